Context: an optimization exercise on an open-source flow, tuned for small area. The choices shown serve that exercise and are no tape-out recipe. Function was checked by simulation only, so behaviour that the tests miss may differ from the original. Runs are listed by start time; runs that overlapped did not see each other's results, and the first one shown may already differ from the original design. The series may have gaps, and a smaller design here may also do less where the tests do not look.

==> design.v <==
module LZdetect2(
	IN,
	VALID,
	POSITION
);
	input [1:0] IN;
	output VALID, POSITION;
	assign VALID = IN[1] | IN[0];
	assign POSITION = ~IN[1];
endmodule
module LZdetect4(
	IN,
	VALID,
	POSITION
);
	input [3:0] IN;
	output VALID;
	output [1:0] POSITION;
	wire V_Upper, V_Lower, P_Upper, P_Lower;
	LZdetect2 u32 (IN[3:2], V_Upper, P_Upper);
	LZdetect2 u10 (IN[1:0], V_Lower, P_Lower);
	assign VALID = V_Upper | V_Lower;
	assign POSITION[1] = ~V_Upper;
	assign POSITION[0] = V_Upper? P_Upper : P_Lower;
endmodule
module LZdetect8(
	IN,
	VALID,
	POSITION
);
	input [7:0] IN;
	output VALID;
	output [2:0] POSITION;
	wire V_Upper, V_Lower;
	wire [1:0] P_Upper, P_Lower;
	LZdetect4 u32 (IN[7:4], V_Upper, P_Upper);
	LZdetect4 u10 (IN[3:0], V_Lower, P_Lower);
	assign VALID = V_Upper | V_Lower;
	assign POSITION[2] = ~V_Upper;
	assign POSITION[1:0] = V_Upper? P_Upper : P_Lower;
endmodule
module FP_MUL(
	input [15:0] opA_i, opB_i,
	output [15:0] MUL_o
);
	reg SIGN_A, SIGN_B;  
	reg [4:0] EXPO_A, EXPO_B;  
	reg [9:0] MANT_A, MANT_B;  
	reg Sign;  
	reg [4:0] Exponent;  
	reg [9:0] Mantisa;  
	reg [10:0] Mant_val_A, Mant_val_B;  
	reg signed [6:0] Expo_result;  
	reg signed [6:0] Expo_shifted;  
	reg [21:0] Mant_result;  
	reg [32:0] Mant_rounded;  
	reg signed [6:0] Expo_shifted_plus_10;  
	reg [5:0] denorm_round_ind;  
	reg [5:0] round_bit_ind;  
	wire [2:0] zero_count1[0:2];  
	wire valid1[0:2];  
	reg [4:0] zero_detected1;  
	reg [4:0] zero_index;  
	wire [2:0] zero_count2[0:2];  
	wire valid2[0:2];  
	reg [4:0] zero_detected2;  
	reg denorm;  
	reg round_bit;  
	reg [32:0] round_val;  
	integer count;  
	reg [15:0] mul_out;  
	reg [72:0] Mant_rounded_den;
	reg unsigned [5:0] denorm_ind;  
	reg Ex_A_den, Ex_B_den;
	always @(*) begin
		SIGN_A = opA_i[15];  
		SIGN_B = opB_i[15];
		EXPO_A = opA_i[14:10];  
		EXPO_B = opB_i[14:10];	
		MANT_A = opA_i[9:0];  
		MANT_B = opB_i[9:0];
	end
	always @* begin
		if (EXPO_A == 5'b00000) Ex_A_den = 1;
		else Ex_A_den = 0;
		if (EXPO_B == 5'b00000) Ex_B_den = 1;
		else Ex_B_den = 0;
	end
	always @* begin
		Sign = SIGN_A ^ SIGN_B;  
	end
	always @* begin
		Expo_result = {1'b0, EXPO_A} + {1'b0, EXPO_B} - 15;  
	end
	always @(*)begin
		if (EXPO_A == 0) Mant_val_A = {1'b0, MANT_A};  
		else Mant_val_A = {1'b1, MANT_A};  
		if (EXPO_B == 0) Mant_val_B = {1'b0, MANT_B};  
		else Mant_val_B = {1'b1, MANT_B};  
	end
	always @* begin
		Mant_result = Mant_val_A * Mant_val_B;
	end
	LZdetect8 u1(.IN(Mant_result[21:14]), .VALID(valid1[0]), .POSITION(zero_count1[0]));  
	LZdetect8 u2(.IN(Mant_result[13:6]), .VALID(valid1[1]), .POSITION(zero_count1[1]));  
	LZdetect8 u3(.IN({Mant_result[5:0], 2'b00}), .VALID(valid1[2]), .POSITION(zero_count1[2]));  
	LZdetect8 u11(.IN(Mant_rounded[32:25]), .VALID(valid2[0]), .POSITION(zero_count2[0]));  
	LZdetect8 u12(.IN(Mant_rounded[24:17]), .VALID(valid2[1]), .POSITION(zero_count2[1]));  
	LZdetect8 u13(.IN({Mant_rounded[16:9]}), .VALID(valid2[2]), .POSITION(zero_count2[2]));  
	always @(*)begin
		if (valid1[0] == 1) zero_detected1 = zero_count1[0];
		else if (valid1[1] == 1) zero_detected1 = zero_count1[1] + 8;
		else if (valid1[2] == 1) zero_detected1 = zero_count1[2] + 16;
		else zero_detected1 = 5'b11111;  
		if (valid2[0] == 1) zero_detected2 = zero_count2[0];
		else if (valid2[1] == 1) zero_detected2 = zero_count2[1] + 8;
		else if (valid2[2] == 1) zero_detected2 = zero_count2[2] + 16;
		else zero_detected2 = 5'b11111;
	end
	always @*begin
		zero_index = 21-zero_detected1;
	end
	always @*begin
		Expo_shifted = Expo_result + 1 - zero_detected1 + Ex_A_den + Ex_B_den;
		Expo_shifted_plus_10 = Expo_shifted + 10;
	end
	always @(*) begin
		if (EXPO_A == 5'b11111 || EXPO_B == 5'b11111) begin  
			Exponent = 5'b11111;
			denorm = 0;
		end else if(zero_detected1 == 0) begin  
			if (Expo_result + 1 >= 31) begin  
				Exponent = 5'b11111;  
			end else begin  
				Exponent = Expo_result + 1;  
			end
			denorm = 0;
		end else if (Expo_shifted > 0) begin  
			Exponent = Expo_shifted;
			denorm = 0;
		end else begin
			Exponent = 5'b00000;
			denorm = 1;
		end
	end
	always @*begin
		denorm_round_ind = 21-zero_detected1-Expo_shifted+1;
		round_bit_ind = 21-zero_detected1 - 10 - Expo_shifted;
	end
	always @(*) begin
		round_bit = 1'b0;
		count = 0;
		round_val = 33'b0;
		if (denorm == 1) begin  
			if (zero_index < Expo_shifted_plus_10) begin  
				Mant_rounded = {1'b0, Mant_result, 10'b0};
			end else begin 
				round_bit = Mant_result[round_bit_ind];
				for (count = 0; count < 33; count++)begin
					if (count == denorm_round_ind) round_val[count] = 1;
					else round_val[count] = 0;
				end
				Mant_rounded = {1'b0, Mant_result, 10'b0} + ((round_bit == 0)? {32'b0}:round_val);
			end
		end else if (21-zero_detected1 < 11) begin  
			Mant_rounded = {1'b0, Mant_result, 10'b0};  
		end else begin  
			round_bit = Mant_result[21-zero_detected1-11];  
			for (count = 0; count < 33; count++)begin
				if (count == 21-zero_detected1) round_val[count] = 1;
				else round_val[count] = 0;
			end
			Mant_rounded = {1'b0, Mant_result, 10'b0} + ((round_bit == 0)? {32'b0}:round_val);
		end
	end
	always @*begin
		Mant_rounded_den = {31'b0, Mant_rounded, 9'b0};
	end
	always @*begin
		denorm_ind = 32 - zero_detected2 - Expo_shifted;
	end
	always @(*) begin
		if (zero_detected1 == 5'b11111) begin  
			Mantisa = 10'b0000_0000_00;
		end else if (denorm == 1) begin  
			Mantisa = Mant_rounded_den[denorm_ind + 9 -: 10];
		end else begin  
			Mantisa = Mant_rounded_den[32 - zero_detected2 - 1 + 9 -: 10];
		end
	end
	always @(*) begin
		if (EXPO_A != 5'b11111 && EXPO_B != 5'b11111) mul_out = {Sign, Exponent, Mantisa};  
		else mul_out = 16'b0_11111_0000000000;  
	end
	assign MUL_o = mul_out;
endmodule
module FP_ADD(
	input [15:0] opA_i, opB_i,
	output [15:0] ADD_o
);
	reg SIGN_A, SIGN_B;  
	reg [4:0] EXPO_A, EXPO_B;  
	reg [9:0] MANT_A, MANT_B;  
	reg Sign;  
	reg [4:0] Exponent;  
	reg [9:0] Mantisa;  
	reg [21:0] Mant_val_A, Mant_val_B;  
	reg [21:0] Mant_A_shifted, Mant_B_shifted;  
	reg [21:0] Mant_result;  
	reg [41:0] Mant_rounded;  
	reg [4:0] Expo_result;  
	reg signed [6:0] Expo_shifted;  
	reg signed [6:0] Expo_shifted_plus_10;  
	reg [5:0] denorm_round_ind;  
	reg [5:0] round_bit_ind;  
	reg [1:0] AB_abs;  
	reg [1:0] AB_sign;  
	parameter AB_same = 2'b00, A_bigger_B = 2'b01, B_bigger_A = 2'b10;  
	parameter nA_nB = 2'b00, nA_pB = 2'b01, pA_nB = 2'b10, pA_pB = 2'b11;  
	wire [2:0] zero_count[0:2];  
	wire valid[0:2];  
	reg [4:0] zero_detected;  
	reg [4:0] zero_index;  
	reg denorm;  
	reg unsigned [5:0] denorm_ind;  
	reg round_bit;  
	reg [41:0] round_val;  
	integer count;  
	wire [72:0] Mant_rounded_pad;
	reg [15:0] add_out;  
	always @(*) begin
		SIGN_A = opA_i[15];  
		SIGN_B = opB_i[15];
		EXPO_A = opA_i[14:10];  
		EXPO_B = opB_i[14:10];	
		MANT_A = opA_i[9:0];  
		MANT_B = opB_i[9:0];
	end
	always @*begin
		if (EXPO_A == 0) Mant_val_A = {2'b00, MANT_A, 10'b0};  
		else Mant_val_A = {1'b0, 1'b1, MANT_A, 10'b0};  
		if (EXPO_B == 0) Mant_val_B = {2'b00, MANT_B, 10'b0};  
		else Mant_val_B = {1'b0, 1'b1, MANT_B, 10'b0};  
	end
	always @*begin
		if (EXPO_A == EXPO_B)begin  
			Mant_A_shifted = Mant_val_A;
			Mant_B_shifted = Mant_val_B;
		end else if (EXPO_A > EXPO_B)begin
			Mant_A_shifted = Mant_val_A;
			Mant_B_shifted = Mant_val_B >> (EXPO_A - EXPO_B);
		end else begin
			Mant_A_shifted = Mant_val_A >> (EXPO_B - EXPO_A);
			Mant_B_shifted = Mant_val_B;
		end
	end
	always @*begin
		if (EXPO_A == EXPO_B)begin  
			Expo_result = EXPO_A;
			if (Mant_A_shifted == Mant_B_shifted) AB_abs = AB_same;
			else if (Mant_A_shifted > Mant_B_shifted) AB_abs = A_bigger_B;
			else AB_abs = B_bigger_A;
		end else if (EXPO_A > EXPO_B)begin
			Expo_result = EXPO_A;
			AB_abs = A_bigger_B;
		end else begin
			Expo_result = EXPO_B;
			AB_abs = B_bigger_A;
		end
	end
	always @*begin
		if (SIGN_A == 1'b1 && SIGN_B == 1'b1) AB_sign = nA_nB;
		else if (SIGN_A == 1'b1 && SIGN_B == 1'b0) AB_sign = nA_pB;
		else if (SIGN_A == 1'b0 && SIGN_B == 1'b1) AB_sign = pA_nB;
		else AB_sign = pA_pB;
	end
	always @*begin
		Sign = 1'b0;
		Mant_result = 22'b0;
		case(AB_sign)
			nA_nB : begin
				Sign = 1'b1;
				Mant_result = Mant_A_shifted + Mant_B_shifted;
			end
			nA_pB : begin
				case(AB_abs)
					AB_same : begin
						Sign = 1'b0;
						Mant_result = 22'b0;
					end
					A_bigger_B : begin
						Sign = 1'b1;
						Mant_result = Mant_A_shifted - Mant_B_shifted;
					end
					B_bigger_A : begin
						Sign = 1'b0;
						Mant_result = Mant_B_shifted - Mant_A_shifted;
					end
				endcase
			end
			pA_nB : begin
				case(AB_abs)
					AB_same : begin
						Sign = 1'b0;
						Mant_result = 22'b0;
					end
					A_bigger_B : begin
						Sign = 1'b0;
						Mant_result = Mant_A_shifted - Mant_B_shifted;
					end
					B_bigger_A : begin
						Sign = 1'b1;
						Mant_result = Mant_B_shifted - Mant_A_shifted;
					end
				endcase
			end
			pA_pB : begin
				Sign = 1'b0;
				Mant_result = Mant_A_shifted + Mant_B_shifted;
			end
		endcase
	end
	LZdetect8 u1(.IN(Mant_result[21:14]), .VALID(valid[0]), .POSITION(zero_count[0]));  
	LZdetect8 u2(.IN(Mant_result[13:6]), .VALID(valid[1]), .POSITION(zero_count[1]));  
	LZdetect8 u3(.IN({Mant_result[5:0], 2'b00}), .VALID(valid[2]), .POSITION(zero_count[2]));  
	always @(*)begin
		if (valid[0] == 1) zero_detected = zero_count[0];
		else if (valid[1] == 1) zero_detected = zero_count[1] + 8;
		else if (valid[2] == 1) zero_detected = zero_count[2] + 16;
		else zero_detected = 5'b11111;  
	end
	always @*begin
		zero_index = 21-zero_detected;
	end
	always @*begin
		Expo_shifted = Expo_result + 1 - zero_detected;
		Expo_shifted_plus_10 = Expo_shifted + 10;
	end
	always @(*) begin
		if (EXPO_A == 5'b11111 || EXPO_B == 5'b11111) begin  
			Exponent = 5'b11111;
			denorm = 0;
		end else if (zero_detected == 0) begin  
			if (Expo_result + 1 >= 31) begin  
				Exponent = 5'b11111;  
			end else begin  
				Exponent = Expo_result + 1;  
			end
			denorm = 0;
		end else if (Expo_shifted > 0) begin  
			Exponent = Expo_shifted;
			denorm = 0;
		end else begin
			Exponent = 5'b00000;
			denorm = 1;
		end
	end
	always @*begin
		denorm_round_ind = 21-zero_detected-Expo_shifted+1;
		round_bit_ind = 21-zero_detected - 10 - Expo_shifted;
	end
	always @(*) begin
		round_bit = 1'b0;
		count = 0;
		round_val = 42'b0;
		if (denorm == 1)begin  
			if (zero_index < Expo_shifted_plus_10) begin  
				Mant_rounded = {10'b0, Mant_result, 10'b0};
			end else begin 
				round_bit = Mant_result[round_bit_ind];
				for (count = 0; count < 42; count++)begin
					if (count == denorm_round_ind) round_val[count] = 1;
					else round_val[count] = 0;
				end
				Mant_rounded = {10'b0, Mant_result, 10'b0} + ((round_bit == 0)? {42'b0}:round_val);
			end
		end else if (21-zero_detected < 11) begin  
			Mant_rounded = {10'b0, Mant_result, 10'b0};  
		end else begin  
			round_bit = Mant_result[21-zero_detected-11];  
			for (count = 0; count < 42; count++)begin
				if (count == 21-zero_detected) round_val[count] = 1;
				else round_val[count] = 0;
			end
			Mant_rounded = {10'b0, Mant_result, 10'b0} + ((round_bit == 0)? {32'b0}:round_val);
		end
	end
	assign Mant_rounded_pad = {22'b0, Mant_rounded, 9'b0};
	always @*begin
		denorm_ind = 21 - zero_detected + 20 - Expo_shifted - 1;
	end
	always @(*) begin
		if (zero_detected == 5'b11111) begin  
			Mantisa = 10'b0000_0000_00;
		end else if (denorm == 1) begin  
			Mantisa = Mant_rounded_pad[denorm_ind + 9 -: 10];
		end else begin  
			Mantisa = Mant_rounded[21 - zero_detected + 10 - 1 -: 10];  
		end
	end
	always @(*) begin
		if (EXPO_A != 5'b11111 && EXPO_B != 5'b11111) add_out = {Sign, Exponent, Mantisa};  
		else add_out = 16'b0_11111_0000000000;  
	end
	assign ADD_o = add_out;
endmodule
module FP_MAC(
	input clk, 
	input reset_n, 
	input val_MAC, 
	input enA, enB, 
	input [15:0] opA, opB,
	input enADD, 
	input [15:0] opADD, 
	output val_o, 
	output [15:0] out_o
);
	reg [15:0] Ain_r0, Bin_r0;
	reg [15:0] ADDin_r1;
	wire [15:0] mul_out, sum_out;
	reg [15:0] mul_r1;
	reg val_AB;
	reg val_out;
	always @(posedge clk or negedge reset_n) begin
		if (~reset_n) begin
			Ain_r0 <= 0;
			Bin_r0 <= 0;
		end else begin
			if (enA == 1 && val_MAC == 1) Ain_r0 <= opA;
			else Ain_r0 <= Ain_r0;
			if (enB == 1 && val_MAC == 1) Bin_r0 <= opB;
			else Bin_r0 <= Bin_r0;
		end
	end
	FP_MUL u1(.opA_i(Ain_r0), .opB_i(Bin_r0), .MUL_o(mul_out));
	always @(posedge clk or negedge reset_n) begin
		if (~reset_n) begin
			mul_r1 <= 0;
			ADDin_r1 <= 0;
		end else begin
			mul_r1 <= mul_out;
			if(enADD == 1 && val_MAC == 1) ADDin_r1 <= opADD;
			else ADDin_r1 <= 16'b0;
		end
	end
	FP_ADD u2(.opA_i(mul_r1), .opB_i(ADDin_r1), .ADD_o(sum_out));
	assign out_o = sum_out;
	always @(posedge clk or negedge reset_n)begin
		if (~reset_n) begin
			val_AB <= 0;
			val_out <= 0;
		end else begin
			if (enA == 1 && enB == 1 && val_MAC == 1) val_AB <= 1;
			else val_AB <= 0;
			if (val_AB == 1 && enADD == 1 && val_MAC == 1) val_out <= 1;
			else val_out <= 0;
		end
	end
	assign val_o = val_out;
endmodule
module macrow4(
	input clk, 
	input reset_n, 
	input enX, 
	input [3:0] enW, 
	input [15:0] X_i, W_i,
	output valid_o, 
	output [15:0] Y_o
);
	parameter w3 = 4'b1000, w2 = 4'b0100, w1 = 4'b0010, w0 = 4'b0001;
	reg [15:0] Xin;
	reg [15:0] Win[0:3];
	integer i;
	reg enA[0:3];
	reg enB[0:3];
	reg enADD[0:3];
	wire [15:0] Wout[0:3];
	reg val_to[0:3];
	wire val_from[0:3];
	reg [3:0] count;
	parameter mac0 = 4'b0000, mac1 = 4'b1000, mac2 = 4'b0100, mac3 = 4'b0010, mac4 = 4'b0001;
	always @(posedge clk or negedge reset_n)begin
		if (~reset_n) Xin <= 0;
		else if (enX == 1) Xin <= X_i;
		else Xin <= Xin;
	end
	always @(posedge clk or negedge reset_n)begin
		if (~reset_n) begin
			for (i = 0; i < 4; i = i + 1) Win[i] <= 0;
		end else begin
			case(enW)
				w0: Win[0] <= W_i;
				w1: Win[1] <= W_i;
				w2: Win[2] <= W_i;
				w3: Win[3] <= W_i;
			endcase
		end
	end
	always @(posedge clk or negedge reset_n)begin
		if (~reset_n) begin
			for (i = 0; i < 4; i = i + 1) begin
				enA[i] <= 0;
				enB[i] <= 0;
				enADD[i] <= 0;
				val_to[i] <= 0;
			end
			count <= 0;
		end else if (enX == 1) begin
			case(count)
				mac0: begin
					enA[0] <= 1;
					enB[0] <= 1;
					enADD[0] <= 1;
					val_to[0] <= 1;
					count <= mac1;
				end
				mac1: begin
					enA[1] <= 1;
					enB[1] <= 1;
					enADD[1] <= 1;
					val_to[1] <= 1;
					count <= mac2;
				end
				mac2: begin
					enA[2] <= 1;
					enB[2] <= 1;
					enADD[2] <= 1;
					val_to[2] <= 1;
					count <= mac3;
				end
				mac3: begin
					enA[3] <= 1;
					enB[3] <= 1;
					enADD[3] <= 1;
					val_to[3] <= 1;
					count <= mac4;
				end
				mac4: count <= mac4;
			endcase
		end
	end
	FP_MAC u1(.clk(clk),  .reset_n(reset_n), .val_MAC(val_to[0]), .enA(enA[0]), .enB(enB[0]), .opA(Xin), .opB(Win[0]), .enADD(enADD[0]), .opADD(16'b0), .val_o(val_from[0]), .out_o(Wout[0]));
	FP_MAC u2(.clk(clk),  .reset_n(reset_n), .val_MAC(val_to[1]), .enA(enA[1]), .enB(enB[1]), .opA(Xin), .opB(Win[1]), .enADD(enADD[1]), .opADD(Wout[0]), .val_o(val_from[1]), .out_o(Wout[1]));
	FP_MAC u3(.clk(clk),  .reset_n(reset_n), .val_MAC(val_to[2]), .enA(enA[2]), .enB(enB[2]), .opA(Xin), .opB(Win[2]), .enADD(enADD[2]), .opADD(Wout[1]), .val_o(val_from[2]), .out_o(Wout[2]));
	FP_MAC u4(.clk(clk),  .reset_n(reset_n), .val_MAC(val_to[3]), .enA(enA[3]), .enB(enB[3]), .opA(Xin), .opB(Win[3]), .enADD(enADD[3]), .opADD(Wout[2]), .val_o(val_from[3]), .out_o(Wout[3]));
	assign valid_o = val_from[3];
	assign Y_o = Wout[3];
endmodule
==> run.sh <==
#!/bin/bash
# synth_recipe.tcl (not shown) runs the flow's synth.tcl, then flattens the netlist and writes it again
# the make line also repeats each setting of config.mk as NAME=value (left out here)
make -C /OpenROAD-flow-scripts/flow DESIGN_CONFIG=/design/flow/config.mk WORK_HOME=/design/flow/orfs CLKGATE_MAP_FILE= SYNTH_SCRIPT=/design/flow/synth_recipe.tcl finish
==> config.mk <==
export PLATFORM = sky130hd
export DESIGN_NAME = macrow4
export DESIGN_NICKNAME = macrow4
export VERILOG_FILES = /design/flow/design.v
export SDC_FILE = /design/flow/constraint.sdc
export NUM_CORES = 4
export LEC_CHECK = 0
export CAP_MARGIN = 20
export CORE_MARGIN = 2
export CORE_UTILIZATION = 40
export SLEW_MARGIN = 20
==> constraint.sdc <==
create_clock -name core_clock -period 24.0 [get_ports {clk}]
set_input_delay 4.8000 -clock core_clock [delete_from_list [all_inputs] [get_ports {clk}]]
set_output_delay 4.8000 -clock core_clock [all_outputs]
set_load 0.01 [all_outputs]
==> results of run 1 <==
## layout by cell type, fill, tap and decap left out, drive strengths merged, types with 150 or more instances in the layout
master | Yosys | final
nor3 | 552 | 552
nor2 | 1617 | 1617
ha | 1185 | 1185
nand2b | 175 | 175
inv | 1297 | 1306
or3 | 150 | 150
nor4 | 152 | 152
buf | 135 | 297
fa | 391 | 391
dfrtp | 330 | 330
a21o | 283 | 283
mux2i | 413 | 413
o21ai | 984 | 984
o211ai | 226 | 226
nand3 | 441 | 441
and2 | 432 | 432
mux2 | 315 | 315
o21a | 185 | 185
a211oi | 255 | 255
and3 | 164 | 164
mux4 | 221 | 221
a21oi | 1101 | 1101
nand2 | 1681 | 1681
xor2 | 226 | 226
a31oi | 172 | 172
xnor2 | 449 | 449
## stage by stage
step                area (um2)  std cells
finish                  126000      20000
floorplan               120000      16500
global route            126000      20000
global placement        124000      19900
detailed placement      124000      19900
CTS                     126000      20000
## critical path, delay by kind of cell (launching register included)
family          cells  cell delay (ps)
flops               1              500
fa+ha+maj           8             2760
compound gates     28             6310
mux                 2              400
xor+xnor            3              640
simple gates       26             4260
buf+inv            13             2360
## how the worst max path moves through the flow
| stage | startpoint | to | slack [ps] |
|---|---|---|---|
| after CTS | u4.ADDin_r1[10]$_DFF_PN0_ | Y_o[5] | 200 |
| after global routing | u4.mul_r1[12]$_DFF_PN0_ | Y_o[5] | 30 |
| after global placement | u4.ADDin_r1[10]$_DFF_PN0_ | Y_o[5] | 1240 |
| after floorplan | u4.mul_r1[11]$_DFF_PN0_ | Y_o[5] | 3910 |
| final | u4.mul_r1[11]$_DFF_PN0_ | Y_o[5] | 1200 |
| after detailed placement | u4.ADDin_r1[10]$_DFF_PN0_ | Y_o[5] | 1070 |
## sequential cells by signal, summed over array words and instances (netlist names)
| signal | flops |
|---|---|
| u4.Bin_r0 | 16 |
| u4.Ain_r0 | 16 |
| u4.ADDin_r1 | 16 |
| u4.val_out | 1 |
| count | 4 |
| u3.ADDin_r1 | 16 |
| Win | 64 |
| u3.Ain_r0 | 16 |
| u2.mul_r1 | 16 |
| Xin | 16 |
| u2.ADDin_r1 | 16 |
| u4.val_AB | 1 |
| val_to | 1 |
| u3.Bin_r0 | 16 |
| u1.Ain_r0 | 16 |
| u1.Bin_r0 | 16 |
| u4.mul_r1 | 16 |
| u3.mul_r1 | 16 |
| u2.Bin_r0 | 16 |
| u1.mul_r1 | 16 |
| enADD | 3 |
| u2.Ain_r0 | 16 |
## cell type report
class                   instances  area [um2]
inverters                    1323        4970
flip-flops and latches        330        8260
fillers                     30800      171000
multi-input cells           14000      103000
well taps                    3939        4930
clock buffers                  58        1210
clock inverters                22         283
diodes                          4        10.0
repair buffers                352        2790
## logic make-up (layout without fill, tap and decap cells)
group,after synthesis,count (layout)
AND/OR/NAND/NOR,5961,5961
AO/OA/AOI/OAI,4812,4812
other,2,13
flip-flops,330,330
adder cells (fa/ha/maj),1581,1581
buffers and inverters,2193,1755
multiplexers,949,949
XOR/XNOR,686,686
## layer usage
layer | GRT usage | share of wire
met3 | 0.0323 | 0.077
met5 | 0 | 0.00010
met2 | 0.449 | 0.44
met1 | 0.391 | 0.44
met4 | 0.114 | 0.044
## what timing repair did
| item | in CTS | in global routing |
|---|---|---|
| hold buffers | 0 | 0 |
| setup endpoints to repair | 0 | 10 |
| gates resized for setup | 0 | 25 |
| setup buffers | 0 | 6 |
==> qor.yml, run 1 <==
status: "complete, no violations"
wl_um: 447000
hp-start: "Win[2][3]$_DFFE_PN0N_"
setup_tns_ps: 0
synth_ff_type: "dfrtp_1"
ios: 56
regToRegSetupSlack_ps: 2600
initial_core_util: 0.402
max_stage_delay_ps: 530
worstRegToRegCells: 64
cp-end-kind: "output pin"
yosysTopAreaCellShare: 0.124
synthArstFlopShare: 1.00
min_period_ps: 22800
wl_per_cell_um: 22.3
drv_slew: 0
ant_nets: 0
cts-root-buf: "clkbuf_16"
ys_warn_count: 14
slew_headroom: 0.233
layout-drive-gt1-share: 0.0810
synth_area_per_cell_um2: 7.24
setup_viol: 0
crit_arrival_ps: 18000
place.gp.congestion: 1.01
synth_common_cells: "nand2_1, nor2_1, inv_1"
cts_buffers: 44
hold_depth: 1
path_common_cell: "ha_1"
cts_htree_levels: 2
clk_latency_ps: 700
synth_xor_area_frac: 0.0535
crit_type: "reg2out"
grt_antenna_before_repair: 10
grt_remaining_overflow: 0
die_x_um: 551
final_core_util: 0.424
io_buffers: 55
post_synth_num_cell_types: 148
grt_pass1_wl_um: 695000
fin_crit_sh: 0.950
cts.path.max_buffers: 3
firstDrtPassIters: 9
yosysMostFrequentCell: "nand2_1"
place_ws_ps: 1070
num-nets-final: 17700
synth-seq-cells: 330
synth.area.mux_share: 0.106
required_ps: 19200
fmax_ghz: 0.0439
drc: 0
clkTransAtPathRegs_ps: 60
grt_usage: 0.284
rows: 200
synthToLayoutAreaGrowth_pct: 5.30
dp_hpwl_um: 353000
rr_startpoint: "u3.Bin_r0[11]$_DFFE_PN0P_"
worst-slew-pin-transition_ps: 1140
yosys-top-cells-area: "ha_1, dfrtp_1, fa_1"
grt_pass1_vias: 117000
hold-path-endpoint: "u3.Bin_r0[3]$_DFFE_PN0P_"
vias_per_cell: 6.31
synth.largest_area_cell: "ha_1"
synth_edf_count: 0
worstPathMaxFanout: 20
die_y_um: 551
min_path_type: "reg2reg"
synth_top_family_by_area: "compound AO/OA/AOI/OAI gates"
skew_ps: 91.6
drtIter0Drc: 14000
cts.sinks: 330
max_cap_violations: 0
die-area_um2: 303000
synth_compound_area_frac: 0.274
vias: 126000
cts_tree: "yes"
grt_max_degree: 161
cp_slowest_cell: "clkdlybuf4s50_1"
fin_ws_ps: 1200
rsz0062_at_grt: "false"
synthAdderAreaFrac: 0.190
netlist_area_um2: 120000
syn_inst: 16500
holdWs_ps: 450
core-area_um2: 297000
start_kind: "flop"
synth_simple_gate_area_frac: 0.238
ys_seq_area_frac: 0.0691
worstReg2RegEnd: "u3.mul_r1[5]$_DFF_PN0_"
hold_viol: 0
Power of run 1 is left out: the tool's default activity adds up to more than one toggle a clock period on the data nets, which glitch-free logic cannot reach.
==> run 2, diff against run 1 <==
==> design.v (replaced) <==
module LZdetect2(
	IN,
	VALID,
	POSITION
);
	input [1:0] IN;
	output VALID, POSITION;
	assign VALID = IN[1] | IN[0];
	assign POSITION = ~IN[1];
endmodule
module LZdetect4(
	IN,
	VALID,
	POSITION
);
	input [3:0] IN;
	output VALID;
	output [1:0] POSITION;
	wire V_Upper, V_Lower, P_Upper, P_Lower;
	LZdetect2 u32 (IN[3:2], V_Upper, P_Upper);
	LZdetect2 u10 (IN[1:0], V_Lower, P_Lower);
	assign VALID = V_Upper | V_Lower;
	assign POSITION[1] = ~V_Upper;
	assign POSITION[0] = V_Upper? P_Upper : P_Lower;
endmodule
module LZdetect8(
	IN,
	VALID,
	POSITION
);
	input [7:0] IN;
	output VALID;
	output [2:0] POSITION;
	wire V_Upper, V_Lower;
	wire [1:0] P_Upper, P_Lower;
	LZdetect4 u32 (IN[7:4], V_Upper, P_Upper);
	LZdetect4 u10 (IN[3:0], V_Lower, P_Lower);
	assign VALID = V_Upper | V_Lower;
	assign POSITION[2] = ~V_Upper;
	assign POSITION[1:0] = V_Upper? P_Upper : P_Lower;
endmodule
module FP_NORM(
	input [15:0] in_i,
	output [16:0] out_o
);
	wire [4:0] E = in_i[14:10];
	wire [9:0] M = in_i[9:0];
	reg [3:0] lz;
	integer k;
	always @* begin
		lz = 4'd0;
		for (k = 0; k < 10; k = k + 1)
			if (M[k]) lz = 4'd9 - k[3:0];
	end
	wire [9:0] Msh = M << lz;           
	wire nz = |E;
	wire [5:0] q = nz ? {1'b1, E} : ((|M) ? (6'd32 - {2'b00, lz}) : 6'd0);
	wire [9:0] m = nz ? M : {Msh[8:0], 1'b0};
	assign out_o = {in_i[15], q, m};
endmodule
module FP_MUL(
	input [16:0] opA_i, opB_i,
	output [15:0] MUL_o
);
	wire sA = opA_i[16], sB = opB_i[16];
	wire [5:0] qA = opA_i[15:10], qB = opB_i[15:10];
	wire [9:0] mA = opA_i[9:0], mB = opB_i[9:0];
	wire sat  = (&qA) | (&qB);
	wire zero = ~(qA[5] | qA[4]) | ~(qB[5] | qB[4]);
	wire denA = ~qA[5] | ~(|qA[4:0]);
	wire denB = ~qB[5] | ~(|qB[4:0]);
	wire sign = sA ^ sB;
	wire [21:0] P = {1'b1, mA} * {1'b1, mB};
	wire lzn = ~P[21];
	wire [7:0] Ep = {2'b00, qA} + {2'b00, qB} - 8'd78 - {7'b0, lzn};
	wire lz0 = ~denA & ~denB & P[21];
	wire Epos = ~Ep[7] & (|Ep[6:0]);
	wire Ege31 = ~Ep[7] & (Ep[6:0] >= 7'd31);
	wire den = ~lz0 & ~Epos;
	reg [4:0] expo;
	always @* begin
		if (lz0) expo = Ege31 ? 5'd31 : Ep[4:0];
		else if (Epos) expo = Ep[4:0];
		else expo = 5'd0;
	end
	wire [7:0] sh = 8'd1 - Ep;
	wire [11:0] N = lzn ? P[20:9] : P[21:10];
	wire [11:0] D = den ? ((|sh[7:4]) ? 12'd0 : (N >> sh[3:0])) : N;
	wire [10:0] X11 = D[11:1];
	wire rb = D[0];
	wire [11:0] T = {1'b0, X11} + {11'b0, rb};
	wire ovf = rb & ~(|(X11 & T[10:0]));
	wire [9:0] Mo = ovf ? T[10:1] : T[9:0];
	assign MUL_o = sat ? 16'h7C00 : (zero ? {sign, 15'b0} : {sign, expo, Mo});
endmodule
module FP_ADD(
	input [15:0] opA_i, opB_i,
	output [15:0] ADD_o
);
	wire SA = opA_i[15], SB = opB_i[15];
	wire [4:0] EA = opA_i[14:10], EB = opB_i[14:10];
	wire [9:0] MA = opA_i[9:0], MB = opB_i[9:0];
	wire sat = (&EA) | (&EB);
	wire a_ge = (EA > EB) | ((EA == EB) & (MA >= MB));
	wire Sbig = a_ge ? SA : SB;
	wire [4:0] Ebig = a_ge ? EA : EB;
	wire [4:0] Esml = a_ge ? EB : EA;
	wire [9:0] Mbig = a_ge ? MA : MB;
	wire [9:0] Msml = a_ge ? MB : MA;
	wire [4:0] d = Ebig - Esml;
	wire sub = SA ^ SB;
	wire [13:0] bigw = {1'b0, |Ebig, Mbig, 2'b00};
	wire [21:0] smlx = {1'b0, |Esml, Msml, 10'b0} >> d;
	wire [13:0] smlw = smlx[21:8];
	wire sticky = |smlx[7:0];
	wire [13:0] MR = sub ? (bigw - smlw - {13'b0, sticky}) : (bigw + smlw);
	wire mrzero = ~(|MR);
	reg [3:0] lz;
	integer k;
	always @* begin
		lz = 4'd0;
		for (k = 0; k < 14; k = k + 1)
			if (MR[k]) lz = 4'd13 - k[3:0];
	end
	wire [13:0] Nw = MR << lz;
	wire [11:0] N = Nw[13:2];           
	wire [6:0] Es = {2'b00, Ebig} + 7'd1 - {3'b000, lz};
	wire Epos = ~Es[6] & (|Es[5:0]);
	wire norm = (lz == 4'd0) | Epos;
	wire [9:0] Mn = N[10:1] + {9'b0, N[0]};
	wire Es0 = (Es == 7'd0);
	wire Esm1 = (Es == 7'h7f);
	wire [9:0] Md = Es0 ? {8'b0, &N[10:1], ~(&N[10:1])} : {9'b0, Esm1 & (&N[10:2])};
	wire [4:0] expo = (lz == 4'd0) ? (Ebig + 5'd1) : (Epos ? Es[4:0] : 5'd0);
	wire [9:0] Mo = mrzero ? 10'd0 : (norm ? Mn : Md);
	wire [4:0] Eo = mrzero ? 5'd0 : expo;
	wire So = Sbig & ~(sub & mrzero);
	assign ADD_o = sat ? 16'h7C00 : {So, Eo, Mo};
endmodule
module FP_ADD0(
	input [15:0] opA_i,
	output [15:0] ADD_o
);
	wire [4:0] EA = opA_i[14:10];
	wire [9:0] MA = opA_i[9:0];
	assign ADD_o = (&EA) ? 16'h7C00 :
	               (|EA) ? opA_i : {opA_i[15] & (|MA), 14'b0, &MA};
endmodule
module FP_MAC(
	input [16:0] opA, opB,
	input [15:0] opADD,
	output [15:0] out_o
);
	wire [15:0] mul_out;
	FP_MUL u1(.opA_i(opA), .opB_i(opB), .MUL_o(mul_out));
	FP_ADD u2(.opA_i(mul_out), .opB_i(opADD), .ADD_o(out_o));
endmodule
module FP_MAC0(
	input [16:0] opA, opB,
	output [15:0] out_o
);
	wire [15:0] mul_out;
	FP_MUL u1(.opA_i(opA), .opB_i(opB), .MUL_o(mul_out));
	FP_ADD0 u2(.opA_i(mul_out), .ADD_o(out_o));
endmodule
module macrow4(
	input clk, 
	input reset_n, 
	input enX, 
	input [3:0] enW, 
	input [15:0] X_i, W_i,
	output valid_o, 
	output [15:0] Y_o
);
	wire [16:0] xn, wn;
	FP_NORM nx(.in_i(X_i), .out_o(xn));
	FP_NORM nw(.in_i(W_i), .out_o(wn));
	reg [16:0] Xin;
	reg [16:0] W0, W1, W2, W3;
	reg [15:0] S0, S1, S2, S3, Yr;
	reg [2:0] count;
	reg v1, v2;
	always @(posedge clk)
		if (enX) Xin <= xn;
	always @(posedge clk or negedge reset_n) begin
		if (~reset_n) begin
			W0 <= 17'd0;
			W1 <= 17'd0;
			W2 <= 17'd0;
			W3 <= 17'd0;
		end else begin
			case (enW)
				4'b0001: W0 <= wn;
				4'b0010: W1 <= wn;
				4'b0100: W2 <= wn;
				4'b1000: W3 <= wn;
				default: ;
			endcase
		end
	end
	wire [15:0] s0, s1, s2, s3;
	FP_MAC0 u1(.opA(Xin), .opB(W0), .out_o(s0));
	FP_MAC  u2(.opA(Xin), .opB(W1), .opADD(S0), .out_o(s1));
	FP_MAC  u3(.opA(Xin), .opB(W2), .opADD(S1), .out_o(s2));
	FP_MAC  u4(.opA(Xin), .opB(W3), .opADD(S2), .out_o(s3));
	always @(posedge clk) begin
		S0 <= s0;
		S1 <= s1;
		S2 <= s2;
		S3 <= s3;
		Yr <= S3;
	end
	always @(posedge clk or negedge reset_n) begin
		if (~reset_n) begin
			count <= 3'd0;
			v1 <= 1'b0;
			v2 <= 1'b0;
		end else begin
			if (enX && !count[2]) count <= count + 3'd1;
			v1 <= count[2];
			v2 <= v1;
		end
	end
	assign valid_o = v2;
	assign Y_o = Yr;
endmodule
--- a/config.mk
+++ b/config.mk
@@ -7,2 +7,3 @@
 export LEC_CHECK = 0
+export ABC_AREA = 1
 export CAP_MARGIN = 20
==> run 2 against run 1 <==
Net effect: still clean; sequential share of layout area rose by 2.3 points; cell count decreased by 61%; critical path depth rose by 27; critical endpoint is now S2[0]$_SDFF_PP0_; highest routed layer is now met4.
==> qor.yml, run 2 <==
status: "complete, no violations"
grt_usage: 0.222  # -0.0614
vias_per_cell: 5.10  # -19%
setup_tns_ps: 0  # unchanged
grt_max_degree: 56  # -65%
synth.area.mux_share: 0.000505  # -0.105
cts_buffers: 17  # -61%
place_area_um2: 43700  # -65%
max_stage_delay_ps: 850  # +320 ps
seqCellArea_um2: 3940  # -52%
wl_um: 118000  # -74%
cts.sinks: 170  # -48%
vias: 40300  # -68%
mostFrequentLayoutCells: "nand2_1, inv_1, nand3_1"
rsz0062_at_grt: "false"
synth_ff_type: "dfxtp_1"
syn_inst: 6596  # -60%
stdcell_area_um2: 44300  # -65%
crit_arrival_ps: 22290  # +4290 ps
ant_nets: 0  # unchanged
fmax_ghz: 0.0456  # +4.0%
io_buffers: 55  # unchanged
required_ps: 24380  # +5180 ps
firstDrtPassIters: 6  # -3
drtIter0Drc: 2747  # -80%
setup_viol: 0  # unchanged
ys_seq_area_frac: 0.0936  # +0.0245
ios: 56  # unchanged
cts_htree_levels: 4  # +2
synth_edf_count: 17  # +17
die_x_um: 328  # -40%
yosysMostFrequentCell: "nand2_1"
wl_per_cell_um: 15.0  # -33%
synth_xor_area_frac: 0.0216  # -0.0319
cts_tree: "yes"
grt_pass1_wl_um: 197000  # -72%
die-area_um2: 108000  # -64%
worst-slew-pin-transition_ps: 1070  # -74.6 ps
path_common_cell: "nand2_1"
drc: 0  # unchanged
max_cap_violations: 0  # unchanged
cp-end-kind: "flop"
yosysTopAreaCellShare: 0.159  # +0.0348
num-nets-final: 7397  # -58%
crit_type: "reg2reg"
synthArstFlopShare: 0.429  # -0.571
ys_warn_count: 4  # -10
mostFrequentLayoutCell: "nand2_1"
fin_crit_sh: 0.913  # -0.0368
clkTransAtPathRegs_ps: 80  # +20 ps
synth_area_per_cell_um2: 6.38  # -12%
yosys-top-cells-area: "fa_1, ha_1, nand2_1"
hold_viol: 0  # unchanged
place.gp.congestion: 0.909  # -10%
synth-seq-cells: 170  # -48%
synth_simple_gate_area_frac: 0.322  # +0.0838
netlist_area_um2: 42100  # -65%
drv_slew: 0  # unchanged
holdWs_ps: 325  # -125 ps
min_period_ps: 21920  # -882 ps
clk_latency_ps: 520  # -180 ps
grt_pass1_vias: 39400  # -66%
post_synth_num_cell_types: 74  # -50%
multi_input_area_um2: 32000  # -69%
cp_slowest_cell: "edfxtp_1"
synth_top_family_by_area: "simple AND/OR/NAND/NOR gates"
cts_resized: 0  # unchanged
initial_core_util: 0.405  # +0.00250
synth.largest_area_cell: "fa_1"
skew_ps: 29.1  # -62.6 ps
grt_remaining_overflow: 0  # unchanged
cts.path.max_buffers: 2  # -1
min_path_type: "reg2reg"
start_kind: "flop"
layout-drive-gt1-share: 0.0410  # -0.0400
die_y_um: 328  # -40%
cts-root-buf: "clkbuf_16"
synth_compound_area_frac: 0.102  # -0.172
synthAdderAreaFrac: 0.314  # +0.124
rows: 118  # -41%
grt_antenna_before_repair: 0  # -10
n_fill_cell: 11100  # -64%
synth_common_cells: "nand2_1, inv_1, nand3_1"
n_antenna_cell: 0  # -4
worstPathMaxFanout: 26  # +30%
synthToLayoutAreaGrowth_pct: 5.16
dp_hpwl_um: 98400  # -72%
slew_headroom: 0.289  # +0.0552
core-area_um2: 104000  # -65%
## run 2: path summary, 6_finish.rpt
kind | slack, ps | to | startpoint | depth (start not counted)
hold reg to reg | 320 | Yr[3]$_DFF_P_ | S3[3]$_SDFF_PP0_ | 0
setup reg to reg | 2080 | S2[0]$_SDFF_PP0_ | Xin[9]$_DFFE_PP_ | 107
max in group asynchronous | 18680 | W1[14]$_DFFE_PN0N_ | reset_n | 2
setup / recovery | 2080 | S2[0]$_SDFF_PP0_ | Xin[9]$_DFFE_PP_ | 107
min in group asynchronous | 4180 | W0[5]$_DFFE_PN0N_ | reset_n | 1
hold / removal | 320 | Yr[3]$_DFF_P_ | S3[3]$_SDFF_PP0_ | 0
## run 2: kinds of logic after synthesis
| group | after synthesis |
|---|---|
| adders and majority gates | 855 |
| xor gates and xnor gates | 102 |
| buffers and inverters | 1599 |
| muxes | 2 |
| DFF | 170 |
| and+or+nand+nor | 3107 |
| AOI/OAI and AO/OA | 761 |
## run 2: cell type report
class	instances	area share
multi-input cells	4827	0.723
repair buffers	82	0.0170
clock buffers	21	0.0109
flip-flops and latches	170	0.0890
well taps	1380	0.0390
clock inverters	11	0.00229
inverters	1405	0.119
## run 2: repair_timing
item,4_1_cts,5_1_grt
hold buffers,0,0
endpoints found under the setup margin,0,4
buffers inserted,0,2
## run 2: per-stage QoR
| step | setup slack, ps | std cells | util |
|---|---|---|---|
| final | 2080 | 7896 | 0.426 |
| after detailed placement | 2190 | 7862 | 0.420 |
| after global routing | 154 | 7896 | 0.426 |
| after global placement | 2240 | 7862 | 0.420 |
| after CTS | 2080 | 7894 | 0.426 |
| after floorplan | 6100 | 6596 | - |
## run 2: critical path: cells and delay by family (launching register included)
family,cells,cell delay [ps]
adders and majority gates,21,7070
and+or+nand+nor,46,6360
AOI/OAI and AO/OA,20,4070
buffers and inverters,17,2450
xor gates and xnor gates,3,870
DFF,1,850
## run 2: layer usage
metal	vias to the layer above	wire length, um	track usage
li1	20500	-	-
met1	18700	54800	0.294
met2	845	55700	0.383
met3	167	4630	0.0221
met4	0	3120	0.0654
met5	-	0	0
Power of run 2 is left out for the same reason.
==> run 3, diff against run 2 <==
==> design.v (replaced) <==
module LZdetect2(
	IN,
	VALID,
	POSITION
);
	input [1:0] IN;
	output VALID, POSITION;
	assign VALID = IN[1] | IN[0];
	assign POSITION = ~IN[1];
endmodule
module LZdetect4(
	IN,
	VALID,
	POSITION
);
	input [3:0] IN;
	output VALID;
	output [1:0] POSITION;
	wire V_Upper, V_Lower, P_Upper, P_Lower;
	LZdetect2 u32 (IN[3:2], V_Upper, P_Upper);
	LZdetect2 u10 (IN[1:0], V_Lower, P_Lower);
	assign VALID = V_Upper | V_Lower;
	assign POSITION[1] = ~V_Upper;
	assign POSITION[0] = V_Upper? P_Upper : P_Lower;
endmodule
module LZdetect8(
	IN,
	VALID,
	POSITION
);
	input [7:0] IN;
	output VALID;
	output [2:0] POSITION;
	wire V_Upper, V_Lower;
	wire [1:0] P_Upper, P_Lower;
	LZdetect4 u32 (IN[7:4], V_Upper, P_Upper);
	LZdetect4 u10 (IN[3:0], V_Lower, P_Lower);
	assign VALID = V_Upper | V_Lower;
	assign POSITION[2] = ~V_Upper;
	assign POSITION[1:0] = V_Upper? P_Upper : P_Lower;
endmodule
module FP_NORM(
	input [15:0] in_i,
	output [16:0] out_o
);
	wire [4:0] E = in_i[14:10];
	wire [9:0] M = in_i[9:0];
	reg [3:0] lz;
	integer k;
	always @* begin
		lz = 4'd0;
		for (k = 0; k < 10; k = k + 1)
			if (M[k]) lz = 4'd9 - k[3:0];
	end
	wire [9:0] Msh = M << lz;           
	wire nz = |E;
	wire [5:0] q = nz ? {1'b1, E} : ((|M) ? (6'd32 - {2'b00, lz}) : 6'd0);
	wire [9:0] m = nz ? M : {Msh[8:0], 1'b0};
	assign out_o = {in_i[15], q, ~m};
endmodule
module FP_MUL(
	input [16:0] opA_i, opB_i,
	input [9:0] mA_i, mB_i,             
	output [15:0] MUL_o
);
	wire sA = opA_i[16], sB = opB_i[16];
	wire [5:0] qA = opA_i[15:10], qB = opB_i[15:10];
	wire sat  = (&qA) | (&qB);
	wire zero = ~(qA[5] | qA[4]) | ~(qB[5] | qB[4]);
	wire denA = ~qA[5] | ~(|qA[4:0]);
	wire denB = ~qB[5] | ~(|qB[4:0]);
	wire sign = sA ^ sB;
	wire [12:0] Ph;
	MUL11 um(.a(mA_i), .b(mB_i), .na(opA_i[9:0]), .nb(opB_i[9:0]), .p(Ph));
	wire lzn = ~Ph[12];
	genvar i;
	wire [6:0] qs;
	wire [6:0] cq;
	HA_CELL hq(.a(qA[0]), .b(qB[0]), .s(qs[0]), .co(cq[1]));
	generate for (i = 1; i < 6; i = i + 1) begin : g_q
		FA_CELL fq(.a(qA[i]), .b(qB[i]), .c(cq[i]), .s(qs[i]), .co(cq[i+1]));
	end endgenerate
	assign qs[6] = cq[6];
	wire [7:0] K = {6'b101100, ~lzn, lzn};
	wire [7:0] qx = {1'b0, qs};
	wire [7:0] Ep;
	wire [8:0] ck;
	assign ck[0] = 1'b0;
	generate for (i = 0; i < 8; i = i + 1) begin : g_k
		assign Ep[i] = qx[i] ^ K[i] ^ ck[i];
		assign ck[i+1] = (qx[i] & K[i]) | (ck[i] & (qx[i] ^ K[i]));
	end endgenerate
	wire lz0 = ~denA & ~denB & Ph[12];
	wire Epos = ~Ep[7] & (|Ep[6:0]);
	wire Ege31 = ~Ep[7] & ((|Ep[6:5]) | (&Ep[4:0]));
	wire den = ~lz0 & ~Epos;
	wire [4:0] expo = lz0 ? (Ege31 ? 5'd31 : Ep[4:0]) : (Epos ? Ep[4:0] : 5'd0);
	wire [7:0] nE = ~Ep;
	wire [7:0] sh;
	wire [7:0] cs;
	assign sh[0] = nE[0];
	assign cs[1] = 1'b1;
	generate for (i = 1; i < 8; i = i + 1) begin : g_sh
		assign sh[i] = nE[i] ^ cs[i];
		if (i < 7) begin : g_c
			assign cs[i+1] = nE[i] & cs[i];
		end
	end endgenerate
	wire [11:0] N = lzn ? Ph[11:0] : Ph[12:1];
	wire [11:0] r1 = sh[0] ? {1'b0, N[11:1]} : N;
	wire [11:0] r2 = sh[1] ? {2'b0, r1[11:2]} : r1;
	wire [11:0] r3 = sh[2] ? {4'b0, r2[11:4]} : r2;
	wire [11:0] r4 = sh[3] ? {8'b0, r3[11:8]} : r3;
	wire [11:0] D = den ? ((|sh[7:4]) ? 12'd0 : r4) : N;
	wire [10:0] X11 = D[11:1];
	wire rb = D[0];
	wire [11:0] T;
	wire [11:0] cr;
	assign cr[0] = rb;
	generate for (i = 0; i < 11; i = i + 1) begin : g_r
		HA_CELL hr(.a(X11[i]), .b(cr[i]), .s(T[i]), .co(cr[i+1]));
	end endgenerate
	assign T[11] = cr[11];
	wire ovf = rb & ~(|(X11 & T[10:0]));
	wire [9:0] Mo = ovf ? T[10:1] : T[9:0];
	assign MUL_o = sat ? 16'h7C00 : (zero ? {sign, 15'b0} : {sign, expo, Mo});
endmodule
module MUL11(input [9:0] a, b, na, nb, output [12:0] p);
	wire t1, t2;
	HA_CELL h_t1(.a(~(na[0] | nb[9])), .b(~(na[1] | nb[8])), .s(t1), .co(t2));
	wire t3, t4;
	FA_CELL f_t3(.a(~(na[1] | nb[9])), .b(~(na[2] | nb[8])), .c(~(na[3] | nb[7])), .s(t3), .co(t4));
	wire t5, t6;
	HA_CELL h_t5(.a(~(na[4] | nb[6])), .b(~(na[5] | nb[5])), .s(t5), .co(t6));
	wire t7, t8;
	FA_CELL f_t7(.a(~(na[2] | nb[9])), .b(~(na[3] | nb[8])), .c(~(na[4] | nb[7])), .s(t7), .co(t8));
	wire t9, t10;
	HA_CELL h_t9(.a(~(na[5] | nb[6])), .b(~(na[6] | nb[5])), .s(t9), .co(t10));
	wire t11, t12;
	FA_CELL f_t11(.a(~(na[3] | nb[9])), .b(~(na[4] | nb[8])), .c(~(na[5] | nb[7])), .s(t11), .co(t12));
	wire t13, t14;
	HA_CELL h_t13(.a(~(na[0] | nb[6])), .b(~(na[1] | nb[5])), .s(t13), .co(t14));
	wire t15, t16;
	FA_CELL f_t15(.a(~(na[0] | nb[7])), .b(~(na[1] | nb[6])), .c(~(na[2] | nb[5])), .s(t15), .co(t16));
	wire t17, t18;
	HA_CELL h_t17(.a(~(na[3] | nb[4])), .b(~(na[4] | nb[3])), .s(t17), .co(t18));
	wire t19, t20;
	FA_CELL f_t19(.a(~(na[0] | nb[8])), .b(~(na[1] | nb[7])), .c(~(na[2] | nb[6])), .s(t19), .co(t20));
	wire t21, t22;
	FA_CELL f_t21(.a(~(na[3] | nb[5])), .b(~(na[4] | nb[4])), .c(~(na[5] | nb[3])), .s(t21), .co(t22));
	wire t23, t24;
	HA_CELL h_t23(.a(~(na[6] | nb[2])), .b(~(na[7] | nb[1])), .s(t23), .co(t24));
	wire t25, t26;
	FA_CELL f_t25(.a(t1), .b(~(na[2] | nb[7])), .c(~(na[3] | nb[6])), .s(t25), .co(t26));
	wire t27, t28;
	FA_CELL f_t27(.a(~(na[4] | nb[5])), .b(~(na[5] | nb[4])), .c(~(na[6] | nb[3])), .s(t27), .co(t28));
	wire t29, t30;
	FA_CELL f_t29(.a(~(na[7] | nb[2])), .b(~(na[8] | nb[1])), .c(~(na[9] | nb[0])), .s(t29), .co(t30));
	wire t31, t32;
	FA_CELL f_t31(.a(t2), .b(t3), .c(t5), .s(t31), .co(t32));
	wire t33, t34;
	FA_CELL f_t33(.a(~(na[6] | nb[4])), .b(~(na[7] | nb[3])), .c(~(na[8] | nb[2])), .s(t33), .co(t34));
	wire t35, t36;
	FA_CELL f_t35(.a(~(na[9] | nb[1])), .b(a[0]), .c(b[0]), .s(t35), .co(t36));
	wire t37, t38;
	FA_CELL f_t37(.a(t4), .b(t6), .c(t7), .s(t37), .co(t38));
	wire t39, t40;
	FA_CELL f_t39(.a(t9), .b(~(na[7] | nb[4])), .c(~(na[8] | nb[3])), .s(t39), .co(t40));
	wire t41, t42;
	FA_CELL f_t41(.a(~(na[9] | nb[2])), .b(a[1]), .c(b[1]), .s(t41), .co(t42));
	wire t43, t44;
	FA_CELL f_t43(.a(t8), .b(t10), .c(t11), .s(t43), .co(t44));
	wire t45, t46;
	FA_CELL f_t45(.a(~(na[6] | nb[6])), .b(~(na[7] | nb[5])), .c(~(na[8] | nb[4])), .s(t45), .co(t46));
	wire t47, t48;
	FA_CELL f_t47(.a(~(na[9] | nb[3])), .b(a[2]), .c(b[2]), .s(t47), .co(t48));
	wire t49, t50;
	FA_CELL f_t49(.a(t12), .b(~(na[4] | nb[9])), .c(~(na[5] | nb[8])), .s(t49), .co(t50));
	wire t51, t52;
	FA_CELL f_t51(.a(~(na[6] | nb[7])), .b(~(na[7] | nb[6])), .c(~(na[8] | nb[5])), .s(t51), .co(t52));
	wire t53, t54;
	FA_CELL f_t53(.a(~(na[9] | nb[4])), .b(a[3]), .c(b[3]), .s(t53), .co(t54));
	wire t55, t56;
	FA_CELL f_t55(.a(~(na[5] | nb[9])), .b(~(na[6] | nb[8])), .c(~(na[7] | nb[7])), .s(t55), .co(t56));
	wire t57, t58;
	FA_CELL f_t57(.a(~(na[8] | nb[6])), .b(~(na[9] | nb[5])), .c(a[4]), .s(t57), .co(t58));
	wire t59, t60;
	FA_CELL f_t59(.a(~(na[6] | nb[9])), .b(~(na[7] | nb[8])), .c(~(na[8] | nb[7])), .s(t59), .co(t60));
	wire t61, t62;
	HA_CELL h_t61(.a(~(na[0] | nb[4])), .b(~(na[1] | nb[3])), .s(t61), .co(t62));
	wire t63, t64;
	FA_CELL f_t63(.a(~(na[0] | nb[5])), .b(~(na[1] | nb[4])), .c(~(na[2] | nb[3])), .s(t63), .co(t64));
	wire t65, t66;
	HA_CELL h_t65(.a(~(na[3] | nb[2])), .b(~(na[4] | nb[1])), .s(t65), .co(t66));
	wire t67, t68;
	FA_CELL f_t67(.a(t13), .b(~(na[2] | nb[4])), .c(~(na[3] | nb[3])), .s(t67), .co(t68));
	wire t69, t70;
	FA_CELL f_t69(.a(~(na[4] | nb[2])), .b(~(na[5] | nb[1])), .c(~(na[6] | nb[0])), .s(t69), .co(t70));
	wire t71, t72;
	FA_CELL f_t71(.a(t14), .b(t15), .c(t17), .s(t71), .co(t72));
	wire t73, t74;
	FA_CELL f_t73(.a(~(na[5] | nb[2])), .b(~(na[6] | nb[1])), .c(~(na[7] | nb[0])), .s(t73), .co(t74));
	wire t75, t76;
	FA_CELL f_t75(.a(t16), .b(t18), .c(t19), .s(t75), .co(t76));
	wire t77, t78;
	FA_CELL f_t77(.a(t21), .b(t23), .c(~(na[8] | nb[0])), .s(t77), .co(t78));
	wire t79, t80;
	FA_CELL f_t79(.a(t20), .b(t22), .c(t24), .s(t79), .co(t80));
	wire t81, t82;
	FA_CELL f_t81(.a(t25), .b(t27), .c(t29), .s(t81), .co(t82));
	wire t83, t84;
	FA_CELL f_t83(.a(t26), .b(t28), .c(t30), .s(t83), .co(t84));
	wire t85, t86;
	FA_CELL f_t85(.a(t31), .b(t33), .c(t35), .s(t85), .co(t86));
	wire t87, t88;
	FA_CELL f_t87(.a(t32), .b(t34), .c(t36), .s(t87), .co(t88));
	wire t89, t90;
	FA_CELL f_t89(.a(t37), .b(t39), .c(t41), .s(t89), .co(t90));
	wire t91, t92;
	FA_CELL f_t91(.a(t38), .b(t40), .c(t42), .s(t91), .co(t92));
	wire t93, t94;
	FA_CELL f_t93(.a(t43), .b(t45), .c(t47), .s(t93), .co(t94));
	wire t95, t96;
	FA_CELL f_t95(.a(t44), .b(t46), .c(t48), .s(t95), .co(t96));
	wire t97, t98;
	FA_CELL f_t97(.a(t49), .b(t51), .c(t53), .s(t97), .co(t98));
	wire t99, t100;
	FA_CELL f_t99(.a(t50), .b(t52), .c(t54), .s(t99), .co(t100));
	wire t101, t102;
	FA_CELL f_t101(.a(t55), .b(t57), .c(b[4]), .s(t101), .co(t102));
	wire t103, t104;
	FA_CELL f_t103(.a(t56), .b(t58), .c(t59), .s(t103), .co(t104));
	wire t105, t106;
	FA_CELL f_t105(.a(~(na[9] | nb[6])), .b(a[5]), .c(b[5]), .s(t105), .co(t106));
	wire t107, t108;
	FA_CELL f_t107(.a(t60), .b(~(na[7] | nb[9])), .c(~(na[8] | nb[8])), .s(t107), .co(t108));
	wire t109, t110;
	FA_CELL f_t109(.a(~(na[9] | nb[7])), .b(a[6]), .c(b[6]), .s(t109), .co(t110));
	wire t111, t112;
	FA_CELL f_t111(.a(~(na[8] | nb[9])), .b(~(na[9] | nb[8])), .c(a[7]), .s(t111), .co(t112));
	wire t113, t114;
	HA_CELL h_t113(.a(~(na[0] | nb[3])), .b(~(na[1] | nb[2])), .s(t113), .co(t114));
	wire t115, t116;
	FA_CELL f_t115(.a(t61), .b(~(na[2] | nb[2])), .c(~(na[3] | nb[1])), .s(t115), .co(t116));
	wire t117, t118;
	FA_CELL f_t117(.a(t62), .b(t63), .c(t65), .s(t117), .co(t118));
	wire t119, t120;
	FA_CELL f_t119(.a(t64), .b(t66), .c(t67), .s(t119), .co(t120));
	wire t121, t122;
	FA_CELL f_t121(.a(t68), .b(t70), .c(t71), .s(t121), .co(t122));
	wire t123, t124;
	FA_CELL f_t123(.a(t72), .b(t74), .c(t75), .s(t123), .co(t124));
	wire t125, t126;
	FA_CELL f_t125(.a(t76), .b(t78), .c(t79), .s(t125), .co(t126));
	wire t127, t128;
	FA_CELL f_t127(.a(t80), .b(t82), .c(t83), .s(t127), .co(t128));
	wire t129, t130;
	FA_CELL f_t129(.a(t84), .b(t86), .c(t87), .s(t129), .co(t130));
	wire t131, t132;
	FA_CELL f_t131(.a(t88), .b(t90), .c(t91), .s(t131), .co(t132));
	wire t133, t134;
	FA_CELL f_t133(.a(t92), .b(t94), .c(t95), .s(t133), .co(t134));
	wire t135, t136;
	FA_CELL f_t135(.a(t96), .b(t98), .c(t99), .s(t135), .co(t136));
	wire t137, t138;
	FA_CELL f_t137(.a(t100), .b(t102), .c(t103), .s(t137), .co(t138));
	wire t139, t140;
	FA_CELL f_t139(.a(t104), .b(t106), .c(t107), .s(t139), .co(t140));
	wire t141, t142;
	FA_CELL f_t141(.a(t108), .b(t110), .c(t111), .s(t141), .co(t142));
	wire t143, t144;
	FA_CELL f_t143(.a(t112), .b(~(na[9] | nb[9])), .c(a[8]), .s(t143), .co(t144));
	wire t145, t146;
	HA_CELL h_t145(.a(~(na[0] | nb[2])), .b(~(na[1] | nb[1])), .s(t145), .co(t146));
	wire t147, t148;
	FA_CELL f_t147(.a(t113), .b(~(na[2] | nb[1])), .c(~(na[3] | nb[0])), .s(t147), .co(t148));
	wire t149, t150;
	FA_CELL f_t149(.a(t114), .b(t115), .c(~(na[4] | nb[0])), .s(t149), .co(t150));
	wire t151, t152;
	FA_CELL f_t151(.a(t116), .b(t117), .c(~(na[5] | nb[0])), .s(t151), .co(t152));
	wire t153, t154;
	FA_CELL f_t153(.a(t118), .b(t119), .c(t69), .s(t153), .co(t154));
	wire t155, t156;
	FA_CELL f_t155(.a(t120), .b(t121), .c(t73), .s(t155), .co(t156));
	wire t157, t158;
	FA_CELL f_t157(.a(t122), .b(t123), .c(t77), .s(t157), .co(t158));
	wire t159, t160;
	FA_CELL f_t159(.a(t124), .b(t125), .c(t81), .s(t159), .co(t160));
	wire t161, t162;
	FA_CELL f_t161(.a(t126), .b(t127), .c(t85), .s(t161), .co(t162));
	wire t163, t164;
	FA_CELL f_t163(.a(t128), .b(t129), .c(t89), .s(t163), .co(t164));
	wire t165, t166;
	FA_CELL f_t165(.a(t130), .b(t131), .c(t93), .s(t165), .co(t166));
	wire t167, t168;
	FA_CELL f_t167(.a(t132), .b(t133), .c(t97), .s(t167), .co(t168));
	wire t169, t170;
	FA_CELL f_t169(.a(t134), .b(t135), .c(t101), .s(t169), .co(t170));
	wire t171, t172;
	FA_CELL f_t171(.a(t136), .b(t137), .c(t105), .s(t171), .co(t172));
	wire t173, t174;
	FA_CELL f_t173(.a(t138), .b(t139), .c(t109), .s(t173), .co(t174));
	wire t175, t176;
	FA_CELL f_t175(.a(t140), .b(t141), .c(b[7]), .s(t175), .co(t176));
	wire t177, t178;
	FA_CELL f_t177(.a(t142), .b(t143), .c(b[8]), .s(t177), .co(t178));
	wire t179, t180;
	FA_CELL f_t179(.a(t144), .b(a[9]), .c(b[9]), .s(t179), .co(t180));
	wire t181 = ~(na[0] | nb[1]) & ~(na[1] | nb[0]);
	wire t182 = (t145 & ~(na[2] | nb[0])) | (t181 & (t145 | ~(na[2] | nb[0])));
	wire t183 = (t146 & t147) | (t182 & (t146 | t147));
	wire t184 = (t148 & t149) | (t183 & (t148 | t149));
	wire t185 = (t150 & t151) | (t184 & (t150 | t151));
	wire t186 = (t152 & t153) | (t185 & (t152 | t153));
	wire t187 = (t154 & t155) | (t186 & (t154 | t155));
	wire t188 = (t156 & t157) | (t187 & (t156 | t157));
	wire t189, t190;
	FA_CELL f_t189(.a(t158), .b(t159), .c(t188), .s(t189), .co(t190));
	wire t191, t192;
	FA_CELL f_t191(.a(t160), .b(t161), .c(t190), .s(t191), .co(t192));
	wire t193, t194;
	FA_CELL f_t193(.a(t162), .b(t163), .c(t192), .s(t193), .co(t194));
	wire t195, t196;
	FA_CELL f_t195(.a(t164), .b(t165), .c(t194), .s(t195), .co(t196));
	wire t197, t198;
	FA_CELL f_t197(.a(t166), .b(t167), .c(t196), .s(t197), .co(t198));
	wire t199, t200;
	FA_CELL f_t199(.a(t168), .b(t169), .c(t198), .s(t199), .co(t200));
	wire t201, t202;
	FA_CELL f_t201(.a(t170), .b(t171), .c(t200), .s(t201), .co(t202));
	wire t203, t204;
	FA_CELL f_t203(.a(t172), .b(t173), .c(t202), .s(t203), .co(t204));
	wire t205, t206;
	FA_CELL f_t205(.a(t174), .b(t175), .c(t204), .s(t205), .co(t206));
	wire t207, t208;
	FA_CELL f_t207(.a(t176), .b(t177), .c(t206), .s(t207), .co(t208));
	wire t209, t210;
	FA_CELL f_t209(.a(t178), .b(t179), .c(t208), .s(t209), .co(t210));
	wire t211 = ~(t180 ^ t210);
	wire t212 = t180 | t210;
	assign p = {t212, t211, t209, t207, t205, t203, t201, t199, t197, t195, t193, t191, t189};
endmodule
module FP_ADD(
	input [15:0] opA_i, opB_i,
	output [15:0] ADD_o
);
	wire SA = opA_i[15], SB = opB_i[15];
	wire [4:0] EA = opA_i[14:10], EB = opB_i[14:10];
	wire sat = (&EA) | (&EB);
	wire [15:0] cg;
	assign cg[0] = 1'b1;
	genvar i;
	generate for (i = 0; i < 15; i = i + 1) begin : g_cmp
		assign cg[i+1] = (opA_i[i] & ~opB_i[i]) | (cg[i] & (opA_i[i] | ~opB_i[i]));
	end endgenerate
	wire a_ge = cg[15];
	wire [14:0] big = a_ge ? opA_i[14:0] : opB_i[14:0];
	wire [14:0] sml = a_ge ? opB_i[14:0] : opA_i[14:0];
	wire Sbig = a_ge ? SA : SB;
	wire [4:0] Ebig = big[14:10];
	wire [4:0] Esml = sml[14:10];
	wire sub = SA ^ SB;
	wire [5:0] cd;
	wire [4:0] d;
	assign cd[0] = 1'b1;
	generate for (i = 0; i < 5; i = i + 1) begin : g_d
		FA_CELL fd(.a(Ebig[i]), .b(~Esml[i]), .c(cd[i]), .s(d[i]), .co(cd[i+1]));
	end endgenerate
	wire [10:0] ssig = {|Esml, sml[9:0]};
	wire [21:0] a0 = {1'b0, ssig, 10'b0};
	wire [21:0] a1 = d[4] ? {16'b0, a0[21:16]} : a0;
	wire [21:0] a2 = d[3] ? {8'b0, a1[21:8]} : a1;
	wire [21:0] a3 = d[2] ? {4'b0, a2[21:4]} : a2;
	wire [21:0] a4 = d[1] ? {2'b0, a3[21:2]} : a3;
	wire [21:0] a5 = d[0] ? {1'b0, a4[21:1]} : a4;
	wire [13:0] smlw = a5[21:8];
	wire sticky = |a5[7:0];
	wire [13:0] bigw = {1'b0, |Ebig, big[9:0], 2'b00};
	wire [13:0] y = smlw ^ {14{sub}};
	wire [13:0] cm;
	wire [13:0] MR;
	assign cm[0] = sub & ~sticky;
	assign MR[0] = y[0] ^ cm[0];
	assign cm[1] = y[0] & cm[0];
	assign MR[1] = y[1] ^ cm[1];
	assign cm[2] = y[1] & cm[1];
	generate for (i = 2; i < 13; i = i + 1) begin : g_add
		FA_CELL fm(.a(bigw[i]), .b(y[i]), .c(cm[i]), .s(MR[i]), .co(cm[i+1]));
	end endgenerate
	assign MR[13] = y[13] ^ cm[13];
	wire mrzero = ~(|MR);
	wire z8 = ~(|MR[13:6]);
	wire [13:0] n1 = z8 ? {MR[5:0], 8'b0} : MR;
	wire z4 = ~(|n1[13:10]);
	wire [13:0] n2 = z4 ? {n1[9:0], 4'b0} : n1;
	wire z2 = ~(|n2[13:12]);
	wire [13:0] n3 = z2 ? {n2[11:0], 2'b0} : n2;
	wire z1 = ~n3[13];
	wire [13:0] n4 = z1 ? {n3[12:0], 1'b0} : n3;
	wire [3:0] lz = {z8, z4, z2, z1};
	wire [11:0] N = n4[13:2];           
	wire [6:0] eb1 = {2'b00, Ebig};
	wire [6:0] nlz = ~{3'b000, lz};
	wire [7:0] ce;
	wire [6:0] Es;
	assign ce[0] = 1'b0;
	wire [6:0] two = 7'd2;
	wire [6:0] t1;
	wire [7:0] ct;
	assign ct[0] = 1'b0;
	generate for (i = 0; i < 7; i = i + 1) begin : g_es
		assign t1[i] = eb1[i] ^ nlz[i] ^ ct[i];
		assign ct[i+1] = (eb1[i] & nlz[i]) | (ct[i] & (eb1[i] ^ nlz[i]));
	end endgenerate
	generate for (i = 0; i < 7; i = i + 1) begin : g_es2
		assign Es[i] = t1[i] ^ two[i] ^ ce[i];
		assign ce[i+1] = (t1[i] & two[i]) | (ce[i] & (t1[i] ^ two[i]));
	end endgenerate
	wire Epos = ~Es[6] & (|Es[5:0]);
	wire lzz = ~(|lz);
	wire norm = lzz | Epos;
	wire [10:0] ci;
	wire [9:0] Mn;
	assign ci[0] = N[0];
	generate for (i = 0; i < 9; i = i + 1) begin : g_rnd
		HA_CELL hr(.a(N[i+1]), .b(ci[i]), .s(Mn[i]), .co(ci[i+1]));
	end endgenerate
	assign Mn[9] = N[10] ^ ci[9];
	wire Es0 = ~(|Es);
	wire Esm1 = &Es;
	wire all11 = &N[10:1];
	wire [9:0] Md = Es0 ? {8'b0, all11, ~all11} : {9'b0, Esm1 & (&N[10:2])};
	wire [4:0] ebp1;
	wire [5:0] cp;
	assign cp[0] = 1'b1;
	generate for (i = 0; i < 5; i = i + 1) begin : g_ep
		assign ebp1[i] = Ebig[i] ^ cp[i];
		assign cp[i+1] = Ebig[i] & cp[i];
	end endgenerate
	wire [4:0] expo = lzz ? ebp1 : (Epos ? Es[4:0] : 5'd0);
	wire [9:0] Mo = mrzero ? 10'd0 : (norm ? Mn : Md);
	wire [4:0] Eo = mrzero ? 5'd0 : expo;
	wire So = Sbig & ~(sub & mrzero);
	assign ADD_o = sat ? 16'h7C00 : {So, Eo, Mo};
endmodule
module FP_ADD0(
	input [15:0] opA_i,
	output [15:0] ADD_o
);
	wire [4:0] EA = opA_i[14:10];
	wire [9:0] MA = opA_i[9:0];
	assign ADD_o = (&EA) ? 16'h7C00 :
	               (|EA) ? opA_i : {opA_i[15] & (|MA), 14'b0, &MA};
endmodule
module FA_CELL(input a, b, c, output s, co);
	assign s = a ^ b ^ c;
	assign co = (a & b) | (c & (a ^ b));
endmodule
module HA_CELL(input a, b, output s, co);
	assign s = a ^ b;
	assign co = a & b;
endmodule
module macrow4(
	input clk, 
	input reset_n, 
	input enX, 
	input [3:0] enW, 
	input [15:0] X_i, W_i,
	output valid_o, 
	output [15:0] Y_o
);
	wire [16:0] xn, wn;
	FP_NORM nx(.in_i(X_i), .out_o(xn));
	FP_NORM nw(.in_i(W_i), .out_o(wn));
	reg [16:0] Xin;
	reg [16:0] W0, W1, W2, W3;
	reg [15:0] M0, M1, M2, M3;
	reg [15:0] S0, S1, S2, S3;
	reg [2:0] count;
	reg v1, v2;
	always @(posedge clk)
		if (enX) Xin <= xn;
	always @(posedge clk or negedge reset_n) begin
		if (~reset_n) begin
			W0 <= 17'd0;
			W1 <= 17'd0;
			W2 <= 17'd0;
			W3 <= 17'd0;
		end else begin
			case (enW)
				4'b0001: W0 <= wn;
				4'b0010: W1 <= wn;
				4'b0100: W2 <= wn;
				4'b1000: W3 <= wn;
				default: ;
			endcase
		end
	end
	wire [9:0] xm = ~Xin[9:0];
	wire [9:0] w0m = ~W0[9:0], w1m = ~W1[9:0], w2m = ~W2[9:0], w3m = ~W3[9:0];
	wire [15:0] m0, m1, m2, m3, s0, s1, s2, s3;
	FP_MUL u1(.opA_i(Xin), .opB_i(W0), .mA_i(xm), .mB_i(w0m), .MUL_o(m0));
	FP_MUL u2(.opA_i(Xin), .opB_i(W1), .mA_i(xm), .mB_i(w1m), .MUL_o(m1));
	FP_MUL u3(.opA_i(Xin), .opB_i(W2), .mA_i(xm), .mB_i(w2m), .MUL_o(m2));
	FP_MUL u4(.opA_i(Xin), .opB_i(W3), .mA_i(xm), .mB_i(w3m), .MUL_o(m3));
	FP_ADD0 a1(.opA_i(M0), .ADD_o(s0));
	FP_ADD  a2(.opA_i(M1), .opB_i(S0), .ADD_o(s1));
	FP_ADD  a3(.opA_i(M2), .opB_i(S1), .ADD_o(s2));
	FP_ADD  a4(.opA_i(M3), .opB_i(S2), .ADD_o(s3));
	always @(posedge clk) begin
		M0 <= m0;
		M1 <= m1;
		M2 <= m2;
		M3 <= m3;
		S0 <= s0;
		S1 <= s1;
		S2 <= s2;
		S3 <= s3;
	end
	always @(posedge clk or negedge reset_n) begin
		if (~reset_n) begin
			count <= 3'd0;
			v1 <= 1'b0;
			v2 <= 1'b0;
		end else begin
			if (enX && !count[2]) count <= count + 3'd1;
			v1 <= count[2];
			v2 <= v1;
		end
	end
	assign valid_o = v2;
	assign Y_o = S3;
endmodule
==> run 3 against run 2 <==
Net effect: still clean on timing, DRC and antenna; worst setup slack improved by 6900 ps; routed wire length shrank 20%; die area down 19%; sequential cell count increased by 48; non-clock buffer count fell by 2; hold slack gained 27 ps; clock skew is 20 ps higher; largest cell class unchanged; highest routed layer is now met5.
==> qor.yml, run 3 <==
grt_pass1_vias: 29400  # -26%
dp_hpwl_um: 76500  # -22%
rsz0062_at_grt: "false"
cts_resized: 0  # unchanged
worstPathMaxFanout: 25  # -3.8%
die_x_um: 295  # -10%
drtIter0Drc: 2230  # -19%
status: "complete, no violations"
synthToLayoutAreaGrowth_pct: 7.20
die_y_um: 295  # -10%
vias_per_cell: 5.11  # +0.22%
max_cap_violations: 0  # unchanged
synth_ff_type: "dfxtp_1"
min_path_type: "reg2reg"
synthArstFlopShare: 0.335  # -0.0945
skew_ps: 49.4  # +20.3 ps
clk_latency_ps: 600  # +80 ps
cts_buffers: 28  # +11
die-area_um2: 87100  # -19%
synthAdderAreaFrac: 0.346  # +0.0320
grt_antenna_before_repair: 2  # +2
max_stage_delay_ps: 780  # -70 ps
yosysMostFrequentCell: "nand2_1"
firstDrtPassIters: 5  # -1
cp-end-kind: "flop"
ys_seq_area_frac: 0.145  # +0.0510
grt_max_degree: 69  # +23%
path_common_cell: "ha_1"
cts.path.max_buffers: 3  # +1
synth_edf_count: 17  # unchanged
start_kind: "flop"
regToRegSetupSlack_ps: 8970  # +6880 ps
io_buffers: 55  # unchanged
rr_startpoint: "Xin[2]$_DFFE_PP_"
core-area_um2: 83800  # -19%
drc: 0  # unchanged
crit_end: "M2[9]$_SDFF_PP0_"
synth.area.mux_share: 0.00388  # +0.00337
rows: 106  # -10%
required_ps: 24490  # +110 ps
n_fill_cell: 8784  # -21%
num-nets-final: 5475  # -26%
multi_input_area_um2: 25000  # -22%
cts_tree: "yes"
hold_viol: 0  # unchanged
synth-seq-cells: 218  # +28%
worstRegToRegCells: 52  # -51%
syn_inst: 4818  # -27%
vias: 30200  # -25%
post_synth_num_cell_types: 80  # +8.1%
netlist_area_um2: 33900  # -19%
fin_crit_sh: 0.626  # -0.287
setup_tns_ps: 0  # unchanged
synth_xor_area_frac: 0.00687  # -0.0147
mostFrequentLayoutCells: "nand2_1, inv_1, o21ai_0"
mostFrequentLayoutCell: "nand2_1"
crit_type: "reg2reg"
postCtsHoldBufs: 0  # unchanged
slew_headroom: 0.234  # -0.0549
seqCellArea_um2: 4900  # +24%
cp_slowest_cell: "fa_1"
synth_compound_area_frac: 0.135  # +0.0330
synth.largest_area_cell: "fa_1"
grt_usage: 0.221  # -0.00165
clkTransAtPathRegs_ps: 70  # about the same
crit_arrival_ps: 15530  # -6760 ps
synth_top_family_by_area: "adder cells"
wl_um: 94900  # -20%
ys_warn_count: 2  # -2
worstReg2RegEnd: "M2[9]$_SDFF_PP0_"
grt_pass1_wl_um: 155000  # -21%
worst-slew-pin-transition_ps: 1140  # +70.3 ps
place.gp.congestion: 0.917  # +0.88%
grt_remaining_overflow: 0  # unchanged
synth_common_cells: "nand2_1, inv_1, o21ai_0"
drv_slew: 0  # unchanged
ios: 56  # unchanged
cts.sinks: 218  # +28%
initial_core_util: 0.404  # -0.000516
n_antenna_cell: 0  # unchanged
startpoint: "Xin[2]$_DFFE_PP_"
synth_area_per_cell_um2: 7.03  # +10%
cts_htree_levels: 1  # -3
wl_per_cell_um: 16.0  # +7.1%
setup_viol: 0  # unchanged
final_core_util: 0.433  # +0.00770
yosys-top-cells-area: "fa_1, nand2_1, inv_1"
synth_simple_gate_area_frac: 0.244  # -0.0772
fmax_ghz: 0.0665  # +46%
ant_nets: 0  # unchanged
layout-drive-gt1-share: 0.0370  # -0.00395
yosysTopAreaCellShare: 0.254  # +0.0951
cts-root-buf: "clkbuf_16"
min_period_ps: 15030  # -6880 ps
cts_setup_buffers: 0  # unchanged
## run 3: changes by cell type after synthesis, sizes merged, moves of 24 or more
cell   change
nand3    -452
inv      -509
nand4     -51
nor2      +65
xor2      -49
nand2    -592
ha       -274
xnor2     -29
a21oi    -132
o21ai    +170
dfxtp     +48
fa        +96
or2       -24
## run 3: how the worst min path moves through the flow
stage	startpoint	to	slack [ps]	cells after the start
global route	v1$_DFF_PN0_	v2$_DFF_PN0_	360	0
floorplan	v1$_DFF_PN0_	v2$_DFF_PN0_	330	0
finish	v1$_DFF_PN0_	v2$_DFF_PN0_	350	0
global placement	v1$_DFF_PN0_	v2$_DFF_PN0_	340	0
detailed placement	v1$_DFF_PN0_	v2$_DFF_PN0_	340	0
CTS	v1$_DFF_PN0_	v2$_DFF_PN0_	360	0
## run 3: cells by family after synthesis
| family | after synthesis |
|---|---|
| and+or+nand+nor | 2022 |
| muxes | 13 |
| adders and majority gates | 679 |
| buffers and inverters | 1063 |
| DFF | 218 |
| xor gates and xnor gates | 24 |
| AOI/OAI and AO/OA | 799 |
## run 3: cell type report
type	count	share of cell area
clock buffers	32	0.0211
repair buffers	80	0.0202
multi-input cells	3537	0.687
well taps	1134	0.0391
inverters	894	0.0926
clock inverters	20	0.00523
flip-flops and latches	218	0.135
## run 3: metal layers
metal | part of all wire | vias up | wire (um) | GRT usage
met1 | 0.46 | 14300 | 44000 | 0.304
li1 | - | 15000 | - | -
met2 | 0.46 | 757 | 43700 | 0.368
met5 | 0.00024 | - | 23 | 0
met4 | 0.023 | 4 | 2140 | 0.0529
met3 | 0.053 | 127 | 5000 | 0.0283
## run 3: worst max-delay path: cells and delay by family (launching register included)
family | cells | cell delay, ps
fa+ha+maj | 33 | 10010
buf+inv | 8 | 1850
simple gates | 6 | 1720
compound gates | 4 | 830
flops | 1 | 350
xor+xnor | 1 | 130
## run 3: through the flow
stage	cells	instance area (um2)	worst slack, ps	hold slack, ps
detailed placement	5863	35400	9130	345
global route	5915	36300	7680	365
finish	5915	36300	8970	352
CTS	5915	36300	9060	359
global placement	5863	35400	9500	339
floorplan	4818	33900	10410	331
Power of run 3 is left out for the same reason.
==> run 4, diff against run 3 <==
--- a/design.v
+++ b/design.v
@@ -97,19 +97,18 @@
 	wire [4:0] expo = lz0 ? (Ege31 ? 5'd31 : Ep[4:0]) : (Epos ? Ep[4:0] : 5'd0);
-	wire [7:0] nE = ~Ep;
-	wire [7:0] sh;
-	wire [7:0] cs;
-	assign sh[0] = nE[0];
-	assign cs[1] = 1'b1;
-	generate for (i = 1; i < 8; i = i + 1) begin : g_sh
-		assign sh[i] = nE[i] ^ cs[i];
-		if (i < 7) begin : g_c
-			assign cs[i+1] = nE[i] & cs[i];
-		end
+	wire [6:0] nq = ~qs;
+	wire [6:0] k80 = 7'd81;
+	wire [6:0] am;
+	wire [7:0] ca;
+	assign ca[0] = 1'b0;
+	generate for (i = 0; i < 7; i = i + 1) begin : g_am
+		assign am[i] = nq[i] ^ k80[i] ^ ca[i];
+		assign ca[i+1] = (nq[i] & k80[i]) | (ca[i] & (nq[i] ^ k80[i]));
 	end endgenerate
-	wire [11:0] N = lzn ? Ph[11:0] : Ph[12:1];
-	wire [11:0] r1 = sh[0] ? {1'b0, N[11:1]} : N;
-	wire [11:0] r2 = sh[1] ? {2'b0, r1[11:2]} : r1;
-	wire [11:0] r3 = sh[2] ? {4'b0, r2[11:4]} : r2;
-	wire [11:0] r4 = sh[3] ? {8'b0, r3[11:8]} : r3;
-	wire [11:0] D = den ? ((|sh[7:4]) ? 12'd0 : r4) : N;
+	wire [3:0] amt = den ? am[3:0] : {3'b000, Ph[12]};
+	wire big = den & (|am[6:4]);
+	wire [12:0] r1 = amt[0] ? {1'b0, Ph[12:1]} : Ph;
+	wire [12:0] r2 = amt[1] ? {2'b0, r1[12:2]} : r1;
+	wire [12:0] r3 = amt[2] ? {4'b0, r2[12:4]} : r2;
+	wire [11:0] r4 = amt[3] ? {4'b0, r3[12:8]} : r3[11:0];
+	wire [11:0] D = big ? 12'd0 : r4;
 	wire [10:0] X11 = D[11:1];
@@ -369,10 +368,15 @@
 	wire [10:0] ssig = {|Esml, sml[9:0]};
-	wire [21:0] a0 = {1'b0, ssig, 10'b0};
-	wire [21:0] a1 = d[4] ? {16'b0, a0[21:16]} : a0;
-	wire [21:0] a2 = d[3] ? {8'b0, a1[21:8]} : a1;
-	wire [21:0] a3 = d[2] ? {4'b0, a2[21:4]} : a2;
-	wire [21:0] a4 = d[1] ? {2'b0, a3[21:2]} : a3;
-	wire [21:0] a5 = d[0] ? {1'b0, a4[21:1]} : a4;
-	wire [13:0] smlw = a5[21:8];
-	wire sticky = |a5[7:0];
+	wire [12:0] a0 = {ssig, 2'b00};
+	wire [12:0] a1 = d[0] ? {1'b0, a0[12:1]} : a0;
+	wire [12:0] a2 = d[1] ? {2'b0, a1[12:2]} : a1;
+	wire [12:0] a3 = d[2] ? {4'b0, a2[12:4]} : a2;
+	wire [12:0] a4 = d[3] ? {8'b0, a3[12:8]} : a3;
+	wire [13:0] smlw = d[4] ? 14'd0 : {1'b0, a4};
+	reg sticky;
+	integer j;
+	always @* begin
+		sticky = 1'b0;
+		for (j = 0; j < 11; j = j + 1)
+			if ((d >= j + 3) && (d <= j + 10)) sticky = sticky | ssig[j];
+	end
 	wire [13:0] bigw = {1'b0, |Ebig, big[9:0], 2'b00};
==> flow/run.sh (new file) <==
#!/bin/bash
set -o pipefail
here=$(pwd)
cp standard.sh standard_sh.copy.log
rm -rf "$here/scripts_mod"
cp -r "$FLOW_HOME/scripts" "$here/scripts_mod"
cp "$here/flow/abc_area.script" "$here/scripts_mod/abc_area.script"
export SCRIPTS_DIR="$here/scripts_mod"
bash standard.sh > standard.log 2>&1
status=$?
cp -r orfs/logs tool_logs 2>/dev/null
exit $status
==> flow/abc_area.script (new file) <==
strash
dc2
dch -f
amap
topo
==> standard.sh (new file) <==
#!/bin/bash
# synth_recipe.tcl (not shown) runs the flow's synth.tcl, then flattens the netlist and writes it again
# the make line also repeats each setting of config.mk as NAME=value (left out here)
make -C /OpenROAD-flow-scripts/flow DESIGN_CONFIG=/design/flow/config.mk WORK_HOME=/design/flow/orfs CLKGATE_MAP_FILE= SYNTH_SCRIPT=/design/flow/synth_recipe.tcl "${@:-finish}"
removed: run.sh
==> run 4 against run 3 <==
Net effect: still clean; worst setup slack worse by 3100 ps; die area down 9.5%; register-to-register slack worse by 3100 ps; synthesized area is 9.7% lower; count of clock-buffer cells in the layout is 2 lower; synthesized cell count down 24%; sequential cell count did not move; global-route usage grew 0.39 points.
==> qor.yml, run 4 <==
ys_warn_count: 3  # +1
core-area_um2: 75800  # -9.5%
grt_remaining_overflow: 0  # unchanged
synth.largest_area_cell: "fa_1"
worstRegToRegCells: 86  # +65%
status: "complete, no violations"
synth_ff_type: "dfxtp_1"
skew_ps: 47.1  # -2.28 ps
postCtsHoldBufs: 0  # unchanged
clk_latency_ps: 610  # about the same
cts_htree_levels: 1  # unchanged
drc: 0  # unchanged
crit_arrival_ps: 18590  # +3060 ps
synth_edf_count: 17  # unchanged
cts-root-buf: "clkbuf_16"
yosysMostFrequentCell: "clkinv_1"
yosysTopAreaCellShare: 0.281  # +0.0272
cts_tree: "yes"
vias_per_cell: 5.60  # +9.6%
hold_depth: 0  # unchanged
cp_num_cells: 86  # +65%
cts.path.max_buffers: 3  # unchanged
fmax_ghz: 0.0553  # -17%
max_stage_delay_ps: 750  # -30 ps
fin_crit_sh: 0.754  # +0.127
cts_buffers: 28  # unchanged
cts_resized: 0  # unchanged
start_kind: "flop"
rsz0062_at_grt: "false"
ys_seq_area_frac: 0.160  # +0.0155
grt_max_degree: 53  # -23%
setup_tns_ps: 0  # unchanged
synth-seq-cells: 218  # unchanged
required_ps: 24500  # about the same
num-nets-final: 4514  # -18%
wl_um: 87800  # -7.5%
synth_area_per_cell_um2: 8.33  # +18%
synthArstFlopShare: 0.335  # unchanged
firstDrtPassIters: 6  # +1
cp-end-kind: "flop"
place.gp.congestion: 0.983  # +7.1%
vias: 26900  # -11%
grt_pass1_vias: 26500  # -9.6%
dp_hpwl_um: 69600  # -9.0%
ant_nets: 0  # unchanged
layout-drive-gt1-share: 0.0272  # -0.00980
path_buf_inv: 19  # +11
grt_usage: 0.225  # +0.00390
grt_antenna_before_repair: 0  # -2
max_cap_violations: 0  # unchanged
die_y_um: 281  # -4.9%
yosys-top-cells-area: "fa_1, ha_1, clkinv_1"
worst-slew-pin-transition_ps: 963  # -174 ps
drtIter0Drc: 2070  # -7.2%
ios: 56  # unchanged
synth_common_cells: "clkinv_1, nor2_1, fa_1"
n_antenna_cell: 0  # unchanged
path_common_cell: "clkinv_1"
min_period_ps: 18090  # +3050 ps
crit_type: "reg2reg"
cts.sinks: 218  # unchanged
cts_setup_buffers: 0  # unchanged
syn_inst: 3675  # -24%
cp_top_family: "adder cells"
slew_headroom: 0.356  # +0.122
io_buffers: 55  # unchanged
rows: 101  # -4.7%
grt_pass1_wl_um: 143000  # -7.9%
synthToLayoutAreaGrowth_pct: 10.1
hold_viol: 0  # unchanged
cp_slowest_cell: "o21ai_0"
worstPathMaxFanout: 30  # +20%
clkTransAtPathRegs_ps: 70  # about the same
die_x_um: 281  # -4.9%
initial_core_util: 0.404  # -0.000583
post_synth_num_cell_types: 60  # -25%
drv_slew: 0  # unchanged
netlist_area_um2: 30600  # -9.7%
mostFrequentLayoutCell: "clkinv_1"
min_path_type: "reg2reg"
die-area_um2: 78800  # -9.5%
wl_per_cell_um: 18.3  # +14%
mostFrequentLayoutCells: "clkinv_1, nor2_1, fa_1"
setup_viol: 0  # unchanged
==> run 4: cell count changes after synthesis, moves of 41 or more <==
cell / change
a21oi_1: +65
clkinv_1: +710
inv_1: -853
o22ai_1: +250
o221a_1: +43
o22a_1: +60
nor2b_1: +41
or2_0: +162
nand3_1: -185
nand2_1: -954
clkbuf_1: -129
nor2_1: +81
o21ai_0: -340
==> run 4: layout make-up <==
type	instances	area [um2]
Timing Repair Buffer	98	871
Sequential cell	218	4900
Fill cell	7554	42100
Clock buffer	30	739
Multi-Input combinational cell	2729	23000
Clock inverter	22	246
Inverter	723	2710
Tap cell	978	1220
==> run 4: path summary, 6_finish.rpt <==
kind,startpoint,to,slack [ps]
worst min register to register,M0[13]$_SDFF_PP1_,S0[13]$_SDFF_PP1_,370
max in group asynchronous,reset_n,W3[9]$_DFFE_PN0N_,18800
worst min-delay path,M0[13]$_SDFF_PP1_,S0[13]$_SDFF_PP1_,370
worst max-delay path,S1[1]$_SDFF_PP0_,S2[3]$_SDFF_PP0_,5910
min in group asynchronous,reset_n,W0[7]$_DFFE_PN0N_,4100
worst max register to register,S1[1]$_SDFF_PP0_,S2[3]$_SDFF_PP0_,5910
==> run 4: metrics by stage <==
step | cells | instance area, um2 | hold slack (ps) | setup slack [ps] | util
floorplan | 3675 | 30600 | 331 | 6580 | -
global placement | 4746 | 32700 | 333 | 6520 | 0.431
detailed placement | 4746 | 32700 | 358 | 6220 | 0.431
CTS | 4798 | 33700 | 368 | 6150 | 0.444
global route | 4798 | 33700 | 375 | 3930 | 0.445
finish | 4798 | 33700 | 367 | 5910 | 0.445
==> run 4: kinds of logic (layout without fill, tap and decap cells) <==
logic type | after synthesis | count (layout) | share of synthesized area
AND/OR/NAND/NOR | 1143 | 1143 | 0.166
AO/OA/AOI/OAI | 909 | 909 | 0.202
buffers and inverters | 728 | 873 | 0.0893
adder cells (fa/ha/maj) | 677 | 677 | 0.382
flip-flops | 218 | 218 | 0.160
==> run 4: metal layers <==
metal  track usage  wire length [um]  vias to the layer above
met2         0.368             40200                      823
met1         0.312             40200                    13000
met3        0.0241              4480                      173
li1              -                 -                    12900
met4        0.0688              2900                        0
met5             0                 0                        -
Power of run 4 is left out for the same reason.
==> run 5, diff against run 4 <==
--- a/config.mk
+++ b/config.mk
@@ -12 +12,2 @@
 export SLEW_MARGIN = 20
+export SYNTH_HIERARCHICAL = 1
==> run 5 against run 4 <==
Net effect: worst setup slack worse by 1100 ps; register-to-register slack worse by 1100 ps; maximum frequency down 5.8%; sequential share of layout area up 0.78 points; first-iteration DRC count up 4.1%; routed wire length down 0.53%; synthesized cell count down 7.1%; die area down 3.7%; critical path depth down 15; still clean on timing, DRC and antenna; critical path type unchanged; synthesized area down 3.8%.
==> qor.yml, run 5 <==
skew_ps: 24.8  # -22.3 ps
max_stage_delay_ps: 790  # +40 ps
cp-end-kind: "flop"
grt_usage: 0.230  # +0.00563
cts.path.max_buffers: 3  # unchanged
regToRegSetupSlack_ps: 4800  # -1110 ps
slew_headroom: 0.300  # -0.0567
synthToLayoutAreaGrowth_pct: 8.62
ys_seq_area_frac: 0.166  # +0.00625
wl_per_cell_um: 19.6  # +7.3%
worstRegToRegCells: 71  # -17%
setup_tns_ps: 0  # unchanged
multi_input_area_um2: 22600  # -2.0%
ys_warn_count: 9  # +6
dp_hpwl_um: 67200  # -3.4%
cts_htree_levels: 1  # unchanged
clk_latency_ps: 590  # -20 ps
syn_inst: 3413  # -7.1%
die_y_um: 275  # -1.9%
wl_um: 87300  # -0.53%
yosysTopAreaCellShare: 0.302  # +0.0212
drv_slew: 0  # unchanged
core-area_um2: 73000  # -3.8%
crit_type: "reg2reg"
cts_setup_buffers: 0  # unchanged
holdWs_ps: 354  # -12.1 ps
status: "complete, no violations"
layout-drive-gt1-share: 0.0226  # -0.00459
n_antenna_cell: 0  # unchanged
cts_tree: "yes"
hold_viol: 0  # unchanged
post_synth_num_cell_types: 51  # -15%
grt_remaining_overflow: 0  # unchanged
worstReg2RegEnd: "S3[1]$_DFF_P_"
initial_core_util: 0.404  # about the same
synth.largest_area_cell: "fa_1"
cts_buffers: 29  # +3.6%
cts.sinks: 218  # unchanged
die_x_um: 275  # -1.9%
n_fill_cell: 7171  # -5.1%
num-nets-final: 4155  # -8.0%
start_kind: "flop"
grt_pass1_wl_um: 141000  # -1.5%
drtIter0Drc: 2154  # +4.1%
postCtsHoldBufs: 0  # unchanged
synthArstFlopShare: 0.335  # unchanged
startpoint: "M3[2]$_DFF_P_"
rows: 99  # -2.0%
synth_area_per_cell_um2: 8.63  # +3.6%
setup_viol: 0  # unchanged
place.gp.congestion: 0.947  # -3.7%
crit_end: "S3[1]$_DFF_P_"
synth-seq-cells: 218  # unchanged
io_buffers: 55  # unchanged
fmax_ghz: 0.0521  # -5.8%
grt_antenna_before_repair: 0  # unchanged
clkTransAtPathRegs_ps: 60  # about the same
mostFrequentLayoutCells: "nor2_1, fa_1, clkinv_1"
cts_resized: 0  # unchanged
worstPathMaxFanout: 37  # +23%
vias: 26000  # -3.3%
rr_startpoint: "M3[2]$_DFF_P_"
worst-slew-pin-transition_ps: 1020  # +61.0 ps
netlist_area_um2: 29500  # -3.8%
mostFrequentLayoutCell: "nor2_1"
rsz0062_at_grt: "false"
cts-root-buf: "clkbuf_16"
firstDrtPassIters: 6  # unchanged
synth_common_cells: "nor2_1, fa_1, clkinv_1"
required_ps: 24450  # -50 ps
cp_slowest_cell: "clkinv_1"
grt_max_degree: 74  # +40%
die-area_um2: 75800  # -3.7%
fin_crit_sh: 0.800  # +0.0464
vias_per_cell: 5.84  # +4.3%
max_cap_violations: 0  # unchanged
grt_pass1_vias: 25500  # -4.0%
min_path_type: "reg2reg"
yosysMostFrequentCell: "nor2_1"
synth_edf_count: 17  # unchanged
synth_ff_type: "dfxtp_1"
crit_arrival_ps: 19650  # +1060 ps
ios: 56  # unchanged
drc: 0  # unchanged
ant_nets: 0  # unchanged
seqCellArea_um2: 4900  # unchanged
path_common_cell: "fa_1"
min_period_ps: 19200  # +1110 ps
yosys-top-cells-area: "fa_1, dfxtp_1, ha_1"
-- run 5: cell count changes in the layout (fill, tap and decap cells not counted), moves of 36 or more --
cell | previous run | this run
or2_0 | 164 | 15
o21ai_0 | 140 | 176
clkinv_1 | 723 | 425
ha_1 | 247 | 202
nor2_1 | 540 | 656
a21oi_1 | 140 | 90
-- run 5: cell families (layout without fill, tap and decap cells) --
kind of cell / Yosys count / count (layout) / synth area share
other: 3 / 3 / 0.000382
buffers and inverters: 484 / 561 / 0.0685
AND/OR/NAND/NOR: 1149 / 1149 / 0.162
flip-flops: 218 / 218 / 0.166
AO/OA/AOI/OAI: 908 / 908 / 0.213
adder cells (fa/ha/maj): 647 / 647 / 0.388
XOR/XNOR: 4 / 4 / 0.00119
-- run 5: per-stage QoR --
step | cells | util | area (um2) | worst slack (ps)
after global routing | 4449 | 0.439 | 32000 | 3330
after detailed placement | 4396 | 0.425 | 31000 | 5160
after CTS | 4448 | 0.438 | 32000 | 5110
after floorplan | 3413 | - | 29500 | 6600
after global placement | 4396 | 0.425 | 31000 | 5500
final | 4449 | 0.439 | 32000 | 4800
-- run 5: per-module statistics from Yosys (local to each module, per instance), excerpt --
| module | flops+latches | copies in the design | cells | area (um2) |
|---|---|---|---|---|
| MUL11 | 0 | 4 | 128 | 573 |
| FP_NORM | 0 | 2 | 97 | 500 |
| FA_CELL | 0 | 432 | 1 | 20.0 |
| macrow4 | 218 | 1 | 401 | 5750 |
| HA_CELL | 0 | 115 | 1 | 12.5 |
| FP_MUL | 0 | 4 | 148 | 976 |
-- run 5: critical path: cells and delay by family (launching register included) --
family | cells | cell delay, ps
AO/OA/AOI/OAI | 20 | 3830
AND/OR/NAND/NOR | 16 | 3580
buffers and inverters | 10 | 2250
adder cells (fa/ha/maj) | 25 | 9070
flip-flops | 1 | 340
-- run 5: per-layer routing --
metal | wire [um] | track usage | vias up
met4 | 2210 | 0.0541 | 0
met1 | 39300 | 0.322 | 12700
li1 | - | - | 12200
met5 | 0 | 0 | -
met3 | 5640 | 0.0301 | 167
met2 | 40200 | 0.379 | 992
-- run 5: worst min-delay path by stage --
| stage | startpoint | to | slack [ps] | depth (start not counted) |
|---|---|---|---|---|
| global placement | v1$_DFF_PN0_ | v2$_DFF_PN0_ | 340 | 0 |
| global route | v1$_DFF_PN0_ | v2$_DFF_PN0_ | 360 | 0 |
| CTS | v1$_DFF_PN0_ | v2$_DFF_PN0_ | 360 | 0 |
| floorplan | v1$_DFF_PN0_ | v2$_DFF_PN0_ | 330 | 0 |
| finish | v1$_DFF_PN0_ | v2$_DFF_PN0_ | 350 | 0 |
| detailed placement | v1$_DFF_PN0_ | v2$_DFF_PN0_ | 340 | 0 |
-- run 5: final cells by class --
type,count,share of cell area
Clock buffer,38,0.0253
Clock inverter,14,0.00543
Inverter,425,0.0498
Multi-Input combinational cell,2711,0.705
Sequential cell,218,0.153
Tap cell,959,0.0375
Timing Repair Buffer,84,0.0242
Power of run 5 is left out for the same reason.
==> run 6, diff against run 5 <==
--- a/design.v
+++ b/design.v
@@ -43,3 +43,3 @@
 	input [15:0] in_i,
-	output [16:0] out_o
+	output [15:0] out_o                
 );
@@ -58,3 +58,3 @@
 	wire [9:0] m = nz ? M : {Msh[8:0], 1'b0};
-	assign out_o = {in_i[15], q, ~m};
+	assign out_o = {q, ~m};
 endmodule
@@ -315,27 +315,26 @@
 	wire t188 = (t156 & t157) | (t187 & (t156 | t157));
-	wire t189, t190;
-	FA_CELL f_t189(.a(t158), .b(t159), .c(t188), .s(t189), .co(t190));
-	wire t191, t192;
-	FA_CELL f_t191(.a(t160), .b(t161), .c(t190), .s(t191), .co(t192));
-	wire t193, t194;
-	FA_CELL f_t193(.a(t162), .b(t163), .c(t192), .s(t193), .co(t194));
-	wire t195, t196;
-	FA_CELL f_t195(.a(t164), .b(t165), .c(t194), .s(t195), .co(t196));
-	wire t197, t198;
-	FA_CELL f_t197(.a(t166), .b(t167), .c(t196), .s(t197), .co(t198));
-	wire t199, t200;
-	FA_CELL f_t199(.a(t168), .b(t169), .c(t198), .s(t199), .co(t200));
-	wire t201, t202;
-	FA_CELL f_t201(.a(t170), .b(t171), .c(t200), .s(t201), .co(t202));
-	wire t203, t204;
-	FA_CELL f_t203(.a(t172), .b(t173), .c(t202), .s(t203), .co(t204));
-	wire t205, t206;
-	FA_CELL f_t205(.a(t174), .b(t175), .c(t204), .s(t205), .co(t206));
-	wire t207, t208;
-	FA_CELL f_t207(.a(t176), .b(t177), .c(t206), .s(t207), .co(t208));
-	wire t209, t210;
-	FA_CELL f_t209(.a(t178), .b(t179), .c(t208), .s(t209), .co(t210));
-	wire t211 = ~(t180 ^ t210);
-	wire t212 = t180 | t210;
-	assign p = {t212, t211, t209, t207, t205, t203, t201, t199, t197, t195, t193, t191, t189};
+	wire t190;
+	FA_CELL f_t189(.a(t158), .b(t159), .c(t188), .s(p[0]), .co(t190));
+	wire t192;
+	FA_CELL f_t191(.a(t160), .b(t161), .c(t190), .s(p[1]), .co(t192));
+	wire t194;
+	FA_CELL f_t193(.a(t162), .b(t163), .c(t192), .s(p[2]), .co(t194));
+	wire t196;
+	FA_CELL f_t195(.a(t164), .b(t165), .c(t194), .s(p[3]), .co(t196));
+	wire t198;
+	FA_CELL f_t197(.a(t166), .b(t167), .c(t196), .s(p[4]), .co(t198));
+	wire t200;
+	FA_CELL f_t199(.a(t168), .b(t169), .c(t198), .s(p[5]), .co(t200));
+	wire t202;
+	FA_CELL f_t201(.a(t170), .b(t171), .c(t200), .s(p[6]), .co(t202));
+	wire t204;
+	FA_CELL f_t203(.a(t172), .b(t173), .c(t202), .s(p[7]), .co(t204));
+	wire t206;
+	FA_CELL f_t205(.a(t174), .b(t175), .c(t204), .s(p[8]), .co(t206));
+	wire t208;
+	FA_CELL f_t207(.a(t176), .b(t177), .c(t206), .s(p[9]), .co(t208));
+	wire t210;
+	FA_CELL f_t209(.a(t178), .b(t179), .c(t208), .s(p[10]), .co(t210));
+	assign p[11] = ~(t180 ^ t210);
+	assign p[12] = t180 | t210;
 endmodule
@@ -475,5 +474,7 @@
 );
-	wire [16:0] xn, wn;
-	FP_NORM nx(.in_i(X_i), .out_o(xn));
-	FP_NORM nw(.in_i(W_i), .out_o(wn));
+	wire [15:0] xq, wq;
+	FP_NORM nx(.in_i(X_i), .out_o(xq));
+	FP_NORM nw(.in_i(W_i), .out_o(wq));
+	wire [16:0] xn = {X_i[15], xq};
+	wire [16:0] wn = {W_i[15], wq};
 	reg [16:0] Xin;
@@ -509,3 +510,4 @@
 	FP_MUL u4(.opA_i(Xin), .opB_i(W3), .mA_i(xm), .mB_i(w3m), .MUL_o(m3));
-	FP_ADD0 a1(.opA_i(M0), .ADD_o(s0));
+	wire [4:0] e0 = M0[14:10];
+	assign s0 = (&e0) ? 16'h7C00 : (|e0) ? M0 : {M0[15] & (|M0[9:0]), 14'b0, &M0[9:0]};
 	FP_ADD  a2(.opA_i(M1), .opB_i(S0), .ADD_o(s1));
==> run 6 against run 5 <==
Net effect: first-iteration DRC count decreased by 15%; synthesized area down 1.4%; critical path depth fell by 1; maximum frequency increased by 1.1%; non-clock buffer count rose by 2.
==> qor.yml, run 6 <==
setup_viol: 0  # unchanged
cts_tree: "yes"
hold_depth: 0  # unchanged
synthArstFlopShare: 0.335  # unchanged
final_core_util: 0.445  # +0.00660
path_common_cell: "fa_1"
slew_headroom: 0.321  # +0.0212
grt_max_degree: 69  # -6.8%
grt_antenna_before_repair: 0  # unchanged
n_antenna_cell: 0  # unchanged
synth.largest_area_cell: "fa_1"
cts_htree_levels: 1  # unchanged
grt_remaining_overflow: 0  # unchanged
rsz0062_at_grt: "false"
setup_tns_ps: 0  # unchanged
fin_cells: 4437  # -0.27%
worstPathMaxFanout: 37  # unchanged
syn_inst: 3356  # -1.7%
firstDrtPassIters: 7  # +1
wl_um: 83200  # -4.7%
min_path_type: "reg2reg"
hold_viol: 0  # unchanged
netlist_area_um2: 29100  # -1.4%
ant_nets: 0  # unchanged
max_stage_delay_ps: 800  # about the same
mostFrequentLayoutCell: "nor2_1"
cts_setup_buffers: 0  # unchanged
synth_common_cells: "nor2_1, fa_1, clkinv_1"
synth_ff_type: "dfxtp_1"
yosys-top-cells-area: "fa_1, dfxtp_1, ha_1"
synth-seq-cells: 218  # unchanged
min_period_ps: 18990  # -205 ps
worstRegToRegCells: 70  # -1.4%
cp_slowest_cell: "clkinv_1"
fin_crit_sh: 0.791  # -0.00853
synth_area_per_cell_um2: 8.66  # +0.30%
clkTransAtPathRegs_ps: 60  # about the same
status: "complete, no violations"
place_area_um2: 31000  # about the same
vias: 25600  # -1.4%
cts.sinks: 218  # unchanged
dp_hpwl_um: 66200  # -1.6%
wl_per_cell_um: 18.7  # -4.5%
ys_warn_count: 9  # unchanged
cts-root-buf: "clkbuf_16"
die_y_um: 274  # -0.68%
skew_ps: 42.0  # +17.2 ps
yosysTopAreaCellShare: 0.307  # +0.00422
ios: 56  # unchanged
mostFrequentLayoutCells: "nor2_1, fa_1, clkinv_1"
layout-drive-gt1-share: 0.0224  # -0.000267
post_synth_num_cell_types: 48  # -5.9%
place.gp.congestion: 0.930  # -1.8%
grt_usage: 0.224  # -0.00590
crit_arrival_ps: 19410  # -240 ps
cts_resized: 0  # unchanged
synthToLayoutAreaGrowth_pct: 9.91
post-place-cells: 4386  # -0.23%
core-area_um2: 71700  # -1.7%
postCtsHoldBufs: 0  # unchanged
vias_per_cell: 5.78  # -1.2%
initial_core_util: 0.405  # +0.00126
max_cap_violations: 0  # unchanged
drv_slew: 0  # unchanged
die-area_um2: 74800  # -1.4%
grt_pass1_wl_um: 137000  # -2.8%
fmax_ghz: 0.0527  # +1.1%
worst-slew-pin-transition_ps: 1020  # -7.75 ps
synth_edf_count: 17  # unchanged
ys_seq_area_frac: 0.169  # +0.00232
die_x_um: 274  # -0.68%
num-nets-final: 4152  # -0.072%
grt_pass1_vias: 25900  # +1.6%
cp-end-kind: "flop"
stdcell_area_um2: 31900  # -0.20%
start_kind: "flop"
drtIter0Drc: 1835  # -15%
rows: 98  # -1.0%
drc: 0  # unchanged
required_ps: 24420  # -30 ps
cts_buffers: 27  # -6.9%
yosysMostFrequentCell: "nor2_1"
io_buffers: 55  # unchanged
crit_type: "reg2reg"
cts.path.max_buffers: 3  # unchanged
clk_latency_ps: 580  # about the same
## run 6: cell types whose count changed in the layout (fill, tap and decap cells not counted), sizes merged, moves of 5 or more
| cell | delta |
|---|---|
| or3 | +6 |
| nand2 | -7 |
| clkinv | +5 |
| o21ai | -16 |
| nor2 | +10 |
| nor3 | -7 |
## run 6: cell type report
type / instances / area, um2
clock inverters: 13 / 144
multi-input cells: 2705 / 22500
inverters: 428 / 1610
well taps: 950 / 1190
flip-flops and latches: 218 / 4900
repair buffers: 86 / 785
clock buffers: 37 / 774
fillers: 7189 / 39800
## run 6: stage by stage
| stage | hold slack, ps | setup WS [ps] |
|---|---|---|
| after floorplan | 331 | 6600 |
| after detailed placement | 336 | 5230 |
| after global routing | 370 | 3270 |
| final | 350 | 5010 |
| after global placement | 335 | 5380 |
| after CTS | 351 | 5120 |
## run 6: worst max-delay path: cells and delay by family (launching register included)
kind / cells / cell delay (ps)
DFF: 1 / 330
AOI/OAI and AO/OA: 20 / 3640
and+or+nand+nor: 17 / 3650
buffers and inverters: 9 / 2180
adders and majority gates: 24 / 8990
## run 6: per-module statistics from Yosys, one instance, submodules excluded
module	times used	cells inside	flip-flops and latches
macrow4	1	440	218
FP_ADD	3	377	0
FP_MUL	4	148	0
FP_NORM	2	93	0
MUL11	4	115	0
FA_CELL	432	1	0
HA_CELL	115	1	0
## run 6: cell families after synthesis
group,count (synthesis),synth area share
AOI/OAI and AO/OA,902,0.216
and+or+nand+nor,1149,0.165
adders and majority gates,647,0.394
DFF,218,0.169
other,3,0.000387
xor gates and xnor gates,4,0.00121
buffers and inverters,433,0.0559
## run 6: final timing paths
kind	startpoint	end	slack (ps)
setup / recovery	M1[2]$_DFF_P_	S1[1]$_DFF_P_	5010
hold / removal	v1$_DFF_PN0_	v2$_DFF_PN0_	350
setup reg to reg	M1[2]$_DFF_P_	S1[1]$_DFF_P_	5010
hold reg to reg	v1$_DFF_PN0_	v2$_DFF_PN0_	350
max in group asynchronous	reset_n	W3[12]$_DFFE_PN0N_	18800
min in group asynchronous	reset_n	v1$_DFF_PN0_	4020
## run 6: routing by layer
| layer | GRT usage | routed length, um | share of wire | up-vias |
|---|---|---|---|---|
| met5 | 0 | 0 | 0 | - |
| met4 | 0.0479 | 1750 | 0.021 | 0 |
| met3 | 0.0252 | 4120 | 0.049 | 126 |
| met2 | 0.397 | 40700 | 0.49 | 753 |
| met1 | 0.295 | 36600 | 0.44 | 12500 |
| li1 | - | - | - | 12200 |
Power of run 6 is left out for the same reason.
==> run 7, diff against run 6 <==
--- a/flow/run.sh
+++ b/flow/run.sh
@@ -8,2 +8,4 @@
 export SCRIPTS_DIR="$here/scripts_mod"
+export BUFFER_PORTS_ARGS="-buffer_cell sky130_fd_sc_hd__buf_1"
+export CTS_ARGS="-sink_clustering_enable -repair_clock_nets -dont_use_dummy_load -buf_list sky130_fd_sc_hd__clkbuf_16 -sink_clustering_size 24 -sink_clustering_max_diameter 60"
 bash standard.sh > standard.log 2>&1
==> run 7 against run 6 <==
Net effect: global-route usage down 0.58 points; non-clock buffer count grew 2; clock skew up 56 ps; die area did not move; first-iteration DRC count fell by 10%; synthesized area unchanged; synthesized cell count unchanged; routed wire length down 2.4%; worst setup slack improved by 320 ps; highest routed layer unchanged.
==> qor.yml, run 7 <==
status: "complete, no violations"
met1_length_um: 35800  # -2.1%
ys_warn_count: 9  # unchanged
cts_setup_buffers: 0  # unchanged
die_x_um: 274  # unchanged
drc: 0  # unchanged
top_layer: "met4"
drtIter0Drc: 1647  # -10%
fin_crit_sh: 0.778  # -0.0132
dp_hpwl_um: 64800  # -2.1%
grt_remaining_overflow: 0  # unchanged
fmax_ghz: 0.0535  # +1.7%
place.gp.congestion: 0.909  # -2.2%
required_ps: 24360  # -60 ps
ys_seq_area_frac: 0.169  # unchanged
synth.largest_area_cell: "fa_1"
wl_per_cell_um: 18.4  # -1.9%
initial_core_util: 0.405  # unchanged
clk_latency_ps: 580  # about the same
drv_slew: 0  # unchanged
yosys-top-cells-area: "fa_1, dfxtp_1, ha_1"
layout-drive-gt1-share: 0.0170  # -0.00533
grt_usage: 0.219  # -0.00581
wl_met3_um: 4120  # +0.22%
synth_top_family_by_area: "adder cells"
rsz0062_at_grt: "false"
synth_xor_area_frac: 0.00121  # unchanged
syn_inst: 3356  # unchanged
vias: 25500  # -0.57%
skew_ps: 98.1  # +56.1 ps
die_y_um: 274  # unchanged
cts_buffers: 24  # -11%
die-area_um2: 74800  # unchanged
worstRegToRegCells: 71  # +1.4%
cts-root-buf: "clkbuf_16"
cp_slowest_cell: "fa_1"
grt_pass1_vias: 25700  # -0.71%
synthAdderAreaFrac: 0.394  # unchanged
io_buffers: 55  # unchanged
slew_headroom: 0.330  # +0.00947
cts_tree: "yes"
synthToLayoutAreaGrowth_pct: 7.81
clkTransAtPathRegs_ps: 80  # +20 ps
min_path_type: "reg2reg"
netlist_area_um2: 29100  # unchanged
start_kind: "flop"
num-nets-final: 4151  # -0.024%
regToRegSetupSlack_ps: 5320  # +320 ps
grt_max_degree: 74  # +7.2%
cts.path.max_buffers: 3  # unchanged
grt_pass1_wl_um: 134000  # -2.2%
worstPathMaxFanout: 37  # unchanged
hold-path-endpoint: "v2$_DFF_PN0_"
postCtsHoldBufs: 0  # unchanged
crit_arrival_ps: 19040  # -370 ps
post_synth_num_cell_types: 48  # unchanged
worstReg2RegEnd: "S1[1]$_DFF_P_"
mostFrequentLayoutCell: "nor2_1"
synth_edf_count: 17  # unchanged
synth_compound_area_frac: 0.216  # unchanged
yosysTopAreaCellShare: 0.307  # unchanged
mostFrequentLayoutCells: "nor2_1, fa_1, clkinv_1"
routed-wl-met2_um: 39400  # -3.4%
cts_htree_levels: 1  # unchanged
yosysMostFrequentCell: "nor2_1"
cts_resized: 0  # unchanged
firstDrtPassIters: 5  # -2
wl_um: 81200  # -2.4%
n_antenna_cell: 0  # unchanged
synth-seq-cells: 218  # unchanged
cts.sinks: 218  # unchanged
setup_viol: 0  # unchanged
core-area_um2: 71700  # unchanged
cp-end-kind: "flop"
min_period_ps: 18680  # -316 ps
hold_viol: 0  # unchanged
synth_common_cells: "nor2_1, fa_1, clkinv_1"
setup_tns_ps: 0  # unchanged
hp-start: "v1$_DFF_PN0_"
synth_simple_gate_area_frac: 0.165  # unchanged
synth_area_per_cell_um2: 8.66  # unchanged
synth.area.mux_share: 0  # unchanged
ant_nets: 0  # unchanged
hold_depth: 0  # unchanged
max_stage_delay_ps: 610  # -190 ps
crit_type: "reg2reg"
vias_per_cell: 5.77  # about the same
ios: 56  # unchanged
max_cap_violations: 0  # unchanged
path_common_cell: "fa_1"
rr_startpoint: "M1[2]$_DFF_P_"
grt_antenna_before_repair: 1  # +1
rows: 98  # unchanged
synth_ff_type: "dfxtp_1"
worst-slew-pin-transition_ps: 1000  # -11.7 ps
synthArstFlopShare: 0.335  # unchanged
-- run 7: cell counts after synthesis --
Identical to the previous run, type by type.
-- run 7: how the worst max path moves through the flow --
stage / start / end / cells past startpoint
6_report: M1[2]$_DFF_P_ / S1[1]$_DFF_P_ / 71
5_1_grt: M1[2]$_DFF_P_ / S1[1]$_DFF_P_ / 72
4_1_cts: M3[2]$_DFF_P_ / S3[1]$_DFF_P_ / 70
3_5_place_dp: M3[2]$_DFF_P_ / S3[1]$_DFF_P_ / 70
3_3_place_gp: M3[2]$_DFF_P_ / S3[1]$_DFF_P_ / 70
2_1_floorplan: M1[2]$_DFF_P_ / S1[1]$_DFF_P_ / 71
-- run 7: worst max-delay path: cells and delay by family (launching register included) --
kind / cells / cell delay (ps)
flip-flops: 1 / 340
adder cells (fa/ha/maj): 24 / 9030
buffers and inverters: 10 / 2230
AND/OR/NAND/NOR: 17 / 3110
AO/OA/AOI/OAI: 20 / 3740
-- run 7: cell families (layout without fill, tap and decap cells) --
logic type,count (synthesis),after routing
other,3,3
flip-flops,218,218
buffers and inverters,433,540
adder cells (fa/ha/maj),647,647
AO/OA/AOI/OAI,902,902
AND/OR/NAND/NOR,1149,1149
XOR/XNOR,4,4
-- run 7: per-module statistics from Yosys (local to each module, per instance) --
module,copies in the design,flops+latches
FP_ADD,3,0
FP_NORM,2,0
FA_CELL,432,0
macrow4,1,218
HA_CELL,115,0
MUL11,4,0
FP_MUL,4,0
-- run 7: per-layer routing --
layer | track usage | up-vias
met5 | 0 | -
met4 | 0.0518 | 0
met3 | 0.0233 | 113
met2 | 0.386 | 793
met1 | 0.286 | 12400
li1 | - | 12200
-- run 7: final cells by class --
type | count | area, um2
clock buffers | 24 | 601
fillers | 7152 | 40400
inverters | 428 | 1610
multi-input cells | 2705 | 22500
flip-flops and latches | 218 | 4900
well taps | 950 | 1190
repair buffers | 88 | 493
-- run 7: through the flow --
stage / util / hold slack (ps) / instance area [um2] / setup slack [ps] / instances
2_1_floorplan: - / 331 / 29100 / 6600 / 3356
3_3_place_gp: 0.428 / 334 / 30700 / 5520 / 4386
3_5_place_dp: 0.428 / 336 / 30700 / 5190 / 4386
4_1_cts: 0.436 / 349 / 31300 / 5150 / 4410
5_1_grt: 0.437 / 366 / 31300 / 3870 / 4413
6_report: 0.437 / 347 / 31300 / 5320 / 4413
Power of run 7 is left out for the same reason.
==> run 8, diff against run 7 <==
--- a/design.v
+++ b/design.v
@@ -366,3 +366,4 @@
 	end endgenerate
-	wire [10:0] ssig = {|Esml, sml[9:0]};
+	wire hA = |EA, hB = |EB;
+	wire [10:0] ssig = {hA & hB, sml[9:0]};
 	wire [12:0] a0 = {ssig, 2'b00};
@@ -380,3 +381,3 @@
 	end
-	wire [13:0] bigw = {1'b0, |Ebig, big[9:0], 2'b00};
+	wire [13:0] bigw = {1'b0, hA | hB, big[9:0], 2'b00};
 	wire [13:0] y = smlw ^ {14{sub}};
@@ -387,4 +388,3 @@
 	assign cm[1] = y[0] & cm[0];
-	assign MR[1] = y[1] ^ cm[1];
-	assign cm[2] = y[1] & cm[1];
+	HA_CELL hm1(.a(y[1]), .b(cm[1]), .s(MR[1]), .co(cm[2]));
 	generate for (i = 2; i < 13; i = i + 1) begin : g_add
--- a/flow/run.sh
+++ b/flow/run.sh
@@ -9,3 +9,3 @@
 export BUFFER_PORTS_ARGS="-buffer_cell sky130_fd_sc_hd__buf_1"
-export CTS_ARGS="-sink_clustering_enable -repair_clock_nets -dont_use_dummy_load -buf_list sky130_fd_sc_hd__clkbuf_16 -sink_clustering_size 24 -sink_clustering_max_diameter 60"
+export CTS_ARGS="-sink_clustering_enable -repair_clock_nets -dont_use_dummy_load -buf_list sky130_fd_sc_hd__clkbuf_16 -sink_clustering_size 26 -sink_clustering_max_diameter 100"
 bash standard.sh > standard.log 2>&1
==> run 8 against run 7 <==
Net effect: non-clock buffer count grew 2; still clean on timing, DRC and antenna; synthesized cell count grew 0.45%; critical path type unchanged; count of clock-buffer cells in the layout shrank 11; synthesized area shrank 0.12%; critical path depth is the same; global-route usage grew 0.63 points; cell count grew 0.14%.
==> qor.yml, run 8 <==
dp_hpwl_um: 65900  # +1.7%
grt_remaining_overflow: 0  # unchanged
mostFrequentLayoutCell: "nor2_1"
max_stage_delay_ps: 830  # +220 ps
synth_edf_count: 17  # unchanged
start_kind: "flop"
synthToLayoutAreaGrowth_pct: 6.85
rsz0062_at_grt: "false"
place.gp.congestion: 0.909  # unchanged
crit_end: "S2[0]$_DFF_P_"
rr_startpoint: "M2[2]$_DFF_P_"
grt_pass1_wl_um: 137000  # +2.2%
drv_slew: 0  # unchanged
ios: 56  # unchanged
die_y_um: 273  # about the same
stdcell_area_um2: 31000  # -1.0%
io_buffers: 55  # unchanged
setup_tns_ps: 0  # unchanged
synth_ff_type: "dfxtp_1"
grt_usage: 0.225  # +0.00626
cts_tree: "yes"
setup_viol: 0  # unchanged
startpoint: "M2[2]$_DFF_P_"
min_path_type: "reg2reg"
yosysTopAreaCellShare: 0.307  # +0.000357
clkTransAtPathRegs_ps: 110  # +30 ps
cts_buffers: 13  # -46%
cp_slowest_cell: "fa_1"
fmax_ghz: 0.0557  # +4.0%
hold_viol: 0  # unchanged
initial_core_util: 0.405  # about the same
wl_per_cell_um: 18.9  # +2.7%
synth-seq-cells: 218  # unchanged
synth_common_cells: "nor2_1, fa_1, clkinv_1"
worstPathMaxFanout: 35  # -5.4%
num-nets-final: 4154  # +0.072%
regToRegSetupSlack_ps: 6050  # +720 ps
min_period_ps: 17950  # -725 ps
cts-root-buf: "clkbuf_16"
cts_htree_levels: 1  # unchanged
cts_setup_buffers: 0  # unchanged
cp-end-kind: "flop"
die-area_um2: 74700  # -0.11%
synthArstFlopShare: 0.335  # unchanged
wl_um: 83400  # +2.8%
holdWs_ps: 349  # +1.74 ps
crit_arrival_ps: 18300  # -740 ps
cts_resized: 0  # unchanged
grt_max_degree: 74  # unchanged
required_ps: 24350  # about the same
path_common_cell: "fa_1"
grt_antenna_before_repair: 0  # -1
firstDrtPassIters: 6  # +1
place_area_um2: 30700  # about the same
clk_latency_ps: 530  # -50 ps
worstReg2RegEnd: "S2[0]$_DFF_P_"
slew_headroom: 0.344  # +0.0136
yosysMostFrequentCell: "nor2_1"
post_synth_num_cell_types: 49  # +2.1%
vias_per_cell: 5.81  # +0.67%
layout-drive-gt1-share: 0.0153  # -0.00176
crit_type: "reg2reg"
netlist_area_um2: 29000  # -0.12%
ys_seq_area_frac: 0.169  # +0.000196
n_antenna_cell: 0  # unchanged
ant_nets: 0  # unchanged
worst-slew-pin-transition_ps: 984  # -20.3 ps
die_x_um: 273  # about the same
cts.path.max_buffers: 3  # unchanged
grt_pass1_vias: 25700  # +0.20%
rows: 98  # unchanged
drtIter0Drc: 1886  # +15%
vias: 25700  # +0.80%
syn_inst: 3371  # +0.45%
skew_ps: 59.1  # -39.0 ps
cts.sinks: 218  # unchanged
worstRegToRegCells: 71  # unchanged
synth.largest_area_cell: "fa_1"
status: "complete, no violations"
synth_area_per_cell_um2: 8.61  # -0.56%
drc: 0  # unchanged
postCtsHoldBufs: 0  # unchanged
core-area_um2: 71600  # -0.17%
ys_warn_count: 9  # unchanged
fin_crit_sh: 0.748  # -0.0302
mostFrequentLayoutCells: "nor2_1, fa_1, clkinv_1"
max_cap_violations: 0  # unchanged
n_fill_cell: 7166  # +0.20%
yosys-top-cells-area: "fa_1, dfxtp_1, nor2_1"
run 8: changes by cell type in the layout (fill, tap and decap cells not counted), sizes merged, moves of 11 or more:
cell    change
o21ai      +21
clkbuf     -11
nand3      +12
nand2      -21
o22ai      -15
nor2       +12
nor3       +15
run 8: per-stage QoR:
step                      std cells  utilization  worst slack, ps
after floorplan                3371            -             6200
after global placement         4406        0.429             6310
after detailed placement       4406        0.429             6300
after CTS                      4419        0.433             6290
after global routing           4419        0.433             4690
final                          4419        0.433             6050
run 8: worst max-delay path: cells and delay by family, from the launching register on:
family	cells	cell delay [ps]
AO/OA/AOI/OAI	25	4530
adder cells (fa/ha/maj)	24	8910
buffers and inverters	10	2060
flip-flops	1	410
AND/OR/NAND/NOR	12	1880
run 8: worst min-delay path by stage:
stage,cells after the start,startpoint,slack (ps),endpoint
finish,0,M0[11]$_DFF_P_,350,S0[11]$_SDFF_PP1_
global route,0,M0[11]$_DFF_P_,370,S0[11]$_SDFF_PP1_
detailed placement,0,v1$_DFF_PN0_,340,v2$_DFF_PN0_
CTS,0,M0[11]$_DFF_P_,350,S0[11]$_SDFF_PP1_
global placement,0,v1$_DFF_PN0_,340,v2$_DFF_PN0_
floorplan,0,v1$_DFF_PN0_,330,v2$_DFF_PN0_
run 8: layout make-up:
class | count | area, um2 | share of cell area
clock buffers | 13 | 325 | 0.0105
flip-flops and latches | 218 | 4900 | 0.158
inverters | 419 | 1570 | 0.0507
repair buffers | 90 | 477 | 0.0154
well taps | 950 | 1190 | 0.0383
multi-input cells | 2729 | 22600 | 0.727
run 8: kinds of logic (layout without fill, tap and decap cells):
group / after synthesis / count (layout) / synth area share
flip-flops: 218 / 218 / 0.169
AO/OA/AOI/OAI: 905 / 905 / 0.213
AND/OR/NAND/NOR: 1173 / 1173 / 0.169
XOR/XNOR: 4 / 4 / 0.00121
buffers and inverters: 424 / 522 / 0.0548
adder cells (fa/ha/maj): 644 / 644 / 0.393
other: 3 / 3 / 0.000388
run 8: per-module statistics from Yosys (local to each module, per instance):
module	flops+latches	cells inside	area, um2
macrow4	218	440	5920
FP_ADD	0	381	2060
FP_MUL	0	148	976
FP_NORM	0	93	495
MUL11	0	115	475
FA_CELL	0	1	20.0
HA_CELL	0	1	12.5
run 8: routing by layer:
layer	GRT usage	routed length, um	up-vias
met1	0.300	36800	12600
met4	0.0548	2210	0
met2	0.392	40400	795
met3	0.0219	4020	113
met5	0	0	-
li1	-	-	12200
Power of run 8 is left out for the same reason.
==> run 9, diff against run 8 <==
--- a/design.v
+++ b/design.v
@@ -63,2 +63,3 @@
 	input [9:0] mA_i, mB_i,             
+	input [2:0] fA_i,                   
 	output [15:0] MUL_o
@@ -67,5 +68,5 @@
 	wire [5:0] qA = opA_i[15:10], qB = opB_i[15:10];
-	wire sat  = (&qA) | (&qB);
-	wire zero = ~(qA[5] | qA[4]) | ~(qB[5] | qB[4]);
-	wire denA = ~qA[5] | ~(|qA[4:0]);
+	wire sat  = fA_i[2] | (&qB);
+	wire zero = fA_i[1] | ~(qB[5] | qB[4]);
+	wire denA = fA_i[0];
 	wire denB = ~qB[5] | ~(|qB[4:0]);
@@ -106,4 +107,4 @@
 	end endgenerate
-	wire [3:0] amt = den ? am[3:0] : {3'b000, Ph[12]};
-	wire big = den & (|am[6:4]);
+	wire big = |am[6:4];
+	wire [3:0] amt = den ? (am[3:0] | {4{big}}) : {3'b000, Ph[12]};
 	wire [12:0] r1 = amt[0] ? {1'b0, Ph[12:1]} : Ph;
@@ -112,3 +113,3 @@
 	wire [11:0] r4 = amt[3] ? {4'b0, r3[12:8]} : r3[11:0];
-	wire [11:0] D = big ? 12'd0 : r4;
+	wire [11:0] D = r4;
 	wire [10:0] X11 = D[11:1];
@@ -118,6 +119,7 @@
 	assign cr[0] = rb;
-	generate for (i = 0; i < 11; i = i + 1) begin : g_r
+	generate for (i = 0; i < 10; i = i + 1) begin : g_r
 		HA_CELL hr(.a(X11[i]), .b(cr[i]), .s(T[i]), .co(cr[i+1]));
 	end endgenerate
-	assign T[11] = cr[11];
+	assign T[10] = X11[10] ^ cr[10];
+	assign T[11] = 1'b0;               
 	wire ovf = rb & ~(|(X11 & T[10:0]));
@@ -505,7 +507,9 @@
 	wire [9:0] w0m = ~W0[9:0], w1m = ~W1[9:0], w2m = ~W2[9:0], w3m = ~W3[9:0];
+	wire [5:0] xqq = Xin[15:10];
+	wire [2:0] xf = {&xqq, ~(xqq[5] | xqq[4]), ~xqq[5] | ~(|xqq[4:0])};
 	wire [15:0] m0, m1, m2, m3, s0, s1, s2, s3;
-	FP_MUL u1(.opA_i(Xin), .opB_i(W0), .mA_i(xm), .mB_i(w0m), .MUL_o(m0));
-	FP_MUL u2(.opA_i(Xin), .opB_i(W1), .mA_i(xm), .mB_i(w1m), .MUL_o(m1));
-	FP_MUL u3(.opA_i(Xin), .opB_i(W2), .mA_i(xm), .mB_i(w2m), .MUL_o(m2));
-	FP_MUL u4(.opA_i(Xin), .opB_i(W3), .mA_i(xm), .mB_i(w3m), .MUL_o(m3));
+	FP_MUL u1(.opA_i(Xin), .opB_i(W0), .mA_i(xm), .mB_i(w0m), .fA_i(xf), .MUL_o(m0));
+	FP_MUL u2(.opA_i(Xin), .opB_i(W1), .mA_i(xm), .mB_i(w1m), .fA_i(xf), .MUL_o(m1));
+	FP_MUL u3(.opA_i(Xin), .opB_i(W2), .mA_i(xm), .mB_i(w2m), .fA_i(xf), .MUL_o(m2));
+	FP_MUL u4(.opA_i(Xin), .opB_i(W3), .mA_i(xm), .mB_i(w3m), .fA_i(xf), .MUL_o(m3));
 	wire [4:0] e0 = M0[14:10];
==> run 9 against run 8 <==
Net effect: count of clock-buffer cells in the layout rose by 6; maximum frequency hardly changed; via count fell by 0.55%; clock skew shrank 9.5 ps; synthesized area decreased by 0.41%; hold slack gained 16 ps; cell count shrank 0.23%; register-to-register slack barely moved; non-clock buffer count is 8 higher; critical endpoint is now S2[4]$_DFF_P_; largest cell class unchanged; highest routed layer unchanged.
==> qor.yml, run 9 <==
cts_tree: "yes"
required_ps: 24450  # +100 ps
skew_ps: 49.6  # -9.54 ps
place.gp.congestion: 0.951  # +4.6%
io_buffers: 55  # unchanged
crit_type: "reg2reg"
fin_crit_sh: 0.747  # about the same
fmax_ghz: 0.0558  # about the same
regToRegSetupSlack_ps: 6060  # about the same
postCtsHoldBufs: 0  # unchanged
mostFrequentLayoutCell: "nor2_1"
ys_warn_count: 9  # unchanged
ant_nets: 0  # unchanged
netlist_area_um2: 28900  # -0.41%
cts-root-buf: "clkbuf_16"
synthToLayoutAreaGrowth_pct: 7.77
worst-slew-pin-transition_ps: 1040  # +53.4 ps
mostFrequentLayoutCells: "nor2_1, fa_1, clkinv_1"
vias_per_cell: 5.79  # -0.32%
cts.sinks: 218  # unchanged
max_stage_delay_ps: 830  # about the same
synth_common_cells: "nor2_1, fa_1, clkinv_1"
crit_arrival_ps: 18380  # +80 ps
firstDrtPassIters: 7  # +1
max_cap_violations: 0  # unchanged
yosysTopAreaCellShare: 0.308  # +0.00126
clk_latency_ps: 540  # about the same
rr_startpoint: "M2[2]$_DFF_P_"
clkTransAtPathRegs_ps: 80  # -30 ps
grt_usage: 0.222  # -0.00272
initial_core_util: 0.404  # -0.000968
rsz0062_at_grt: "false"
cp-end-kind: "flop"
cts_resized: 0  # unchanged
wl_per_cell_um: 18.8  # -0.66%
cts_buffers: 19  # +6
drc: 0  # unchanged
drtIter0Drc: 2201  # +17%
hold_viol: 0  # unchanged
synth_area_per_cell_um2: 8.64  # +0.30%
fin_cells: 4409  # -0.23%
post-place-cells: 4389  # -0.39%
worstPathMaxFanout: 24  # -31%
synth.largest_area_cell: "fa_1"
worstRegToRegCells: 71  # unchanged
yosys-top-cells-area: "fa_1, dfxtp_1, nor2_1"
grt_pass1_vias: 24800  # -3.6%
synthArstFlopShare: 0.335  # unchanged
grt_max_degree: 74  # unchanged
dp_hpwl_um: 64800  # -1.6%
path_common_cell: "fa_1"
post_synth_num_cell_types: 52  # +6.1%
ios: 56  # unchanged
drv_slew: 0  # unchanged
cp_slowest_cell: "fa_1"
min_path_type: "reg2reg"
synth_edf_count: 17  # unchanged
synth-seq-cells: 218  # unchanged
syn_inst: 3347  # -0.71%
vias: 25500  # -0.55%
cts_setup_buffers: 0  # unchanged
n_antenna_cell: 0  # unchanged
yosysMostFrequentCell: "nor2_1"
grt_remaining_overflow: 0  # unchanged
setup_tns_ps: 0  # unchanged
grt_pass1_wl_um: 135000  # -1.2%
core-area_um2: 71500  # -0.17%
cts_htree_levels: 1  # unchanged
num-nets-final: 4144  # -0.24%
grt_antenna_before_repair: 0  # unchanged
worstReg2RegEnd: "S2[4]$_DFF_P_"
ys_seq_area_frac: 0.170  # +0.000694
die-area_um2: 74400  # -0.40%
status: "complete, no violations"
die_y_um: 273  # -0.20%
hold_depth: 0  # unchanged
rows: 98  # unchanged
cts.path.max_buffers: 3  # unchanged
die_x_um: 273  # -0.20%
hp-start: "M0[14]$_DFF_P_"
start_kind: "flop"
synth_ff_type: "dfxtp_1"
min_period_ps: 17940  # -14.9 ps
wl_um: 82700  # -0.88%
setup_viol: 0  # unchanged
hold-path-endpoint: "S0[14]$_SDFF_PP1_"
layout-drive-gt1-share: 0.0202  # +0.00496
slew_headroom: 0.307  # -0.0369
==> run 9: cell types whose count changed in the layout (fill, tap and decap cells not counted), sizes merged, moves of 10 or more <==
cell	previous run	this run
a22oi	31	19
o21ai	181	193
a31oi	32	19
nand2	241	229
nand3	53	43
a21oi	100	120
o22ai	259	271
o22a	67	51
a22o	0	12
nand4	25	14
==> run 9: how the worst max path moves through the flow <==
stage	to	start
finish	S2[4]$_DFF_P_	M2[2]$_DFF_P_
global route	S2[4]$_DFF_P_	M2[2]$_DFF_P_
CTS	S2[4]$_DFF_P_	M2[2]$_DFF_P_
detailed placement	S2[4]$_DFF_P_	M2[2]$_DFF_P_
global placement	S2[4]$_DFF_P_	M2[2]$_DFF_P_
floorplan	S1[2]$_DFF_P_	M1[2]$_DFF_P_
==> run 9: critical path: cells and delay by family, from the launching register on <==
kind	cells	cell delay, ps
AND/OR/NAND/NOR	15	2840
AO/OA/AOI/OAI	23	3770
buffers and inverters	9	1900
adder cells (fa/ha/maj)	24	8870
flip-flops	1	400
==> run 9: logic make-up (layout without fill, tap and decap cells) <==
kind of cell / Yosys count / count (layout) / synth area share
compound gates: 934 / 934 / 0.219
buf+inv: 426 / 538 / 0.0553
other cells: 3 / 3 / 0.000390
simple gates: 1122 / 1122 / 0.162
flops: 218 / 218 / 0.170
fa+ha+maj: 644 / 644 / 0.394
==> run 9: cell type report <==
cell class                 count  area, um2
fill                        7171      40300
multi-input combinational   2703      22500
sequential                   218       4900
inverter                     421       1580
tap                          950       1190
timing repair buffer          98        541
clock buffer                  19        475
==> run 9: through the flow <==
stage | hold WS (ps) | worst slack, ps | cell area [um2] | utilization
detailed placement | 352 | 6290 | 30600 | 0.429
global placement | 347 | 6210 | 30600 | 0.429
CTS | 364 | 6190 | 31100 | 0.435
global route | 369 | 4580 | 31200 | 0.436
finish | 365 | 6060 | 31200 | 0.436
floorplan | 331 | 6200 | 28900 | -
==> run 9: Yosys stat by module, one instance, submodules excluded <==
| module | times used | flip-flops and latches | area (um2) |
|---|---|---|---|
| HA_CELL | 114 | 0 | 12.5 |
| FP_NORM | 2 | 0 | 495 |
| MUL11 | 4 | 0 | 475 |
| FP_ADD | 3 | 0 | 2060 |
| FA_CELL | 432 | 0 | 20.0 |
| macrow4 | 1 | 218 | 5950 |
| FP_MUL | 4 | 0 | 951 |
==> run 9: per-layer routing <==
metal / vias to the layer above / routed length, um / track usage
met5: - / 0 / 0
met4: 0 / 1670 / 0.0431
met3: 113 / 4290 / 0.0174
met2: 807 / 37900 / 0.361
met1: 12500 / 38900 / 0.325
li1: 12100 / - / -
Power of run 9 is left out for the same reason.
==> run 10, diff against run 9 <==
==> design.v (replaced) <==
module LZdetect2(
	IN,
	VALID,
	POSITION
);
	input [1:0] IN;
	output VALID, POSITION;
	assign VALID = IN[1] | IN[0];
	assign POSITION = ~IN[1];
endmodule
module LZdetect4(
	IN,
	VALID,
	POSITION
);
	input [3:0] IN;
	output VALID;
	output [1:0] POSITION;
	wire V_Upper, V_Lower, P_Upper, P_Lower;
	LZdetect2 u32 (IN[3:2], V_Upper, P_Upper);
	LZdetect2 u10 (IN[1:0], V_Lower, P_Lower);
	assign VALID = V_Upper | V_Lower;
	assign POSITION[1] = ~V_Upper;
	assign POSITION[0] = V_Upper? P_Upper : P_Lower;
endmodule
module LZdetect8(
	IN,
	VALID,
	POSITION
);
	input [7:0] IN;
	output VALID;
	output [2:0] POSITION;
	wire V_Upper, V_Lower;
	wire [1:0] P_Upper, P_Lower;
	LZdetect4 u32 (IN[7:4], V_Upper, P_Upper);
	LZdetect4 u10 (IN[3:0], V_Lower, P_Lower);
	assign VALID = V_Upper | V_Lower;
	assign POSITION[2] = ~V_Upper;
	assign POSITION[1:0] = V_Upper? P_Upper : P_Lower;
endmodule
module FP_NORM(
	input [15:0] in_i,
	output [15:0] out_o                
);
	wire [4:0] E = in_i[14:10];
	wire [9:0] M = in_i[9:0];
	reg [3:0] lz;
	integer k;
	always @* begin
		lz = 4'd0;
		for (k = 0; k < 10; k = k + 1)
			if (M[k]) lz = 4'd9 - k[3:0];
	end
	wire [9:0] Msh = M << lz;           
	wire nz = |E;
	wire [5:0] q = nz ? {1'b1, E} : ((|M) ? (6'd32 - {2'b00, lz}) : 6'd0);
	wire [9:0] m = nz ? M : {Msh[8:0], 1'b0};
	assign out_o = {q, ~m};
endmodule
module FP_MUL(
	input [16:0] opA_i, opB_i,
	input [9:0] mA_i,                   
	input [12:0] m3A_i,                 
	input [2:0] fA_i,                   
	output [15:0] MUL_o
);
	wire sA = opA_i[16], sB = opB_i[16];
	wire [5:0] qA = opA_i[15:10], qB = opB_i[15:10];
	wire sat  = fA_i[2] | (&qB);
	wire zero = fA_i[1] | ~(qB[5] | qB[4]);
	wire denA = fA_i[0];
	wire denB = ~qB[5] | ~(|qB[4:0]);
	wire sign = sA ^ sB;
	wire [12:0] nPh;
	MULR4 um(.x(mA_i), .nx(opA_i[9:0]), .nw(opB_i[9:0]), .x3(m3A_i), .np(nPh));
	wire [12:0] Ph = ~nPh;
	wire lzn = ~Ph[12];
	genvar i;
	wire [6:0] qs;
	wire [6:0] cq;
	HA_CELL hq(.a(qA[0]), .b(qB[0]), .s(qs[0]), .co(cq[1]));
	generate for (i = 1; i < 6; i = i + 1) begin : g_q
		FA_CELL fq(.a(qA[i]), .b(qB[i]), .c(cq[i]), .s(qs[i]), .co(cq[i+1]));
	end endgenerate
	assign qs[6] = cq[6];
	wire [7:0] K = {6'b101100, ~lzn, lzn};
	wire [7:0] qx = {1'b0, qs};
	wire [7:0] Ep;
	wire [8:0] ck;
	assign ck[0] = 1'b0;
	generate for (i = 0; i < 8; i = i + 1) begin : g_k
		assign Ep[i] = qx[i] ^ K[i] ^ ck[i];
		assign ck[i+1] = (qx[i] & K[i]) | (ck[i] & (qx[i] ^ K[i]));
	end endgenerate
	wire lz0 = ~denA & ~denB & Ph[12];
	wire Epos = ~Ep[7] & (|Ep[6:0]);
	wire Ege31 = ~Ep[7] & ((|Ep[6:5]) | (&Ep[4:0]));
	wire den = ~lz0 & ~Epos;
	wire [4:0] expo = lz0 ? (Ege31 ? 5'd31 : Ep[4:0]) : (Epos ? Ep[4:0] : 5'd0);
	wire [6:0] nq = ~qs;
	wire [6:0] k80 = 7'd81;
	wire [6:0] am;
	wire [7:0] ca;
	assign ca[0] = 1'b0;
	generate for (i = 0; i < 7; i = i + 1) begin : g_am
		assign am[i] = nq[i] ^ k80[i] ^ ca[i];
		assign ca[i+1] = (nq[i] & k80[i]) | (ca[i] & (nq[i] ^ k80[i]));
	end endgenerate
	wire big = |am[6:4];
	wire [3:0] amt = den ? (am[3:0] | {4{big}}) : {3'b000, Ph[12]};
	wire [12:0] r1 = amt[0] ? {1'b0, Ph[12:1]} : Ph;
	wire [12:0] r2 = amt[1] ? {2'b0, r1[12:2]} : r1;
	wire [12:0] r3 = amt[2] ? {4'b0, r2[12:4]} : r2;
	wire [11:0] r4 = amt[3] ? {4'b0, r3[12:8]} : r3[11:0];
	wire [11:0] D = r4;
	wire [10:0] X11 = D[11:1];
	wire rb = D[0];
	wire [11:0] T;
	wire [11:0] cr;
	assign cr[0] = rb;
	generate for (i = 0; i < 10; i = i + 1) begin : g_r
		HA_CELL hr(.a(X11[i]), .b(cr[i]), .s(T[i]), .co(cr[i+1]));
	end endgenerate
	assign T[10] = X11[10] ^ cr[10];
	assign T[11] = 1'b0;               
	wire ovf = rb & ~(|(X11 & T[10:0]));
	wire [9:0] Mo = ovf ? T[10:1] : T[9:0];
	assign MUL_o = sat ? 16'h7C00 : (zero ? {sign, 15'b0} : {sign, expo, Mo});
endmodule
module MULR4(input [9:0] x, nx, nw, input [12:0] x3, output [12:0] np);
	wire s1_0 = nw[1] & ~nw[0];    
	wire s2_0 = nw[0] & ~nw[1];    
	wire s3_0 = ~(nw[1] | nw[0]);   
	wire s1_1 = nw[3] & ~nw[2];    
	wire s2_1 = nw[2] & ~nw[3];    
	wire s3_1 = ~(nw[3] | nw[2]);   
	wire s1_2 = nw[5] & ~nw[4];    
	wire s2_2 = nw[4] & ~nw[5];    
	wire s3_2 = ~(nw[5] | nw[4]);   
	wire s1_3 = nw[7] & ~nw[6];    
	wire s2_3 = nw[6] & ~nw[7];    
	wire s3_3 = ~(nw[7] | nw[6]);   
	wire s1_4 = nw[9] & ~nw[8];    
	wire s2_4 = nw[8] & ~nw[9];    
	wire s3_4 = ~(nw[9] | nw[8]);   
	wire np0_0 = ~((s1_0 & x[0]) | (s3_0 & x3[0]));
	wire np0_1 = ~((s1_0 & x[1]) | (s2_0 & x[0]) | (s3_0 & x3[1]));
	wire np0_2 = ~((s1_0 & x[2]) | (s2_0 & x[1]) | (s3_0 & x3[2]));
	wire np0_3 = ~((s1_0 & x[3]) | (s2_0 & x[2]) | (s3_0 & x3[3]));
	wire np0_4 = ~((s1_0 & x[4]) | (s2_0 & x[3]) | (s3_0 & x3[4]));
	wire np0_5 = ~((s1_0 & x[5]) | (s2_0 & x[4]) | (s3_0 & x3[5]));
	wire np0_6 = ~((s1_0 & x[6]) | (s2_0 & x[5]) | (s3_0 & x3[6]));
	wire np0_7 = ~((s1_0 & x[7]) | (s2_0 & x[6]) | (s3_0 & x3[7]));
	wire np0_8 = ~((s1_0 & x[8]) | (s2_0 & x[7]) | (s3_0 & x3[8]));
	wire np0_9 = ~((s1_0 & x[9]) | (s2_0 & x[8]) | (s3_0 & x3[9]));
	wire np0_10 = ~(s1_0 | (s2_0 & x[9]) | (s3_0 & x3[10]));
	wire np0_11 = ~(s2_0 | (s3_0 & x3[11]));
	wire np0_12 = ~((s3_0 & x3[12]));
	wire np1_0 = ~((s1_1 & x[0]) | (s3_1 & x3[0]));
	wire np1_1 = ~((s1_1 & x[1]) | (s2_1 & x[0]) | (s3_1 & x3[1]));
	wire np1_2 = ~((s1_1 & x[2]) | (s2_1 & x[1]) | (s3_1 & x3[2]));
	wire np1_3 = ~((s1_1 & x[3]) | (s2_1 & x[2]) | (s3_1 & x3[3]));
	wire np1_4 = ~((s1_1 & x[4]) | (s2_1 & x[3]) | (s3_1 & x3[4]));
	wire np1_5 = ~((s1_1 & x[5]) | (s2_1 & x[4]) | (s3_1 & x3[5]));
	wire np1_6 = ~((s1_1 & x[6]) | (s2_1 & x[5]) | (s3_1 & x3[6]));
	wire np1_7 = ~((s1_1 & x[7]) | (s2_1 & x[6]) | (s3_1 & x3[7]));
	wire np1_8 = ~((s1_1 & x[8]) | (s2_1 & x[7]) | (s3_1 & x3[8]));
	wire np1_9 = ~((s1_1 & x[9]) | (s2_1 & x[8]) | (s3_1 & x3[9]));
	wire np1_10 = ~(s1_1 | (s2_1 & x[9]) | (s3_1 & x3[10]));
	wire np1_11 = ~(s2_1 | (s3_1 & x3[11]));
	wire np1_12 = ~((s3_1 & x3[12]));
	wire np2_0 = ~((s1_2 & x[0]) | (s3_2 & x3[0]));
	wire np2_1 = ~((s1_2 & x[1]) | (s2_2 & x[0]) | (s3_2 & x3[1]));
	wire np2_2 = ~((s1_2 & x[2]) | (s2_2 & x[1]) | (s3_2 & x3[2]));
	wire np2_3 = ~((s1_2 & x[3]) | (s2_2 & x[2]) | (s3_2 & x3[3]));
	wire np2_4 = ~((s1_2 & x[4]) | (s2_2 & x[3]) | (s3_2 & x3[4]));
	wire np2_5 = ~((s1_2 & x[5]) | (s2_2 & x[4]) | (s3_2 & x3[5]));
	wire np2_6 = ~((s1_2 & x[6]) | (s2_2 & x[5]) | (s3_2 & x3[6]));
	wire np2_7 = ~((s1_2 & x[7]) | (s2_2 & x[6]) | (s3_2 & x3[7]));
	wire np2_8 = ~((s1_2 & x[8]) | (s2_2 & x[7]) | (s3_2 & x3[8]));
	wire np2_9 = ~((s1_2 & x[9]) | (s2_2 & x[8]) | (s3_2 & x3[9]));
	wire np2_10 = ~(s1_2 | (s2_2 & x[9]) | (s3_2 & x3[10]));
	wire np2_11 = ~(s2_2 | (s3_2 & x3[11]));
	wire np2_12 = ~((s3_2 & x3[12]));
	wire np3_0 = ~((s1_3 & x[0]) | (s3_3 & x3[0]));
	wire np3_1 = ~((s1_3 & x[1]) | (s2_3 & x[0]) | (s3_3 & x3[1]));
	wire np3_2 = ~((s1_3 & x[2]) | (s2_3 & x[1]) | (s3_3 & x3[2]));
	wire np3_3 = ~((s1_3 & x[3]) | (s2_3 & x[2]) | (s3_3 & x3[3]));
	wire np3_4 = ~((s1_3 & x[4]) | (s2_3 & x[3]) | (s3_3 & x3[4]));
	wire np3_5 = ~((s1_3 & x[5]) | (s2_3 & x[4]) | (s3_3 & x3[5]));
	wire np3_6 = ~((s1_3 & x[6]) | (s2_3 & x[5]) | (s3_3 & x3[6]));
	wire np3_7 = ~((s1_3 & x[7]) | (s2_3 & x[6]) | (s3_3 & x3[7]));
	wire np3_8 = ~((s1_3 & x[8]) | (s2_3 & x[7]) | (s3_3 & x3[8]));
	wire np3_9 = ~((s1_3 & x[9]) | (s2_3 & x[8]) | (s3_3 & x3[9]));
	wire np3_10 = ~(s1_3 | (s2_3 & x[9]) | (s3_3 & x3[10]));
	wire np3_11 = ~(s2_3 | (s3_3 & x3[11]));
	wire np3_12 = ~((s3_3 & x3[12]));
	wire np4_0 = ~((s1_4 & x[0]) | (s3_4 & x3[0]));
	wire np4_1 = ~((s1_4 & x[1]) | (s2_4 & x[0]) | (s3_4 & x3[1]));
	wire np4_2 = ~((s1_4 & x[2]) | (s2_4 & x[1]) | (s3_4 & x3[2]));
	wire np4_3 = ~((s1_4 & x[3]) | (s2_4 & x[2]) | (s3_4 & x3[3]));
	wire np4_4 = ~((s1_4 & x[4]) | (s2_4 & x[3]) | (s3_4 & x3[4]));
	wire np4_5 = ~((s1_4 & x[5]) | (s2_4 & x[4]) | (s3_4 & x3[5]));
	wire np4_6 = ~((s1_4 & x[6]) | (s2_4 & x[5]) | (s3_4 & x3[6]));
	wire np4_7 = ~((s1_4 & x[7]) | (s2_4 & x[6]) | (s3_4 & x3[7]));
	wire np4_8 = ~((s1_4 & x[8]) | (s2_4 & x[7]) | (s3_4 & x3[8]));
	wire np4_9 = ~((s1_4 & x[9]) | (s2_4 & x[8]) | (s3_4 & x3[9]));
	wire np4_10 = ~(s1_4 | (s2_4 & x[9]) | (s3_4 & x3[10]));
	wire np4_11 = ~(s2_4 | (s3_4 & x3[11]));
	wire np4_12 = ~((s3_4 & x3[12]));
	wire t1 = ~(np0_8 ^ np1_6);
	wire t2 = np0_8 | np1_6;
	wire t3, t4;
	FA_CELL f_t3(.a(np0_9), .b(np1_7), .c(np2_5), .s(t3), .co(t4));
	wire t5, t6;
	FA_CELL f_t5(.a(np0_10), .b(np1_8), .c(np2_6), .s(t5), .co(t6));
	wire t7 = ~(np3_4 ^ np4_2);
	wire t8 = np3_4 | np4_2;
	wire t9, t10;
	FA_CELL f_t9(.a(np0_11), .b(np1_9), .c(np2_7), .s(t9), .co(t10));
	wire t11, t12;
	FA_CELL f_t11(.a(np3_5), .b(np4_3), .c(nx[1]), .s(t11), .co(t12));
	wire t13, t14;
	FA_CELL f_t13(.a(np0_12), .b(np1_10), .c(np2_8), .s(t13), .co(t14));
	wire t15, t16;
	FA_CELL f_t15(.a(np3_6), .b(np4_4), .c(nx[2]), .s(t15), .co(t16));
	wire t17, t18;
	FA_CELL f_t17(.a(np1_11), .b(np2_9), .c(np3_7), .s(t17), .co(t18));
	wire t19 = ~(np4_5 ^ nx[3]);
	wire t20 = np4_5 | nx[3];
	wire t21, t22;
	FA_CELL f_t21(.a(np1_12), .b(np2_10), .c(np3_8), .s(t21), .co(t22));
	wire t23 = ~(np4_6 ^ nx[4]);
	wire t24 = np4_6 | nx[4];
	wire t25, t26;
	FA_CELL f_t25(.a(np2_11), .b(np3_9), .c(np4_7), .s(t25), .co(t26));
	wire t27 = ~(np2_12 ^ np3_10);
	wire t28 = np2_12 | np3_10;
	wire t29 = ~(np0_6 ^ np1_4);
	wire t30 = np0_6 | np1_4;
	wire t31, t32;
	FA_CELL f_t31(.a(np0_7), .b(np1_5), .c(np2_3), .s(t31), .co(t32));
	wire t33, t34;
	FA_CELL f_t33(.a(t1), .b(np2_4), .c(np3_2), .s(t33), .co(t34));
	wire t35, t36;
	FA_CELL f_t35(.a(t2), .b(t3), .c(np3_3), .s(t35), .co(t36));
	wire t37, t38;
	FA_CELL f_t37(.a(t4), .b(t5), .c(t7), .s(t37), .co(t38));
	wire t39, t40;
	FA_CELL f_t39(.a(t6), .b(t8), .c(t9), .s(t39), .co(t40));
	wire t41, t42;
	FA_CELL f_t41(.a(t10), .b(t12), .c(t13), .s(t41), .co(t42));
	wire t43, t44;
	FA_CELL f_t43(.a(t14), .b(t16), .c(t17), .s(t43), .co(t44));
	wire t45, t46;
	FA_CELL f_t45(.a(t18), .b(t20), .c(t21), .s(t45), .co(t46));
	wire t47, t48;
	FA_CELL f_t47(.a(t22), .b(t24), .c(t25), .s(t47), .co(t48));
	wire t49, t50;
	FA_CELL f_t49(.a(t26), .b(t27), .c(np4_8), .s(t49), .co(t50));
	wire t51, t52;
	FA_CELL f_t51(.a(t28), .b(np3_11), .c(np4_9), .s(t51), .co(t52));
	wire t53 = ~(np3_12 ^ np4_10);
	wire t54 = np3_12 | np4_10;
	wire t55 = ~(np0_4 ^ np1_2);
	wire t56 = np0_4 | np1_2;
	wire t57, t58;
	FA_CELL f_t57(.a(np0_5), .b(np1_3), .c(np2_1), .s(t57), .co(t58));
	wire t59, t60;
	FA_CELL f_t59(.a(t29), .b(np2_2), .c(np3_0), .s(t59), .co(t60));
	wire t61, t62;
	FA_CELL f_t61(.a(t30), .b(t31), .c(np3_1), .s(t61), .co(t62));
	wire t63, t64;
	FA_CELL f_t63(.a(t32), .b(t33), .c(np4_0), .s(t63), .co(t64));
	wire t65, t66;
	FA_CELL f_t65(.a(t34), .b(t35), .c(np4_1), .s(t65), .co(t66));
	wire t67, t68;
	FA_CELL f_t67(.a(t36), .b(t37), .c(nx[0]), .s(t67), .co(t68));
	wire t69, t70;
	FA_CELL f_t69(.a(t38), .b(t39), .c(t11), .s(t69), .co(t70));
	wire t71, t72;
	FA_CELL f_t71(.a(t40), .b(t41), .c(t15), .s(t71), .co(t72));
	wire t73, t74;
	FA_CELL f_t73(.a(t42), .b(t43), .c(t19), .s(t73), .co(t74));
	wire t75, t76;
	FA_CELL f_t75(.a(t44), .b(t45), .c(t23), .s(t75), .co(t76));
	wire t77, t78;
	FA_CELL f_t77(.a(t46), .b(t47), .c(nx[5]), .s(t77), .co(t78));
	wire t79, t80;
	FA_CELL f_t79(.a(t48), .b(t49), .c(nx[6]), .s(t79), .co(t80));
	wire t81, t82;
	FA_CELL f_t81(.a(t50), .b(t51), .c(nx[7]), .s(t81), .co(t82));
	wire t83, t84;
	FA_CELL f_t83(.a(t52), .b(t53), .c(nx[8]), .s(t83), .co(t84));
	wire t85, t86;
	FA_CELL f_t85(.a(t54), .b(np4_11), .c(nx[9]), .s(t85), .co(t86));
	wire t87 = ~np4_12;
	wire t88 = np4_12;
	wire t89 = np0_2 | np1_0;
	wire t90 = (np0_3 & np1_1) | (t89 & (np0_3 | np1_1));
	wire t91 = (t55 & np2_0) | (t90 & (t55 | np2_0));
	wire t92 = (t56 & t57) | (t91 & (t56 | t57));
	wire t93 = (t58 & t59) | (t92 & (t58 | t59));
	wire t94 = (t60 & t61) | (t93 & (t60 | t61));
	wire t95 = (t62 & t63) | (t94 & (t62 | t63));
	wire t97;
	FA_CELL f_t96(.a(t64), .b(t65), .c(t95), .s(np[0]), .co(t97));
	wire t99;
	FA_CELL f_t98(.a(t66), .b(t67), .c(t97), .s(np[1]), .co(t99));
	wire t101;
	FA_CELL f_t100(.a(t68), .b(t69), .c(t99), .s(np[2]), .co(t101));
	wire t103;
	FA_CELL f_t102(.a(t70), .b(t71), .c(t101), .s(np[3]), .co(t103));
	wire t105;
	FA_CELL f_t104(.a(t72), .b(t73), .c(t103), .s(np[4]), .co(t105));
	wire t107;
	FA_CELL f_t106(.a(t74), .b(t75), .c(t105), .s(np[5]), .co(t107));
	wire t109;
	FA_CELL f_t108(.a(t76), .b(t77), .c(t107), .s(np[6]), .co(t109));
	wire t111;
	FA_CELL f_t110(.a(t78), .b(t79), .c(t109), .s(np[7]), .co(t111));
	wire t113;
	FA_CELL f_t112(.a(t80), .b(t81), .c(t111), .s(np[8]), .co(t113));
	wire t115;
	FA_CELL f_t114(.a(t82), .b(t83), .c(t113), .s(np[9]), .co(t115));
	wire t117;
	FA_CELL f_t116(.a(t84), .b(t85), .c(t115), .s(np[10]), .co(t117));
	wire t119;
	FA_CELL f_t118(.a(t86), .b(t87), .c(t117), .s(np[11]), .co(t119));
	assign np[12] = ~(t88 ^ t119);
	wire t121 = t88 | t119;
endmodule
module FP_ADD(
	input [15:0] opA_i, opB_i,
	output [15:0] ADD_o
);
	wire SA = opA_i[15], SB = opB_i[15];
	wire [4:0] EA = opA_i[14:10], EB = opB_i[14:10];
	wire sat = (&EA) | (&EB);
	wire [15:0] cg;
	assign cg[0] = 1'b1;
	genvar i;
	generate for (i = 0; i < 15; i = i + 1) begin : g_cmp
		assign cg[i+1] = (opA_i[i] & ~opB_i[i]) | (cg[i] & (opA_i[i] | ~opB_i[i]));
	end endgenerate
	wire a_ge = cg[15];
	wire [14:0] big = a_ge ? opA_i[14:0] : opB_i[14:0];
	wire [14:0] sml = a_ge ? opB_i[14:0] : opA_i[14:0];
	wire Sbig = a_ge ? SA : SB;
	wire [4:0] Ebig = big[14:10];
	wire [4:0] Esml = sml[14:10];
	wire sub = SA ^ SB;
	wire [5:0] cd;
	wire [4:0] d;
	assign cd[0] = 1'b1;
	generate for (i = 0; i < 5; i = i + 1) begin : g_d
		FA_CELL fd(.a(Ebig[i]), .b(~Esml[i]), .c(cd[i]), .s(d[i]), .co(cd[i+1]));
	end endgenerate
	wire hA = |EA, hB = |EB;
	wire [10:0] ssig = {hA & hB, sml[9:0]};
	wire [12:0] a0 = {ssig, 2'b00};
	wire [12:0] a1 = d[0] ? {1'b0, a0[12:1]} : a0;
	wire [12:0] a2 = d[1] ? {2'b0, a1[12:2]} : a1;
	wire [12:0] a3 = d[2] ? {4'b0, a2[12:4]} : a2;
	wire [12:0] a4 = d[3] ? {8'b0, a3[12:8]} : a3;
	wire [13:0] smlw = d[4] ? 14'd0 : {1'b0, a4};
	reg sticky;
	integer j;
	always @* begin
		sticky = 1'b0;
		for (j = 0; j < 11; j = j + 1)
			if ((d >= j + 3) && (d <= j + 10)) sticky = sticky | ssig[j];
	end
	wire [13:0] bigw = {1'b0, hA | hB, big[9:0], 2'b00};
	wire [13:0] y = smlw ^ {14{sub}};
	wire [13:0] cm;
	wire [13:0] MR;
	assign cm[0] = sub & ~sticky;
	assign MR[0] = y[0] ^ cm[0];
	assign cm[1] = y[0] & cm[0];
	HA_CELL hm1(.a(y[1]), .b(cm[1]), .s(MR[1]), .co(cm[2]));
	generate for (i = 2; i < 13; i = i + 1) begin : g_add
		FA_CELL fm(.a(bigw[i]), .b(y[i]), .c(cm[i]), .s(MR[i]), .co(cm[i+1]));
	end endgenerate
	assign MR[13] = y[13] ^ cm[13];
	wire mrzero = ~(|MR);
	wire z8 = ~(|MR[13:6]);
	wire [13:0] n1 = z8 ? {MR[5:0], 8'b0} : MR;
	wire z4 = ~(|n1[13:10]);
	wire [13:0] n2 = z4 ? {n1[9:0], 4'b0} : n1;
	wire z2 = ~(|n2[13:12]);
	wire [13:0] n3 = z2 ? {n2[11:0], 2'b0} : n2;
	wire z1 = ~n3[13];
	wire [13:0] n4 = z1 ? {n3[12:0], 1'b0} : n3;
	wire [3:0] lz = {z8, z4, z2, z1};
	wire [11:0] N = n4[13:2];           
	wire [6:0] eb1 = {2'b00, Ebig};
	wire [6:0] nlz = ~{3'b000, lz};
	wire [7:0] ce;
	wire [6:0] Es;
	assign ce[0] = 1'b0;
	wire [6:0] two = 7'd2;
	wire [6:0] t1;
	wire [7:0] ct;
	assign ct[0] = 1'b0;
	generate for (i = 0; i < 7; i = i + 1) begin : g_es
		assign t1[i] = eb1[i] ^ nlz[i] ^ ct[i];
		assign ct[i+1] = (eb1[i] & nlz[i]) | (ct[i] & (eb1[i] ^ nlz[i]));
	end endgenerate
	generate for (i = 0; i < 7; i = i + 1) begin : g_es2
		assign Es[i] = t1[i] ^ two[i] ^ ce[i];
		assign ce[i+1] = (t1[i] & two[i]) | (ce[i] & (t1[i] ^ two[i]));
	end endgenerate
	wire Epos = ~Es[6] & (|Es[5:0]);
	wire lzz = ~(|lz);
	wire norm = lzz | Epos;
	wire [10:0] ci;
	wire [9:0] Mn;
	assign ci[0] = N[0];
	generate for (i = 0; i < 9; i = i + 1) begin : g_rnd
		HA_CELL hr(.a(N[i+1]), .b(ci[i]), .s(Mn[i]), .co(ci[i+1]));
	end endgenerate
	assign Mn[9] = N[10] ^ ci[9];
	wire Es0 = ~(|Es);
	wire Esm1 = &Es;
	wire all11 = &N[10:1];
	wire [9:0] Md = Es0 ? {8'b0, all11, ~all11} : {9'b0, Esm1 & (&N[10:2])};
	wire [4:0] ebp1;
	wire [5:0] cp;
	assign cp[0] = 1'b1;
	generate for (i = 0; i < 5; i = i + 1) begin : g_ep
		assign ebp1[i] = Ebig[i] ^ cp[i];
		assign cp[i+1] = Ebig[i] & cp[i];
	end endgenerate
	wire [4:0] expo = lzz ? ebp1 : (Epos ? Es[4:0] : 5'd0);
	wire [9:0] Mo = mrzero ? 10'd0 : (norm ? Mn : Md);
	wire [4:0] Eo = mrzero ? 5'd0 : expo;
	wire So = Sbig & ~(sub & mrzero);
	assign ADD_o = sat ? 16'h7C00 : {So, Eo, Mo};
endmodule
module FP_ADD0(
	input [15:0] opA_i,
	output [15:0] ADD_o
);
	wire [4:0] EA = opA_i[14:10];
	wire [9:0] MA = opA_i[9:0];
	assign ADD_o = (&EA) ? 16'h7C00 :
	               (|EA) ? opA_i : {opA_i[15] & (|MA), 14'b0, &MA};
endmodule
module FA_CELL(input a, b, c, output s, co);
	assign s = a ^ b ^ c;
	assign co = (a & b) | (c & (a ^ b));
endmodule
module HA_CELL(input a, b, output s, co);
	assign s = a ^ b;
	assign co = a & b;
endmodule
module macrow4(
	input clk, 
	input reset_n, 
	input enX, 
	input [3:0] enW, 
	input [15:0] X_i, W_i,
	output valid_o, 
	output [15:0] Y_o
);
	wire [15:0] xq, wq;
	FP_NORM nx(.in_i(X_i), .out_o(xq));
	FP_NORM nw(.in_i(W_i), .out_o(wq));
	wire [16:0] xn = {X_i[15], xq};
	wire [16:0] wn = {W_i[15], wq};
	reg [16:0] Xin;
	reg [16:0] W0, W1, W2, W3;
	reg [15:0] M0, M1, M2, M3;
	reg [15:0] S0, S1, S2, S3;
	reg [2:0] count;
	reg v1, v2;
	always @(posedge clk)
		if (enX) Xin <= xn;
	always @(posedge clk or negedge reset_n) begin
		if (~reset_n) begin
			W0 <= 17'd0;
			W1 <= 17'd0;
			W2 <= 17'd0;
			W3 <= 17'd0;
		end else begin
			case (enW)
				4'b0001: W0 <= wn;
				4'b0010: W1 <= wn;
				4'b0100: W2 <= wn;
				4'b1000: W3 <= wn;
				default: ;
			endcase
		end
	end
	wire [9:0] xm = ~Xin[9:0];
	wire [10:0] xa = {1'b1, xm};
	wire [12:0] x3;
	wire [11:0] c3;
	assign x3[0] = xa[0];
	HA_CELL h3(.a(xa[1]), .b(xa[0]), .s(x3[1]), .co(c3[2]));
	genvar g;
	generate for (g = 2; g < 10; g = g + 1) begin : g_x3
		FA_CELL f3(.a(xa[g]), .b(xa[g-1]), .c(c3[g]), .s(x3[g]), .co(c3[g+1]));
	end endgenerate
	assign x3[10] = ~(xa[9] ^ c3[10]);
	assign c3[11] = xa[9] | c3[10];
	assign x3[11] = ~c3[11];
	assign x3[12] = c3[11];
	wire [5:0] xqq = Xin[15:10];
	wire [2:0] xf = {&xqq, ~(xqq[5] | xqq[4]), ~xqq[5] | ~(|xqq[4:0])};
	wire [15:0] m0, m1, m2, m3, s0, s1, s2, s3;
	FP_MUL u1(.opA_i(Xin), .opB_i(W0), .mA_i(xm), .m3A_i(x3), .fA_i(xf), .MUL_o(m0));
	FP_MUL u2(.opA_i(Xin), .opB_i(W1), .mA_i(xm), .m3A_i(x3), .fA_i(xf), .MUL_o(m1));
	FP_MUL u3(.opA_i(Xin), .opB_i(W2), .mA_i(xm), .m3A_i(x3), .fA_i(xf), .MUL_o(m2));
	FP_MUL u4(.opA_i(Xin), .opB_i(W3), .mA_i(xm), .m3A_i(x3), .fA_i(xf), .MUL_o(m3));
	wire [4:0] e0 = M0[14:10];
	assign s0 = (&e0) ? 16'h7C00 : (|e0) ? M0 : {M0[15] & (|M0[9:0]), 14'b0, &M0[9:0]};
	FP_ADD  a2(.opA_i(M1), .opB_i(S0), .ADD_o(s1));
	FP_ADD  a3(.opA_i(M2), .opB_i(S1), .ADD_o(s2));
	FP_ADD  a4(.opA_i(M3), .opB_i(S2), .ADD_o(s3));
	always @(posedge clk) begin
		M0 <= m0;
		M1 <= m1;
		M2 <= m2;
		M3 <= m3;
		S0 <= s0;
		S1 <= s1;
		S2 <= s2;
		S3 <= s3;
	end
	always @(posedge clk or negedge reset_n) begin
		if (~reset_n) begin
			count <= 3'd0;
			v1 <= 1'b0;
			v2 <= 1'b0;
		end else begin
			if (enX && !count[2]) count <= count + 3'd1;
			v1 <= count[2];
			v2 <= v1;
		end
	end
	assign valid_o = v2;
	assign Y_o = S3;
endmodule
--- a/config.mk
+++ b/config.mk
@@ -9,4 +9,7 @@
 export CAP_MARGIN = 20
+export CELL_PAD_IN_SITES_DETAIL_PLACEMENT = 1
+export CELL_PAD_IN_SITES_GLOBAL_PLACEMENT = 1
 export CORE_MARGIN = 2
 export CORE_UTILIZATION = 40
+export PLACE_DENSITY = 0.45
 export SLEW_MARGIN = 20
==> run 10 against run 9 <==
Net effect: core utilization is essentially flat; critical path depth decreased by 5; clock skew up 14 ps; cell count down 3.2%; register-to-register slack got worse by 2500 ps; maximum frequency shrank 12%; die area decreased by 6.6%; largest cell class unchanged; highest routed layer unchanged.
==> qor.yml, run 10 <==
drtIter0Drc: 3020  # +37%
synth_area_per_cell_um2: 8.23  # -4.7%
num-nets-final: 3902  # -5.8%
fin_ws_ps: 3560  # -2510 ps
n_fill_cell: 8063  # +12%
max_stage_delay_ps: 850  # +20 ps
yosys-top-cells-area: "fa_1, dfxtp_1, ha_1"
max_cap_violations: 0  # unchanged
synthToLayoutAreaGrowth_pct: 8.12
hold_viol: 0  # unchanged
grt_remaining_overflow: 0  # unchanged
cts.path.max_buffers: 3  # unchanged
place_ws_ps: 3620  # -2670 ps
yosysTopAreaCellShare: 0.206  # -0.103
crit_arrival_ps: 20870  # +2490 ps
skew_ps: 63.9  # +14.3 ps
cts_setup_buffers: 0  # unchanged
drc: 0  # unchanged
synth_common_cells: "clkinv_1, nor2_1, fa_1"
ios: 56  # unchanged
start_kind: "flop"
ys_warn_count: 9  # unchanged
place.gp.congestion: 0.904  # -4.9%
regToRegSetupSlack_ps: 3560  # -2510 ps
setup_tns_ps: 0  # unchanged
grt_max_degree: 67  # -9.5%
hold-path-endpoint: "v2$_DFF_PN0_"
cts.sinks: 218  # unchanged
grt_usage: 0.277  # +0.0549
wl_per_cell_um: 22.9  # +22%
cts_htree_levels: 1  # unchanged
core-area_um2: 66900  # -6.4%
die_y_um: 264  # -3.3%
cts_tree: "yes"
vias_per_cell: 6.29  # +8.5%
required_ps: 24430  # -20 ps
grt_pass1_vias: 27700  # +12%
synth-seq-cells: 218  # unchanged
initial_core_util: 0.403  # -0.00119
rsz0062_at_grt: "false"
synthArstFlopShare: 0.335  # unchanged
firstDrtPassIters: 14  # +7
ys_seq_area_frac: 0.182  # +0.0121
slew_headroom: 0.211  # -0.0964
mostFrequentLayoutCell: "clkinv_1"
drv_slew: 0  # unchanged
cp-end-kind: "flop"
netlist_area_um2: 27000  # -6.7%
path_common_cell: "fa_1"
min_period_ps: 20440  # +2510 ps
setup_viol: 0  # unchanged
status: "complete, no violations"
post_synth_num_cell_types: 51  # -1.9%
vias: 26800  # +5.0%
mostFrequentLayoutCells: "clkinv_1, nor2_1, fa_1"
grt_antenna_before_repair: 0  # unchanged
hold_depth: 0  # unchanged
synth.largest_area_cell: "fa_1"
dp_hpwl_um: 77500  # +20%
worstReg2RegEnd: "M1[0]$_DFF_P_"
cts_resized: 0  # unchanged
rr_startpoint: "Xin[1]$_DFFE_PP_"
clkTransAtPathRegs_ps: 90  # about the same
ant_nets: 0  # unchanged
hp-start: "v1$_DFF_PN0_"
worstPathMaxFanout: 13  # -46%
crit_type: "reg2reg"
yosysMostFrequentCell: "clkinv_1"
cp_slowest_cell: "a2111oi_2"
wl_um: 97700  # +18%
syn_inst: 3279  # -2.0%
min_path_type: "reg2reg"
worstRegToRegCells: 66  # -7.0%
die-area_um2: 69500  # -6.6%
worst-slew-pin-transition_ps: 1180  # +145 ps
synth_edf_count: 17  # unchanged
n_antenna_cell: 0  # unchanged
cts_buffers: 18  # -1
fmax_ghz: 0.0489  # -12%
io_buffers: 55  # unchanged
grt_pass1_wl_um: 157000  # +16%
cts-root-buf: "clkbuf_16"
clk_latency_ps: 550  # about the same
die_x_um: 264  # -3.3%
postCtsHoldBufs: 0  # unchanged
fin_crit_sh: 0.852  # +0.104
layout-drive-gt1-share: 0.0230  # +0.00274
rows: 95  # -3.1%
synth_ff_type: "dfxtp_1"
## run 10: cell count changes after synthesis, moves of 10 or more
| cell | change |
|---|---|
| clkinv_1 | +85 |
| ha_1 | -10 |
| fa_1 | -168 |
| a22oi_1 | +12 |
| o22a_1 | -12 |
| a222oi_1 | +176 |
| o22ai_1 | -36 |
| nor2_1 | -244 |
| a21oi_1 | +92 |
| o21ai_0 | -16 |
| nor2b_1 | +20 |
| nor3_1 | +23 |
## run 10: cell families after synthesis
logic type / count (synthesis) / synth area share
flops: 218 / 0.182
compound gates: 1162 / 0.307
simple gates: 919 / 0.147
buf+inv: 511 / 0.0711
other cells: 3 / 0.000417
fa+ha+maj: 466 / 0.293
## run 10: worst max-delay path by stage
stage / startpoint / to / depth (start not counted)
after floorplan: Xin[0]$_DFFE_PP_ / M0[0]$_DFF_P_ / 62
after global placement: Xin[1]$_DFFE_PP_ / M1[8]$_DFF_P_ / 63
after detailed placement: Xin[1]$_DFFE_PP_ / M2[1]$_DFF_P_ / 62
after CTS: Xin[1]$_DFFE_PP_ / M2[1]$_DFF_P_ / 62
after global routing: Xin[1]$_DFFE_PP_ / M1[5]$_DFF_P_ / 66
final: Xin[1]$_DFFE_PP_ / M1[0]$_DFF_P_ / 66
## run 10: layout make-up
class | instances | area [um2] | share of cell area
clock buffer | 18 | 450 | 0.0154
tap | 873 | 1090 | 0.0374
timing repair buffer | 103 | 571 | 0.0196
inverter | 506 | 1900 | 0.0651
multi-input combinational | 2550 | 20300 | 0.694
sequential | 218 | 4900 | 0.168
## run 10: metal layers
layer,track usage,share of wire,vias up
li1,-,-,12500
met1,0.375,0.45,13200
met2,0.470,0.47,898
met3,0.0245,0.051,162
met4,0.0843,0.034,0
met5,0,0,-
## run 10: per-module statistics from Yosys (local to each module, per instance)
module | flops+latches | copies in the design
FA_CELL | 0 | 264
FP_ADD | 0 | 3
FP_MUL | 0 | 4
FP_NORM | 0 | 2
HA_CELL | 0 | 75
MULR4 | 0 | 4
macrow4 | 218 | 1
## run 10: stage by stage
stage,std cells,util,hold WS [ps],cell area [um2]
after global routing,4268,0.436,373,29200
after floorplan,3279,-,331,27000
final,4268,0.436,355,29200
after detailed placement,4250,0.429,350,28700
after CTS,4268,0.435,360,29100
after global placement,4250,0.429,335,28700
## run 10: critical path: cells and delay by family, from the launching register on
kind,cells,cell delay [ps]
simple gates,7,1380
fa+ha+maj,40,12910
flops,1,600
buf+inv,8,1640
compound gates,11,3770
Power of run 10 is left out for the same reason.
==> run 11, diff against run 10 <==
--- a/config.mk
+++ b/config.mk
@@ -10,6 +10,6 @@
 export CELL_PAD_IN_SITES_DETAIL_PLACEMENT = 1
-export CELL_PAD_IN_SITES_GLOBAL_PLACEMENT = 1
+export CELL_PAD_IN_SITES_GLOBAL_PLACEMENT = 2
 export CORE_MARGIN = 2
-export CORE_UTILIZATION = 40
-export PLACE_DENSITY = 0.45
+export CORE_UTILIZATION = 30
+export PLACE_DENSITY = 0.35
 export SLEW_MARGIN = 20
==> run 11 against run 10 <==
Net effect: clock skew down 20 ps; die area up 33%; register-to-register slack worse by 600 ps; cell count up 7.3%; non-clock buffer count up 14; global-route usage down 4.7 points; highest routed layer is now met5; routed wire length up 11%; still clean on timing, DRC and antenna.
==> qor.yml, run 11 <==
synthArstFlopShare: 0.335  # unchanged
grt_pass1_wl_um: 168000  # +7.1%
worst-slew-pin-transition_ps: 1100  # -82.3 ps
ios: 56  # unchanged
vias: 26700  # -0.37%
cts_setup_buffers: 0  # unchanged
max_stage_delay_ps: 820  # -30 ps
firstDrtPassIters: 12  # -2
mostFrequentLayoutCell: "clkinv_1"
fmax_ghz: 0.0475  # -2.8%
cts_buffers: 22  # +4
cts-root-buf: "clkbuf_16"
synth.largest_area_cell: "fa_1"
hp-start: "v1$_DFF_PN0_"
synth_area_per_cell_um2: 8.23  # unchanged
multi_input_area_um2: 20200  # about the same
synth-seq-cells: 218  # unchanged
cts.path.max_buffers: 3  # unchanged
netlist_area_um2: 27000  # unchanged
hold_viol: 0  # unchanged
cp-end-kind: "flop"
yosysMostFrequentCell: "clkinv_1"
syn_inst: 3279  # unchanged
synth_common_cells: "clkinv_1, nor2_1, fa_1"
synth_edf_count: 17  # unchanged
crit_type: "reg2reg"
grt_max_degree: 50  # -25%
drv_slew: 0  # unchanged
drtIter0Drc: 2322  # -23%
rr_startpoint: "Xin[1]$_DFFE_PP_"
n_fill_cell: 10500  # +31%
clk_latency_ps: 580  # +30 ps
synth_ff_type: "dfxtp_1"
core-area_um2: 88800  # +33%
min_path_type: "reg2reg"
n_antenna_cell: 0  # unchanged
min_period_ps: 21040  # +599 ps
skew_ps: 43.6  # -20.3 ps
worstPathMaxFanout: 38  # +25
yosysTopAreaCellShare: 0.206  # unchanged
drc: 0  # unchanged
cts_htree_levels: 1  # unchanged
start_kind: "flop"
grt_pass1_vias: 27800  # +0.30%
synthToLayoutAreaGrowth_pct: 10.2
required_ps: 24460  # +30 ps
clkTransAtPathRegs_ps: 80  # about the same
cp_slowest_cell: "a2111oi_2"
grt_remaining_overflow: 0  # unchanged
dp_hpwl_um: 86500  # +12%
layout-drive-gt1-share: 0.0284  # +0.00545
postCtsHoldBufs: 0  # unchanged
cts_tree: "yes"
slew_headroom: 0.265  # +0.0544
fin_crit_sh: 0.877  # +0.0250
num-nets-final: 3920  # +0.46%
ys_warn_count: 9  # unchanged
grt_usage: 0.230  # -0.0474
grt_antenna_before_repair: 1  # +1
ant_nets: 0  # unchanged
wl_per_cell_um: 23.8  # +3.9%
die_x_um: 304  # +15%
vias_per_cell: 5.84  # -7.1%
setup_viol: 0  # unchanged
mostFrequentLayoutCells: "clkinv_1, nor2_1, fa_1"
path_common_cell: "fa_1"
yosys-top-cells-area: "fa_1, dfxtp_1, ha_1"
die-area_um2: 92400  # +33%
max_cap_violations: 0  # unchanged
seqCellArea_um2: 4900  # unchanged
crit_arrival_ps: 21500  # +630 ps
io_buffers: 55  # unchanged
initial_core_util: 0.304  # -0.0993
status: "complete, no violations"
post_synth_num_cell_types: 51  # unchanged
rsz0062_at_grt: "false"
place.gp.congestion: 0.879  # -2.7%
rows: 109  # +15%
startpoint: "Xin[1]$_DFFE_PP_"
cts.sinks: 218  # unchanged
setup_tns_ps: 0  # unchanged
ys_seq_area_frac: 0.182  # unchanged
die_y_um: 304  # +15%
cts_resized: 0  # unchanged
wl_um: 109000  # +11%
[run 11: cell count changes in the layout (fill, tap and decap cells not counted), sizes merged]
cell,delta
buf,+14
clkbuf,+4
[run 11: Yosys stat by module (local to each module, per instance)]
module	flip-flops and latches	copies in the design
MULR4	0	4
FP_ADD	0	3
HA_CELL	0	75
macrow4	218	1
FA_CELL	0	264
FP_MUL	0	4
FP_NORM	0	2
[run 11: cell type report]
class                   instances  area share
clock buffers                  22      0.0185
multi-input cells            2550       0.681
well taps                    1165      0.0490
repair buffers                117      0.0227
inverters                     506      0.0639
flip-flops and latches        218       0.165
[run 11: logic make-up after synthesis]
kind of cell | count (synthesis) | share of synthesized area
simple gates | 919 | 0.147
buf+inv | 511 | 0.0711
fa+ha+maj | 466 | 0.293
compound gates | 1162 | 0.307
flops | 218 | 0.182
other cells | 3 | 0.000417
[run 11: routing by layer]
layer	track usage	up-vias	wire length, um
met5	0	-	8
met4	0.0540	2	2620
met3	0.0259	111	4760
met2	0.389	665	50800
met1	0.313	13400	50700
li1	-	12600	-
[run 11: worst max-delay path: cells and delay by family, from the launching register on]
family          cells  cell delay, ps
fa+ha+maj          40           12960
compound gates     10            4030
buf+inv             8            1600
simple gates        7            1490
flops               1             810
[run 11: through the flow]
step,cells,utilization,area (um2),setup slack [ps],hold slack (ps)
detailed placement,4556,0.328,29200,3230,338
global route,4578,0.335,29700,1860,366
finish,4578,0.335,29700,2960,350
floorplan,3279,-,27000,4030,331
CTS,4578,0.335,29700,3130,352
global placement,4556,0.328,29200,3540,333
[run 11: worst paths after layout]
kind / endpoint / cells after the start / slack [ps]
min in group asynchronous: W3[3]$_DFFE_PN0N_ / 1 / 4240
max in group asynchronous: W1[11]$_DFFE_PN0N_ / 2 / 18670
worst max register to register: M0[2]$_DFF_P_ / 65 / 2960
worst min-delay path: v2$_DFF_PN0_ / 0 / 350
worst min register to register: v2$_DFF_PN0_ / 0 / 350
worst max-delay path: M0[2]$_DFF_P_ / 65 / 2960
Power of run 11 is left out for the same reason.
==> run 12, diff against run 11 <==
--- a/design.v
+++ b/design.v
@@ -62,3 +62,2 @@
 	input [16:0] opA_i, opB_i,
-	input [9:0] mA_i,                   
 	input [12:0] m3A_i,                 
@@ -75,3 +74,4 @@
 	wire [12:0] nPh;
-	MULR4 um(.x(mA_i), .nx(opA_i[9:0]), .nw(opB_i[9:0]), .x3(m3A_i), .np(nPh));
+	wire [9:0] mA = ~opA_i[9:0];
+	MULR4 um(.x(mA), .nx(opA_i[9:0]), .nw(opB_i[9:0]), .x3(m3A_i), .np(nPh));
 	wire [12:0] Ph = ~nPh;
@@ -513,6 +513,6 @@
 	wire [15:0] m0, m1, m2, m3, s0, s1, s2, s3;
-	FP_MUL u1(.opA_i(Xin), .opB_i(W0), .mA_i(xm), .m3A_i(x3), .fA_i(xf), .MUL_o(m0));
-	FP_MUL u2(.opA_i(Xin), .opB_i(W1), .mA_i(xm), .m3A_i(x3), .fA_i(xf), .MUL_o(m1));
-	FP_MUL u3(.opA_i(Xin), .opB_i(W2), .mA_i(xm), .m3A_i(x3), .fA_i(xf), .MUL_o(m2));
-	FP_MUL u4(.opA_i(Xin), .opB_i(W3), .mA_i(xm), .m3A_i(x3), .fA_i(xf), .MUL_o(m3));
+	FP_MUL u1(.opA_i(Xin), .opB_i(W0), .m3A_i(x3), .fA_i(xf), .MUL_o(m0));
+	FP_MUL u2(.opA_i(Xin), .opB_i(W1), .m3A_i(x3), .fA_i(xf), .MUL_o(m1));
+	FP_MUL u3(.opA_i(Xin), .opB_i(W2), .m3A_i(x3), .fA_i(xf), .MUL_o(m2));
+	FP_MUL u4(.opA_i(Xin), .opB_i(W3), .m3A_i(x3), .fA_i(xf), .MUL_o(m3));
 	wire [4:0] e0 = M0[14:10];
--- a/config.mk
+++ b/config.mk
@@ -10,6 +10,6 @@
 export CELL_PAD_IN_SITES_DETAIL_PLACEMENT = 1
-export CELL_PAD_IN_SITES_GLOBAL_PLACEMENT = 2
+export CELL_PAD_IN_SITES_GLOBAL_PLACEMENT = 1
 export CORE_MARGIN = 2
-export CORE_UTILIZATION = 30
-export PLACE_DENSITY = 0.35
+export CORE_UTILIZATION = 40
+export PLACE_DENSITY = 0.45
 export SLEW_MARGIN = 20
==> run 12 against run 11 <==
Net effect: sequential share of layout area is 0.29 points higher; largest cell class unchanged; routed wire length is 11% lower; via count is 1.0% higher; cell count is 6.3% lower; critical path depth is 3 higher; count of clock-buffer cells in the layout is 4 lower.
==> qor.yml, run 12 <==
status: "complete, no violations"
holdWs_ps: 359  # +8.69 ps
synth_ff_type: "dfxtp_1"
cts_htree_levels: 1  # unchanged
worstReg2RegEnd: "M1[7]$_DFF_P_"
synthToLayoutAreaGrowth_pct: 7.88
yosys-top-cells-area: "fa_1, dfxtp_1, ha_1"
vias_per_cell: 6.30  # +7.8%
num-nets-final: 3924  # +0.10%
yosysMostFrequentCell: "clkinv_1"
skew_ps: 75.5  # +31.9 ps
synth_area_per_cell_um2: 8.19  # -0.46%
grt_antenna_before_repair: 0  # -1
setup_tns_ps: 0  # unchanged
grt_usage: 0.273  # +0.0438
seqCellArea_um2: 4900  # unchanged
cts.sinks: 218  # unchanged
wl_um: 97100  # -11%
die_x_um: 264  # -13%
ys_warn_count: 9  # unchanged
wl_per_cell_um: 22.6  # -4.8%
drtIter0Drc: 2836  # +22%
post-place-cells: 4270  # -6.3%
clkTransAtPathRegs_ps: 90  # about the same
crit_arrival_ps: 20900  # -600 ps
cts_resized: 0  # unchanged
worstPathMaxFanout: 20  # -47%
netlist_area_um2: 27100  # +0.39%
multi_input_area_um2: 20200  # -0.18%
worst-slew-pin-transition_ps: 1220  # +121 ps
max_stage_delay_ps: 900  # +80 ps
die-area_um2: 69800  # -24%
cp-end-kind: "flop"
cts.path.max_buffers: 3  # unchanged
regToRegSetupSlack_ps: 3550  # +590 ps
mostFrequentLayoutCells: "clkinv_1, nor2_1, fa_1"
synthArstFlopShare: 0.335  # unchanged
die_y_um: 264  # -13%
fmax_ghz: 0.0489  # +2.9%
grt_pass1_vias: 27600  # -0.71%
grt_remaining_overflow: 0  # unchanged
yosysTopAreaCellShare: 0.205  # -0.000798
max_cap_violations: 0  # unchanged
hold_depth: 0  # unchanged
postCtsHoldBufs: 0  # unchanged
rr_startpoint: "Xin[0]$_DFFE_PP_"
grt_pass1_wl_um: 155000  # -7.5%
synth.largest_area_cell: "fa_1"
clk_latency_ps: 560  # -20 ps
cts_setup_buffers: 0  # unchanged
min_period_ps: 20450  # -589 ps
ys_seq_area_frac: 0.181  # -0.000705
layout-drive-gt1-share: 0.0214  # -0.00706
core-area_um2: 67200  # -24%
cts-root-buf: "clkbuf_16"
worstRegToRegCells: 68  # +4.6%
final_core_util: 0.435  # +0.100
start_kind: "flop"
hold_viol: 0  # unchanged
rows: 95  # -13%
crit_type: "reg2reg"
drv_slew: 0  # unchanged
required_ps: 24450  # about the same
synth_edf_count: 17  # unchanged
synth-seq-cells: 218  # unchanged
slew_headroom: 0.185  # -0.0804
grt_max_degree: 66  # +32%
hp-start: "v1$_DFF_PN0_"
min_path_type: "reg2reg"
synth_common_cells: "clkinv_1, nor2_1, fa_1"
cts_tree: "yes"
ios: 56  # unchanged
io_buffers: 55  # unchanged
fin_crit_sh: 0.852  # -0.0246
n_fill_cell: 8210  # -22%
dp_hpwl_um: 77900  # -10%
place.gp.congestion: 0.933  # +6.1%
path_common_cell: "fa_1"
drc: 0  # unchanged
fin_cells: 4290  # -6.3%
rsz0062_at_grt: "false"
n_antenna_cell: 0  # unchanged
firstDrtPassIters: 11  # -1
initial_core_util: 0.403  # +0.0994
syn_inst: 3307  # +0.85%
cp_slowest_cell: "a2111oi_2"
setup_viol: 0  # unchanged
post_synth_num_cell_types: 51  # unchanged
cts_buffers: 18  # -18%
vias: 27000  # +1.0%
mostFrequentLayoutCell: "clkinv_1"
hold-path-endpoint: "v2$_DFF_PN0_"
ant_nets: 0  # unchanged
run 12: stage by stage:
step | cell area [um2] | setup slack (ps)
global route | 29200 | 2520
global placement | 28700 | 4320
CTS | 29200 | 3650
floorplan | 27100 | 4590
finish | 29200 | 3550
detailed placement | 28700 | 3680
run 12: layout make-up:
| class | instances | area share |
|---|---|---|
| clock buffer | 18 | 0.0154 |
| tap | 873 | 0.0374 |
| sequential | 218 | 0.168 |
| inverter | 546 | 0.0701 |
| multi-input combinational | 2538 | 0.692 |
| timing repair buffer | 97 | 0.0178 |
run 12: cells by family (layout without fill, tap and decap cells):
kind of cell / after synthesis / after routing / synth area share
adder cells (fa/ha/maj): 466 / 466 / 0.292
other: 3 / 3 / 0.000416
AO/OA/AOI/OAI: 1162 / 1162 / 0.306
flip-flops: 218 / 218 / 0.181
buffers and inverters: 551 / 661 / 0.0764
AND/OR/NAND/NOR: 907 / 907 / 0.144
run 12: how the worst max path moves through the flow:
stage / startpoint / end / slack [ps] / cells past startpoint
after floorplan: Xin[0]$_DFFE_PP_ / M0[0]$_DFF_P_ / 4590 / 63
after global placement: Xin[1]$_DFFE_PP_ / M3[5]$_DFF_P_ / 4320 / 64
after detailed placement: Xin[0]$_DFFE_PP_ / M0[3]$_DFF_P_ / 3680 / 66
after CTS: Xin[0]$_DFFE_PP_ / M0[3]$_DFF_P_ / 3650 / 66
after global routing: Xin[0]$_DFFE_PP_ / M1[7]$_DFF_P_ / 2520 / 68
final: Xin[0]$_DFFE_PP_ / M1[7]$_DFF_P_ / 3550 / 68
run 12: metal layers:
metal / routed length, um / share of wire / track usage
met1: 43800 / 0.45 / 0.371
met4: 2650 / 0.027 / 0.0694
met5: 0 / 0 / 0
met2: 45700 / 0.47 / 0.465
met3: 4960 / 0.051 / 0.0288
run 12: Yosys stat by module (local to each module, per instance):
module   cell area, um2  cells  times used
FA_CELL            20.0      1         264
macrow4            5910    443           1
FP_MUL              986    153           4
FP_ADD             2060    381           3
FP_NORM             495     93           2
HA_CELL            12.5      1          75
MULR4               958    146           4
run 12: worst max-delay path, delay by kind of cell (launching register included):
family / cells / cell delay [ps]
AND/OR/NAND/NOR: 7 / 1350
adder cells (fa/ha/maj): 42 / 13130
AO/OA/AOI/OAI: 10 / 3510
flip-flops: 1 / 780
buffers and inverters: 9 / 1600
Power of run 12 is left out for the same reason.

==> port drivers added, routing unchanged <==
How much do the figures lean on ideal ports? The routed layouts below were timed once more, with nothing changed but the port constraints.
Step 1, drivers: a clkbuf_16 drives clk and a buf_2 each remaining input, both assumed.
Step 2 times the ports against the registers' clock, not the clock port: input delays grow and output delays shrink by t, the midpoint of the rising clock arrivals with the driver on.
Three values: ideal, step 1, step 2; two values: the first two.
| run | t (ns) | setup slack, ns | clock arrival spread, ns |
|---|---|---|---|
| run 1 | 0.743 | 1.202 / 1.108 / 1.851 | 0.092 / 0.092 |
| run 2 | 0.570 | 2.084 / 2.084 / 2.084 | 0.029 / 0.029 |
| run 3 | 0.642 | 8.966 / 8.966 / 8.966 | 0.052 / 0.052 |
| run 4 | 0.651 | 5.915 / 5.915 / 5.915 | 0.048 / 0.048 |
| run 5 | 0.645 | 4.802 / 4.802 / 4.802 | 0.027 / 0.027 |
| run 6 | 0.624 | 5.007 / 5.007 / 5.007 | 0.046 / 0.046 |
| run 7 | 0.590 | 5.323 / 5.323 / 5.323 | 0.112 / 0.112 |
| run 8 | 0.557 | 6.048 / 6.048 / 6.048 | 0.063 / 0.063 |
| run 9 | 0.573 | 6.063 / 6.063 / 6.063 | 0.050 / 0.050 |
| run 10 | 0.589 | 3.557 / 3.557 / 3.557 | 0.064 / 0.064 |
| run 11 | 0.622 | 2.958 / 2.958 / 2.958 | 0.046 / 0.046 |
| run 12 | 0.591 | 3.547 / 3.547 / 3.547 | 0.083 / 0.082 |
After both steps every run listed still meets setup and hold.
